This is an optimization exercise on Yosys and OpenROAD, whose aim is small area and a short achievable clock period, not a production implementation. In this exercise RTL edits were held to simulation tests only and were not proved equivalent to the original. Runs are listed by start time; runs that overlapped did not see each other's results, and the first one shown may already differ from the original design. Some runs may be left out. An edit can pass the tests and still lose a function that they never use.

**design.v**
```verilog
module Triangle_wave (freq, clk, out, reset, stop, volume);
	input  logic        clk, reset, stop;
	input  logic [11:0] freq;
	input  logic [3:0]  volume;
	output logic [23:0] out;
	logic signed [14:0] v;
	logic               h;
	logic signed [14:0] a, am, fv, fs;
	assign fs   = {3'b000, freq};
	logic               park, turn;
	assign a    = v + fs;
	assign fv   = fs - v;
	assign park = stop & ~a[14] & ~fv[14];           
	assign turn = (a >= 15'sd12000);
	assign am   = a - 15'sd24000;
	always_ff @(posedge clk) begin
		if (reset) begin
			v <= -15'sd12000;
			h <= 1'b0;
		end else if (park) begin
			v <= '0;
			h <= 1'b0;
		end else if (turn) begin
			v <= am;
			h <= ~h;
		end else begin
			v <= a;
		end
	end
	logic signed [14:0] u;
	logic signed [21:0] q;
	logic        [31:0] s;
	assign u = h ? -v : v;
	assign q = 22'sd87 * u + 22'sd529856;
	assign s = {{8{q[21]}}, q, 2'b00};
	assign out = s >> volume;
endmodule
module synth (reset, freqs, play, clk, out, volume);
	input  logic        reset, clk;
	input  logic [5:0]  play;
	input  logic [71:0] freqs;
	input  logic [23:0] volume;
	output logic [23:0] out;
	logic [5:0][23:0] w;
	genvar n;
	generate
		for (n = 0; n < 6; n = n + 1) begin : all_notes
			Triangle_wave tr_note (.freq(freqs[12*n +: 12]), .clk(clk), .out(w[n]), .reset(reset),
				.stop(~play[n]), .volume(volume[4*n +: 4]));
		end
	endgenerate
	logic signed [26:0] S;
	assign S = (play[0] ? {{3{w[0][23]}}, w[0]} : 27'd0) + (play[1] ? {{3{w[1][23]}}, w[1]} : 27'd0)
	         + (play[2] ? {{3{w[2][23]}}, w[2]} : 27'd0) + (play[3] ? {{3{w[3][23]}}, w[3]} : 27'd0)
	         + (play[4] ? {{3{w[4][23]}}, w[4]} : 27'd0) + {{3{w[5][23]}}, w[5]};
	logic [2:0] cnt;
	assign cnt = play[0] + play[1] + play[2] + play[3] + play[4];
	logic m3, m5;
	logic [1:0] k;
	always_comb begin
		m3 = 0; m5 = 0; k = 0;
		case (cnt)
			3'd1: k = 1;
			3'd2: m3 = 1;
			3'd3: k = 2;
			3'd4: m5 = 1;
			3'd5: begin m3 = 1; k = 1; end
			default: ;
		endcase
	end
	logic [26:0] Q;
	logic [2:0]  r [27];
	logic [3:0]  t [26];
	always_comb begin
		Q[26] = S[26];
		r[26] = S[26] ? (m5 ? 3'd4 : m3 ? 3'd2 : 3'd0) : 3'd0;
		for (int i = 25; i >= 0; i--) begin
			t[i] = {r[i+1], S[i]};
			if (m5) begin
				Q[i] = t[i] >= 5;
				r[i] = Q[i] ? t[i] - 5 : t[i];
			end else if (m3) begin
				Q[i] = t[i] >= 3;
				r[i] = Q[i] ? t[i] - 3 : t[i];
			end else begin
				Q[i] = S[i];
				r[i] = 0;
			end
		end
	end
	logic [23:0] Qs;
	logic        inexact;
	always_comb begin
		case (k)
			2'd1: begin Qs = Q[24:1]; inexact = (r[0] != 0) | Q[0]; end
			2'd2: begin Qs = Q[25:2]; inexact = (r[0] != 0) | (Q[1:0] != 0); end
			default: begin Qs = Q[23:0]; inexact = (r[0] != 0); end
		endcase
	end
	assign out = Qs + (S[26] & inexact);
endmodule
```
**run.sh**
```bash
#!/bin/bash
# synth_recipe.tcl (not shown) runs the flow's synth.tcl, then flattens the netlist and writes it again
# the make line also repeats each setting of config.mk as NAME=value (left out here)
make -C /OpenROAD-flow-scripts/flow DESIGN_CONFIG=/design/flow/config.mk WORK_HOME=/design/flow/orfs CLKGATE_MAP_FILE= SYNTH_SCRIPT=/design/flow/synth_recipe.tcl finish
```
**config.mk**
```make
export PLATFORM = sky130hd
export DESIGN_NAME = synth
export DESIGN_NICKNAME = synth
export VERILOG_FILES = /design/flow/design.v
export SDC_FILE = /design/flow/constraint.sdc
export NUM_CORES = 4
export LEC_CHECK = 0
export CAP_MARGIN = 20
export CORE_MARGIN = 2
export CORE_UTILIZATION = 40
export SLEW_MARGIN = 20
```
**constraint.sdc**
```tcl
create_clock -name core_clock -period 120.0 [get_ports {clk}]
set_input_delay 24.0000 -clock core_clock [delete_from_list [all_inputs] [get_ports {clk}]]
set_output_delay 24.0000 -clock core_clock [all_outputs]
set_load 0.01 [all_outputs]
```
==> impl_metrics.json, run 1 <==
{
  "rsz0062_at_grt": "false",
  "root_buffer": "clkbuf_16",
  "synth_top_area_share_pct": 17.7,
  "timing.fmax_mhz": 11.3,
  "place_congestion": 0.922,
  "antenna_found_initial": 7,
  "grt_pass1_vias": 35400,
  "status": "complete, no violations",
  "slew_headroom_pct": 25.9,
  "synth_ff_type": "dfxtp_1",
  "hp-start": "all_notes[0].tr_note.v[13]$_SDFF_PP0_",
  "die_area_sq_um": 108000,
  "wire_per_inst_um": 15.3,
  "yosys_warnings": 4,
  "crit_required_ps": 96000,
  "timing.rr.start": "all_notes[2].tr_note.v[1]$_SDFF_PP0_",
  "period_needed_ps": 88630,
  "start_util_pct": 40.2,
  "synthTopCellsByCount": "inv_1 (963), ha_1 (573), nor2_1 (553), fa_1 (373), nand2_1 (338)",
  "drive_gt1_share_pct": 3.85,
  "synth_area_leaders": "fa_1 (18%), ha_1 (17%), inv_1 (8.6%), xnor2_1 (6.3%), mux2i_1 (6.2%)",
  "arrival_ps": 64630,
  "crit_top_cell": "ha_1",
  "nets": 6526,
  "dieWidth_um": 328,
  "cts_sinks": 96,
  "hold_buffers": 0,
  "port_buffers": 127,
  "clk_latency_ps": 410,
  "synth_cell_types": 120,
  "maxCapViolCount": 0,
  "synth-seq-cells": 96,
  "critPathLaunch": "volume[13]",
  "drv_slew": 0,
  "hold_path.class": "reg2reg",
  "final_antenna_net_count": 0,
  "syn_area_per_cell_sq_um": 7.65,
  "cpPeakStageDelay_ps": 1020,
  "syn_nets": 6552,
  "wirelength_mm": 105,
  "first_pass_iters": 6,
  "cts_tree": "built",
  "cpMaxStageDelayCell": "clkdlybuf4s50_1",
  "drc": 0,
  "setup_viol": 0,
  "vias": 36300,
  "post-synth-top-area-cell": "fa_1",
  "drt_iter0_markers": 2208,
  "start_kind": "input pin",
  "htreeDepth": 3,
  "die_h_um": 328,
  "grt_usage_pct": 19.6,
  "synth_edf_count": 0,
  "clock_path_buffers": 2,
  "multi_input_area_sq_um": 35700,
  "syn2layout_area_growth_pct": 6.67,
  "grt_start_max_net_pins": 63,
  "yosysSeqAreaShare_pct": 4.56,
  "synthCells": 5502,
  "yosysMostFrequentCell": "inv_1",
  "finClkSkew_ps": 11.8,
  "post-cts-setup-buffers": 0,
  "path_clk_slew_ps": 70,
  "r2r_cells": 27,
  "rows": 119,
  "post-route-period-util_pct": 73.9,
  "critPathKind": "in2out",
  "synthArstFlopShare_pct": 0,
  "synth_area_sq_um": 42100,
  "seq_area_sq_um": 1920,
  "dpl.hpwl_mm": 88.6,
  "numCtsBuffers": 9,
  "post_cts_resized": 0,
  "grt_pass1_wl_mm": 177,
  "core_area_sq_um": 105000,
  "end_kind": "primary output",
  "ios": 128,
  "worstMarginPinSlew_ps": 1100,
  "hold_depth": 2,
  "vias_per_cell": 5.28,
  "fin_setup_tns_ps": 0,
  "fillCellCount": 10800,
  "gr-total-overflow": 0,
  "hold_viol_final": 0,
  "critPathMaxFanout": 25
}
[cell usage in the layout, fill, tap and decap left out, drive strengths merged, types with 44 or more instances in the layout]
cell type | Yosys | layout
a211oi | 86 | 86
a21oi | 313 | 313
a31oi | 44 | 44
clkdlybuf4s50 | 0 | 126
dfxtp | 96 | 96
fa | 373 | 373
ha | 573 | 573
inv | 972 | 975
mux2i | 260 | 260
nand2 | 338 | 338
nand2b | 55 | 55
nand3 | 80 | 80
nor2 | 554 | 554
nor2b | 47 | 47
nor3 | 77 | 77
o21ai | 247 | 247
o21bai | 106 | 106
xnor2 | 305 | 305
xor2 | 76 | 76
[per-layer routing]
metal  part of all wire [%]  GRT usage, %  vias up
met5                  0.065             0        -
met4                    1.9          4.60       10
met3                    4.0          1.92       88
met2                     47          33.4      766
met1                     47          26.5    17000
li1                       -             -    18400
[cell type report]
class                           instances  area share (%)
Timing Repair Buffer                  164            3.44
Sequential cell                        96            4.28
Tap cell                             1391            3.88
Clock buffer                            9           0.501
Clock inverter                          7           0.139
Antenna cell                            3          0.0167
Multi-Input combinational cell       4222            79.5
Inverter                              983            8.22
[sequential cells by signal, summed over array words and instances (netlist names)]
name / cells
all_notes.tr_note.h: 6
all_notes.tr_note.v: 90
[metrics by stage]
stage	instance area [sq um]	setup WS, ps	hold WS (ps)	util, %	std cells
after floorplan	42100	38220	603	-	5502
after CTS	44900	32080	689	42.8	6872
after detailed placement	44600	32250	676	42.6	6856
after global routing	44900	27740	727	42.8	6873
final	44900	31370	693	42.8	6875
after global placement	44600	33410	664	42.6	6856
[path summary, 6_finish.rpt]
check | end | slack, ps
max reg2reg | all_notes[2].tr_note.v[12]$_SDFF_PP1_ | 115470
min reg2reg | all_notes[0].tr_note.v[13]$_SDFF_PP0_ | 690
max | out[20] | 31370
min | all_notes[0].tr_note.v[13]$_SDFF_PP0_ | 690
[cells by family after synthesis]
| logic type | share of synthesized area, % |
|---|---|
| muxes | 7.54 |
| AOI/OAI and AO/OA | 19.2 |
| DFF | 4.56 |
| and+or+nand+nor | 15.4 |
| buffers and inverters | 10.6 |
| adders and majority gates | 34.8 |
| xor gates and xnor gates | 7.94 |
[worst max-delay path: cells and delay by family]
family          cells  cell delay, ps
fa+ha+maj          32            8350
buf+inv            25            4380
mux                 2             580
compound gates     69           16570
xor+xnor            4             680
simple gates       52           10020
Power of run 1 is not shown: default switching activity piles up to over one toggle a cycle in this logic, so the estimate is an artifact.
==> run 2, diff against run 1 <==
==> design.v (replaced) <==
module rca #(parameter W = 8) (
	input  logic [W-1:0] a, b,
	input  logic         ci,
	output logic [W-1:0] s,
	output logic         co
);
	logic [W:0] c;
	assign c[0] = ci;
	genvar i;
	generate
		for (i = 0; i < W; i = i + 1) begin : bit_
			assign s[i]   = a[i] ^ b[i] ^ c[i];
			assign c[i+1] = (a[i] & b[i]) | (c[i] & (a[i] ^ b[i]));
		end
	endgenerate
	assign co = c[W];
endmodule
module csa #(parameter W = 8) (
	input  logic [W-1:0] a, b, c,
	output logic [W-1:0] s, y
);
	assign s = a ^ b ^ c;
	assign y = (a & b) | (c & (a ^ b));
endmodule
module Triangle_wave (freq, clk, out, reset, stop, volume);
	input  logic        clk, reset, stop;
	input  logic [11:0] freq;
	input  logic [3:0]  volume;
	output logic [23:0] out;
	logic [14:0] v;       
	logic        h;
	logic [14:0] a;
	rca #(15) add_a (.a(v), .b({3'b000, freq}), .ci(1'b0), .s(a), .co());
	logic turn;
	assign turn = ~a[14] & a[13] & (a[12] | (a[11] & a[10] & a[9] & (a[8] | (a[7] & a[6] & a[5]))));
	logic [12:0] lc;
	assign lc[0] = 1'b1;
	genvar i;
	generate
		for (i = 0; i < 12; i = i + 1) begin : le_
			assign lc[i+1] = (freq[i] & ~v[i]) | (lc[i] & (freq[i] | ~v[i]));
		end
	endgenerate
	logic park;
	assign park = stop & ~a[14] & (v[14] | (~v[13] & ~v[12] & lc[12]));
	logic [8:0] an;
	rca #(9) add_t (.a(a[14:6]), .b({1'b0, turn, 3'b000, turn, 2'b00, turn}), .ci(1'b0), .s(an), .co());
	always_ff @(posedge clk) begin
		if (reset) begin
			v <= 15'b101_0001_0010_0000;    
			h <= 1'b0;
		end else if (park) begin
			v <= '0;
			h <= 1'b0;
		end else begin
			v <= {an, a[5:0]};
			h <= h ^ turn;
		end
	end
	logic [14:0] e, ef, nf;
	assign e  = v ^ {15{h}};
	assign ef = {~e[14], e[13:0]};
	assign nf = {e[14], ~e[13:0]};
	logic [21:0] q;
	logic mq_w1, mq_w2, mq_w3, mq_w4, mq_w5, mq_w6, mq_w7, mq_w8, mq_w9, mq_w10, mq_w11, mq_w12;
	logic mq_w13, mq_w14, mq_w15, mq_w16, mq_w17, mq_w18, mq_w19, mq_w20, mq_w21, mq_w22, mq_w23, mq_w24;
	logic mq_w25, mq_w26, mq_w27, mq_w28, mq_w29, mq_w30, mq_w31, mq_w32, mq_w33, mq_w34, mq_w35, mq_w36;
	logic mq_w37, mq_w38, mq_w39, mq_w40, mq_w41, mq_w42, mq_w43, mq_w44, mq_w45, mq_w46, mq_w47, mq_w48;
	logic mq_w49, mq_w50, mq_w51, mq_w52, mq_w53, mq_w54, mq_w55, mq_w56, mq_w57, mq_w58, mq_w59, mq_w60;
	logic mq_w61, mq_w62, mq_w63, mq_w64, mq_w65, mq_w66, mq_w67, mq_w68, mq_w69, mq_w70, mq_w71, mq_w72;
	logic mq_w73, mq_w74, mq_w75, mq_w76, mq_w77, mq_w78, mq_w79, mq_w80, mq_w81, mq_w82, mq_w83, mq_w84;
	logic mq_w85, mq_w86, mq_w87, mq_w88, mq_w89, mq_w90, mq_w91, mq_w92, mq_w93, mq_w94, mq_w95, mq_w96;
	logic mq_w97, mq_w98, mq_w99, mq_w100, mq_w101, mq_w102, mq_w103, mq_w104, mq_w105, mq_w106, mq_w107, mq_w108;
	logic mq_w109, mq_w110, mq_w111, mq_w112, mq_w113, mq_w114, mq_w115, mq_w116, mq_w117, mq_w118, mq_w119;
	assign mq_w1 = 1'b1 ^ nf[0] ^ h;
	assign mq_w2 = (1'b1 & nf[0]) | (h & (1'b1 ^ nf[0]));
	assign mq_w3 = nf[1] ^ h ^ mq_w2;
	assign mq_w4 = (nf[1] & h) | (mq_w2 & (nf[1] ^ h));
	assign mq_w5 = nf[2] ^ h ^ mq_w4;
	assign mq_w6 = (nf[2] & h) | (mq_w4 & (nf[2] ^ h));
	assign mq_w7 = ef[0] ^ nf[3] ^ mq_w6;
	assign mq_w8 = (ef[0] & nf[3]) | (mq_w6 & (ef[0] ^ nf[3]));
	assign mq_w9 = ef[0] ^ ef[1] ^ nf[4];
	assign mq_w10 = (ef[0] & ef[1]) | (nf[4] & (ef[0] ^ ef[1]));
	assign mq_w11 = h ^ mq_w9 ^ mq_w8;
	assign mq_w12 = (h & mq_w9) | (mq_w8 & (h ^ mq_w9));
	assign mq_w13 = ef[1] ^ ef[2] ^ nf[5];
	assign mq_w14 = (ef[1] & ef[2]) | (nf[5] & (ef[1] ^ ef[2]));
	assign mq_w15 = mq_w10 ^ mq_w13 ^ mq_w12;
	assign mq_w16 = (mq_w10 & mq_w13) | (mq_w12 & (mq_w10 ^ mq_w13));
	assign mq_w17 = 1'b1 ^ ef[0] ^ ef[2];
	assign mq_w18 = (1'b1 & ef[0]) | (ef[2] & (1'b1 ^ ef[0]));
	assign mq_w19 = ef[3] ^ nf[6] ^ h;
	assign mq_w20 = (ef[3] & nf[6]) | (h & (ef[3] ^ nf[6]));
	assign mq_w21 = mq_w14 ^ mq_w17 ^ mq_w19;
	assign mq_w22 = (mq_w14 & mq_w17) | (mq_w19 & (mq_w14 ^ mq_w17));
	assign mq_w23 = 1'b1 ^ ef[1] ^ ef[3];
	assign mq_w24 = (1'b1 & ef[1]) | (ef[3] & (1'b1 ^ ef[1]));
	assign mq_w25 = ef[4] ^ nf[7] ^ mq_w18;
	assign mq_w26 = (ef[4] & nf[7]) | (mq_w18 & (ef[4] ^ nf[7]));
	assign mq_w27 = mq_w20 ^ mq_w23 ^ mq_w22;
	assign mq_w28 = (mq_w20 & mq_w23) | (mq_w22 & (mq_w20 ^ mq_w23));
	assign mq_w29 = 1'b1 ^ ef[2] ^ ef[4];
	assign mq_w30 = (1'b1 & ef[2]) | (ef[4] & (1'b1 ^ ef[2]));
	assign mq_w31 = ef[5] ^ nf[8] ^ mq_w24;
	assign mq_w32 = (ef[5] & nf[8]) | (mq_w24 & (ef[5] ^ nf[8]));
	assign mq_w33 = mq_w29 ^ mq_w26 ^ mq_w31;
	assign mq_w34 = (mq_w29 & mq_w26) | (mq_w31 & (mq_w29 ^ mq_w26));
	assign mq_w35 = ef[3] ^ ef[5] ^ ef[6];
	assign mq_w36 = (ef[3] & ef[5]) | (ef[6] & (ef[3] ^ ef[5]));
	assign mq_w37 = nf[9] ^ mq_w30 ^ mq_w35;
	assign mq_w38 = (nf[9] & mq_w30) | (mq_w35 & (nf[9] ^ mq_w30));
	assign mq_w39 = mq_w32 ^ mq_w37 ^ mq_w34;
	assign mq_w40 = (mq_w32 & mq_w37) | (mq_w34 & (mq_w32 ^ mq_w37));
	assign mq_w41 = 1'b1 ^ ef[4] ^ ef[6];
	assign mq_w42 = (1'b1 & ef[4]) | (ef[6] & (1'b1 ^ ef[4]));
	assign mq_w43 = ef[7] ^ nf[10] ^ mq_w36;
	assign mq_w44 = (ef[7] & nf[10]) | (mq_w36 & (ef[7] ^ nf[10]));
	assign mq_w45 = mq_w41 ^ mq_w38 ^ mq_w43;
	assign mq_w46 = (mq_w41 & mq_w38) | (mq_w43 & (mq_w41 ^ mq_w38));
	assign mq_w47 = ef[5] ^ ef[7] ^ ef[8];
	assign mq_w48 = (ef[5] & ef[7]) | (ef[8] & (ef[5] ^ ef[7]));
	assign mq_w49 = nf[11] ^ mq_w42 ^ mq_w47;
	assign mq_w50 = (nf[11] & mq_w42) | (mq_w47 & (nf[11] ^ mq_w42));
	assign mq_w51 = mq_w44 ^ mq_w49 ^ mq_w46;
	assign mq_w52 = (mq_w44 & mq_w49) | (mq_w46 & (mq_w44 ^ mq_w49));
	assign mq_w53 = 1'b1 ^ ef[6] ^ ef[8];
	assign mq_w54 = (1'b1 & ef[6]) | (ef[8] & (1'b1 ^ ef[6]));
	assign mq_w55 = ef[9] ^ nf[12] ^ mq_w48;
	assign mq_w56 = (ef[9] & nf[12]) | (mq_w48 & (ef[9] ^ nf[12]));
	assign mq_w57 = mq_w53 ^ mq_w50 ^ mq_w55;
	assign mq_w58 = (mq_w53 & mq_w50) | (mq_w55 & (mq_w53 ^ mq_w50));
	assign mq_w59 = ef[7] ^ ef[9] ^ ef[10];
	assign mq_w60 = (ef[7] & ef[9]) | (ef[10] & (ef[7] ^ ef[9]));
	assign mq_w61 = nf[13] ^ mq_w54 ^ mq_w59;
	assign mq_w62 = (nf[13] & mq_w54) | (mq_w59 & (nf[13] ^ mq_w54));
	assign mq_w63 = mq_w56 ^ mq_w61 ^ mq_w58;
	assign mq_w64 = (mq_w56 & mq_w61) | (mq_w58 & (mq_w56 ^ mq_w61));
	assign mq_w65 = 1'b1 ^ ef[8] ^ ef[10];
	assign mq_w66 = (1'b1 & ef[8]) | (ef[10] & (1'b1 ^ ef[8]));
	assign mq_w67 = ef[11] ^ nf[14] ^ mq_w60;
	assign mq_w68 = (ef[11] & nf[14]) | (mq_w60 & (ef[11] ^ nf[14]));
	assign mq_w69 = mq_w65 ^ mq_w62 ^ mq_w67;
	assign mq_w70 = (mq_w65 & mq_w62) | (mq_w67 & (mq_w65 ^ mq_w62));
	assign mq_w71 = 1'b1 ^ ef[9] ^ ef[11];
	assign mq_w72 = (1'b1 & ef[9]) | (ef[11] & (1'b1 ^ ef[9]));
	assign mq_w73 = ef[12] ^ mq_w66 ^ mq_w71;
	assign mq_w74 = (ef[12] & mq_w66) | (mq_w71 & (ef[12] ^ mq_w66));
	assign mq_w75 = mq_w68 ^ mq_w73 ^ mq_w70;
	assign mq_w76 = (mq_w68 & mq_w73) | (mq_w70 & (mq_w68 ^ mq_w73));
	assign mq_w77 = 1'b1 ^ ef[10] ^ ef[12];
	assign mq_w78 = (1'b1 & ef[10]) | (ef[12] & (1'b1 ^ ef[10]));
	assign mq_w79 = ef[13] ^ mq_w72 ^ mq_w77;
	assign mq_w80 = (ef[13] & mq_w72) | (mq_w77 & (ef[13] ^ mq_w72));
	assign mq_w81 = mq_w74 ^ mq_w79 ^ mq_w76;
	assign mq_w82 = (mq_w74 & mq_w79) | (mq_w76 & (mq_w74 ^ mq_w79));
	assign mq_w83 = ef[11] ^ ef[13] ^ ef[14];
	assign mq_w84 = (ef[11] & ef[13]) | (ef[14] & (ef[11] ^ ef[13]));
	assign mq_w85 = mq_w78 ^ mq_w83 ^ mq_w80;
	assign mq_w86 = (mq_w78 & mq_w83) | (mq_w80 & (mq_w78 ^ mq_w83));
	assign mq_w87 = ef[12] ^ ef[14] ^ mq_w84;
	assign mq_w88 = (ef[12] & ef[14]) | (mq_w84 & (ef[12] ^ ef[14]));
	assign mq_w89 = mq_w16 ^ mq_w21;
	assign mq_w90 = mq_w16 & mq_w21;
	assign mq_w91 = mq_w25 ^ mq_w27 ^ mq_w90;
	assign mq_w92 = (mq_w25 & mq_w27) | (mq_w90 & (mq_w25 ^ mq_w27));
	assign mq_w93 = mq_w28 ^ mq_w33 ^ mq_w92;
	assign mq_w94 = (mq_w28 & mq_w33) | (mq_w92 & (mq_w28 ^ mq_w33));
	assign mq_w95 = mq_w39 ^ mq_w94;
	assign mq_w96 = mq_w39 & mq_w94;
	assign mq_w97 = mq_w40 ^ mq_w45 ^ mq_w96;
	assign mq_w98 = (mq_w40 & mq_w45) | (mq_w96 & (mq_w40 ^ mq_w45));
	assign mq_w99 = mq_w51 ^ mq_w98;
	assign mq_w100 = mq_w51 & mq_w98;
	assign mq_w101 = mq_w52 ^ mq_w57 ^ mq_w100;
	assign mq_w102 = (mq_w52 & mq_w57) | (mq_w100 & (mq_w52 ^ mq_w57));
	assign mq_w103 = mq_w63 ^ mq_w102;
	assign mq_w104 = mq_w63 & mq_w102;
	assign mq_w105 = mq_w64 ^ mq_w69 ^ mq_w104;
	assign mq_w106 = (mq_w64 & mq_w69) | (mq_w104 & (mq_w64 ^ mq_w69));
	assign mq_w107 = mq_w75 ^ mq_w106;
	assign mq_w108 = mq_w75 & mq_w106;
	assign mq_w109 = mq_w81 ^ mq_w108;
	assign mq_w110 = mq_w81 & mq_w108;
	assign mq_w111 = mq_w82 ^ mq_w85 ^ mq_w110;
	assign mq_w112 = (mq_w82 & mq_w85) | (mq_w110 & (mq_w82 ^ mq_w85));
	assign mq_w113 = mq_w86 ^ mq_w87 ^ mq_w112;
	assign mq_w114 = (mq_w86 & mq_w87) | (mq_w112 & (mq_w86 ^ mq_w87));
	assign mq_w115 = ef[13] ^ mq_w88 ^ mq_w114;
	assign mq_w116 = (ef[13] & mq_w88) | (mq_w114 & (ef[13] ^ mq_w88));
	assign mq_w117 = ef[14] ^ 1'b1 ^ mq_w116;
	assign mq_w118 = (ef[14] & 1'b1) | (mq_w116 & (ef[14] ^ 1'b1));
	assign mq_w119 = 1'b1 ^ mq_w118;
	assign q = {mq_w119, mq_w117, mq_w115, mq_w113, mq_w111, mq_w109, mq_w107, mq_w105, mq_w103, mq_w101, mq_w99, mq_w97, mq_w95, mq_w93, mq_w91, mq_w89, mq_w15, mq_w11, mq_w7, mq_w5, mq_w3, mq_w1};
	logic [31:0] s;
	assign s = {{8{q[21]}}, q, 2'b00};
	assign out = s >> volume;
endmodule
module synth (reset, freqs, play, clk, out, volume);
	input  logic        reset, clk;
	input  logic [5:0]  play;
	input  logic [71:0] freqs;
	input  logic [23:0] volume;
	output logic [23:0] out;
	logic [5:0][23:0] w;
	genvar n;
	generate
		for (n = 0; n < 6; n = n + 1) begin : all_notes
			Triangle_wave tr_note (.freq(freqs[12*n +: 12]), .clk(clk), .out(w[n]), .reset(reset),
				.stop(~play[n]), .volume(volume[4*n +: 4]));
		end
	endgenerate
	logic [5:0][22:0] wm;
	logic [5:0]       wn;
	generate
		for (n = 0; n < 6; n = n + 1) begin : mask
			if (n < 5) begin : m
				assign wm[n] = w[n][22:0] & {23{play[n]}};
				assign wn[n] = ~(w[n][23] & play[n]);
			end else begin : m
				assign wm[n] = w[n][22:0];
				assign wn[n] = ~w[n][23];
			end
		end
	endgenerate
	logic [26:0] S, SA, SB;
	logic ms_w1, ms_w2, ms_w3, ms_w4, ms_w5, ms_w6, ms_w7, ms_w8, ms_w9, ms_w10, ms_w11, ms_w12;
	logic ms_w13, ms_w14, ms_w15, ms_w16, ms_w17, ms_w18, ms_w19, ms_w20, ms_w21, ms_w22, ms_w23, ms_w24;
	logic ms_w25, ms_w26, ms_w27, ms_w28, ms_w29, ms_w30, ms_w31, ms_w32, ms_w33, ms_w34, ms_w35, ms_w36;
	logic ms_w37, ms_w38, ms_w39, ms_w40, ms_w41, ms_w42, ms_w43, ms_w44, ms_w45, ms_w46, ms_w47, ms_w48;
	logic ms_w49, ms_w50, ms_w51, ms_w52, ms_w53, ms_w54, ms_w55, ms_w56, ms_w57, ms_w58, ms_w59, ms_w60;
	logic ms_w61, ms_w62, ms_w63, ms_w64, ms_w65, ms_w66, ms_w67, ms_w68, ms_w69, ms_w70, ms_w71, ms_w72;
	logic ms_w73, ms_w74, ms_w75, ms_w76, ms_w77, ms_w78, ms_w79, ms_w80, ms_w81, ms_w82, ms_w83, ms_w84;
	logic ms_w85, ms_w86, ms_w87, ms_w88, ms_w89, ms_w90, ms_w91, ms_w92, ms_w93, ms_w94, ms_w95, ms_w96;
	logic ms_w97, ms_w98, ms_w99, ms_w100, ms_w101, ms_w102, ms_w103, ms_w104, ms_w105, ms_w106, ms_w107, ms_w108;
	logic ms_w109, ms_w110, ms_w111, ms_w112, ms_w113, ms_w114, ms_w115, ms_w116, ms_w117, ms_w118, ms_w119, ms_w120;
	logic ms_w121, ms_w122, ms_w123, ms_w124, ms_w125, ms_w126, ms_w127, ms_w128, ms_w129, ms_w130, ms_w131, ms_w132;
	logic ms_w133, ms_w134, ms_w135, ms_w136, ms_w137, ms_w138, ms_w139, ms_w140, ms_w141, ms_w142, ms_w143, ms_w144;
	logic ms_w145, ms_w146, ms_w147, ms_w148, ms_w149, ms_w150, ms_w151, ms_w152, ms_w153, ms_w154, ms_w155, ms_w156;
	logic ms_w157, ms_w158, ms_w159, ms_w160, ms_w161, ms_w162, ms_w163, ms_w164, ms_w165, ms_w166, ms_w167, ms_w168;
	logic ms_w169, ms_w170, ms_w171, ms_w172, ms_w173, ms_w174, ms_w175, ms_w176, ms_w177, ms_w178, ms_w179, ms_w180;
	logic ms_w181, ms_w182, ms_w183, ms_w184, ms_w185, ms_w186, ms_w187, ms_w188, ms_w189, ms_w190;
	assign ms_w1 = wm[0][0] ^ wm[1][0] ^ wm[2][0];
	assign ms_w2 = (wm[0][0] & wm[1][0]) | (wm[2][0] & (wm[0][0] ^ wm[1][0]));
	assign ms_w3 = wm[3][0] ^ wm[4][0] ^ wm[5][0];
	assign ms_w4 = (wm[3][0] & wm[4][0]) | (wm[5][0] & (wm[3][0] ^ wm[4][0]));
	assign ms_w5 = wm[0][1] ^ wm[1][1] ^ wm[2][1];
	assign ms_w6 = (wm[0][1] & wm[1][1]) | (wm[2][1] & (wm[0][1] ^ wm[1][1]));
	assign ms_w7 = wm[3][1] ^ wm[4][1] ^ wm[5][1];
	assign ms_w8 = (wm[3][1] & wm[4][1]) | (wm[5][1] & (wm[3][1] ^ wm[4][1]));
	assign ms_w9 = ms_w2 ^ ms_w4 ^ ms_w5;
	assign ms_w10 = (ms_w2 & ms_w4) | (ms_w5 & (ms_w2 ^ ms_w4));
	assign ms_w11 = wm[0][2] ^ wm[1][2] ^ wm[2][2];
	assign ms_w12 = (wm[0][2] & wm[1][2]) | (wm[2][2] & (wm[0][2] ^ wm[1][2]));
	assign ms_w13 = wm[3][2] ^ wm[4][2] ^ wm[5][2];
	assign ms_w14 = (wm[3][2] & wm[4][2]) | (wm[5][2] & (wm[3][2] ^ wm[4][2]));
	assign ms_w15 = ms_w6 ^ ms_w8 ^ ms_w11;
	assign ms_w16 = (ms_w6 & ms_w8) | (ms_w11 & (ms_w6 ^ ms_w8));
	assign ms_w17 = ms_w13 ^ ms_w10 ^ ms_w15;
	assign ms_w18 = (ms_w13 & ms_w10) | (ms_w15 & (ms_w13 ^ ms_w10));
	assign ms_w19 = wm[0][3] ^ wm[1][3] ^ wm[2][3];
	assign ms_w20 = (wm[0][3] & wm[1][3]) | (wm[2][3] & (wm[0][3] ^ wm[1][3]));
	assign ms_w21 = wm[3][3] ^ wm[4][3] ^ wm[5][3];
	assign ms_w22 = (wm[3][3] & wm[4][3]) | (wm[5][3] & (wm[3][3] ^ wm[4][3]));
	assign ms_w23 = ms_w12 ^ ms_w14 ^ ms_w19;
	assign ms_w24 = (ms_w12 & ms_w14) | (ms_w19 & (ms_w12 ^ ms_w14));
	assign ms_w25 = ms_w21 ^ ms_w16 ^ ms_w23;
	assign ms_w26 = (ms_w21 & ms_w16) | (ms_w23 & (ms_w21 ^ ms_w16));
	assign ms_w27 = wm[0][4] ^ wm[1][4] ^ wm[2][4];
	assign ms_w28 = (wm[0][4] & wm[1][4]) | (wm[2][4] & (wm[0][4] ^ wm[1][4]));
	assign ms_w29 = wm[3][4] ^ wm[4][4] ^ wm[5][4];
	assign ms_w30 = (wm[3][4] & wm[4][4]) | (wm[5][4] & (wm[3][4] ^ wm[4][4]));
	assign ms_w31 = ms_w20 ^ ms_w22 ^ ms_w27;
	assign ms_w32 = (ms_w20 & ms_w22) | (ms_w27 & (ms_w20 ^ ms_w22));
	assign ms_w33 = ms_w29 ^ ms_w24 ^ ms_w31;
	assign ms_w34 = (ms_w29 & ms_w24) | (ms_w31 & (ms_w29 ^ ms_w24));
	assign ms_w35 = wm[0][5] ^ wm[1][5] ^ wm[2][5];
	assign ms_w36 = (wm[0][5] & wm[1][5]) | (wm[2][5] & (wm[0][5] ^ wm[1][5]));
	assign ms_w37 = wm[3][5] ^ wm[4][5] ^ wm[5][5];
	assign ms_w38 = (wm[3][5] & wm[4][5]) | (wm[5][5] & (wm[3][5] ^ wm[4][5]));
	assign ms_w39 = ms_w28 ^ ms_w30 ^ ms_w35;
	assign ms_w40 = (ms_w28 & ms_w30) | (ms_w35 & (ms_w28 ^ ms_w30));
	assign ms_w41 = ms_w37 ^ ms_w32 ^ ms_w39;
	assign ms_w42 = (ms_w37 & ms_w32) | (ms_w39 & (ms_w37 ^ ms_w32));
	assign ms_w43 = wm[0][6] ^ wm[1][6] ^ wm[2][6];
	assign ms_w44 = (wm[0][6] & wm[1][6]) | (wm[2][6] & (wm[0][6] ^ wm[1][6]));
	assign ms_w45 = wm[3][6] ^ wm[4][6] ^ wm[5][6];
	assign ms_w46 = (wm[3][6] & wm[4][6]) | (wm[5][6] & (wm[3][6] ^ wm[4][6]));
	assign ms_w47 = ms_w36 ^ ms_w38 ^ ms_w43;
	assign ms_w48 = (ms_w36 & ms_w38) | (ms_w43 & (ms_w36 ^ ms_w38));
	assign ms_w49 = ms_w45 ^ ms_w40 ^ ms_w47;
	assign ms_w50 = (ms_w45 & ms_w40) | (ms_w47 & (ms_w45 ^ ms_w40));
	assign ms_w51 = wm[0][7] ^ wm[1][7] ^ wm[2][7];
	assign ms_w52 = (wm[0][7] & wm[1][7]) | (wm[2][7] & (wm[0][7] ^ wm[1][7]));
	assign ms_w53 = wm[3][7] ^ wm[4][7] ^ wm[5][7];
	assign ms_w54 = (wm[3][7] & wm[4][7]) | (wm[5][7] & (wm[3][7] ^ wm[4][7]));
	assign ms_w55 = ms_w44 ^ ms_w46 ^ ms_w51;
	assign ms_w56 = (ms_w44 & ms_w46) | (ms_w51 & (ms_w44 ^ ms_w46));
	assign ms_w57 = ms_w53 ^ ms_w48 ^ ms_w55;
	assign ms_w58 = (ms_w53 & ms_w48) | (ms_w55 & (ms_w53 ^ ms_w48));
	assign ms_w59 = wm[0][8] ^ wm[1][8] ^ wm[2][8];
	assign ms_w60 = (wm[0][8] & wm[1][8]) | (wm[2][8] & (wm[0][8] ^ wm[1][8]));
	assign ms_w61 = wm[3][8] ^ wm[4][8] ^ wm[5][8];
	assign ms_w62 = (wm[3][8] & wm[4][8]) | (wm[5][8] & (wm[3][8] ^ wm[4][8]));
	assign ms_w63 = ms_w52 ^ ms_w54 ^ ms_w59;
	assign ms_w64 = (ms_w52 & ms_w54) | (ms_w59 & (ms_w52 ^ ms_w54));
	assign ms_w65 = ms_w61 ^ ms_w56 ^ ms_w63;
	assign ms_w66 = (ms_w61 & ms_w56) | (ms_w63 & (ms_w61 ^ ms_w56));
	assign ms_w67 = wm[0][9] ^ wm[1][9] ^ wm[2][9];
	assign ms_w68 = (wm[0][9] & wm[1][9]) | (wm[2][9] & (wm[0][9] ^ wm[1][9]));
	assign ms_w69 = wm[3][9] ^ wm[4][9] ^ wm[5][9];
	assign ms_w70 = (wm[3][9] & wm[4][9]) | (wm[5][9] & (wm[3][9] ^ wm[4][9]));
	assign ms_w71 = ms_w60 ^ ms_w62 ^ ms_w67;
	assign ms_w72 = (ms_w60 & ms_w62) | (ms_w67 & (ms_w60 ^ ms_w62));
	assign ms_w73 = ms_w69 ^ ms_w64 ^ ms_w71;
	assign ms_w74 = (ms_w69 & ms_w64) | (ms_w71 & (ms_w69 ^ ms_w64));
	assign ms_w75 = wm[0][10] ^ wm[1][10] ^ wm[2][10];
	assign ms_w76 = (wm[0][10] & wm[1][10]) | (wm[2][10] & (wm[0][10] ^ wm[1][10]));
	assign ms_w77 = wm[3][10] ^ wm[4][10] ^ wm[5][10];
	assign ms_w78 = (wm[3][10] & wm[4][10]) | (wm[5][10] & (wm[3][10] ^ wm[4][10]));
	assign ms_w79 = ms_w68 ^ ms_w70 ^ ms_w75;
	assign ms_w80 = (ms_w68 & ms_w70) | (ms_w75 & (ms_w68 ^ ms_w70));
	assign ms_w81 = ms_w77 ^ ms_w72 ^ ms_w79;
	assign ms_w82 = (ms_w77 & ms_w72) | (ms_w79 & (ms_w77 ^ ms_w72));
	assign ms_w83 = wm[0][11] ^ wm[1][11] ^ wm[2][11];
	assign ms_w84 = (wm[0][11] & wm[1][11]) | (wm[2][11] & (wm[0][11] ^ wm[1][11]));
	assign ms_w85 = wm[3][11] ^ wm[4][11] ^ wm[5][11];
	assign ms_w86 = (wm[3][11] & wm[4][11]) | (wm[5][11] & (wm[3][11] ^ wm[4][11]));
	assign ms_w87 = ms_w76 ^ ms_w78 ^ ms_w83;
	assign ms_w88 = (ms_w76 & ms_w78) | (ms_w83 & (ms_w76 ^ ms_w78));
	assign ms_w89 = ms_w85 ^ ms_w80 ^ ms_w87;
	assign ms_w90 = (ms_w85 & ms_w80) | (ms_w87 & (ms_w85 ^ ms_w80));
	assign ms_w91 = wm[0][12] ^ wm[1][12] ^ wm[2][12];
	assign ms_w92 = (wm[0][12] & wm[1][12]) | (wm[2][12] & (wm[0][12] ^ wm[1][12]));
	assign ms_w93 = wm[3][12] ^ wm[4][12] ^ wm[5][12];
	assign ms_w94 = (wm[3][12] & wm[4][12]) | (wm[5][12] & (wm[3][12] ^ wm[4][12]));
	assign ms_w95 = ms_w84 ^ ms_w86 ^ ms_w91;
	assign ms_w96 = (ms_w84 & ms_w86) | (ms_w91 & (ms_w84 ^ ms_w86));
	assign ms_w97 = ms_w93 ^ ms_w88 ^ ms_w95;
	assign ms_w98 = (ms_w93 & ms_w88) | (ms_w95 & (ms_w93 ^ ms_w88));
	assign ms_w99 = wm[0][13] ^ wm[1][13] ^ wm[2][13];
	assign ms_w100 = (wm[0][13] & wm[1][13]) | (wm[2][13] & (wm[0][13] ^ wm[1][13]));
	assign ms_w101 = wm[3][13] ^ wm[4][13] ^ wm[5][13];
	assign ms_w102 = (wm[3][13] & wm[4][13]) | (wm[5][13] & (wm[3][13] ^ wm[4][13]));
	assign ms_w103 = ms_w92 ^ ms_w94 ^ ms_w99;
	assign ms_w104 = (ms_w92 & ms_w94) | (ms_w99 & (ms_w92 ^ ms_w94));
	assign ms_w105 = ms_w101 ^ ms_w96 ^ ms_w103;
	assign ms_w106 = (ms_w101 & ms_w96) | (ms_w103 & (ms_w101 ^ ms_w96));
	assign ms_w107 = wm[0][14] ^ wm[1][14] ^ wm[2][14];
	assign ms_w108 = (wm[0][14] & wm[1][14]) | (wm[2][14] & (wm[0][14] ^ wm[1][14]));
	assign ms_w109 = wm[3][14] ^ wm[4][14] ^ wm[5][14];
	assign ms_w110 = (wm[3][14] & wm[4][14]) | (wm[5][14] & (wm[3][14] ^ wm[4][14]));
	assign ms_w111 = ms_w100 ^ ms_w102 ^ ms_w107;
	assign ms_w112 = (ms_w100 & ms_w102) | (ms_w107 & (ms_w100 ^ ms_w102));
	assign ms_w113 = ms_w109 ^ ms_w104 ^ ms_w111;
	assign ms_w114 = (ms_w109 & ms_w104) | (ms_w111 & (ms_w109 ^ ms_w104));
	assign ms_w115 = wm[0][15] ^ wm[1][15] ^ wm[2][15];
	assign ms_w116 = (wm[0][15] & wm[1][15]) | (wm[2][15] & (wm[0][15] ^ wm[1][15]));
	assign ms_w117 = wm[3][15] ^ wm[4][15] ^ wm[5][15];
	assign ms_w118 = (wm[3][15] & wm[4][15]) | (wm[5][15] & (wm[3][15] ^ wm[4][15]));
	assign ms_w119 = ms_w108 ^ ms_w110 ^ ms_w115;
	assign ms_w120 = (ms_w108 & ms_w110) | (ms_w115 & (ms_w108 ^ ms_w110));
	assign ms_w121 = ms_w117 ^ ms_w112 ^ ms_w119;
	assign ms_w122 = (ms_w117 & ms_w112) | (ms_w119 & (ms_w117 ^ ms_w112));
	assign ms_w123 = wm[0][16] ^ wm[1][16] ^ wm[2][16];
	assign ms_w124 = (wm[0][16] & wm[1][16]) | (wm[2][16] & (wm[0][16] ^ wm[1][16]));
	assign ms_w125 = wm[3][16] ^ wm[4][16] ^ wm[5][16];
	assign ms_w126 = (wm[3][16] & wm[4][16]) | (wm[5][16] & (wm[3][16] ^ wm[4][16]));
	assign ms_w127 = ms_w116 ^ ms_w118 ^ ms_w123;
	assign ms_w128 = (ms_w116 & ms_w118) | (ms_w123 & (ms_w116 ^ ms_w118));
	assign ms_w129 = ms_w125 ^ ms_w120 ^ ms_w127;
	assign ms_w130 = (ms_w125 & ms_w120) | (ms_w127 & (ms_w125 ^ ms_w120));
	assign ms_w131 = wm[0][17] ^ wm[1][17] ^ wm[2][17];
	assign ms_w132 = (wm[0][17] & wm[1][17]) | (wm[2][17] & (wm[0][17] ^ wm[1][17]));
	assign ms_w133 = wm[3][17] ^ wm[4][17] ^ wm[5][17];
	assign ms_w134 = (wm[3][17] & wm[4][17]) | (wm[5][17] & (wm[3][17] ^ wm[4][17]));
	assign ms_w135 = ms_w124 ^ ms_w126 ^ ms_w131;
	assign ms_w136 = (ms_w124 & ms_w126) | (ms_w131 & (ms_w124 ^ ms_w126));
	assign ms_w137 = ms_w133 ^ ms_w128 ^ ms_w135;
	assign ms_w138 = (ms_w133 & ms_w128) | (ms_w135 & (ms_w133 ^ ms_w128));
	assign ms_w139 = wm[0][18] ^ wm[1][18] ^ wm[2][18];
	assign ms_w140 = (wm[0][18] & wm[1][18]) | (wm[2][18] & (wm[0][18] ^ wm[1][18]));
	assign ms_w141 = wm[3][18] ^ wm[4][18] ^ wm[5][18];
	assign ms_w142 = (wm[3][18] & wm[4][18]) | (wm[5][18] & (wm[3][18] ^ wm[4][18]));
	assign ms_w143 = ms_w132 ^ ms_w134 ^ ms_w139;
	assign ms_w144 = (ms_w132 & ms_w134) | (ms_w139 & (ms_w132 ^ ms_w134));
	assign ms_w145 = ms_w141 ^ ms_w136 ^ ms_w143;
	assign ms_w146 = (ms_w141 & ms_w136) | (ms_w143 & (ms_w141 ^ ms_w136));
	assign ms_w147 = wm[0][19] ^ wm[1][19] ^ wm[2][19];
	assign ms_w148 = (wm[0][19] & wm[1][19]) | (wm[2][19] & (wm[0][19] ^ wm[1][19]));
	assign ms_w149 = wm[3][19] ^ wm[4][19] ^ wm[5][19];
	assign ms_w150 = (wm[3][19] & wm[4][19]) | (wm[5][19] & (wm[3][19] ^ wm[4][19]));
	assign ms_w151 = ms_w140 ^ ms_w142 ^ ms_w147;
	assign ms_w152 = (ms_w140 & ms_w142) | (ms_w147 & (ms_w140 ^ ms_w142));
	assign ms_w153 = ms_w149 ^ ms_w144 ^ ms_w151;
	assign ms_w154 = (ms_w149 & ms_w144) | (ms_w151 & (ms_w149 ^ ms_w144));
	assign ms_w155 = wm[0][20] ^ wm[1][20] ^ wm[2][20];
	assign ms_w156 = (wm[0][20] & wm[1][20]) | (wm[2][20] & (wm[0][20] ^ wm[1][20]));
	assign ms_w157 = wm[3][20] ^ wm[4][20] ^ wm[5][20];
	assign ms_w158 = (wm[3][20] & wm[4][20]) | (wm[5][20] & (wm[3][20] ^ wm[4][20]));
	assign ms_w159 = ms_w148 ^ ms_w150 ^ ms_w155;
	assign ms_w160 = (ms_w148 & ms_w150) | (ms_w155 & (ms_w148 ^ ms_w150));
	assign ms_w161 = ms_w157 ^ ms_w152 ^ ms_w159;
	assign ms_w162 = (ms_w157 & ms_w152) | (ms_w159 & (ms_w157 ^ ms_w152));
	assign ms_w163 = wm[0][21] ^ wm[1][21] ^ wm[2][21];
	assign ms_w164 = (wm[0][21] & wm[1][21]) | (wm[2][21] & (wm[0][21] ^ wm[1][21]));
	assign ms_w165 = wm[3][21] ^ wm[4][21] ^ wm[5][21];
	assign ms_w166 = (wm[3][21] & wm[4][21]) | (wm[5][21] & (wm[3][21] ^ wm[4][21]));
	assign ms_w167 = ms_w156 ^ ms_w158 ^ ms_w163;
	assign ms_w168 = (ms_w156 & ms_w158) | (ms_w163 & (ms_w156 ^ ms_w158));
	assign ms_w169 = ms_w165 ^ ms_w160 ^ ms_w167;
	assign ms_w170 = (ms_w165 & ms_w160) | (ms_w167 & (ms_w165 ^ ms_w160));
	assign ms_w171 = wm[0][22] ^ wm[1][22] ^ wm[2][22];
	assign ms_w172 = (wm[0][22] & wm[1][22]) | (wm[2][22] & (wm[0][22] ^ wm[1][22]));
	assign ms_w173 = wm[3][22] ^ wm[4][22] ^ wm[5][22];
	assign ms_w174 = (wm[3][22] & wm[4][22]) | (wm[5][22] & (wm[3][22] ^ wm[4][22]));
	assign ms_w175 = ms_w164 ^ ms_w166 ^ ms_w171;
	assign ms_w176 = (ms_w164 & ms_w166) | (ms_w171 & (ms_w164 ^ ms_w166));
	assign ms_w177 = ms_w173 ^ ms_w168 ^ ms_w175;
	assign ms_w178 = (ms_w173 & ms_w168) | (ms_w175 & (ms_w173 ^ ms_w168));
	assign ms_w179 = wn[0] ^ wn[1] ^ wn[2];
	assign ms_w180 = (wn[0] & wn[1]) | (wn[2] & (wn[0] ^ wn[1]));
	assign ms_w181 = wn[3] ^ wn[4] ^ wn[5];
	assign ms_w182 = (wn[3] & wn[4]) | (wn[5] & (wn[3] ^ wn[4]));
	assign ms_w183 = ms_w172 ^ ms_w174 ^ ms_w179;
	assign ms_w184 = (ms_w172 & ms_w174) | (ms_w179 & (ms_w172 ^ ms_w174));
	assign ms_w185 = ms_w181 ^ ms_w176 ^ ms_w183;
	assign ms_w186 = (ms_w181 & ms_w176) | (ms_w183 & (ms_w181 ^ ms_w176));
	assign ms_w187 = 1'b1 ^ ms_w180 ^ ms_w182;
	assign ms_w188 = (1'b1 & ms_w180) | (ms_w182 & (1'b1 ^ ms_w180));
	assign ms_w189 = ms_w184 ^ ms_w187 ^ ms_w186;
	assign ms_w190 = (ms_w184 & ms_w187) | (ms_w186 & (ms_w184 ^ ms_w187));
	assign SA = {1'b1, ms_w188, ms_w189, ms_w178, ms_w170, ms_w162, ms_w154, ms_w146, ms_w138, ms_w130, ms_w122, ms_w114, ms_w106, ms_w98, ms_w90, ms_w82, ms_w74, ms_w66, ms_w58, ms_w50, ms_w42, ms_w34, ms_w26, ms_w18, ms_w17, ms_w7, ms_w1};
	assign SB = {1'b0, ms_w190, 1'b0, ms_w185, ms_w177, ms_w169, ms_w161, ms_w153, ms_w145, ms_w137, ms_w129, ms_w121, ms_w113, ms_w105, ms_w97, ms_w89, ms_w81, ms_w73, ms_w65, ms_w57, ms_w49, ms_w41, ms_w33, ms_w25, 1'b0, ms_w9, ms_w3};
	assign S = SA + SB;
	logic [2:0] cnt;
	assign cnt = play[0] + play[1] + play[2] + play[3] + play[4];
	logic m3, m5;
	logic [1:0] k;
	always_comb begin
		m3 = 0; m5 = 0; k = 0;
		case (cnt)
			3'd1: k = 1;
			3'd2: m3 = 1;
			3'd3: k = 2;
			3'd4: m5 = 1;
			3'd5: begin m3 = 1; k = 1; end
			default: ;
		endcase
	end
	logic [25:0] Q3, Q5;
	logic [2:0]  R3 [27];
	logic [4:0]  R5 [27];
	assign R3[26] = S[26] ? 3'b100 : 3'b001;
	assign R5[26] = S[26] ? 5'b10000 : 5'b00001;
	generate
		for (n = 25; n >= 0; n = n - 1) begin : div
			logic b;
			logic [2:0] p3;
			logic [4:0] p5;
			assign b  = S[n];
			assign p3 = R3[n+1];
			assign p5 = R5[n+1];
			assign Q3[n] = p3[2] | (p3[1] & b);
			assign R3[n] = b ? {p3[2], p3[0], p3[1]} : {p3[1], p3[2], p3[0]};
			assign Q5[n] = p5[4] | p5[3] | (p5[2] & b);
			assign R5[n] = b ? {p5[4], p5[1], p5[3], p5[0], p5[2]} : {p5[2], p5[4], p5[1], p5[3], p5[0]};
		end
	endgenerate
	logic [25:0] Q;
	logic        rnz;
	assign Q   = m5 ? Q5 : m3 ? Q3 : S[25:0];
	assign rnz = m5 ? ~R5[0][0] : m3 ? ~R3[0][0] : 1'b0;
	logic [23:0] Qs;
	logic        inexact;
	always_comb begin
		case (k)
			2'd1: begin Qs = Q[24:1]; inexact = rnz | Q[0]; end
			2'd2: begin Qs = Q[25:2]; inexact = rnz | (Q[1:0] != 0); end
			default: begin Qs = Q[23:0]; inexact = rnz; end
		endcase
	end
	logic [23:0] ones;
	assign ones[0] = S[26] & inexact;
	generate
		for (n = 1; n < 24; n = n + 1) begin : inc
			assign ones[n] = ones[0] & (&Qs[n-1:0]);
		end
	endgenerate
	assign out = Qs ^ ones;
endmodule
==> impl_metrics.json, run 2 <==
{
  "yosys_warnings": 4,
  "numCtsBuffers": 9,
  "synth_edf_count": 0,
  "holdWs_ps": 571,
  "syn2layout_area_growth_pct": 7.02,
  "syn_area_per_cell_sq_um": 7.88,
  "setup_viol": 0,
  "final_antenna_net_count": 0,
  "largest-register": "all_notes.tr_note.v",
  "path_clk_slew_ps": 70,
  "r2r_setup_slack_ps": 112360,
  "timing.fmax_mhz": 15.8,
  "wirelength_mm": 99.4,
  "status": "complete, no violations",
  "rsz0062_at_grt": "false",
  "yosysMostFrequentCell": "inv_1",
  "port_buffers": 127,
  "synthTopCellsByCount": "inv_1 (674), nor2_1 (461), fa_1 (415), nand2_1 (407), ha_1 (319)",
  "post-synth-top-area-cell": "fa_1",
  "reg.largest.list": "all_notes.tr_note.v: 90 flops, all_notes.tr_note.h: 6 flops",
  "first_pass_iters": 6,
  "timing.rr.start": "all_notes[3].tr_note.v[1]$_SDFF_PP0_",
  "yosysSeqAreaShare_pct": 5.39,
  "dieWidth_um": 303,
  "post_cts_resized": 0,
  "clock_path_buffers": 2,
  "hold_buffers": 0,
  "worstMarginPinSlew_ps": 1090,
  "grt_pass1_vias": 30400,
  "post-cts-setup-buffers": 0,
  "cpPeakStageDelay_ps": 1100,
  "drive_gt1_share_pct": 6.50,
  "cts_tree": "built",
  "hold_depth": 2,
  "end_kind": "primary output",
  "nets": 5322,
  "slew_headroom_pct": 26.9,
  "cp_top_family": "compound AO/OA/AOI/OAI gates",
  "ios": 128,
  "post-route-period-util_pct": 52.7,
  "vias": 31100,
  "drc": 0,
  "final_cell_mix": "inv_1 (674), nor2_1 (459), fa_1 (415), nand2_1 (407), ha_1 (319)",
  "place_congestion": 0.974,
  "holdPathEnd": "all_notes[1].tr_note.v[0]$_SDFF_PP0_",
  "hold_path.class": "reg2reg",
  "cpMaxStageDelayCell": "clkdlybuf4s50_1",
  "arrival_ps": 39300,
  "synth_ff_type": "dfxtp_1",
  "hp-start": "all_notes[1].tr_note.v[0]$_SDFF_PP0_",
  "maxCapViolCount": 0,
  "path_buf_inv": 5,
  "drt_iter0_markers": 2324,
  "synth_top_area_share_pct": 23.3,
  "wire_per_inst_um": 17.6,
  "vias_per_cell": 5.50,
  "layout_commonest_cell": "inv_1",
  "critPathKind": "in2out",
  "grt_start_max_net_pins": 43,
  "gr-total-overflow": 0,
  "start_kind": "input pin",
  "start_util_pct": 40.3,
  "synth-seq-cells": 96,
  "syn_nets": 5362,
  "synth_area_sq_um": 35700,
  "crit_required_ps": 96000,
  "synthArstFlopShare_pct": 0,
  "critPathMaxFanout": 30,
  "reg2reg_to": "all_notes[3].tr_note.v[14]$_SDFF_PP1_",
  "dpl.hpwl_mm": 82.7,
  "drv_slew": 0,
  "period_needed_ps": 63300,
  "finClkSkew_ps": 14.1,
  "synthCells": 4524,
  "grt_usage_pct": 21.8,
  "r2r_cells": 31,
  "seq_area_sq_um": 1920,
  "root_buffer": "clkbuf_16",
  "synth_area_leaders": "fa_1 (23%), ha_1 (11%), inv_1 (7.1%), dfxtp_1 (5.4%), nor2_1 (4.9%)",
  "hold_viol_final": 0,
  "htreeDepth": 3,
  "largest_reg_flops": 90,
  "antenna_found_initial": 3,
  "crit_top_cell": "a211oi_1",
  "core_area_sq_um": 88400,
  "die_h_um": 303,
  "die_area_sq_um": 91500,
  "rows": 109,
  "grt_pass1_wl_mm": 162,
  "synth_cell_types": 121,
  "clk_latency_ps": 410,
  "cts_sinks": 96,
  "fin_setup_tns_ps": 0,
  "fillCellCount": 9059,
  "multi_input_area_sq_um": 30100
}
-- run 2: worst max-delay path by stage --
stage	start	to	slack (ps)	depth (start not counted)
2_1_floorplan	volume[9]	out[18]	60630	48
5_1_grt	volume[3]	out[22]	55440	45
3_3_place_gp	volume[2]	out[19]	57140	45
4_1_cts	volume[3]	out[22]	56930	44
6_report	volume[3]	out[19]	56700	44
3_5_place_dp	volume[3]	out[22]	56980	44
-- run 2: routing by layer --
| metal | vias to the layer above | global-route usage, % | wire (um) |
|---|---|---|---|
| met4 | 4 | 6.35 | 2940 |
| met3 | 126 | 1.91 | 4300 |
| met1 | 14900 | 29.9 | 45300 |
| met5 | - | 0 | 24 |
| met2 | 804 | 36.5 | 46800 |
| li1 | 15300 | - | - |
-- run 2: through the flow --
stage / cell area (sq um) / worst slack (ps) / cells / util, %
after CTS: 38200 / 56930 / 5654 / 43.2
final: 38200 / 56700 / 5655 / 43.2
after floorplan: 35700 / 60630 / 4524 / -
after global placement: 37800 / 57140 / 5638 / 42.8
after detailed placement: 37800 / 56980 / 5638 / 42.8
after global routing: 38200 / 55440 / 5655 / 43.2
-- run 2: layout make-up --
class | count | area share (%)
multi-input combinational | 3499 | 79.0
inverter | 685 | 6.74
sequential | 96 | 5.04
timing repair buffer | 193 | 4.62
tap | 1165 | 3.82
clock buffer | 10 | 0.626
clock inverter | 6 | 0.193
antenna | 1 | 0.00656
-- run 2: worst min-delay path: cells and delay by family, from the launching register on --
family	cells	cell delay (ps)
DFF	1	360
adders and majority gates	1	130
and+or+nand+nor	1	40
-- run 2: cells by family (layout without fill, tap and decap cells) --
| group | after synthesis | after routing | synth area share, % |
|---|---|---|---|
| flops | 96 | 96 | 5.39 |
| simple gates | 1282 | 1282 | 16.2 |
| compound gates | 1039 | 1039 | 20.2 |
| fa+ha+maj | 734 | 734 | 34.5 |
| other cells | 0 | 1 | 0 |
| buf+inv | 929 | 894 | 10.4 |
| mux | 233 | 233 | 8.11 |
| xor+xnor | 211 | 211 | 5.20 |
Power of run 2 is left out for the same reason.
==> run 3, diff against run 2 <==
--- a/config.mk
+++ b/config.mk
@@ -5,6 +5,7 @@
 export SDC_FILE = /design/flow/constraint.sdc
 export NUM_CORES = 4
 export LEC_CHECK = 0
+export ABC_AREA = 1
 export CAP_MARGIN = 20
 export CORE_MARGIN = 2
 export CORE_UTILIZATION = 40
==> impl_metrics.json, run 3 <==
{
  "antenna_found_initial": 10,
  "post-cts-setup-buffers": 0,
  "hold_viol_final": 0,
  "yosysMostFrequentCell": "nand2_1",
  "grt_usage_pct": 20.4,
  "yosysSeqAreaShare_pct": 6.15,
  "synth_area_leaders": "fa_1 (27%), ha_1 (13%), nand2_1 (12%), inv_1 (10%), nand3_1 (6.7%)",
  "port_buffers": 127,
  "vias": 27900,
  "dpl.hpwl_mm": 69.3,
  "drive_gt1_share_pct": 2.62,
  "hold_buffers": 0,
  "synth_top_area_share_pct": 26.6,
  "end_kind": "primary output",
  "drv_slew": 0,
  "drt_iter0_markers": 1979,
  "maxCapViolCount": 0,
  "slew_headroom_pct": 28.8,
  "reg.largest.list": "all_notes.tr_note.v: 90 flops, all_notes.tr_note.h: 6 flops",
  "grt_pass1_vias": 27000,
  "cpMaxStageDelayCell": "clkdlybuf4s50_1",
  "root_buffer": "clkbuf_16",
  "timing.fmax_mhz": 16.5,
  "rsz0062_at_grt": "false",
  "hold_path.class": "reg2reg",
  "clk_latency_ps": 390,
  "start_kind": "input pin",
  "setup_viol": 0,
  "synth_ff_type": "dfxtp_1",
  "synthTopCellsByCount": "nand2_1 (987), inv_1 (867), nand3_1 (419), fa_1 (415), o21ai_0 (350)",
  "final_cell_mix": "nand2_1 (987), inv_1 (867), nand3_1 (419), fa_1 (415), o21ai_0 (350)",
  "start_util_pct": 40.4,
  "path_buf_inv": 7,
  "syn_area_per_cell_sq_um": 6.89,
  "layout_commonest_cell": "nand2_1",
  "critPathKind": "in2out",
  "post-synth-top-area-cell": "fa_1",
  "yosys_warnings": 4,
  "final_antenna_net_count": 0,
  "vias_per_cell": 5.01,
  "synthArstFlopShare_pct": 0,
  "path_clk_slew_ps": 70,
  "htreeDepth": 3,
  "worstMarginPinSlew_ps": 1060,
  "nets": 5370,
  "wirelength_mm": 80.3,
  "rows": 102,
  "cts_tree": "built",
  "synthCells": 4534,
  "crit_top_cell": "nand3_1",
  "synth_cell_types": 60,
  "die_h_um": 283,
  "drc": 0,
  "synth-seq-cells": 96,
  "syn_nets": 5372,
  "first_pass_iters": 6,
  "largest-register": "all_notes.tr_note.v",
  "synth_area_sq_um": 31200,
  "critPathMaxFanout": 26,
  "numCtsBuffers": 9,
  "post_cts_resized": 0,
  "clock_path_buffers": 2,
  "largest_reg_flops": 90,
  "cpPeakStageDelay_ps": 1030,
  "ios": 128,
  "fin_setup_tns_ps": 0,
  "die_area_sq_um": 80400,
  "crit_required_ps": 96000,
  "post-route-period-util_pct": 50.6,
  "cp_top_family": "simple AND/OR/NAND/NOR gates",
  "status": "complete, no violations",
  "grt_start_max_net_pins": 45,
  "core_area_sq_um": 77300,
  "fillCellCount": 8189,
  "grt_pass1_wl_mm": 136,
  "period_needed_ps": 60700,
  "dieWidth_um": 283,
  "wire_per_inst_um": 14.4,
  "arrival_ps": 36700,
  "synth_edf_count": 0,
  "finClkSkew_ps": 12.6,
  "cts_sinks": 96,
  "gr-total-overflow": 0,
  "syn2layout_area_growth_pct": 7.62,
  "place_congestion": 0.968
}
-- run 3: cell types whose count changed after synthesis, moves of 63 or more --
| cell | change |
|---|---|
| nor2_1 | -131 |
| inv_1 | +193 |
| nand3_1 | +331 |
| a21oi_1 | -124 |
| mux2i_1 | -102 |
| nand2_1 | +580 |
| o21ai_0 | +110 |
| xor2_1 | -66 |
| nor3_1 | -68 |
| and2_1 | -63 |
-- run 3: metrics by stage --
step | hold WS (ps) | setup slack, ps | utilization [%] | cells | instance area (sq um)
finish | 573 | 59300 | 43.5 | 5579 | 33600
global route | 604 | 57950 | 43.5 | 5579 | 33600
CTS | 571 | 59390 | 43.5 | 5577 | 33600
detailed placement | 560 | 59400 | 43.1 | 5561 | 33400
global placement | 559 | 59400 | 43.1 | 5561 | 33400
floorplan | 533 | 63290 | - | 4534 | 31200
-- run 3: tightest hold or removal path, delay by kind of cell, from the launching register on --
family	cells	cell delay, ps
adders and majority gates	1	130
DFF	1	370
and+or+nand+nor	1	30
-- run 3: path summary, 6_finish.rpt --
kind,from,endpoint,slack [ps],cells past startpoint
max,volume[4],out[1],59300,59
min,all_notes[0].tr_note.v[0]$_SDFF_PP0_,all_notes[0].tr_note.v[0]$_SDFF_PP0_,570,2
max reg2reg,all_notes[2].tr_note.v[0]$_SDFF_PP0_,all_notes[2].tr_note.v[14]$_SDFF_PP1_,112610,33
min reg2reg,all_notes[0].tr_note.v[0]$_SDFF_PP0_,all_notes[0].tr_note.v[0]$_SDFF_PP0_,570,2
-- run 3: cell families (layout without fill, tap and decap cells) --
kind of cell,count (synthesis),count (layout),share of synthesized area (%)
AOI/OAI and AO/OA,607,607,11.1
and+or+nand+nor,1865,1865,25.4
muxes,44,44,1.41
DFF,96,96,6.15
adders and majority gates,734,734,39.4
other,0,2,0
buffers and inverters,1057,1060,12.8
xor gates and xnor gates,131,131,3.74
-- run 3: layout make-up --
| type | count | area, sq um | share of cell area [%] |
|---|---|---|---|
| antenna | 2 | 5.00 | 0.0149 |
| clock buffer | 11 | 243 | 0.722 |
| clock inverter | 5 | 31.3 | 0.0930 |
| inverter | 894 | 3360 | 9.98 |
| multi-input combinational | 3381 | 25300 | 75.3 |
| sequential | 96 | 1920 | 5.72 |
| tap | 1040 | 1300 | 3.87 |
| timing repair buffer | 150 | 1440 | 4.28 |
-- run 3: layer usage --
layer	global-route usage, %	wire length [um]	share of wire [%]
met5	0	99	0.12
met4	5.98	2020	2.5
met3	2.57	3520	4.4
met2	34.9	38300	48
met1	26.9	36300	45
Power of run 3 is left out for the same reason.
==> run 4, diff against run 3 <==
--- a/design.v
+++ b/design.v
@@ -34,15 +34,15 @@
 	logic turn;
 	assign turn = ~a[14] & a[13] & (a[12] | (a[11] & a[10] & a[9] & (a[8] | (a[7] & a[6] & a[5]))));
 	logic [12:0] lc;
-	assign lc[0] = 1'b1;
+	assign lc[0] = ~a[0];
 	genvar i;
 	generate
 		for (i = 0; i < 12; i = i + 1) begin : le_
-			assign lc[i+1] = (freq[i] & ~v[i]) | (lc[i] & (freq[i] | ~v[i]));
+			assign lc[i+1] = (freq[i] & ~a[i+1]) | (lc[i] & (freq[i] | ~a[i+1]));
 		end
 	endgenerate
 	logic park;
-	assign park = stop & ~a[14] & (v[14] | (~v[13] & ~v[12] & lc[12]));
+	assign park = stop & ~a[14] & ~a[13] & lc[12];
 	logic [8:0] an;
 	rca #(9) add_t (.a(a[14:6]), .b({1'b0, turn, 3'b000, turn, 2'b00, turn}), .ci(1'b0), .s(an), .co());
 	always_ff @(posedge clk) begin
==> impl_metrics.json, run 4 <==
{
  "status": "complete, no violations",
  "cpPeakStageDelay_ps": 1060,
  "die_area_sq_um": 76900,
  "yosysMostFrequentCell": "nand2_1",
  "end_kind": "primary output",
  "path_clk_slew_ps": 80,
  "synth_ff_type": "dfxtp_1",
  "post-route-period-util_pct": 50.3,
  "ios": 128,
  "die_h_um": 277,
  "critPathKind": "in2out",
  "gr-total-overflow": 0,
  "core_area_sq_um": 74200,
  "fillCellCount": 7828,
  "drt_iter0_markers": 1925,
  "rows": 100,
  "numCtsBuffers": 9,
  "layout_commonest_cell": "nand2_1",
  "syn_nets": 5062,
  "synth_top_area_share_pct": 27.8,
  "arrival_ps": 36380,
  "synthCells": 4356,
  "post_cts_resized": 0,
  "wirelength_mm": 76.3,
  "setup_viol": 0,
  "post-synth-top-area-cell": "fa_1",
  "hold_buffers": 0,
  "fin_setup_tns_ps": 0,
  "first_pass_iters": 6,
  "cts_tree": "built",
  "synth_edf_count": 0,
  "root_buffer": "clkbuf_16",
  "synth_area_leaders": "fa_1 (28%), nand2_1 (12%), inv_1 (11%), ha_1 (7.8%), o21ai_0 (7.0%)",
  "syn2layout_area_growth_pct": 7.30,
  "yosysSeqAreaShare_pct": 6.43,
  "final_antenna_net_count": 0,
  "hold_path.class": "reg2reg",
  "grt_pass1_wl_mm": 130,
  "grt_pass1_vias": 26400,
  "period_needed_ps": 60380,
  "timing.fmax_mhz": 16.6,
  "slew_headroom_pct": 30.5,
  "crit_top_cell": "nand2_1",
  "antenna_found_initial": 7,
  "htreeDepth": 3,
  "vias_per_cell": 5.08,
  "grt_start_max_net_pins": 44,
  "cpMaxStageDelayCell": "clkdlybuf4s50_1",
  "synth_cell_types": 58,
  "synthTopCellsByCount": "nand2_1 (959), inv_1 (841), o21ai_0 (416), fa_1 (415), nand3_1 (405)",
  "cts_sinks": 96,
  "post-cts-setup-buffers": 0,
  "wire_per_inst_um": 14.4,
  "drive_gt1_share_pct": 3.11,
  "clock_path_buffers": 2,
  "largest_reg_flops": 90,
  "dieWidth_um": 277,
  "final_cell_mix": "nand2_1 (959), inv_1 (841), o21ai_0 (416), fa_1 (415), nand3_1 (405)",
  "crit_required_ps": 96000,
  "vias": 27000,
  "utilization_pct": 43.2,
  "yosys_warnings": 4,
  "nets": 5046,
  "maxCapViolCount": 0,
  "synth_area_sq_um": 29900,
  "place_congestion": 0.954,
  "drv_slew": 0,
  "start_kind": "input pin",
  "reg.largest.list": "all_notes.tr_note.v: 90 flops, all_notes.tr_note.h: 6 flops",
  "rsz0062_at_grt": "false",
  "finClkSkew_ps": 10.3,
  "hold_viol_final": 0,
  "synthArstFlopShare_pct": 0,
  "critPathMaxFanout": 28,
  "dpl.hpwl_mm": 65.6,
  "largest-register": "all_notes.tr_note.v",
  "clk_latency_ps": 390,
  "grt_usage_pct": 20.4,
  "worstMarginPinSlew_ps": 1040,
  "syn_area_per_cell_sq_um": 6.86,
  "synth-seq-cells": 96,
  "drc": 0,
  "start_util_pct": 40.3,
  "port_buffers": 127
}
==> run 4: metal layers <==
metal / GRT usage, % / vias up / wire length [um]
li1: - / 13800 / -
met1: 27.4 / 12500 / 35100
met2: 34.5 / 567 / 35600
met3: 2.40 / 98 / 3470
met4: 5.87 / 12 / 2030
met5: 0 / - / 87
==> run 4: final timing paths <==
path	depth (start not counted)	slack, ps	end	startpoint
worst min register to register	3	600	all_notes[4].tr_note.h$_SDFF_PP0_	all_notes[4].tr_note.h$_SDFF_PP0_
worst max register to register	28	113010	all_notes[2].tr_note.v[13]$_SDFF_PP0_	all_notes[2].tr_note.v[0]$_SDFF_PP0_
worst min-delay path	3	600	all_notes[4].tr_note.h$_SDFF_PP0_	all_notes[4].tr_note.h$_SDFF_PP0_
worst max-delay path	75	59620	out[18]	volume[0]
==> run 4: kinds of logic (layout without fill, tap and decap cells) <==
| kind of cell | count (synthesis) | count (layout) | synth area share [%] |
|---|---|---|---|
| flip-flops | 96 | 96 | 6.43 |
| AND/OR/NAND/NOR | 1728 | 1728 | 25.1 |
| adder cells (fa/ha/maj) | 603 | 603 | 35.7 |
| XOR/XNOR | 136 | 136 | 4.16 |
| other | 0 | 1 | 0 |
| multiplexers | 51 | 51 | 1.71 |
| buffers and inverters | 1039 | 1028 | 13.5 |
| AO/OA/AOI/OAI | 703 | 703 | 13.5 |
==> run 4: critical path: cells and delay by family <==
| kind | cells | cell delay (ps) |
|---|---|---|
| AO/OA/AOI/OAI | 6 | 1530 |
| adder cells (fa/ha/maj) | 5 | 2080 |
| buffers and inverters | 8 | 2450 |
| AND/OR/NAND/NOR | 56 | 6290 |
==> run 4: cell type report <==
type	instances	area [sq um]	area share, %
repair buffers	141	1380	4.29
multi-input cells	3221	24000	74.7
well taps	969	1210	3.78
flip-flops and latches	96	1920	5.99
clock buffers	11	243	0.757
clock inverters	5	86.3	0.269
inverters	871	3270	10.2
diodes	1	2.50	0.00780
==> run 4: stage by stage <==
stage               area [sq um]  setup WS (ps)  hold slack [ps]  instances
floorplan                  29900          63300              601       4356
global placement           31700          59830              570       5298
detailed placement         31700          59720              593       5298
CTS                        32100          59710              604       5314
global route               32100          58120              650       5314
finish                     32100          59620              603       5315
Power of run 4 is left out for the same reason.
==> run 5, diff against run 4 <==
--- a/config.mk
+++ b/config.mk
@@ -8,5 +8,5 @@
 export ABC_AREA = 1
 export CAP_MARGIN = 20
 export CORE_MARGIN = 2
-export CORE_UTILIZATION = 40
+export CORE_UTILIZATION = 65
 export SLEW_MARGIN = 20
==> impl_metrics.json, run 5 <==
{
  "status": "complete, no violations",
  "cpMaxStageDelayCell": "clkdlybuf4s50_1",
  "die_h_um": 218,
  "largest_reg_flops": 90,
  "core_area_sq_um": 45400,
  "slew_headroom_pct": 29.3,
  "hold_path.class": "reg2reg",
  "grt_pass1_vias": 26400,
  "crit_top_cell": "nand3_1",
  "yosysSeqAreaShare_pct": 6.43,
  "start_util_pct": 65.8,
  "antenna_found_initial": 2,
  "place_congestion": 0.977,
  "vias": 27700,
  "cts_sinks": 96,
  "synth_mux_area_share_pct": 1.71,
  "period_needed_ps": 60310,
  "multi_input_area_sq_um": 24000,
  "root_buffer": "clkbuf_16",
  "finClkSkew_ps": 18.4,
  "timing.rr.start": "all_notes[3].tr_note.v[0]$_SDFF_PP0_",
  "final_antenna_net_count": 0,
  "critPathKind": "in2out",
  "synth_top_family_by_area": "adder cells",
  "path_clk_slew_ps": 70,
  "layout_commonest_cell": "nand2_1",
  "gr-total-overflow": 0,
  "rsz0062_at_grt": "false",
  "final_cell_mix": "nand2_1 (959), inv_1 (841), o21ai_0 (416), fa_1 (415), nand3_1 (405)",
  "yosys_warnings": 4,
  "rows": 78,
  "clk_latency_ps": 410,
  "cts_tree": "built",
  "synthArstFlopShare_pct": 0,
  "synth_compound_area_share_pct": 13.5,
  "nets": 5048,
  "synth_cell_types": 58,
  "vias_per_cell": 5.60,
  "synth_edf_count": 0,
  "crit_required_ps": 96000,
  "syn2layout_area_growth_pct": 5.64,
  "syn_nets": 5062,
  "drt_iter0_markers": 2075,
  "endpoint": "out[18]",
  "end_kind": "primary output",
  "reg2reg_to": "all_notes[3].tr_note.v[13]$_SDFF_PP0_",
  "grt_pass1_wl_mm": 127,
  "drive_gt1_share_pct": 3.15,
  "first_pass_iters": 6,
  "synth_area_leaders": "fa_1 (28%), nand2_1 (12%), inv_1 (11%), ha_1 (7.8%), o21ai_0 (7.0%)",
  "post-route-period-util_pct": 50.3,
  "maxCapViolCount": 0,
  "dieWidth_um": 218,
  "fin_setup_tns_ps": 0,
  "yosysMostFrequentCell": "nand2_1",
  "synthCells": 4356,
  "synthTopCellsByCount": "nand2_1 (959), inv_1 (841), o21ai_0 (416), fa_1 (415), nand3_1 (405)",
  "fillCellCount": 4077,
  "dpl.hpwl_mm": 64.3,
  "cpPeakStageDelay_ps": 1140,
  "setup_viol": 0,
  "synth_ff_type": "dfxtp_1",
  "wirelength_mm": 75.6,
  "ios": 128,
  "synthXorXnorAreaFrac_pct": 4.16,
  "synth_top_area_share_pct": 27.8,
  "grt_start_max_net_pins": 44,
  "critPathLaunch": "volume[4]",
  "arrival_ps": 36310,
  "post_cts_resized": 0,
  "hold_viol_final": 0,
  "yosys.area_share.simple_pct": 25.1,
  "die_area_sq_um": 47700,
  "critPathMaxFanout": 32,
  "worstMarginPinSlew_ps": 1060,
  "hold_buffers": 0,
  "synth_area_sq_um": 29900,
  "seq_area_sq_um": 1920,
  "grt_usage_pct": 32.9,
  "numCtsBuffers": 9,
  "htreeDepth": 3,
  "clock_path_buffers": 2,
  "hp-start": "all_notes[4].tr_note.h$_SDFF_PP0_",
  "synth-adder-area-share_pct": 35.7,
  "drv_slew": 0,
  "post-synth-top-area-cell": "fa_1",
  "post-cts-setup-buffers": 0,
  "hold_depth": 3,
  "largest-register": "all_notes.tr_note.v",
  "start_kind": "input pin",
  "r2r_cells": 28,
  "reg.largest.list": "all_notes.tr_note.v: 90 flops, all_notes.tr_note.h: 6 flops",
  "timing.fmax_mhz": 16.6,
  "synth-seq-cells": 96,
  "wire_per_inst_um": 15.3,
  "syn_area_per_cell_sq_um": 6.86,
  "drc": 0,
  "r2r_setup_slack_ps": 112940,
  "port_buffers": 127
}
-- run 5: cell counts after synthesis --
No cell type changed its count.
-- run 5: per-stage QoR --
step / setup WS [ps] / utilization (%) / instances / hold slack (ps) / instance area, sq um
2_1_floorplan: 63300 / - / 4356 / 601 / 29900
3_3_place_gp: 60030 / 68.9 / 4931 / 573 / 31300
3_5_place_dp: 59900 / 68.9 / 4931 / 592 / 31300
4_1_cts: 59860 / 69.6 / 4947 / 603 / 31600
5_1_grt: 58350 / 69.6 / 4947 / 639 / 31600
6_report: 59690 / 69.6 / 4948 / 610 / 31600
-- run 5: kinds of logic after synthesis --
| family | after synthesis |
|---|---|
| multiplexers | 51 |
| flip-flops | 96 |
| AO/OA/AOI/OAI | 703 |
| buffers and inverters | 1039 |
| adder cells (fa/ha/maj) | 603 |
| AND/OR/NAND/NOR | 1728 |
| XOR/XNOR | 136 |
-- run 5: final cells by class --
type | count | share of cell area, %
well taps | 600 | 2.38
diodes | 1 | 0.00793
flip-flops and latches | 96 | 6.09
multi-input cells | 3221 | 75.9
inverters | 871 | 10.4
clock inverters | 6 | 0.163
clock buffers | 10 | 0.725
repair buffers | 143 | 4.41
-- run 5: critical path: cells and delay by family --
kind / cells / cell delay (ps)
buffers and inverters: 8 / 2470
AOI/OAI and AO/OA: 7 / 1500
adders and majority gates: 5 / 2150
xor gates and xnor gates: 1 / 310
and+or+nand+nor: 40 / 5870
-- run 5: per-layer routing --
layer / track usage, % / wire [um]
met1: 44.1 / 33600
met2: 55.4 / 35800
met5: 0 / 13
met3: 4.16 / 4130
met4: 10.2 / 2120
-- run 5: worst min-delay path by stage --
stage	endpoint	slack, ps
2_1_floorplan	all_notes[0].tr_note.v[0]$_SDFF_PP0_	600
3_3_place_gp	all_notes[4].tr_note.h$_SDFF_PP0_	570
3_5_place_dp	all_notes[4].tr_note.h$_SDFF_PP0_	590
4_1_cts	all_notes[4].tr_note.h$_SDFF_PP0_	600
5_1_grt	all_notes[4].tr_note.h$_SDFF_PP0_	640
6_report	all_notes[4].tr_note.h$_SDFF_PP0_	610
Power of run 5 is left out for the same reason.
==> run 6, diff against run 5 <==
==> flow/run.sh (new file) <==
#!/bin/bash
# The standard layout, with plain buffers (buf_2) on the ports instead of the
# default delay-cell buffers; everything else is standard.sh.
set -euo pipefail
export BUFFER_PORTS_ARGS="-buffer_cell sky130_fd_sc_hd__buf_2"
bash standard.sh > standard.log 2>&1
==> standard.sh (new file) <==
#!/bin/bash
# synth_recipe.tcl (not shown) runs the flow's synth.tcl, then flattens the netlist and writes it again
# the make line also repeats each setting of config.mk as NAME=value (left out here)
make -C /OpenROAD-flow-scripts/flow DESIGN_CONFIG=/design/flow/config.mk WORK_HOME=/design/flow/orfs CLKGATE_MAP_FILE= SYNTH_SCRIPT=/design/flow/synth_recipe.tcl "${@:-finish}"
removed: run.sh
==> impl_metrics.json, run 6 <==
{
  "dpl.hpwl_mm": 63.4,
  "start_util_pct": 65.8,
  "synth_ff_type": "dfxtp_1",
  "dieWidth_um": 218,
  "synth_area_sq_um": 29900,
  "numCtsBuffers": 9,
  "largest_reg_flops": 90,
  "grt_pass1_wl_mm": 127,
  "grt_usage_pct": 32.6,
  "multi_input_area_sq_um": 24000,
  "timing.fmax_mhz": 16.9,
  "first_pass_iters": 6,
  "yosys_warnings": 4,
  "fin_setup_tns_ps": 0,
  "setup_viol": 0,
  "layout_commonest_cell": "nand2_1",
  "fillCellCount": 4266,
  "post-cts-setup-buffers": 0,
  "reg.largest.list": "all_notes.tr_note.v: 90 flops, all_notes.tr_note.h: 6 flops",
  "synthTopCellsByCount": "nand2_1 (959), inv_1 (841), o21ai_0 (416), fa_1 (415), nand3_1 (405)",
  "rsz0062_at_grt": "false",
  "crit_top_cell": "nand3_1",
  "synth_cell_types": 58,
  "period_needed_ps": 59140,
  "yosysSeqAreaShare_pct": 6.43,
  "post_cts_resized": 0,
  "arrival_ps": 35140,
  "ios": 128,
  "worstMarginPinSlew_ps": 1020,
  "critPathMaxFanout": 32,
  "port_buffers": 127,
  "nets": 5045,
  "hp-start": "all_notes[3].tr_note.v[0]$_SDFF_PP0_",
  "cts_sinks": 96,
  "hold_path.class": "reg2reg",
  "post-synth-top-area-cell": "fa_1",
  "wirelength_mm": 74.6,
  "post-route-period-util_pct": 49.3,
  "die_area_sq_um": 47700,
  "timing.rr.start": "all_notes[3].tr_note.v[0]$_SDFF_PP0_",
  "cp_top_family": "simple AND/OR/NAND/NOR gates",
  "r2r_cells": 28,
  "slew_headroom_pct": 31.7,
  "path_clk_slew_ps": 90,
  "gr-total-overflow": 0,
  "antenna_found_initial": 2,
  "hold_buffers": 0,
  "clk_latency_ps": 410,
  "end_kind": "primary output",
  "die_h_um": 218,
  "syn_area_per_cell_sq_um": 6.86,
  "synthArstFlopShare_pct": 0,
  "rows": 78,
  "grt_pass1_vias": 26200,
  "r2r_setup_slack_ps": 112930,
  "root_buffer": "clkbuf_16",
  "path_buf_inv": 7,
  "wire_per_inst_um": 15.1,
  "syn2layout_area_growth_pct": 3.51,
  "start_kind": "input pin",
  "synthCells": 4356,
  "place_congestion": 0.998,
  "drc": 0,
  "maxCapViolCount": 0,
  "synth_area_leaders": "fa_1 (28%), nand2_1 (12%), inv_1 (11%), ha_1 (7.8%), o21ai_0 (7.0%)",
  "seq_area_sq_um": 1920,
  "drv_slew": 0,
  "cpMaxStageDelayCell": "nor2_1",
  "final_antenna_net_count": 0,
  "htreeDepth": 3,
  "yosysMostFrequentCell": "nand2_1",
  "vias_per_cell": 5.56,
  "worstSetupPathDepth": 62,
  "drive_gt1_share_pct": 6.03,
  "vias": 27500,
  "cts_tree": "built",
  "core_area_sq_um": 45400,
  "critPathKind": "in2out",
  "largest-register": "all_notes.tr_note.v",
  "synth-seq-cells": 96,
  "synth_edf_count": 0,
  "cpPeakStageDelay_ps": 620,
  "grt_start_max_net_pins": 44,
  "syn_nets": 5062,
  "drt_iter0_markers": 2013,
  "reg2reg_to": "all_notes[3].tr_note.v[13]$_SDFF_PP0_",
  "crit_required_ps": 96000,
  "status": "complete, no violations",
  "endpoint": "out[19]",
  "final_cell_mix": "nand2_1 (959), inv_1 (841), o21ai_0 (416), fa_1 (415), nand3_1 (405)",
  "synth_top_area_share_pct": 27.8,
  "critPathLaunch": "volume[4]",
  "clock_path_buffers": 2,
  "hold_viol_final": 0,
  "finClkSkew_ps": 10.3
}
==> run 6: how the worst min path moves through the flow <==
stage | cells past startpoint | to | slack (ps)
6_report | 3 | all_notes[3].tr_note.v[0]$_SDFF_PP0_ | 660
2_1_floorplan | 3 | all_notes[0].tr_note.v[0]$_SDFF_PP0_ | 600
5_1_grt | 3 | all_notes[5].tr_note.v[0]$_SDFF_PP0_ | 700
3_3_place_gp | 3 | all_notes[3].tr_note.v[0]$_SDFF_PP0_ | 630
4_1_cts | 3 | all_notes[3].tr_note.v[0]$_SDFF_PP0_ | 660
3_5_place_dp | 3 | all_notes[3].tr_note.v[0]$_SDFF_PP0_ | 640
==> run 6: worst register-to-register path: cells and delay by family, from the launching register on <==
| family | cells | cell delay (ps) |
|---|---|---|
| buffers and inverters | 4 | 310 |
| AOI/OAI and AO/OA | 1 | 90 |
| DFF | 1 | 380 |
| and+or+nand+nor | 3 | 360 |
| adders and majority gates | 20 | 5820 |
==> run 6: logic make-up (layout without fill, tap and decap cells) <==
family                     after synthesis  after routing  share of synthesized area [%]
DFF                                     96             96                           6.43
xor gates and xnor gates               136            136                           4.16
muxes                                   51             51                           1.71
buffers and inverters                 1039           1027                           13.5
AOI/OAI and AO/OA                      703            703                           13.5
other                                    0              1                              0
and+or+nand+nor                       1728           1728                           25.1
adders and majority gates              603            603                           35.7
==> run 6: per-layer routing <==
metal	track usage, %	up-vias	wire length, um	part of all wire [%]
li1	-	13800	-	-
met1	44.9	12900	33700	45
met2	54.7	700	35200	47
met3	3.90	96	4030	5.4
met4	8.14	4	1660	2.2
met5	0	-	22	0.029
==> run 6: area by class of cell <==
type	instances	share of cell area, %
Antenna cell	1	0.00809
Clock buffer	10	0.773
Clock inverter	6	0.202
Inverter	871	10.6
Multi-Input combinational cell	3221	77.4
Sequential cell	96	6.21
Tap cell	600	2.43
Timing Repair Buffer	140	2.37
==> run 6: per-stage QoR <==
step	std cells	instance area, sq um	util [%]	hold WS (ps)	worst slack [ps]
2_1_floorplan	4356	29900	-	601	63300
3_3_place_gp	4928	30600	67.5	630	61240
3_5_place_dp	4928	30600	67.5	643	61150
4_1_cts	4944	30900	68.2	662	61140
5_1_grt	4944	30900	68.2	702	59740
6_report	4945	30900	68.2	659	60860
Power of run 6 is left out for the same reason.
==> run 7, diff against run 6 <==
==> flow/run.sh (replaced) <==
#!/bin/bash
# The standard layout, with plain buffers (buf_2) on the ports instead of the
# default delay-cell buffers, and timing repair aiming for 66 ns of setup slack
# (a 54 ns period) instead of 0; everything else is standard.sh.
set -euo pipefail
export BUFFER_PORTS_ARGS="-buffer_cell sky130_fd_sc_hd__buf_2"
export SETUP_SLACK_MARGIN=66
bash standard.sh > standard.log 2>&1
==> impl_metrics.json, run 7 <==
{
  "rows": 78,
  "synth-seq-cells": 96,
  "dpl_worst_slack_ps": 61550,
  "final_cell_mix": "nand2_1 (818), inv_1 (816), fa_1 (409), o21ai_0 (315), nor2_1 (201)",
  "critPathMaxFanout": 8,
  "drc": 0,
  "hold_path.class": "reg2reg",
  "r2r_setup_slack_ps": 112940,
  "period_needed_ps": 57610,
  "die_area_sq_um": 47700,
  "post-route-period-util_pct": 48.0,
  "numCtsBuffers": 9,
  "fillCellCount": 3441,
  "htreeDepth": 3,
  "start_kind": "input pin",
  "dieWidth_um": 218,
  "syn2layout_area_growth_pct": 17.5,
  "grt_start_max_net_pins": 44,
  "grt_pass1_wl_mm": 134,
  "grt_pass1_vias": 27900,
  "cpMaxStageDelayCell": "fa_2",
  "worstMarginPinSlew_ps": 1280,
  "clk_latency_ps": 390,
  "synthArstFlopShare_pct": 0,
  "largest_reg_flops": 90,
  "synthTopCellsByCount": "nand2_1 (959), inv_1 (841), o21ai_0 (416), fa_1 (415), nand3_1 (405)",
  "clock_path_buffers": 2,
  "setup_viol": 0,
  "cpPeakStageDelay_ps": 600,
  "syn_area_per_cell_sq_um": 6.86,
  "timing.fmax_mhz": 17.4,
  "gr-total-overflow": 0,
  "final_antenna_net_count": 0,
  "drv_slew": 0,
  "root_buffer": "clkbuf_16",
  "crit_required_ps": 96000,
  "place_congestion": 1.02,
  "cts_sinks": 96,
  "yosys_warnings": 4,
  "post-synth-top-area-cell": "fa_1",
  "status": "complete, no violations",
  "fin_ws_ps": 62390,
  "synth_cell_types": 58,
  "port_buffers": 127,
  "crit_top_cell": "nand2_2",
  "dpl.hpwl_mm": 64.3,
  "ios": 128,
  "synth_area_leaders": "fa_1 (28%), nand2_1 (12%), inv_1 (11%), ha_1 (7.8%), o21ai_0 (7.0%)",
  "vias_per_cell": 5.76,
  "yosysSeqAreaShare_pct": 6.43,
  "layout_commonest_cell": "nand2_1",
  "finClkSkew_ps": 8.32,
  "drt_iter0_markers": 2543,
  "reg.largest.list": "all_notes.tr_note.v: 90 flops, all_notes.tr_note.h: 6 flops",
  "syn_nets": 5062,
  "critPathKind": "in2out",
  "slew_headroom_pct": 14.4,
  "maxCapViolCount": 0,
  "yosysMostFrequentCell": "nand2_1",
  "rsz0062_at_grt": "true",
  "antenna_cells": 0,
  "synthCells": 4356,
  "wirelength_mm": 83.0,
  "vias": 29100,
  "synth_ff_type": "dfxtp_1",
  "wire_per_inst_um": 16.4,
  "cts_tree": "built",
  "core_area_sq_um": 45400,
  "path_clk_slew_ps": 80,
  "nets": 5157,
  "end_kind": "primary output",
  "arrival_ps": 33610,
  "antenna_found_initial": 2,
  "first_pass_iters": 6,
  "die_h_um": 218,
  "grt_usage_pct": 34.6,
  "synth_area_sq_um": 29900,
  "fin_setup_tns_ps": 0,
  "start_util_pct": 65.8,
  "synth_top_area_share_pct": 27.8,
  "synth_edf_count": 0,
  "hold_viol_final": 0,
  "drive_gt1_share_pct": 20.0,
  "largest-register": "all_notes.tr_note.v"
}
run 7: changes by cell type in the layout (fill, tap and decap cells not counted), sizes merged, moves of 3 or more:
| cell | previous run | this run |
|---|---|---|
| inv | 854 | 842 |
| clkinvlp | 0 | 26 |
| buf | 140 | 234 |
| bufinv | 0 | 3 |
| clkinv | 23 | 19 |
run 7: through the flow:
step                std cells  utilization [%]  instance area, sq um  hold WS, ps
floorplan                4356                -                 30800          601
global placement         4931             69.2                 31400          572
detailed placement       4931             69.2                 31400          591
CTS                      5032             74.5                 33800          604
global route             5056             77.4                 35100          644
finish                   5056             77.4                 35100          609
run 7: cell type report:
cell class                 count  area, sq um  share of cell area (%)
timing repair buffer         239         1840                    5.24
timing repair inverter        12         85.1                   0.242
clock inverter                 7          138                   0.392
inverter                     871         3390                    9.64
sequential                    96         1920                    5.47
tap                          600          751                    2.14
multi-input combinational   3222        26800                    76.2
clock buffer                   9          225                   0.641
run 7: final timing paths:
kind	to	depth (start not counted)	startpoint
worst min-delay path	all_notes[5].tr_note.h$_SDFF_PP0_	3	all_notes[5].tr_note.h$_SDFF_PP0_
worst max-delay path	out[6]	80	volume[4]
worst min register to register	all_notes[5].tr_note.h$_SDFF_PP0_	3	all_notes[5].tr_note.h$_SDFF_PP0_
worst max register to register	all_notes[1].tr_note.v[13]$_SDFF_PP0_	29	all_notes[1].tr_note.v[0]$_SDFF_PP0_
run 7: timing repair:
| item | in CTS | in global routing |
|---|---|---|
| setup buffers | 69 | 23 |
| pin swaps | 82 | 121 |
| endpoints found under the setup margin | 24 | 24 |
| gates cloned | 16 | 1 |
| resized for setup | 344 | 284 |
| hold buffers | 0 | 0 |
run 7: cell families (layout without fill, tap and decap cells):
kind of cell | Yosys count | after routing | share of synthesized area (%)
buf+inv | 1039 | 1138 | 13.5
xor+xnor | 136 | 136 | 4.16
mux | 51 | 51 | 1.71
simple gates | 1728 | 1728 | 25.1
fa+ha+maj | 603 | 603 | 35.7
compound gates | 703 | 704 | 13.5
flops | 96 | 96 | 6.43
run 7: metal layers:
metal,wire length (um),up-vias,track usage (%)
li1,-,14100,-
met3,5670,226,5.48
met4,3100,4,12.0
met2,39600,1082,58.0
met5,27,-,0
met1,34600,13800,45.4
run 7: worst max-delay path: cells and delay by family:
family          cells  cell delay (ps)
compound gates      8             1380
xor+xnor            1              210
fa+ha+maj           5             1930
buf+inv            10             1270
simple gates       56             4790
Power of run 7 is left out for the same reason.
==> run 8, diff against run 7 <==
==> design.v (replaced) <==
module fa (input logic a, b, c, output logic s, y);
	assign s = a ^ b ^ c;
	assign y = (a & b) | (a & c) | (b & c);
endmodule
module ha (input logic a, b, output logic s, y);
	assign s = a ^ b;
	assign y = a & b;
endmodule
module fa1 (input logic a, b, output logic s, y);
	assign s = ~(a ^ b);
	assign y = a | b;
endmodule
module Triangle_wave (freq, clk, out, reset, stop, volume);
	input  logic        clk, reset, stop;
	input  logic [11:0] freq;
	input  logic [3:0]  volume;
	output logic [23:0] out;
	logic [14:0] v;       
	logic        h;
	logic [14:0] a;
	logic ma_w1, ma_w2, ma_w4, ma_w5, ma_w7, ma_w8, ma_w10, ma_w11, ma_w13, ma_w14, ma_w16, ma_w17;
	logic ma_w19, ma_w20, ma_w22, ma_w23, ma_w25, ma_w26, ma_w28, ma_w29, ma_w31, ma_w32, ma_w34, ma_w35;
	logic ma_w37, ma_w38, ma_w40, ma_w41, ma_w43;
	ha ma_u3 (.a(v[0]), .b(freq[0]), .s(ma_w1), .y(ma_w2));
	fa ma_u6 (.a(v[1]), .b(freq[1]), .c(ma_w2), .s(ma_w4), .y(ma_w5));
	fa ma_u9 (.a(v[2]), .b(freq[2]), .c(ma_w5), .s(ma_w7), .y(ma_w8));
	fa ma_u12 (.a(v[3]), .b(freq[3]), .c(ma_w8), .s(ma_w10), .y(ma_w11));
	fa ma_u15 (.a(v[4]), .b(freq[4]), .c(ma_w11), .s(ma_w13), .y(ma_w14));
	fa ma_u18 (.a(v[5]), .b(freq[5]), .c(ma_w14), .s(ma_w16), .y(ma_w17));
	fa ma_u21 (.a(v[6]), .b(freq[6]), .c(ma_w17), .s(ma_w19), .y(ma_w20));
	fa ma_u24 (.a(v[7]), .b(freq[7]), .c(ma_w20), .s(ma_w22), .y(ma_w23));
	fa ma_u27 (.a(v[8]), .b(freq[8]), .c(ma_w23), .s(ma_w25), .y(ma_w26));
	fa ma_u30 (.a(v[9]), .b(freq[9]), .c(ma_w26), .s(ma_w28), .y(ma_w29));
	fa ma_u33 (.a(v[10]), .b(freq[10]), .c(ma_w29), .s(ma_w31), .y(ma_w32));
	fa ma_u36 (.a(v[11]), .b(freq[11]), .c(ma_w32), .s(ma_w34), .y(ma_w35));
	ha ma_u39 (.a(v[12]), .b(ma_w35), .s(ma_w37), .y(ma_w38));
	ha ma_u42 (.a(v[13]), .b(ma_w38), .s(ma_w40), .y(ma_w41));
	assign ma_w43 = v[14] ^ ma_w41;
	assign a = {ma_w43, ma_w40, ma_w37, ma_w34, ma_w31, ma_w28, ma_w25, ma_w22, ma_w19, ma_w16, ma_w13, ma_w10, ma_w7, ma_w4, ma_w1};
	logic turn;
	assign turn = ~a[14] & a[13] & (a[12] | (a[11] & a[10] & a[9] & (a[8] | (a[7] & a[6] & a[5]))));
	logic [12:0] lc;
	assign lc[0] = ~a[0];
	genvar i;
	generate
		for (i = 0; i < 12; i = i + 1) begin : le_
			assign lc[i+1] = (freq[i] & ~a[i+1]) | (lc[i] & (freq[i] | ~a[i+1]));
		end
	endgenerate
	logic park;
	assign park = stop & ~a[14] & ~a[13] & lc[12];
	logic [8:0] an;
	logic mt_w1, mt_w2, mt_w4, mt_w5, mt_w7, mt_w8, mt_w10, mt_w11, mt_w13, mt_w14, mt_w16, mt_w17;
	logic mt_w19, mt_w20, mt_w22, mt_w23, mt_w25;
	ha mt_u3 (.a(a[6]), .b(turn), .s(mt_w1), .y(mt_w2));
	ha mt_u6 (.a(a[7]), .b(mt_w2), .s(mt_w4), .y(mt_w5));
	ha mt_u9 (.a(a[8]), .b(mt_w5), .s(mt_w7), .y(mt_w8));
	fa mt_u12 (.a(a[9]), .b(turn), .c(mt_w8), .s(mt_w10), .y(mt_w11));
	ha mt_u15 (.a(a[10]), .b(mt_w11), .s(mt_w13), .y(mt_w14));
	ha mt_u18 (.a(a[11]), .b(mt_w14), .s(mt_w16), .y(mt_w17));
	ha mt_u21 (.a(a[12]), .b(mt_w17), .s(mt_w19), .y(mt_w20));
	fa mt_u24 (.a(a[13]), .b(turn), .c(mt_w20), .s(mt_w22), .y(mt_w23));
	assign mt_w25 = a[14] ^ mt_w23;
	assign an = {mt_w25, mt_w22, mt_w19, mt_w16, mt_w13, mt_w10, mt_w7, mt_w4, mt_w1};
	always_ff @(posedge clk) begin
		if (reset) begin
			v <= 15'b101_0001_0010_0000;    
			h <= 1'b0;
		end else if (park) begin
			v <= '0;
			h <= 1'b0;
		end else begin
			v <= {an, a[5:0]};
			h <= h ^ turn;
		end
	end
	logic [14:0] e, ef, nf;
	assign e  = v ^ {15{h}};
	assign ef = {~e[14], e[13:0]};
	assign nf = {e[14], ~e[13:0]};
	logic [21:0] q;
	logic mq_w1, mq_w2, mq_w4, mq_w5, mq_w7, mq_w8, mq_w10, mq_w11, mq_w13, mq_w14, mq_w16, mq_w17;
	logic mq_w19, mq_w20, mq_w22, mq_w23, mq_w25, mq_w26, mq_w28, mq_w29, mq_w31, mq_w32, mq_w34, mq_w35;
	logic mq_w37, mq_w38, mq_w40, mq_w41, mq_w43, mq_w44, mq_w46, mq_w47, mq_w49, mq_w50, mq_w52, mq_w53;
	logic mq_w55, mq_w56, mq_w58, mq_w59, mq_w61, mq_w62, mq_w64, mq_w65, mq_w67, mq_w68, mq_w70, mq_w71;
	logic mq_w73, mq_w74, mq_w76, mq_w77, mq_w79, mq_w80, mq_w82, mq_w83, mq_w85, mq_w86, mq_w88, mq_w89;
	logic mq_w91, mq_w92, mq_w94, mq_w95, mq_w97, mq_w98, mq_w100, mq_w101, mq_w103, mq_w104, mq_w106, mq_w107;
	logic mq_w109, mq_w110, mq_w112, mq_w113, mq_w115, mq_w116, mq_w118, mq_w119, mq_w121, mq_w122, mq_w124, mq_w125;
	logic mq_w127, mq_w128, mq_w130, mq_w131, mq_w133, mq_w134, mq_w136, mq_w137, mq_w139, mq_w140, mq_w142, mq_w143;
	logic mq_w145, mq_w146, mq_w148, mq_w149, mq_w151, mq_w152, mq_w154, mq_w155, mq_w157, mq_w158, mq_w160, mq_w161;
	logic mq_w163, mq_w164, mq_w166, mq_w167, mq_w169, mq_w170, mq_w172, mq_w173, mq_w175, mq_w176, mq_w178;
	fa1 mq_u3 (.a(nf[0]), .b(h), .s(mq_w1), .y(mq_w2));
	fa mq_u6 (.a(nf[1]), .b(h), .c(mq_w2), .s(mq_w4), .y(mq_w5));
	fa mq_u9 (.a(nf[2]), .b(h), .c(mq_w5), .s(mq_w7), .y(mq_w8));
	fa mq_u12 (.a(ef[0]), .b(nf[3]), .c(mq_w8), .s(mq_w10), .y(mq_w11));
	fa mq_u15 (.a(ef[0]), .b(ef[1]), .c(nf[4]), .s(mq_w13), .y(mq_w14));
	fa mq_u18 (.a(h), .b(mq_w13), .c(mq_w11), .s(mq_w16), .y(mq_w17));
	fa mq_u21 (.a(ef[1]), .b(ef[2]), .c(nf[5]), .s(mq_w19), .y(mq_w20));
	fa mq_u24 (.a(mq_w14), .b(mq_w19), .c(mq_w17), .s(mq_w22), .y(mq_w23));
	fa1 mq_u27 (.a(ef[0]), .b(ef[2]), .s(mq_w25), .y(mq_w26));
	fa mq_u30 (.a(ef[3]), .b(nf[6]), .c(h), .s(mq_w28), .y(mq_w29));
	fa mq_u33 (.a(mq_w20), .b(mq_w25), .c(mq_w28), .s(mq_w31), .y(mq_w32));
	fa1 mq_u36 (.a(ef[1]), .b(ef[3]), .s(mq_w34), .y(mq_w35));
	fa mq_u39 (.a(ef[4]), .b(nf[7]), .c(mq_w26), .s(mq_w37), .y(mq_w38));
	fa mq_u42 (.a(mq_w29), .b(mq_w34), .c(mq_w32), .s(mq_w40), .y(mq_w41));
	fa1 mq_u45 (.a(ef[2]), .b(ef[4]), .s(mq_w43), .y(mq_w44));
	fa mq_u48 (.a(ef[5]), .b(nf[8]), .c(mq_w35), .s(mq_w46), .y(mq_w47));
	fa mq_u51 (.a(mq_w43), .b(mq_w38), .c(mq_w46), .s(mq_w49), .y(mq_w50));
	fa mq_u54 (.a(ef[3]), .b(ef[5]), .c(ef[6]), .s(mq_w52), .y(mq_w53));
	fa mq_u57 (.a(nf[9]), .b(mq_w44), .c(mq_w52), .s(mq_w55), .y(mq_w56));
	fa mq_u60 (.a(mq_w47), .b(mq_w55), .c(mq_w50), .s(mq_w58), .y(mq_w59));
	fa1 mq_u63 (.a(ef[4]), .b(ef[6]), .s(mq_w61), .y(mq_w62));
	fa mq_u66 (.a(ef[7]), .b(nf[10]), .c(mq_w53), .s(mq_w64), .y(mq_w65));
	fa mq_u69 (.a(mq_w61), .b(mq_w56), .c(mq_w64), .s(mq_w67), .y(mq_w68));
	fa mq_u72 (.a(ef[5]), .b(ef[7]), .c(ef[8]), .s(mq_w70), .y(mq_w71));
	fa mq_u75 (.a(nf[11]), .b(mq_w62), .c(mq_w70), .s(mq_w73), .y(mq_w74));
	fa mq_u78 (.a(mq_w65), .b(mq_w73), .c(mq_w68), .s(mq_w76), .y(mq_w77));
	fa1 mq_u81 (.a(ef[6]), .b(ef[8]), .s(mq_w79), .y(mq_w80));
	fa mq_u84 (.a(ef[9]), .b(nf[12]), .c(mq_w71), .s(mq_w82), .y(mq_w83));
	fa mq_u87 (.a(mq_w79), .b(mq_w74), .c(mq_w82), .s(mq_w85), .y(mq_w86));
	fa mq_u90 (.a(ef[7]), .b(ef[9]), .c(ef[10]), .s(mq_w88), .y(mq_w89));
	fa mq_u93 (.a(nf[13]), .b(mq_w80), .c(mq_w88), .s(mq_w91), .y(mq_w92));
	fa mq_u96 (.a(mq_w83), .b(mq_w91), .c(mq_w86), .s(mq_w94), .y(mq_w95));
	fa1 mq_u99 (.a(ef[8]), .b(ef[10]), .s(mq_w97), .y(mq_w98));
	fa mq_u102 (.a(ef[11]), .b(nf[14]), .c(mq_w89), .s(mq_w100), .y(mq_w101));
	fa mq_u105 (.a(mq_w97), .b(mq_w92), .c(mq_w100), .s(mq_w103), .y(mq_w104));
	fa1 mq_u108 (.a(ef[9]), .b(ef[11]), .s(mq_w106), .y(mq_w107));
	fa mq_u111 (.a(ef[12]), .b(mq_w98), .c(mq_w106), .s(mq_w109), .y(mq_w110));
	fa mq_u114 (.a(mq_w101), .b(mq_w109), .c(mq_w104), .s(mq_w112), .y(mq_w113));
	fa1 mq_u117 (.a(ef[10]), .b(ef[12]), .s(mq_w115), .y(mq_w116));
	fa mq_u120 (.a(ef[13]), .b(mq_w107), .c(mq_w115), .s(mq_w118), .y(mq_w119));
	fa mq_u123 (.a(mq_w110), .b(mq_w118), .c(mq_w113), .s(mq_w121), .y(mq_w122));
	fa mq_u126 (.a(ef[11]), .b(ef[13]), .c(ef[14]), .s(mq_w124), .y(mq_w125));
	fa mq_u129 (.a(mq_w116), .b(mq_w124), .c(mq_w119), .s(mq_w127), .y(mq_w128));
	fa mq_u132 (.a(ef[12]), .b(ef[14]), .c(mq_w125), .s(mq_w130), .y(mq_w131));
	ha mq_u135 (.a(mq_w23), .b(mq_w31), .s(mq_w133), .y(mq_w134));
	fa mq_u138 (.a(mq_w37), .b(mq_w40), .c(mq_w134), .s(mq_w136), .y(mq_w137));
	fa mq_u141 (.a(mq_w41), .b(mq_w49), .c(mq_w137), .s(mq_w139), .y(mq_w140));
	ha mq_u144 (.a(mq_w58), .b(mq_w140), .s(mq_w142), .y(mq_w143));
	fa mq_u147 (.a(mq_w59), .b(mq_w67), .c(mq_w143), .s(mq_w145), .y(mq_w146));
	ha mq_u150 (.a(mq_w76), .b(mq_w146), .s(mq_w148), .y(mq_w149));
	fa mq_u153 (.a(mq_w77), .b(mq_w85), .c(mq_w149), .s(mq_w151), .y(mq_w152));
	ha mq_u156 (.a(mq_w94), .b(mq_w152), .s(mq_w154), .y(mq_w155));
	fa mq_u159 (.a(mq_w95), .b(mq_w103), .c(mq_w155), .s(mq_w157), .y(mq_w158));
	ha mq_u162 (.a(mq_w112), .b(mq_w158), .s(mq_w160), .y(mq_w161));
	ha mq_u165 (.a(mq_w121), .b(mq_w161), .s(mq_w163), .y(mq_w164));
	fa mq_u168 (.a(mq_w122), .b(mq_w127), .c(mq_w164), .s(mq_w166), .y(mq_w167));
	fa mq_u171 (.a(mq_w128), .b(mq_w130), .c(mq_w167), .s(mq_w169), .y(mq_w170));
	fa mq_u174 (.a(ef[13]), .b(mq_w131), .c(mq_w170), .s(mq_w172), .y(mq_w173));
	fa1 mq_u177 (.a(ef[14]), .b(mq_w173), .s(mq_w175), .y(mq_w176));
	assign mq_w178 = ~mq_w176;
	assign q = {mq_w178, mq_w175, mq_w172, mq_w169, mq_w166, mq_w163, mq_w160, mq_w157, mq_w154, mq_w151, mq_w148, mq_w145, mq_w142, mq_w139, mq_w136, mq_w133, mq_w22, mq_w16, mq_w10, mq_w7, mq_w4, mq_w1};
	logic [31:0] s;
	assign s = {{8{q[21]}}, q, 2'b00};
	assign out = s >> volume;
endmodule
module synth (reset, freqs, play, clk, out, volume);
	input  logic        reset, clk;
	input  logic [5:0]  play;
	input  logic [71:0] freqs;
	input  logic [23:0] volume;
	output logic [23:0] out;
	genvar n;
	logic [5:0][23:0] w;
	generate
		for (n = 0; n < 6; n = n + 1) begin : all_notes
			Triangle_wave tr_note (.freq(freqs[12*n +: 12]), .clk(clk), .out(w[n]), .reset(reset),
				.stop(~play[n]), .volume(volume[4*n +: 4]));
		end
	endgenerate
	logic [5:0][22:0] wm;
	logic [5:0]       wn;
	generate
		for (n = 0; n < 6; n = n + 1) begin : mask
			if (n < 5) begin : m
				assign wm[n] = w[n][22:0] & {23{play[n]}};
				assign wn[n] = ~(w[n][23] & play[n]);
			end else begin : m
				assign wm[n] = w[n][22:0];
				assign wn[n] = ~w[n][23];
			end
		end
	endgenerate
	logic [26:0] S, SA, SB;
	logic ms_w1, ms_w2, ms_w4, ms_w5, ms_w7, ms_w8, ms_w10, ms_w11, ms_w13, ms_w14, ms_w16, ms_w17;
	logic ms_w19, ms_w20, ms_w22, ms_w23, ms_w25, ms_w26, ms_w28, ms_w29, ms_w31, ms_w32, ms_w34, ms_w35;
	logic ms_w37, ms_w38, ms_w40, ms_w41, ms_w43, ms_w44, ms_w46, ms_w47, ms_w49, ms_w50, ms_w52, ms_w53;
	logic ms_w55, ms_w56, ms_w58, ms_w59, ms_w61, ms_w62, ms_w64, ms_w65, ms_w67, ms_w68, ms_w70, ms_w71;
	logic ms_w73, ms_w74, ms_w76, ms_w77, ms_w79, ms_w80, ms_w82, ms_w83, ms_w85, ms_w86, ms_w88, ms_w89;
	logic ms_w91, ms_w92, ms_w94, ms_w95, ms_w97, ms_w98, ms_w100, ms_w101, ms_w103, ms_w104, ms_w106, ms_w107;
	logic ms_w109, ms_w110, ms_w112, ms_w113, ms_w115, ms_w116, ms_w118, ms_w119, ms_w121, ms_w122, ms_w124, ms_w125;
	logic ms_w127, ms_w128, ms_w130, ms_w131, ms_w133, ms_w134, ms_w136, ms_w137, ms_w139, ms_w140, ms_w142, ms_w143;
	logic ms_w145, ms_w146, ms_w148, ms_w149, ms_w151, ms_w152, ms_w154, ms_w155, ms_w157, ms_w158, ms_w160, ms_w161;
	logic ms_w163, ms_w164, ms_w166, ms_w167, ms_w169, ms_w170, ms_w172, ms_w173, ms_w175, ms_w176, ms_w178, ms_w179;
	logic ms_w181, ms_w182, ms_w184, ms_w185, ms_w187, ms_w188, ms_w190, ms_w191, ms_w193, ms_w194, ms_w196, ms_w197;
	logic ms_w199, ms_w200, ms_w202, ms_w203, ms_w205, ms_w206, ms_w208, ms_w209, ms_w211, ms_w212, ms_w214, ms_w215;
	logic ms_w217, ms_w218, ms_w220, ms_w221, ms_w223, ms_w224, ms_w226, ms_w227, ms_w229, ms_w230, ms_w232, ms_w233;
	logic ms_w235, ms_w236, ms_w238, ms_w239, ms_w241, ms_w242, ms_w244, ms_w245, ms_w247, ms_w248, ms_w250, ms_w251;
	logic ms_w253, ms_w254, ms_w256, ms_w257, ms_w259, ms_w260, ms_w262, ms_w263, ms_w265, ms_w266, ms_w268, ms_w269;
	logic ms_w271, ms_w272, ms_w274, ms_w275, ms_w277, ms_w278, ms_w280, ms_w281, ms_w283, ms_w284;
	fa ms_u3 (.a(wm[0][0]), .b(wm[1][0]), .c(wm[2][0]), .s(ms_w1), .y(ms_w2));
	fa ms_u6 (.a(wm[3][0]), .b(wm[4][0]), .c(wm[5][0]), .s(ms_w4), .y(ms_w5));
	fa ms_u9 (.a(wm[0][1]), .b(wm[1][1]), .c(wm[2][1]), .s(ms_w7), .y(ms_w8));
	fa ms_u12 (.a(wm[3][1]), .b(wm[4][1]), .c(wm[5][1]), .s(ms_w10), .y(ms_w11));
	fa ms_u15 (.a(ms_w2), .b(ms_w5), .c(ms_w7), .s(ms_w13), .y(ms_w14));
	fa ms_u18 (.a(wm[0][2]), .b(wm[1][2]), .c(wm[2][2]), .s(ms_w16), .y(ms_w17));
	fa ms_u21 (.a(wm[3][2]), .b(wm[4][2]), .c(wm[5][2]), .s(ms_w19), .y(ms_w20));
	fa ms_u24 (.a(ms_w8), .b(ms_w11), .c(ms_w16), .s(ms_w22), .y(ms_w23));
	fa ms_u27 (.a(ms_w19), .b(ms_w14), .c(ms_w22), .s(ms_w25), .y(ms_w26));
	fa ms_u30 (.a(wm[0][3]), .b(wm[1][3]), .c(wm[2][3]), .s(ms_w28), .y(ms_w29));
	fa ms_u33 (.a(wm[3][3]), .b(wm[4][3]), .c(wm[5][3]), .s(ms_w31), .y(ms_w32));
	fa ms_u36 (.a(ms_w17), .b(ms_w20), .c(ms_w28), .s(ms_w34), .y(ms_w35));
	fa ms_u39 (.a(ms_w31), .b(ms_w23), .c(ms_w34), .s(ms_w37), .y(ms_w38));
	fa ms_u42 (.a(wm[0][4]), .b(wm[1][4]), .c(wm[2][4]), .s(ms_w40), .y(ms_w41));
	fa ms_u45 (.a(wm[3][4]), .b(wm[4][4]), .c(wm[5][4]), .s(ms_w43), .y(ms_w44));
	fa ms_u48 (.a(ms_w29), .b(ms_w32), .c(ms_w40), .s(ms_w46), .y(ms_w47));
	fa ms_u51 (.a(ms_w43), .b(ms_w35), .c(ms_w46), .s(ms_w49), .y(ms_w50));
	fa ms_u54 (.a(wm[0][5]), .b(wm[1][5]), .c(wm[2][5]), .s(ms_w52), .y(ms_w53));
	fa ms_u57 (.a(wm[3][5]), .b(wm[4][5]), .c(wm[5][5]), .s(ms_w55), .y(ms_w56));
	fa ms_u60 (.a(ms_w41), .b(ms_w44), .c(ms_w52), .s(ms_w58), .y(ms_w59));
	fa ms_u63 (.a(ms_w55), .b(ms_w47), .c(ms_w58), .s(ms_w61), .y(ms_w62));
	fa ms_u66 (.a(wm[0][6]), .b(wm[1][6]), .c(wm[2][6]), .s(ms_w64), .y(ms_w65));
	fa ms_u69 (.a(wm[3][6]), .b(wm[4][6]), .c(wm[5][6]), .s(ms_w67), .y(ms_w68));
	fa ms_u72 (.a(ms_w53), .b(ms_w56), .c(ms_w64), .s(ms_w70), .y(ms_w71));
	fa ms_u75 (.a(ms_w67), .b(ms_w59), .c(ms_w70), .s(ms_w73), .y(ms_w74));
	fa ms_u78 (.a(wm[0][7]), .b(wm[1][7]), .c(wm[2][7]), .s(ms_w76), .y(ms_w77));
	fa ms_u81 (.a(wm[3][7]), .b(wm[4][7]), .c(wm[5][7]), .s(ms_w79), .y(ms_w80));
	fa ms_u84 (.a(ms_w65), .b(ms_w68), .c(ms_w76), .s(ms_w82), .y(ms_w83));
	fa ms_u87 (.a(ms_w79), .b(ms_w71), .c(ms_w82), .s(ms_w85), .y(ms_w86));
	fa ms_u90 (.a(wm[0][8]), .b(wm[1][8]), .c(wm[2][8]), .s(ms_w88), .y(ms_w89));
	fa ms_u93 (.a(wm[3][8]), .b(wm[4][8]), .c(wm[5][8]), .s(ms_w91), .y(ms_w92));
	fa ms_u96 (.a(ms_w77), .b(ms_w80), .c(ms_w88), .s(ms_w94), .y(ms_w95));
	fa ms_u99 (.a(ms_w91), .b(ms_w83), .c(ms_w94), .s(ms_w97), .y(ms_w98));
	fa ms_u102 (.a(wm[0][9]), .b(wm[1][9]), .c(wm[2][9]), .s(ms_w100), .y(ms_w101));
	fa ms_u105 (.a(wm[3][9]), .b(wm[4][9]), .c(wm[5][9]), .s(ms_w103), .y(ms_w104));
	fa ms_u108 (.a(ms_w89), .b(ms_w92), .c(ms_w100), .s(ms_w106), .y(ms_w107));
	fa ms_u111 (.a(ms_w103), .b(ms_w95), .c(ms_w106), .s(ms_w109), .y(ms_w110));
	fa ms_u114 (.a(wm[0][10]), .b(wm[1][10]), .c(wm[2][10]), .s(ms_w112), .y(ms_w113));
	fa ms_u117 (.a(wm[3][10]), .b(wm[4][10]), .c(wm[5][10]), .s(ms_w115), .y(ms_w116));
	fa ms_u120 (.a(ms_w101), .b(ms_w104), .c(ms_w112), .s(ms_w118), .y(ms_w119));
	fa ms_u123 (.a(ms_w115), .b(ms_w107), .c(ms_w118), .s(ms_w121), .y(ms_w122));
	fa ms_u126 (.a(wm[0][11]), .b(wm[1][11]), .c(wm[2][11]), .s(ms_w124), .y(ms_w125));
	fa ms_u129 (.a(wm[3][11]), .b(wm[4][11]), .c(wm[5][11]), .s(ms_w127), .y(ms_w128));
	fa ms_u132 (.a(ms_w113), .b(ms_w116), .c(ms_w124), .s(ms_w130), .y(ms_w131));
	fa ms_u135 (.a(ms_w127), .b(ms_w119), .c(ms_w130), .s(ms_w133), .y(ms_w134));
	fa ms_u138 (.a(wm[0][12]), .b(wm[1][12]), .c(wm[2][12]), .s(ms_w136), .y(ms_w137));
	fa ms_u141 (.a(wm[3][12]), .b(wm[4][12]), .c(wm[5][12]), .s(ms_w139), .y(ms_w140));
	fa ms_u144 (.a(ms_w125), .b(ms_w128), .c(ms_w136), .s(ms_w142), .y(ms_w143));
	fa ms_u147 (.a(ms_w139), .b(ms_w131), .c(ms_w142), .s(ms_w145), .y(ms_w146));
	fa ms_u150 (.a(wm[0][13]), .b(wm[1][13]), .c(wm[2][13]), .s(ms_w148), .y(ms_w149));
	fa ms_u153 (.a(wm[3][13]), .b(wm[4][13]), .c(wm[5][13]), .s(ms_w151), .y(ms_w152));
	fa ms_u156 (.a(ms_w137), .b(ms_w140), .c(ms_w148), .s(ms_w154), .y(ms_w155));
	fa ms_u159 (.a(ms_w151), .b(ms_w143), .c(ms_w154), .s(ms_w157), .y(ms_w158));
	fa ms_u162 (.a(wm[0][14]), .b(wm[1][14]), .c(wm[2][14]), .s(ms_w160), .y(ms_w161));
	fa ms_u165 (.a(wm[3][14]), .b(wm[4][14]), .c(wm[5][14]), .s(ms_w163), .y(ms_w164));
	fa ms_u168 (.a(ms_w149), .b(ms_w152), .c(ms_w160), .s(ms_w166), .y(ms_w167));
	fa ms_u171 (.a(ms_w163), .b(ms_w155), .c(ms_w166), .s(ms_w169), .y(ms_w170));
	fa ms_u174 (.a(wm[0][15]), .b(wm[1][15]), .c(wm[2][15]), .s(ms_w172), .y(ms_w173));
	fa ms_u177 (.a(wm[3][15]), .b(wm[4][15]), .c(wm[5][15]), .s(ms_w175), .y(ms_w176));
	fa ms_u180 (.a(ms_w161), .b(ms_w164), .c(ms_w172), .s(ms_w178), .y(ms_w179));
	fa ms_u183 (.a(ms_w175), .b(ms_w167), .c(ms_w178), .s(ms_w181), .y(ms_w182));
	fa ms_u186 (.a(wm[0][16]), .b(wm[1][16]), .c(wm[2][16]), .s(ms_w184), .y(ms_w185));
	fa ms_u189 (.a(wm[3][16]), .b(wm[4][16]), .c(wm[5][16]), .s(ms_w187), .y(ms_w188));
	fa ms_u192 (.a(ms_w173), .b(ms_w176), .c(ms_w184), .s(ms_w190), .y(ms_w191));
	fa ms_u195 (.a(ms_w187), .b(ms_w179), .c(ms_w190), .s(ms_w193), .y(ms_w194));
	fa ms_u198 (.a(wm[0][17]), .b(wm[1][17]), .c(wm[2][17]), .s(ms_w196), .y(ms_w197));
	fa ms_u201 (.a(wm[3][17]), .b(wm[4][17]), .c(wm[5][17]), .s(ms_w199), .y(ms_w200));
	fa ms_u204 (.a(ms_w185), .b(ms_w188), .c(ms_w196), .s(ms_w202), .y(ms_w203));
	fa ms_u207 (.a(ms_w199), .b(ms_w191), .c(ms_w202), .s(ms_w205), .y(ms_w206));
	fa ms_u210 (.a(wm[0][18]), .b(wm[1][18]), .c(wm[2][18]), .s(ms_w208), .y(ms_w209));
	fa ms_u213 (.a(wm[3][18]), .b(wm[4][18]), .c(wm[5][18]), .s(ms_w211), .y(ms_w212));
	fa ms_u216 (.a(ms_w197), .b(ms_w200), .c(ms_w208), .s(ms_w214), .y(ms_w215));
	fa ms_u219 (.a(ms_w211), .b(ms_w203), .c(ms_w214), .s(ms_w217), .y(ms_w218));
	fa ms_u222 (.a(wm[0][19]), .b(wm[1][19]), .c(wm[2][19]), .s(ms_w220), .y(ms_w221));
	fa ms_u225 (.a(wm[3][19]), .b(wm[4][19]), .c(wm[5][19]), .s(ms_w223), .y(ms_w224));
	fa ms_u228 (.a(ms_w209), .b(ms_w212), .c(ms_w220), .s(ms_w226), .y(ms_w227));
	fa ms_u231 (.a(ms_w223), .b(ms_w215), .c(ms_w226), .s(ms_w229), .y(ms_w230));
	fa ms_u234 (.a(wm[0][20]), .b(wm[1][20]), .c(wm[2][20]), .s(ms_w232), .y(ms_w233));
	fa ms_u237 (.a(wm[3][20]), .b(wm[4][20]), .c(wm[5][20]), .s(ms_w235), .y(ms_w236));
	fa ms_u240 (.a(ms_w221), .b(ms_w224), .c(ms_w232), .s(ms_w238), .y(ms_w239));
	fa ms_u243 (.a(ms_w235), .b(ms_w227), .c(ms_w238), .s(ms_w241), .y(ms_w242));
	fa ms_u246 (.a(wm[0][21]), .b(wm[1][21]), .c(wm[2][21]), .s(ms_w244), .y(ms_w245));
	fa ms_u249 (.a(wm[3][21]), .b(wm[4][21]), .c(wm[5][21]), .s(ms_w247), .y(ms_w248));
	fa ms_u252 (.a(ms_w233), .b(ms_w236), .c(ms_w244), .s(ms_w250), .y(ms_w251));
	fa ms_u255 (.a(ms_w247), .b(ms_w239), .c(ms_w250), .s(ms_w253), .y(ms_w254));
	fa ms_u258 (.a(wm[0][22]), .b(wm[1][22]), .c(wm[2][22]), .s(ms_w256), .y(ms_w257));
	fa ms_u261 (.a(wm[3][22]), .b(wm[4][22]), .c(wm[5][22]), .s(ms_w259), .y(ms_w260));
	fa ms_u264 (.a(ms_w245), .b(ms_w248), .c(ms_w256), .s(ms_w262), .y(ms_w263));
	fa ms_u267 (.a(ms_w259), .b(ms_w251), .c(ms_w262), .s(ms_w265), .y(ms_w266));
	fa ms_u270 (.a(wn[0]), .b(wn[1]), .c(wn[2]), .s(ms_w268), .y(ms_w269));
	fa ms_u273 (.a(wn[3]), .b(wn[4]), .c(wn[5]), .s(ms_w271), .y(ms_w272));
	fa ms_u276 (.a(ms_w257), .b(ms_w260), .c(ms_w268), .s(ms_w274), .y(ms_w275));
	fa ms_u279 (.a(ms_w271), .b(ms_w263), .c(ms_w274), .s(ms_w277), .y(ms_w278));
	fa1 ms_u282 (.a(ms_w269), .b(ms_w272), .s(ms_w280), .y(ms_w281));
	fa ms_u285 (.a(ms_w275), .b(ms_w280), .c(ms_w278), .s(ms_w283), .y(ms_w284));
	assign SA = {1'b1, ms_w281, ms_w283, ms_w266, ms_w254, ms_w242, ms_w230, ms_w218, ms_w206, ms_w194, ms_w182, ms_w170, ms_w158, ms_w146, ms_w134, ms_w122, ms_w110, ms_w98, ms_w86, ms_w74, ms_w62, ms_w50, ms_w38, ms_w26, ms_w25, ms_w10, ms_w1};
	assign SB = {1'b0, ms_w284, 1'b0, ms_w277, ms_w265, ms_w253, ms_w241, ms_w229, ms_w217, ms_w205, ms_w193, ms_w181, ms_w169, ms_w157, ms_w145, ms_w133, ms_w121, ms_w109, ms_w97, ms_w85, ms_w73, ms_w61, ms_w49, ms_w37, 1'b0, ms_w13, ms_w4};
	logic [26:0] cpa_g, cpa_p;
	assign cpa_g = SA & SB;
	assign cpa_p = SA ^ SB;
	logic cpa_G1;
	assign cpa_G1 = cpa_g[1] | (cpa_p[1] & cpa_g[0]);
	logic cpa_G2, cpa_P2;
	assign cpa_G2 = cpa_g[3] | (cpa_p[3] & cpa_g[2]);
	assign cpa_P2 = cpa_p[3] & cpa_p[2];
	logic cpa_G3, cpa_P3;
	assign cpa_G3 = cpa_g[5] | (cpa_p[5] & cpa_g[4]);
	assign cpa_P3 = cpa_p[5] & cpa_p[4];
	logic cpa_G4, cpa_P4;
	assign cpa_G4 = cpa_g[7] | (cpa_p[7] & cpa_g[6]);
	assign cpa_P4 = cpa_p[7] & cpa_p[6];
	logic cpa_G5, cpa_P5;
	assign cpa_G5 = cpa_g[9] | (cpa_p[9] & cpa_g[8]);
	assign cpa_P5 = cpa_p[9] & cpa_p[8];
	logic cpa_G6, cpa_P6;
	assign cpa_G6 = cpa_g[11] | (cpa_p[11] & cpa_g[10]);
	assign cpa_P6 = cpa_p[11] & cpa_p[10];
	logic cpa_G7, cpa_P7;
	assign cpa_G7 = cpa_g[13] | (cpa_p[13] & cpa_g[12]);
	assign cpa_P7 = cpa_p[13] & cpa_p[12];
	logic cpa_G8, cpa_P8;
	assign cpa_G8 = cpa_g[15] | (cpa_p[15] & cpa_g[14]);
	assign cpa_P8 = cpa_p[15] & cpa_p[14];
	logic cpa_G9, cpa_P9;
	assign cpa_G9 = cpa_g[17] | (cpa_p[17] & cpa_g[16]);
	assign cpa_P9 = cpa_p[17] & cpa_p[16];
	logic cpa_G10, cpa_P10;
	assign cpa_G10 = cpa_g[19] | (cpa_p[19] & cpa_g[18]);
	assign cpa_P10 = cpa_p[19] & cpa_p[18];
	logic cpa_G11, cpa_P11;
	assign cpa_G11 = cpa_g[21] | (cpa_p[21] & cpa_g[20]);
	assign cpa_P11 = cpa_p[21] & cpa_p[20];
	logic cpa_G12, cpa_P12;
	assign cpa_G12 = cpa_g[23] | (cpa_p[23] & cpa_g[22]);
	assign cpa_P12 = cpa_p[23] & cpa_p[22];
	logic cpa_G13, cpa_P13;
	assign cpa_G13 = cpa_g[25] | (cpa_p[25] & cpa_g[24]);
	assign cpa_P13 = cpa_p[25] & cpa_p[24];
	logic cpa_G14;
	assign cpa_G14 = cpa_G2 | (cpa_P2 & cpa_G1);
	logic cpa_G15, cpa_P15;
	assign cpa_G15 = cpa_G4 | (cpa_P4 & cpa_G3);
	assign cpa_P15 = cpa_P4 & cpa_P3;
	logic cpa_G16, cpa_P16;
	assign cpa_G16 = cpa_G6 | (cpa_P6 & cpa_G5);
	assign cpa_P16 = cpa_P6 & cpa_P5;
	logic cpa_G17, cpa_P17;
	assign cpa_G17 = cpa_G8 | (cpa_P8 & cpa_G7);
	assign cpa_P17 = cpa_P8 & cpa_P7;
	logic cpa_G18, cpa_P18;
	assign cpa_G18 = cpa_G10 | (cpa_P10 & cpa_G9);
	assign cpa_P18 = cpa_P10 & cpa_P9;
	logic cpa_G19, cpa_P19;
	assign cpa_G19 = cpa_G12 | (cpa_P12 & cpa_G11);
	assign cpa_P19 = cpa_P12 & cpa_P11;
	logic cpa_G20;
	assign cpa_G20 = cpa_G15 | (cpa_P15 & cpa_G14);
	logic cpa_G21, cpa_P21;
	assign cpa_G21 = cpa_G17 | (cpa_P17 & cpa_G16);
	assign cpa_P21 = cpa_P17 & cpa_P16;
	logic cpa_G22, cpa_P22;
	assign cpa_G22 = cpa_G19 | (cpa_P19 & cpa_G18);
	assign cpa_P22 = cpa_P19 & cpa_P18;
	logic cpa_G23;
	assign cpa_G23 = cpa_G21 | (cpa_P21 & cpa_G20);
	logic cpa_G24;
	assign cpa_G24 = cpa_G22 | (cpa_P22 & cpa_G23);
	logic cpa_G25;
	assign cpa_G25 = cpa_G16 | (cpa_P16 & cpa_G20);
	logic cpa_G26;
	assign cpa_G26 = cpa_G18 | (cpa_P18 & cpa_G23);
	logic cpa_G27;
	assign cpa_G27 = cpa_G3 | (cpa_P3 & cpa_G14);
	logic cpa_G28;
	assign cpa_G28 = cpa_G5 | (cpa_P5 & cpa_G20);
	logic cpa_G29;
	assign cpa_G29 = cpa_G7 | (cpa_P7 & cpa_G25);
	logic cpa_G30;
	assign cpa_G30 = cpa_G9 | (cpa_P9 & cpa_G23);
	logic cpa_G31;
	assign cpa_G31 = cpa_G11 | (cpa_P11 & cpa_G26);
	logic cpa_G32;
	assign cpa_G32 = cpa_G13 | (cpa_P13 & cpa_G24);
	logic cpa_G33;
	assign cpa_G33 = cpa_g[2] | (cpa_p[2] & cpa_G1);
	logic cpa_G34;
	assign cpa_G34 = cpa_g[4] | (cpa_p[4] & cpa_G14);
	logic cpa_G35;
	assign cpa_G35 = cpa_g[6] | (cpa_p[6] & cpa_G27);
	logic cpa_G36;
	assign cpa_G36 = cpa_g[8] | (cpa_p[8] & cpa_G20);
	logic cpa_G37;
	assign cpa_G37 = cpa_g[10] | (cpa_p[10] & cpa_G28);
	logic cpa_G38;
	assign cpa_G38 = cpa_g[12] | (cpa_p[12] & cpa_G25);
	logic cpa_G39;
	assign cpa_G39 = cpa_g[14] | (cpa_p[14] & cpa_G29);
	logic cpa_G40;
	assign cpa_G40 = cpa_g[16] | (cpa_p[16] & cpa_G23);
	logic cpa_G41;
	assign cpa_G41 = cpa_g[18] | (cpa_p[18] & cpa_G30);
	logic cpa_G42;
	assign cpa_G42 = cpa_g[20] | (cpa_p[20] & cpa_G26);
	logic cpa_G43;
	assign cpa_G43 = cpa_g[22] | (cpa_p[22] & cpa_G31);
	logic cpa_G44;
	assign cpa_G44 = cpa_g[24] | (cpa_p[24] & cpa_G24);
	logic cpa_G45;
	assign cpa_G45 = cpa_g[26] | (cpa_p[26] & cpa_G32);
	assign S[0] = cpa_p[0];
	assign S[1] = cpa_p[1] ^ cpa_g[0];
	assign S[2] = cpa_p[2] ^ cpa_G1;
	assign S[3] = cpa_p[3] ^ cpa_G33;
	assign S[4] = cpa_p[4] ^ cpa_G14;
	assign S[5] = cpa_p[5] ^ cpa_G34;
	assign S[6] = cpa_p[6] ^ cpa_G27;
	assign S[7] = cpa_p[7] ^ cpa_G35;
	assign S[8] = cpa_p[8] ^ cpa_G20;
	assign S[9] = cpa_p[9] ^ cpa_G36;
	assign S[10] = cpa_p[10] ^ cpa_G28;
	assign S[11] = cpa_p[11] ^ cpa_G37;
	assign S[12] = cpa_p[12] ^ cpa_G25;
	assign S[13] = cpa_p[13] ^ cpa_G38;
	assign S[14] = cpa_p[14] ^ cpa_G29;
	assign S[15] = cpa_p[15] ^ cpa_G39;
	assign S[16] = cpa_p[16] ^ cpa_G23;
	assign S[17] = cpa_p[17] ^ cpa_G40;
	assign S[18] = cpa_p[18] ^ cpa_G30;
	assign S[19] = cpa_p[19] ^ cpa_G41;
	assign S[20] = cpa_p[20] ^ cpa_G26;
	assign S[21] = cpa_p[21] ^ cpa_G42;
	assign S[22] = cpa_p[22] ^ cpa_G31;
	assign S[23] = cpa_p[23] ^ cpa_G43;
	assign S[24] = cpa_p[24] ^ cpa_G24;
	assign S[25] = cpa_p[25] ^ cpa_G44;
	assign S[26] = cpa_p[26] ^ cpa_G32;
	logic [2:0] cnt;
	assign cnt = play[0] + play[1] + play[2] + play[3] + play[4];
	logic m3, m5;
	logic [1:0] k;
	always_comb begin
		m3 = 0; m5 = 0; k = 0;
		case (cnt)
			3'd1: k = 1;
			3'd2: m3 = 1;
			3'd3: k = 2;
			3'd4: m5 = 1;
			3'd5: begin m3 = 1; k = 1; end
			default: ;
		endcase
	end
	logic [25:0] Q3, Q5;
	logic [1:0]  r3 [27];
	logic [4:0]  R5 [27];
	assign r3[26] = {S[26], 1'b0};
	assign R5[26] = S[26] ? 5'b10000 : 5'b00001;
	generate
		for (n = 25; n >= 0; n = n - 1) begin : div
			logic b;
			logic [1:0] p3;
			logic [4:0] p5;
			assign b  = S[n];
			assign p3 = r3[n+1];
			assign p5 = R5[n+1];
			assign Q3[n] = p3[1] | (p3[0] & b);
			assign r3[n] = {b ? p3[1] : p3[0], b ? ~(p3[1] | p3[0]) : p3[1]};
			assign Q5[n] = p5[4] | p5[3] | (p5[2] & b);
			assign R5[n] = b ? {p5[4], p5[1], p5[3], p5[0], p5[2]} : {p5[2], p5[4], p5[1], p5[3], p5[0]};
		end
	endgenerate
	logic s1, s2, s4, s3, s6, s5;
	assign s1 = (cnt == 3'd0);
	assign s2 = (cnt == 3'd1);
	assign s3 = (cnt == 3'd2);
	assign s4 = (cnt == 3'd3);
	assign s5 = (cnt == 3'd4);
	assign s6 = (cnt == 3'd5);
	logic [23:0] Qs;
	assign Qs = ({24{s1}} & S[23:0]) | ({24{s2}} & S[24:1]) | ({24{s4}} & S[25:2])
	          | ({24{s3}} & Q3[23:0]) | ({24{s6}} & Q3[24:1]) | ({24{s5}} & Q5[23:0]);
	logic inexact;
	assign inexact = (s2 & S[0]) | (s4 & (S[1] | S[0])) | (s3 & r3[0] != 0) | (s6 & ((r3[0] != 0) | Q3[0]))
	               | (s5 & ~R5[0][0]);
	logic [23:0] ones;
	assign ones[0] = S[26] & inexact;
	generate
		for (n = 1; n < 24; n = n + 1) begin : inc
			assign ones[n] = ones[0] & (&Qs[n-1:0]);
		end
	endgenerate
	assign out = Qs ^ ones;
endmodule
==> flow/run.sh (replaced) <==
#!/bin/bash
# The standard layout, with plain buffers (buf_2) on the ports instead of the
# default delay-cell buffers; everything else is standard.sh.
set -euo pipefail
export BUFFER_PORTS_ARGS="-buffer_cell sky130_fd_sc_hd__buf_2"
bash standard.sh > standard.log 2>&1
==> impl_metrics.json, run 8 <==
{
  "status": "complete, no violations",
  "antenna_cells": 0,
  "synth_ff_type": "dfxtp_1",
  "root_buffer": "clkbuf_16",
  "wire_per_inst_um": 14.4,
  "vias": 25600,
  "yosys_warnings": 4,
  "hold_viol_final": 0,
  "start_kind": "input pin",
  "dpl.hpwl_mm": 58.1,
  "cpPeakStageDelay_ps": 640,
  "ios": 128,
  "grt_usage_pct": 31.1,
  "yosysMostFrequentCell": "nand2_1",
  "synthCells": 4192,
  "vias_per_cell": 5.37,
  "post-route-period-util_pct": 50.8,
  "drive_gt1_share_pct": 5.48,
  "synth_cell_types": 60,
  "slew_headroom_pct": 32.4,
  "rsz0062_at_grt": "false",
  "gr-total-overflow": 0,
  "synth_area_sq_um": 28900,
  "post_cts_resized": 0,
  "first_pass_iters": 8,
  "place_congestion": 0.974,
  "worstMarginPinSlew_ps": 1010,
  "hold_depth": 3,
  "synth_area_leaders": "fa_1 (29%), nand2_1 (13%), inv_1 (12%), ha_1 (8.9%), o21ai_0 (6.9%)",
  "cts_sinks": 96,
  "largest-register": "all_notes.tr_note.v",
  "drc": 0,
  "hold_buffers": 0,
  "arrival_ps": 36990,
  "start_util_pct": 65.6,
  "largest_reg_flops": 90,
  "path_clk_slew_ps": 70,
  "cpMaxStageDelayCell": "nor2_4",
  "hold_path.class": "reg2reg",
  "crit_top_cell": "nand2_1",
  "timing.fmax_mhz": 16.4,
  "die_area_sq_um": 46200,
  "fin_setup_tns_ps": 0,
  "grt_pass1_wl_mm": 119,
  "dpl_worst_slack_ps": 59110,
  "cts_tree": "built",
  "wirelength_mm": 68.8,
  "clock_path_buffers": 2,
  "syn2layout_area_growth_pct": 3.58,
  "critPathMaxFanout": 42,
  "synthArstFlopShare_pct": 0,
  "rows": 77,
  "syn_area_per_cell_sq_um": 6.90,
  "setup_viol": 0,
  "synth_top_area_share_pct": 29.1,
  "final_antenna_net_count": 0,
  "fin_ws_ps": 59010,
  "core_area_sq_um": 44000,
  "drt_iter0_markers": 1663,
  "nets": 4904,
  "antenna_found_initial": 6,
  "drv_slew": 0,
  "post-cts-setup-buffers": 0,
  "crit_required_ps": 96000,
  "reg.largest.list": "all_notes.tr_note.v: 90 flops, all_notes.tr_note.h: 6 flops",
  "end_kind": "primary output",
  "critPathKind": "in2out",
  "port_buffers": 127,
  "die_h_um": 215,
  "final_cell_mix": "nand2_1 (966), inv_1 (900), fa_1 (420), o21ai_0 (398), ha_1 (205)",
  "layout_commonest_cell": "nand2_1",
  "syn_nets": 4921,
  "synth-seq-cells": 96,
  "dieWidth_um": 215,
  "post-synth-top-area-cell": "fa_1",
  "finClkSkew_ps": 31.3,
  "htreeDepth": 3,
  "synth_edf_count": 0,
  "grt_pass1_vias": 24900,
  "r2r_cells": 31,
  "clk_latency_ps": 420,
  "numCtsBuffers": 9,
  "period_needed_ps": 60990,
  "synthTopCellsByCount": "nand2_1 (966), inv_1 (900), fa_1 (420), o21ai_0 (398), ha_1 (205)",
  "maxCapViolCount": 0,
  "yosysSeqAreaShare_pct": 6.65,
  "grt_start_max_net_pins": 43
}
==> run 8: through the flow <==
stage          cells  hold slack [ps]  util (%)  instance area, sq um
2_1_floorplan   4192              601         -                 28900
3_3_place_gp    4756              663      67.4                 29700
3_5_place_dp    4756              663      67.4                 29700
4_1_cts         4772              683      68.0                 29900
5_1_grt         4772              756      68.0                 29900
6_report        4772              677      68.0                 29900
==> run 8: cells by family after synthesis <==
| kind of cell | Yosys count | share of synthesized area, % |
|---|---|---|
| and+or+nand+nor | 1473 | 21.3 |
| muxes | 35 | 1.21 |
| xor gates and xnor gates | 112 | 3.42 |
| adders and majority gates | 626 | 38.0 |
| buffers and inverters | 1084 | 14.3 |
| AOI/OAI and AO/OA | 766 | 15.2 |
| DFF | 96 | 6.65 |
==> run 8: path summary, 6_finish.rpt <==
kind                                                      startpoint                               endpoint  slack [ps]
worst max-delay path                                       volume[0]                                 out[1]       59010
worst max register to register  all_notes[3].tr_note.v[0]$_SDFF_PP0_  all_notes[3].tr_note.v[14]$_SDFF_PP1_      112550
worst min register to register  all_notes[5].tr_note.v[0]$_SDFF_PP0_   all_notes[5].tr_note.v[0]$_SDFF_PP0_         680
worst min-delay path            all_notes[5].tr_note.v[0]$_SDFF_PP0_   all_notes[5].tr_note.v[0]$_SDFF_PP0_         680
==> run 8: worst max-delay path: cells and delay by family <==
kind                     cells  cell delay, ps
adder cells (fa/ha/maj)      7            2540
AND/OR/NAND/NOR             61            6390
XOR/XNOR                     1             130
AO/OA/AOI/OAI               13            2600
buffers and inverters        8            1270
==> run 8: final cells by class <==
type / instances / area [sq um]
sequential: 96 / 1920
clock buffer: 10 / 229
inverter: 924 / 3470
multi-input combinational: 3012 / 22900
clock inverter: 6 / 51.3
timing repair buffer: 132 / 673
fill: 4104 / 14100
tap: 592 / 741
==> run 8: metal layers <==
layer  global-route usage [%]  share of wire, %  up-vias  wire, um
met4                     9.65               2.7       12      1850
met2                     50.0                45      603     30600
met3                     3.64               5.2      136      3550
met5                        0              0.10        -        72
li1                         -                 -    13100         -
met1                     44.0                47    11800     32700
Power of run 8 is left out for the same reason.
==> run 9, diff against run 8 <==
==> flow/run.sh (replaced) <==
#!/bin/bash
# The standard layout (standard.sh) with three changes:
#  - synthesis keeps the fa and ha modules (one full or half adder each) whole
#    until the end, so that each maps to one adder cell, and skips the quick
#    ABC pass inside Yosys's synth (the flow's own ABC mapping still runs);
#  - plain buffers (buf_2) on the ports instead of the default delay cells.
# The final netlist is flattened by synth_recipe.tcl as usual.
set -euo pipefail
export SYNTH_KEEP_MODULES="fa ha"
export SYNTH_ARGS="-noabc"
export BUFFER_PORTS_ARGS="-buffer_cell sky130_fd_sc_hd__buf_2"
bash standard.sh > standard.log 2>&1
==> impl_metrics.json, run 9 <==
{
  "status": "complete, no violations",
  "worstMarginPinSlew_ps": 1040,
  "slew_headroom_pct": 30.5,
  "synth_ff_type": "dfxtp_1",
  "syn2layout_area_growth_pct": 3.67,
  "final_antenna_net_count": 0,
  "critPathMaxFanout": 33,
  "antenna_cells": 0,
  "synthTopCellsByCount": "nand2_1 (918), inv_1 (462), fa_1 (443), nand3_1 (313), o21ai_0 (300)",
  "dpl.hpwl_mm": 62.2,
  "rsz0062_at_grt": "false",
  "ios": 128,
  "post_cts_resized": 0,
  "root_buffer": "clkbuf_16",
  "first_pass_iters": 7,
  "hold_viol_final": 0,
  "grt_start_max_net_pins": 34,
  "gr-total-overflow": 0,
  "synth_area_leaders": "fa_1 (32%), nand2_1 (13%), ha_1 (8.4%), dfxtp_1 (7.0%), inv_1 (6.3%)",
  "drc": 0,
  "drv_slew": 0,
  "timing.fmax_mhz": 16.5,
  "syn_area_per_cell_sq_um": 7.32,
  "port_buffers": 127,
  "yosys_warnings": 4,
  "period_needed_ps": 60500,
  "arrival_ps": 36500,
  "maxCapViolCount": 0,
  "largest-register": "all_notes.tr_note.v",
  "cts_tree": "built",
  "crit_top_cell": "nand2_1",
  "fin_area_sq_um": 28400,
  "fin_setup_tns_ps": 0,
  "dieWidth_um": 209,
  "setup_viol": 0,
  "post-cts-setup-buffers": 0,
  "placed_area_sq_um": 28100,
  "vias_per_cell": 5.91,
  "core_area_sq_um": 41800,
  "start_kind": "input pin",
  "numCtsBuffers": 9,
  "htreeDepth": 3,
  "yosysSeqAreaShare_pct": 7.01,
  "synth_top_area_share_pct": 32.4,
  "critPathKind": "in2out",
  "place_congestion": 0.971,
  "syn_nets": 4474,
  "nets": 4464,
  "grt_usage_pct": 34.2,
  "die_area_sq_um": 43800,
  "cts_sinks": 96,
  "post-route-period-util_pct": 50.4,
  "path_clk_slew_ps": 80,
  "final_cell_mix": "nand2_1 (918), inv_1 (462), fa_1 (443), nand3_1 (313), o21ai_0 (300)",
  "layout_commonest_cell": "nand2_1",
  "fillCellCount": 3641,
  "yosysMostFrequentCell": "nand2_1",
  "reg.largest.list": "all_notes.tr_note.v: 90 flops, all_notes.tr_note.h: 6 flops",
  "hold_buffers": 0,
  "antenna_found_initial": 0,
  "start_util_pct": 65.6,
  "rows": 75,
  "grt_pass1_vias": 25000,
  "wirelength_mm": 72.8,
  "path_buf_inv": 6,
  "cpPeakStageDelay_ps": 670,
  "vias": 25300,
  "hold_path.class": "reg2reg",
  "synthCells": 3743,
  "largest_reg_flops": 90,
  "synth-seq-cells": 96,
  "die_h_um": 209,
  "cp_top_family": "simple AND/OR/NAND/NOR gates",
  "post-synth-top-area-cell": "fa_1",
  "synth_area_sq_um": 27400,
  "grt_pass1_wl_mm": 122,
  "clk_latency_ps": 390,
  "wire_per_inst_um": 17.0,
  "drt_iter0_markers": 2219,
  "synth_edf_count": 0,
  "end_kind": "primary output",
  "crit_required_ps": 96000,
  "finClkSkew_ps": 3.73,
  "cpMaxStageDelayCell": "a21oi_4",
  "drive_gt1_share_pct": 6.74,
  "clock_path_buffers": 2,
  "synthArstFlopShare_pct": 0,
  "synth_cell_types": 57
}
[run 9: cell count changes after synthesis, moves of 35 or more]
cell / previous run / this run
inv_1: 900 / 462
nand3_1: 184 / 313
o21ai_0: 398 / 300
xnor2_1: 89 / 0
xor2_1: 22 / 108
nand2_1: 966 / 918
nand4_1: 44 / 79
[run 9: routing by layer]
metal  routed length (um)  part of all wire [%]  global-route usage (%)  up-vias
met5                    0                     0                       0        -
met4                 2600                   3.6                    11.8        0
met3                 3830                   5.3                    4.62      158
met2                34900                    48                    57.3      880
met1                31400                    43                    45.8    12000
li1                     -                     -                       -    12200
[run 9: cells by family after synthesis]
logic type,Yosys count,synth area share [%]
compound gates,619,13.1
xor+xnor,108,3.45
fa+ha+maj,630,40.9
buf+inv,654,9.30
flops,96,7.01
mux,18,0.658
simple gates,1618,25.6
[run 9: final timing paths]
kind                            slack [ps]                            startpoint  cells after the start                               endpoint
worst min register to register         650  all_notes[4].tr_note.v[0]$_SDFF_PP0_                      3   all_notes[4].tr_note.v[0]$_SDFF_PP0_
worst max register to register      111900  all_notes[4].tr_note.v[0]$_SDFF_PP0_                     31  all_notes[4].tr_note.v[14]$_SDFF_PP1_
worst max-delay path                 59500                             volume[8]                     72                                 out[3]
worst min-delay path                   650  all_notes[4].tr_note.v[0]$_SDFF_PP0_                      3   all_notes[4].tr_note.v[0]$_SDFF_PP0_
[run 9: stage by stage]
stage / utilization, % / setup WS (ps) / hold WS (ps) / instances
floorplan: - / 62900 / 585 / 3743
global placement: 67.3 / 60350 / 619 / 4261
detailed placement: 67.3 / 59930 / 645 / 4261
CTS: 68.0 / 59930 / 664 / 4277
global route: 68.0 / 58320 / 693 / 4277
finish: 68.0 / 59500 / 654 / 4277
[run 9: worst reg2reg max path: cells and delay by family, from the launching register on]
kind                       cells  cell delay (ps)
adders and majority gates     22             6860
xor gates and xnor gates       1              170
DFF                            1              320
buffers and inverters          3              260
and+or+nand+nor                5              370
[run 9: area by class of cell]
class	count	area, sq um	share of cell area, %
Clock buffer	9	225	0.793
Clock inverter	7	71.3	0.251
Inverter	497	1870	6.57
Multi-Input combinational cell	2993	22900	80.8
Sequential cell	96	1920	6.77
Tap cell	539	674	2.37
Timing Repair Buffer	136	703	2.48
[run 9: Yosys stat by module (local to each module, per instance)]
| module | cells | flip-flops and latches | area, sq um |
|---|---|---|---|
| synth | 3223 | 96 | 17700 |
| fa | 1 | 0 | 20.0 |
| ha | 1 | 0 | 12.5 |
Power of run 9 is left out for the same reason.
==> run 10, diff against run 9 <==
--- a/design.v
+++ b/design.v
@@ -79,6 +79,8 @@
 	assign ef = {~e[14], e[13:0]};
 	assign nf = {e[14], ~e[13:0]};
 	logic [21:0] q;
+	logic        hn;
+	assign hn = ~h;
 	logic mq_w1, mq_w2, mq_w4, mq_w5, mq_w7, mq_w8, mq_w10, mq_w11, mq_w13, mq_w14, mq_w16, mq_w17;
 	logic mq_w19, mq_w20, mq_w22, mq_w23, mq_w25, mq_w26, mq_w28, mq_w29, mq_w31, mq_w32, mq_w34, mq_w35;
 	logic mq_w37, mq_w38, mq_w40, mq_w41, mq_w43, mq_w44, mq_w46, mq_w47, mq_w49, mq_w50, mq_w52, mq_w53;
@@ -295,145 +297,7 @@
 	fa ms_u285 (.a(ms_w275), .b(ms_w280), .c(ms_w278), .s(ms_w283), .y(ms_w284));
 	assign SA = {1'b1, ms_w281, ms_w283, ms_w266, ms_w254, ms_w242, ms_w230, ms_w218, ms_w206, ms_w194, ms_w182, ms_w170, ms_w158, ms_w146, ms_w134, ms_w122, ms_w110, ms_w98, ms_w86, ms_w74, ms_w62, ms_w50, ms_w38, ms_w26, ms_w25, ms_w10, ms_w1};
 	assign SB = {1'b0, ms_w284, 1'b0, ms_w277, ms_w265, ms_w253, ms_w241, ms_w229, ms_w217, ms_w205, ms_w193, ms_w181, ms_w169, ms_w157, ms_w145, ms_w133, ms_w121, ms_w109, ms_w97, ms_w85, ms_w73, ms_w61, ms_w49, ms_w37, 1'b0, ms_w13, ms_w4};
-	logic [26:0] cpa_g, cpa_p;
-	assign cpa_g = SA & SB;
-	assign cpa_p = SA ^ SB;
-	logic cpa_G1;
-	assign cpa_G1 = cpa_g[1] | (cpa_p[1] & cpa_g[0]);
-	logic cpa_G2, cpa_P2;
-	assign cpa_G2 = cpa_g[3] | (cpa_p[3] & cpa_g[2]);
-	assign cpa_P2 = cpa_p[3] & cpa_p[2];
-	logic cpa_G3, cpa_P3;
-	assign cpa_G3 = cpa_g[5] | (cpa_p[5] & cpa_g[4]);
-	assign cpa_P3 = cpa_p[5] & cpa_p[4];
-	logic cpa_G4, cpa_P4;
-	assign cpa_G4 = cpa_g[7] | (cpa_p[7] & cpa_g[6]);
-	assign cpa_P4 = cpa_p[7] & cpa_p[6];
-	logic cpa_G5, cpa_P5;
-	assign cpa_G5 = cpa_g[9] | (cpa_p[9] & cpa_g[8]);
-	assign cpa_P5 = cpa_p[9] & cpa_p[8];
-	logic cpa_G6, cpa_P6;
-	assign cpa_G6 = cpa_g[11] | (cpa_p[11] & cpa_g[10]);
-	assign cpa_P6 = cpa_p[11] & cpa_p[10];
-	logic cpa_G7, cpa_P7;
-	assign cpa_G7 = cpa_g[13] | (cpa_p[13] & cpa_g[12]);
-	assign cpa_P7 = cpa_p[13] & cpa_p[12];
-	logic cpa_G8, cpa_P8;
-	assign cpa_G8 = cpa_g[15] | (cpa_p[15] & cpa_g[14]);
-	assign cpa_P8 = cpa_p[15] & cpa_p[14];
-	logic cpa_G9, cpa_P9;
-	assign cpa_G9 = cpa_g[17] | (cpa_p[17] & cpa_g[16]);
-	assign cpa_P9 = cpa_p[17] & cpa_p[16];
-	logic cpa_G10, cpa_P10;
-	assign cpa_G10 = cpa_g[19] | (cpa_p[19] & cpa_g[18]);
-	assign cpa_P10 = cpa_p[19] & cpa_p[18];
-	logic cpa_G11, cpa_P11;
-	assign cpa_G11 = cpa_g[21] | (cpa_p[21] & cpa_g[20]);
-	assign cpa_P11 = cpa_p[21] & cpa_p[20];
-	logic cpa_G12, cpa_P12;
-	assign cpa_G12 = cpa_g[23] | (cpa_p[23] & cpa_g[22]);
-	assign cpa_P12 = cpa_p[23] & cpa_p[22];
-	logic cpa_G13, cpa_P13;
-	assign cpa_G13 = cpa_g[25] | (cpa_p[25] & cpa_g[24]);
-	assign cpa_P13 = cpa_p[25] & cpa_p[24];
-	logic cpa_G14;
-	assign cpa_G14 = cpa_G2 | (cpa_P2 & cpa_G1);
-	logic cpa_G15, cpa_P15;
-	assign cpa_G15 = cpa_G4 | (cpa_P4 & cpa_G3);
-	assign cpa_P15 = cpa_P4 & cpa_P3;
-	logic cpa_G16, cpa_P16;
-	assign cpa_G16 = cpa_G6 | (cpa_P6 & cpa_G5);
-	assign cpa_P16 = cpa_P6 & cpa_P5;
-	logic cpa_G17, cpa_P17;
-	assign cpa_G17 = cpa_G8 | (cpa_P8 & cpa_G7);
-	assign cpa_P17 = cpa_P8 & cpa_P7;
-	logic cpa_G18, cpa_P18;
-	assign cpa_G18 = cpa_G10 | (cpa_P10 & cpa_G9);
-	assign cpa_P18 = cpa_P10 & cpa_P9;
-	logic cpa_G19, cpa_P19;
-	assign cpa_G19 = cpa_G12 | (cpa_P12 & cpa_G11);
-	assign cpa_P19 = cpa_P12 & cpa_P11;
-	logic cpa_G20;
-	assign cpa_G20 = cpa_G15 | (cpa_P15 & cpa_G14);
-	logic cpa_G21, cpa_P21;
-	assign cpa_G21 = cpa_G17 | (cpa_P17 & cpa_G16);
-	assign cpa_P21 = cpa_P17 & cpa_P16;
-	logic cpa_G22, cpa_P22;
-	assign cpa_G22 = cpa_G19 | (cpa_P19 & cpa_G18);
-	assign cpa_P22 = cpa_P19 & cpa_P18;
-	logic cpa_G23;
-	assign cpa_G23 = cpa_G21 | (cpa_P21 & cpa_G20);
-	logic cpa_G24;
-	assign cpa_G24 = cpa_G22 | (cpa_P22 & cpa_G23);
-	logic cpa_G25;
-	assign cpa_G25 = cpa_G16 | (cpa_P16 & cpa_G20);
-	logic cpa_G26;
-	assign cpa_G26 = cpa_G18 | (cpa_P18 & cpa_G23);
-	logic cpa_G27;
-	assign cpa_G27 = cpa_G3 | (cpa_P3 & cpa_G14);
-	logic cpa_G28;
-	assign cpa_G28 = cpa_G5 | (cpa_P5 & cpa_G20);
-	logic cpa_G29;
-	assign cpa_G29 = cpa_G7 | (cpa_P7 & cpa_G25);
-	logic cpa_G30;
-	assign cpa_G30 = cpa_G9 | (cpa_P9 & cpa_G23);
-	logic cpa_G31;
-	assign cpa_G31 = cpa_G11 | (cpa_P11 & cpa_G26);
-	logic cpa_G32;
-	assign cpa_G32 = cpa_G13 | (cpa_P13 & cpa_G24);
-	logic cpa_G33;
-	assign cpa_G33 = cpa_g[2] | (cpa_p[2] & cpa_G1);
-	logic cpa_G34;
-	assign cpa_G34 = cpa_g[4] | (cpa_p[4] & cpa_G14);
-	logic cpa_G35;
-	assign cpa_G35 = cpa_g[6] | (cpa_p[6] & cpa_G27);
-	logic cpa_G36;
-	assign cpa_G36 = cpa_g[8] | (cpa_p[8] & cpa_G20);
-	logic cpa_G37;
-	assign cpa_G37 = cpa_g[10] | (cpa_p[10] & cpa_G28);
-	logic cpa_G38;
-	assign cpa_G38 = cpa_g[12] | (cpa_p[12] & cpa_G25);
-	logic cpa_G39;
-	assign cpa_G39 = cpa_g[14] | (cpa_p[14] & cpa_G29);
-	logic cpa_G40;
-	assign cpa_G40 = cpa_g[16] | (cpa_p[16] & cpa_G23);
-	logic cpa_G41;
-	assign cpa_G41 = cpa_g[18] | (cpa_p[18] & cpa_G30);
-	logic cpa_G42;
-	assign cpa_G42 = cpa_g[20] | (cpa_p[20] & cpa_G26);
-	logic cpa_G43;
-	assign cpa_G43 = cpa_g[22] | (cpa_p[22] & cpa_G31);
-	logic cpa_G44;
-	assign cpa_G44 = cpa_g[24] | (cpa_p[24] & cpa_G24);
-	logic cpa_G45;
-	assign cpa_G45 = cpa_g[26] | (cpa_p[26] & cpa_G32);
-	assign S[0] = cpa_p[0];
-	assign S[1] = cpa_p[1] ^ cpa_g[0];
-	assign S[2] = cpa_p[2] ^ cpa_G1;
-	assign S[3] = cpa_p[3] ^ cpa_G33;
-	assign S[4] = cpa_p[4] ^ cpa_G14;
-	assign S[5] = cpa_p[5] ^ cpa_G34;
-	assign S[6] = cpa_p[6] ^ cpa_G27;
-	assign S[7] = cpa_p[7] ^ cpa_G35;
-	assign S[8] = cpa_p[8] ^ cpa_G20;
-	assign S[9] = cpa_p[9] ^ cpa_G36;
-	assign S[10] = cpa_p[10] ^ cpa_G28;
-	assign S[11] = cpa_p[11] ^ cpa_G37;
-	assign S[12] = cpa_p[12] ^ cpa_G25;
-	assign S[13] = cpa_p[13] ^ cpa_G38;
-	assign S[14] = cpa_p[14] ^ cpa_G29;
-	assign S[15] = cpa_p[15] ^ cpa_G39;
-	assign S[16] = cpa_p[16] ^ cpa_G23;
-	assign S[17] = cpa_p[17] ^ cpa_G40;
-	assign S[18] = cpa_p[18] ^ cpa_G30;
-	assign S[19] = cpa_p[19] ^ cpa_G41;
-	assign S[20] = cpa_p[20] ^ cpa_G26;
-	assign S[21] = cpa_p[21] ^ cpa_G42;
-	assign S[22] = cpa_p[22] ^ cpa_G31;
-	assign S[23] = cpa_p[23] ^ cpa_G43;
-	assign S[24] = cpa_p[24] ^ cpa_G24;
-	assign S[25] = cpa_p[25] ^ cpa_G44;
-	assign S[26] = cpa_p[26] ^ cpa_G32;
+	assign S = SA + SB;
 	logic [2:0] cnt;
 	assign cnt = play[0] + play[1] + play[2] + play[3] + play[4];
 	logic m3, m5;
@@ -450,37 +314,37 @@
 		endcase
 	end
 	logic [25:0] Q3, Q5;
-	logic [1:0]  r3 [27];
+	logic [2:0]  R3 [27];
 	logic [4:0]  R5 [27];
-	assign r3[26] = {S[26], 1'b0};
+	assign R3[26] = S[26] ? 3'b100 : 3'b001;
 	assign R5[26] = S[26] ? 5'b10000 : 5'b00001;
 	generate
 		for (n = 25; n >= 0; n = n - 1) begin : div
 			logic b;
-			logic [1:0] p3;
+			logic [2:0] p3;
 			logic [4:0] p5;
 			assign b  = S[n];
-			assign p3 = r3[n+1];
+			assign p3 = R3[n+1];
 			assign p5 = R5[n+1];
-			assign Q3[n] = p3[1] | (p3[0] & b);
-			assign r3[n] = {b ? p3[1] : p3[0], b ? ~(p3[1] | p3[0]) : p3[1]};
+			assign Q3[n] = p3[2] | (p3[1] & b);
+			assign R3[n] = b ? {p3[2], p3[0], p3[1]} : {p3[1], p3[2], p3[0]};
 			assign Q5[n] = p5[4] | p5[3] | (p5[2] & b);
 			assign R5[n] = b ? {p5[4], p5[1], p5[3], p5[0], p5[2]} : {p5[2], p5[4], p5[1], p5[3], p5[0]};
 		end
 	endgenerate
-	logic s1, s2, s4, s3, s6, s5;
-	assign s1 = (cnt == 3'd0);
-	assign s2 = (cnt == 3'd1);
-	assign s3 = (cnt == 3'd2);
-	assign s4 = (cnt == 3'd3);
-	assign s5 = (cnt == 3'd4);
-	assign s6 = (cnt == 3'd5);
+	logic [25:0] Q;
+	logic        rnz;
+	assign Q   = m5 ? Q5 : m3 ? Q3 : S[25:0];
+	assign rnz = m5 ? ~R5[0][0] : m3 ? ~R3[0][0] : 1'b0;
 	logic [23:0] Qs;
-	assign Qs = ({24{s1}} & S[23:0]) | ({24{s2}} & S[24:1]) | ({24{s4}} & S[25:2])
-	          | ({24{s3}} & Q3[23:0]) | ({24{s6}} & Q3[24:1]) | ({24{s5}} & Q5[23:0]);
-	logic inexact;
-	assign inexact = (s2 & S[0]) | (s4 & (S[1] | S[0])) | (s3 & r3[0] != 0) | (s6 & ((r3[0] != 0) | Q3[0]))
-	               | (s5 & ~R5[0][0]);
+	logic        inexact;
+	always_comb begin
+		case (k)
+			2'd1: begin Qs = Q[24:1]; inexact = rnz | Q[0]; end
+			2'd2: begin Qs = Q[25:2]; inexact = rnz | (Q[1:0] != 0); end
+			default: begin Qs = Q[23:0]; inexact = rnz; end
+		endcase
+	end
 	logic [23:0] ones;
 	assign ones[0] = S[26] & inexact;
 	generate
==> impl_metrics.json, run 10 <==
{
  "period_needed_ps": 58460,
  "critPathMaxFanout": 29,
  "dieWidth_um": 214,
  "rows": 76,
  "worstMarginPinSlew_ps": 1160,
  "wire_per_inst_um": 15.5,
  "htreeDepth": 3,
  "largest-register": "all_notes.tr_note.v",
  "path_clk_slew_ps": 70,
  "syn_nets": 4803,
  "vias": 26700,
  "fin_setup_tns_ps": 0,
  "post-route-period-util_pct": 48.7,
  "status": "complete, no violations",
  "syn_area_per_cell_sq_um": 7.00,
  "synth_top_area_share_pct": 30.4,
  "yosysMostFrequentCell": "nand2_1",
  "drt_iter0_markers": 2225,
  "synth_area_leaders": "fa_1 (30%), nand2_1 (14%), ha_1 (8.1%), nand3_1 (7.8%), dfxtp_1 (6.7%)",
  "setup_viol": 0,
  "arrival_ps": 34460,
  "slew_headroom_pct": 22.4,
  "hold_buffers": 0,
  "wirelength_mm": 72.2,
  "antenna_found_initial": 5,
  "die_area_sq_um": 45600,
  "dpl.hpwl_mm": 61.4,
  "numCtsBuffers": 9,
  "drc": 0,
  "crit_required_ps": 96000,
  "vias_per_cell": 5.71,
  "crit_top_cell": "nand2_1",
  "layout_commonest_cell": "nand2_1",
  "end_kind": "primary output",
  "yosys_warnings": 4,
  "synth_edf_count": 0,
  "start_kind": "input pin",
  "finClkSkew_ps": 18.4,
  "synthTopCellsByCount": "nand2_1 (1089), inv_1 (495), nand3_1 (446), fa_1 (433), o21ai_0 (341)",
  "cpPeakStageDelay_ps": 700,
  "post_cts_resized": 0,
  "cts_sinks": 96,
  "syn2layout_area_growth_pct": 3.96,
  "synth_area_sq_um": 28600,
  "die_h_um": 214,
  "drive_gt1_share_pct": 6.01,
  "hold_viol_final": 0,
  "post-cts-setup-buffers": 0,
  "synthArstFlopShare_pct": 0,
  "root_buffer": "clkbuf_16",
  "cpMaxStageDelayCell": "xor2_1",
  "grt_usage_pct": 32.7,
  "place_congestion": 0.988,
  "cts_tree": "built",
  "grt_pass1_vias": 25100,
  "ios": 128,
  "final_antenna_net_count": 0,
  "grt_start_max_net_pins": 41,
  "clock_path_buffers": 2,
  "yosysSeqAreaShare_pct": 6.73,
  "core_area_sq_um": 43300,
  "nets": 4796,
  "synth_cell_types": 60,
  "gr-total-overflow": 0,
  "final_cell_mix": "nand2_1 (1089), inv_1 (495), nand3_1 (446), fa_1 (433), o21ai_0 (341)",
  "maxCapViolCount": 0,
  "synth-seq-cells": 96,
  "rsz0062_at_grt": "false",
  "drv_slew": 0,
  "start_util_pct": 66.0,
  "post-synth-top-area-cell": "fa_1",
  "port_buffers": 127,
  "critPathKind": "in2out",
  "timing.fmax_mhz": 17.1,
  "grt_pass1_wl_mm": 120,
  "synthCells": 4080,
  "hold_path.class": "reg2reg",
  "reg.largest.list": "all_notes.tr_note.v: 90 flops, all_notes.tr_note.h: 6 flops",
  "synth_ff_type": "dfxtp_1",
  "first_pass_iters": 8,
  "largest_reg_flops": 90,
  "clk_latency_ps": 400
}
-- run 10: stage by stage --
step           instance area [sq um]  worst slack [ps]  cells  hold WS [ps]  util (%)
5_1_grt                        29700             60130   4663           701      68.6
2_1_floorplan                  28600             64100   4080           585         -
3_5_place_dp                   29400             61810   4647           623      68.0
6_report                       29700             61540   4665           662      68.6
3_3_place_gp                   29400             61840   4647           617      68.0
4_1_cts                        29700             61790   4663           669      68.6
-- run 10: layout make-up --
cell class	instances	area, sq um
tap	585	732
sequential	96	1920
inverter	524	1970
antenna	2	5.00
fill	3981	13600
clock buffer	10	229
clock inverter	6	53.8
timing repair buffer	141	741
multi-input combinational	3301	24000
-- run 10: worst max-delay path: cells and delay by family --
kind            cells  cell delay [ps]
fa+ha+maj           4             1860
xor+xnor            1              700
simple gates       44             4940
compound gates      6             1630
buf+inv             5             1300
-- run 10: layer usage --
layer  GRT usage, %  part of all wire, %  up-vias
met5              0                0.053        -
li1               -                    -    13300
met2           54.3                   47      777
met4           9.82                  2.6        6
met1           45.0                   44    12500
met3           4.13                  5.7      118
-- run 10: Yosys stat by module, one instance, submodules excluded --
| module | cells | times used | flip-flops and latches | area (sq um) |
|---|---|---|---|---|
| synth | 3560 | 1 | 96 | 18800 |
| fa | 1 | 430 | 0 | 20.0 |
| ha | 1 | 90 | 0 | 12.5 |
-- run 10: cell families (layout without fill, tap and decap cells) --
family	count (synthesis)	count (layout)	synth area share, %
AOI/OAI and AO/OA	642	642	12.7
xor gates and xnor gates	116	116	3.65
adders and majority gates	623	623	38.6
buffers and inverters	683	681	9.13
DFF	96	96	6.73
muxes	12	12	0.421
other	0	2	0
and+or+nand+nor	1908	1908	28.7
-- run 10: worst paths after layout --
path	from	end	slack (ps)	depth (start not counted)
worst max register to register	all_notes[1].tr_note.v[0]$_SDFF_PP0_	all_notes[1].tr_note.v[14]$_SDFF_PP1_	111970	31
worst min-delay path	all_notes[5].tr_note.v[0]$_SDFF_PP0_	all_notes[5].tr_note.v[0]$_SDFF_PP0_	660	3
worst min register to register	all_notes[5].tr_note.v[0]$_SDFF_PP0_	all_notes[5].tr_note.v[0]$_SDFF_PP0_	660	3
worst max-delay path	volume[20]	out[12]	61540	60
Power of run 10 is left out for the same reason.
==> run 11, diff against run 10 <==
--- a/design.v
+++ b/design.v
@@ -297,7 +297,190 @@
 	fa ms_u285 (.a(ms_w275), .b(ms_w280), .c(ms_w278), .s(ms_w283), .y(ms_w284));
 	assign SA = {1'b1, ms_w281, ms_w283, ms_w266, ms_w254, ms_w242, ms_w230, ms_w218, ms_w206, ms_w194, ms_w182, ms_w170, ms_w158, ms_w146, ms_w134, ms_w122, ms_w110, ms_w98, ms_w86, ms_w74, ms_w62, ms_w50, ms_w38, ms_w26, ms_w25, ms_w10, ms_w1};
 	assign SB = {1'b0, ms_w284, 1'b0, ms_w277, ms_w265, ms_w253, ms_w241, ms_w229, ms_w217, ms_w205, ms_w193, ms_w181, ms_w169, ms_w157, ms_w145, ms_w133, ms_w121, ms_w109, ms_w97, ms_w85, ms_w73, ms_w61, ms_w49, ms_w37, 1'b0, ms_w13, ms_w4};
-	assign S = SA + SB;
+	logic [26:0] cpa_g, cpa_p;
+	assign cpa_g = SA & SB;
+	assign cpa_p = SA ^ SB;
+	logic cpa_G1;
+	assign cpa_G1 = cpa_g[1] | (cpa_p[1] & cpa_g[0]);
+	logic cpa_G2, cpa_P2;
+	assign cpa_G2 = cpa_g[3] | (cpa_p[3] & cpa_g[2]);
+	assign cpa_P2 = cpa_p[3] & cpa_p[2];
+	logic cpa_G3, cpa_P3;
+	assign cpa_G3 = cpa_g[5] | (cpa_p[5] & cpa_g[4]);
+	assign cpa_P3 = cpa_p[5] & cpa_p[4];
+	logic cpa_G4, cpa_P4;
+	assign cpa_G4 = cpa_g[7] | (cpa_p[7] & cpa_g[6]);
+	assign cpa_P4 = cpa_p[7] & cpa_p[6];
+	logic cpa_G5, cpa_P5;
+	assign cpa_G5 = cpa_g[9] | (cpa_p[9] & cpa_g[8]);
+	assign cpa_P5 = cpa_p[9] & cpa_p[8];
+	logic cpa_G6, cpa_P6;
+	assign cpa_G6 = cpa_g[11] | (cpa_p[11] & cpa_g[10]);
+	assign cpa_P6 = cpa_p[11] & cpa_p[10];
+	logic cpa_G7, cpa_P7;
+	assign cpa_G7 = cpa_g[13] | (cpa_p[13] & cpa_g[12]);
+	assign cpa_P7 = cpa_p[13] & cpa_p[12];
+	logic cpa_G8, cpa_P8;
+	assign cpa_G8 = cpa_g[15] | (cpa_p[15] & cpa_g[14]);
+	assign cpa_P8 = cpa_p[15] & cpa_p[14];
+	logic cpa_G9, cpa_P9;
+	assign cpa_G9 = cpa_g[17] | (cpa_p[17] & cpa_g[16]);
+	assign cpa_P9 = cpa_p[17] & cpa_p[16];
+	logic cpa_G10, cpa_P10;
+	assign cpa_G10 = cpa_g[19] | (cpa_p[19] & cpa_g[18]);
+	assign cpa_P10 = cpa_p[19] & cpa_p[18];
+	logic cpa_G11, cpa_P11;
+	assign cpa_G11 = cpa_g[21] | (cpa_p[21] & cpa_g[20]);
+	assign cpa_P11 = cpa_p[21] & cpa_p[20];
+	logic cpa_G12, cpa_P12;
+	assign cpa_G12 = cpa_g[23] | (cpa_p[23] & cpa_g[22]);
+	assign cpa_P12 = cpa_p[23] & cpa_p[22];
+	logic cpa_G13, cpa_P13;
+	assign cpa_G13 = cpa_g[25] | (cpa_p[25] & cpa_g[24]);
+	assign cpa_P13 = cpa_p[25] & cpa_p[24];
+	logic cpa_G14;
+	assign cpa_G14 = cpa_g[2] | (cpa_p[2] & cpa_G1);
+	logic cpa_G15;
+	assign cpa_G15 = cpa_G2 | (cpa_P2 & cpa_G1);
+	logic cpa_G16, cpa_P16;
+	assign cpa_G16 = cpa_g[6] | (cpa_p[6] & cpa_G3);
+	assign cpa_P16 = cpa_p[6] & cpa_P3;
+	logic cpa_G17, cpa_P17;
+	assign cpa_G17 = cpa_G4 | (cpa_P4 & cpa_G3);
+	assign cpa_P17 = cpa_P4 & cpa_P3;
+	logic cpa_G18, cpa_P18;
+	assign cpa_G18 = cpa_g[10] | (cpa_p[10] & cpa_G5);
+	assign cpa_P18 = cpa_p[10] & cpa_P5;
+	logic cpa_G19, cpa_P19;
+	assign cpa_G19 = cpa_G6 | (cpa_P6 & cpa_G5);
+	assign cpa_P19 = cpa_P6 & cpa_P5;
+	logic cpa_G20, cpa_P20;
+	assign cpa_G20 = cpa_g[14] | (cpa_p[14] & cpa_G7);
+	assign cpa_P20 = cpa_p[14] & cpa_P7;
+	logic cpa_G21, cpa_P21;
+	assign cpa_G21 = cpa_G8 | (cpa_P8 & cpa_G7);
+	assign cpa_P21 = cpa_P8 & cpa_P7;
+	logic cpa_G22, cpa_P22;
+	assign cpa_G22 = cpa_g[18] | (cpa_p[18] & cpa_G9);
+	assign cpa_P22 = cpa_p[18] & cpa_P9;
+	logic cpa_G23, cpa_P23;
+	assign cpa_G23 = cpa_G10 | (cpa_P10 & cpa_G9);
+	assign cpa_P23 = cpa_P10 & cpa_P9;
+	logic cpa_G24, cpa_P24;
+	assign cpa_G24 = cpa_g[22] | (cpa_p[22] & cpa_G11);
+	assign cpa_P24 = cpa_p[22] & cpa_P11;
+	logic cpa_G25, cpa_P25;
+	assign cpa_G25 = cpa_G12 | (cpa_P12 & cpa_G11);
+	assign cpa_P25 = cpa_P12 & cpa_P11;
+	logic cpa_G26, cpa_P26;
+	assign cpa_G26 = cpa_g[26] | (cpa_p[26] & cpa_G13);
+	assign cpa_P26 = cpa_p[26] & cpa_P13;
+	logic cpa_G27;
+	assign cpa_G27 = cpa_g[4] | (cpa_p[4] & cpa_G15);
+	logic cpa_G28;
+	assign cpa_G28 = cpa_G3 | (cpa_P3 & cpa_G15);
+	logic cpa_G29;
+	assign cpa_G29 = cpa_G16 | (cpa_P16 & cpa_G15);
+	logic cpa_G30;
+	assign cpa_G30 = cpa_G17 | (cpa_P17 & cpa_G15);
+	logic cpa_G31, cpa_P31;
+	assign cpa_G31 = cpa_g[12] | (cpa_p[12] & cpa_G19);
+	assign cpa_P31 = cpa_p[12] & cpa_P19;
+	logic cpa_G32, cpa_P32;
+	assign cpa_G32 = cpa_G7 | (cpa_P7 & cpa_G19);
+	assign cpa_P32 = cpa_P7 & cpa_P19;
+	logic cpa_G33, cpa_P33;
+	assign cpa_G33 = cpa_G20 | (cpa_P20 & cpa_G19);
+	assign cpa_P33 = cpa_P20 & cpa_P19;
+	logic cpa_G34, cpa_P34;
+	assign cpa_G34 = cpa_G21 | (cpa_P21 & cpa_G19);
+	assign cpa_P34 = cpa_P21 & cpa_P19;
+	logic cpa_G35, cpa_P35;
+	assign cpa_G35 = cpa_g[20] | (cpa_p[20] & cpa_G23);
+	assign cpa_P35 = cpa_p[20] & cpa_P23;
+	logic cpa_G36, cpa_P36;
+	assign cpa_G36 = cpa_G11 | (cpa_P11 & cpa_G23);
+	assign cpa_P36 = cpa_P11 & cpa_P23;
+	logic cpa_G37, cpa_P37;
+	assign cpa_G37 = cpa_G24 | (cpa_P24 & cpa_G23);
+	assign cpa_P37 = cpa_P24 & cpa_P23;
+	logic cpa_G38, cpa_P38;
+	assign cpa_G38 = cpa_G25 | (cpa_P25 & cpa_G23);
+	assign cpa_P38 = cpa_P25 & cpa_P23;
+	logic cpa_G39;
+	assign cpa_G39 = cpa_g[8] | (cpa_p[8] & cpa_G30);
+	logic cpa_G40;
+	assign cpa_G40 = cpa_G5 | (cpa_P5 & cpa_G30);
+	logic cpa_G41;
+	assign cpa_G41 = cpa_G18 | (cpa_P18 & cpa_G30);
+	logic cpa_G42;
+	assign cpa_G42 = cpa_G19 | (cpa_P19 & cpa_G30);
+	logic cpa_G43;
+	assign cpa_G43 = cpa_G31 | (cpa_P31 & cpa_G30);
+	logic cpa_G44;
+	assign cpa_G44 = cpa_G32 | (cpa_P32 & cpa_G30);
+	logic cpa_G45;
+	assign cpa_G45 = cpa_G33 | (cpa_P33 & cpa_G30);
+	logic cpa_G46;
+	assign cpa_G46 = cpa_G34 | (cpa_P34 & cpa_G30);
+	logic cpa_G47, cpa_P47;
+	assign cpa_G47 = cpa_g[24] | (cpa_p[24] & cpa_G38);
+	assign cpa_P47 = cpa_p[24] & cpa_P38;
+	logic cpa_G48, cpa_P48;
+	assign cpa_G48 = cpa_G13 | (cpa_P13 & cpa_G38);
+	assign cpa_P48 = cpa_P13 & cpa_P38;
+	logic cpa_G49, cpa_P49;
+	assign cpa_G49 = cpa_G26 | (cpa_P26 & cpa_G38);
+	assign cpa_P49 = cpa_P26 & cpa_P38;
+	logic cpa_G50;
+	assign cpa_G50 = cpa_g[16] | (cpa_p[16] & cpa_G46);
+	logic cpa_G51;
+	assign cpa_G51 = cpa_G9 | (cpa_P9 & cpa_G46);
+	logic cpa_G52;
+	assign cpa_G52 = cpa_G22 | (cpa_P22 & cpa_G46);
+	logic cpa_G53;
+	assign cpa_G53 = cpa_G23 | (cpa_P23 & cpa_G46);
+	logic cpa_G54;
+	assign cpa_G54 = cpa_G35 | (cpa_P35 & cpa_G46);
+	logic cpa_G55;
+	assign cpa_G55 = cpa_G36 | (cpa_P36 & cpa_G46);
+	logic cpa_G56;
+	assign cpa_G56 = cpa_G37 | (cpa_P37 & cpa_G46);
+	logic cpa_G57;
+	assign cpa_G57 = cpa_G38 | (cpa_P38 & cpa_G46);
+	logic cpa_G58;
+	assign cpa_G58 = cpa_G47 | (cpa_P47 & cpa_G46);
+	logic cpa_G59;
+	assign cpa_G59 = cpa_G48 | (cpa_P48 & cpa_G46);
+	logic cpa_G60;
+	assign cpa_G60 = cpa_G49 | (cpa_P49 & cpa_G46);
+	assign S[0] = cpa_p[0];
+	assign S[1] = cpa_p[1] ^ cpa_g[0];
+	assign S[2] = cpa_p[2] ^ cpa_G1;
+	assign S[3] = cpa_p[3] ^ cpa_G14;
+	assign S[4] = cpa_p[4] ^ cpa_G15;
+	assign S[5] = cpa_p[5] ^ cpa_G27;
+	assign S[6] = cpa_p[6] ^ cpa_G28;
+	assign S[7] = cpa_p[7] ^ cpa_G29;
+	assign S[8] = cpa_p[8] ^ cpa_G30;
+	assign S[9] = cpa_p[9] ^ cpa_G39;
+	assign S[10] = cpa_p[10] ^ cpa_G40;
+	assign S[11] = cpa_p[11] ^ cpa_G41;
+	assign S[12] = cpa_p[12] ^ cpa_G42;
+	assign S[13] = cpa_p[13] ^ cpa_G43;
+	assign S[14] = cpa_p[14] ^ cpa_G44;
+	assign S[15] = cpa_p[15] ^ cpa_G45;
+	assign S[16] = cpa_p[16] ^ cpa_G46;
+	assign S[17] = cpa_p[17] ^ cpa_G50;
+	assign S[18] = cpa_p[18] ^ cpa_G51;
+	assign S[19] = cpa_p[19] ^ cpa_G52;
+	assign S[20] = cpa_p[20] ^ cpa_G53;
+	assign S[21] = cpa_p[21] ^ cpa_G54;
+	assign S[22] = cpa_p[22] ^ cpa_G55;
+	assign S[23] = cpa_p[23] ^ cpa_G56;
+	assign S[24] = cpa_p[24] ^ cpa_G57;
+	assign S[25] = cpa_p[25] ^ cpa_G58;
+	assign S[26] = cpa_p[26] ^ cpa_G59;
 	logic [2:0] cnt;
 	assign cnt = play[0] + play[1] + play[2] + play[3] + play[4];
 	logic m3, m5;
@@ -314,37 +497,37 @@
 		endcase
 	end
 	logic [25:0] Q3, Q5;
-	logic [2:0]  R3 [27];
+	logic [1:0]  r3 [27];
 	logic [4:0]  R5 [27];
-	assign R3[26] = S[26] ? 3'b100 : 3'b001;
+	assign r3[26] = {S[26], 1'b0};
 	assign R5[26] = S[26] ? 5'b10000 : 5'b00001;
 	generate
 		for (n = 25; n >= 0; n = n - 1) begin : div
 			logic b;
-			logic [2:0] p3;
+			logic [1:0] p3;
 			logic [4:0] p5;
 			assign b  = S[n];
-			assign p3 = R3[n+1];
+			assign p3 = r3[n+1];
 			assign p5 = R5[n+1];
-			assign Q3[n] = p3[2] | (p3[1] & b);
-			assign R3[n] = b ? {p3[2], p3[0], p3[1]} : {p3[1], p3[2], p3[0]};
+			assign Q3[n] = p3[1] | (p3[0] & b);
+			assign r3[n] = {b ? p3[1] : p3[0], b ? ~(p3[1] | p3[0]) : p3[1]};
 			assign Q5[n] = p5[4] | p5[3] | (p5[2] & b);
 			assign R5[n] = b ? {p5[4], p5[1], p5[3], p5[0], p5[2]} : {p5[2], p5[4], p5[1], p5[3], p5[0]};
 		end
 	endgenerate
-	logic [25:0] Q;
-	logic        rnz;
-	assign Q   = m5 ? Q5 : m3 ? Q3 : S[25:0];
-	assign rnz = m5 ? ~R5[0][0] : m3 ? ~R3[0][0] : 1'b0;
+	logic s1, s2, s4, s3, s6, s5;
+	assign s1 = (cnt == 3'd0);
+	assign s2 = (cnt == 3'd1);
+	assign s3 = (cnt == 3'd2);
+	assign s4 = (cnt == 3'd3);
+	assign s5 = (cnt == 3'd4);
+	assign s6 = (cnt == 3'd5);
 	logic [23:0] Qs;
-	logic        inexact;
-	always_comb begin
-		case (k)
-			2'd1: begin Qs = Q[24:1]; inexact = rnz | Q[0]; end
-			2'd2: begin Qs = Q[25:2]; inexact = rnz | (Q[1:0] != 0); end
-			default: begin Qs = Q[23:0]; inexact = rnz; end
-		endcase
-	end
+	assign Qs = ({24{s1}} & S[23:0]) | ({24{s2}} & S[24:1]) | ({24{s4}} & S[25:2])
+	          | ({24{s3}} & Q3[23:0]) | ({24{s6}} & Q3[24:1]) | ({24{s5}} & Q5[23:0]);
+	logic inexact;
+	assign inexact = (s2 & S[0]) | (s4 & (S[1] | S[0])) | (s3 & r3[0] != 0) | (s6 & ((r3[0] != 0) | Q3[0]))
+	               | (s5 & ~R5[0][0]);
 	logic [23:0] ones;
 	assign ones[0] = S[26] & inexact;
 	generate
==> impl_metrics.json, run 11 <==
{
  "post-synth-top-area-cell": "fa_1",
  "clock_path_buffers": 2,
  "root_buffer": "clkbuf_16",
  "grt_pass1_wl_mm": 122,
  "drc": 0,
  "met3RoutedLength_mm": 3.60,
  "die_area_sq_um": 44100,
  "reg.largest.list": "all_notes.tr_note.v: 90 flops, all_notes.tr_note.h: 6 flops",
  "numCtsBuffers": 9,
  "place_congestion": 1.04,
  "grt_start_max_net_pins": 37,
  "timing.rr.start": "all_notes[4].tr_note.v[0]$_SDFF_PP0_",
  "end_kind": "primary output",
  "grt_pass1_vias": 25000,
  "hp-start": "all_notes[0].tr_note.v[0]$_SDFF_PP0_",
  "path_clk_slew_ps": 90,
  "syn_nets": 4558,
  "finClkSkew_ps": 19.9,
  "fin_setup_tns_ps": 0,
  "synthTopCellsByCount": "nand2_1 (982), inv_1 (490), fa_1 (436), o21ai_0 (313), nand3_1 (301)",
  "largest-register": "all_notes.tr_note.v",
  "start_kind": "input pin",
  "setup_viol": 0,
  "clk_latency_ps": 410,
  "worstMarginPinSlew_ps": 1020,
  "vias": 25800,
  "synth_edf_count": 0,
  "fin_ws_ps": 60830,
  "wl_met1_mm": 31.7,
  "seq_area_sq_um": 1920,
  "drive_gt1_share_pct": 6.89,
  "arrival_ps": 35170,
  "syn_area_per_cell_sq_um": 7.19,
  "hold_buffers": 0,
  "start_util_pct": 65.7,
  "rsz0062_at_grt": "false",
  "dpl_worst_slack_ps": 61040,
  "grt_usage_pct": 34.3,
  "synthArstFlopShare_pct": 0,
  "core_area_sq_um": 41900,
  "dpl.hpwl_mm": 62.5,
  "nets": 4551,
  "yosys_warnings": 4,
  "rows": 75,
  "htreeDepth": 3,
  "vias_per_cell": 5.89,
  "dpl.cell_count": 4356,
  "drt_iter0_markers": 2150,
  "first_pass_iters": 6,
  "post-route-period-util_pct": 49.3,
  "wirelength_mm": 73.6,
  "hold_path.class": "reg2reg",
  "antenna_found_initial": 1,
  "multi_input_area_sq_um": 23100,
  "yosysSeqAreaShare_pct": 6.97,
  "final_antenna_net_count": 0,
  "cpMaxStageDelayCell": "a21oi_4",
  "period_needed_ps": 59170,
  "critPathKind": "in2out",
  "slew_headroom_pct": 31.9,
  "critPathMaxFanout": 36,
  "utilization_pct": 68.4,
  "syn2layout_area_growth_pct": 4.08,
  "synthCells": 3835,
  "dr_wl_met2_mm": 35.4,
  "fillCellCount": 3537,
  "synth_area_sq_um": 27600,
  "timing.fmax_mhz": 16.9,
  "synth_area_leaders": "fa_1 (32%), nand2_1 (13%), ha_1 (8.3%), dfxtp_1 (7.0%), inv_1 (6.7%)",
  "post_cts_resized": 0,
  "top_layer": "met4",
  "drv_slew": 0,
  "crit_top_cell": "nand2_2",
  "critPathLaunch": "volume[12]",
  "largest_reg_flops": 90,
  "synth_ff_type": "dfxtp_1",
  "post-cts-setup-buffers": 0,
  "synth-seq-cells": 96,
  "port_buffers": 127,
  "gr-total-overflow": 0,
  "yosysMostFrequentCell": "nand2_1",
  "cpPeakStageDelay_ps": 700,
  "final_cell_mix": "nand2_1 (982), inv_1 (490), fa_1 (436), o21ai_0 (313), nand3_1 (301)",
  "layout_commonest_cell": "nand2_1",
  "maxCapViolCount": 0,
  "final_cell_count_no_fill": 4373,
  "cts_tree": "built",
  "dieWidth_um": 210,
  "synth_top_area_share_pct": 31.7,
  "crit_required_ps": 96000,
  "die_h_um": 210,
  "wire_per_inst_um": 16.8,
  "cts_sinks": 96,
  "synth_cell_types": 61,
  "ios": 128,
  "hold_viol_final": 0,
  "status": "complete, no violations"
}
run 11: cell count changes after synthesis, moves of 9 or more:
| cell | delta |
|---|---|
| nand2_2 | +25 |
| o21ai_0 | -28 |
| nand2_1 | -107 |
| nand3_2 | -12 |
| nand3_1 | -145 |
| a21oi_1 | -13 |
| nor2_1 | -11 |
| xnor2_1 | -9 |
| nand4_1 | +26 |
| o22ai_1 | +11 |
run 11: per-layer routing:
layer | track usage, % | up-vias
met1 | 45.5 | 12300
met3 | 3.74 | 139
met2 | 58.0 | 839
met5 | 0 | -
met4 | 13.4 | 0
li1 | - | 12400
run 11: cell type report:
class	instances	share of cell area, %
antenna	1	0.00872
clock buffer	11	0.881
sequential	96	6.70
clock inverter	5	0.375
inverter	512	6.70
tap	539	2.35
multi-input combinational	3071	80.5
timing repair buffer	138	2.50
run 11: cell families (layout without fill, tap and decap cells):
kind of cell,after synthesis,after routing,share of synthesized area [%]
mux,19,19,0.690
xor+xnor,107,107,3.40
simple gates,1707,1707,26.8
compound gates,615,615,12.7
buf+inv,668,666,9.31
other cells,0,1,0
flops,96,96,6.97
fa+ha+maj,623,623,40.1
run 11: metrics by stage:
step                area (sq um)  hold slack, ps
floorplan                  27600             592
global placement           28300             620
detailed placement         28300             626
CTS                        28700             650
global route               28700             709
finish                     28700             646
run 11: final timing paths:
| kind | end | slack, ps | cells after the start |
|---|---|---|---|
| worst min-delay path | all_notes[0].tr_note.v[0]$_SDFF_PP0_ | 650 | 3 |
| worst max-delay path | out[1] | 60830 | 72 |
| worst min register to register | all_notes[0].tr_note.v[0]$_SDFF_PP0_ | 650 | 3 |
| worst max register to register | all_notes[4].tr_note.v[14]$_SDFF_PP1_ | 111820 | 31 |
run 11: critical path, delay by kind of cell:
kind	cells	cell delay, ps
buffers and inverters	5	1270
and+or+nand+nor	57	5530
AOI/OAI and AO/OA	3	1370
xor gates and xnor gates	2	760
adders and majority gates	5	2190
run 11: modules after synthesis (local to each module, per instance):
module	cells	flops+latches	copies in the design	area, sq um
synth	3315	96	1	17800
fa	1	0	430	20.0
ha	1	0	90	12.5
Power of run 11 is left out for the same reason.
==> run 12, diff against run 11 <==
==> design.v: back to that of run 8 <==
==> flow/run.sh (replaced) <==
#!/bin/bash
# The standard layout (standard.sh) with three changes:
#  - synthesis keeps the fa and ha modules (one full or half adder each) whole
#    until the end, so that each maps to one adder cell, and skips the quick
#    ABC pass inside Yosys's synth (the flow's own ABC mapping still runs);
#  - plain buffers (buf_2) on the ports instead of the default delay cells;
#  - timing repair aims for 61 ns of setup slack (a 59 ns period), not 0.
# The final netlist is flattened by synth_recipe.tcl as usual.
set -euo pipefail
export SYNTH_KEEP_MODULES="fa ha"
export SYNTH_ARGS="-noabc"
export BUFFER_PORTS_ARGS="-buffer_cell sky130_fd_sc_hd__buf_2"
export SETUP_SLACK_MARGIN=61
bash standard.sh > standard.log 2>&1
==> impl_metrics.json, run 12 <==
{
  "status": "complete, no violations",
  "cpPeakStageDelay_ps": 510,
  "grt_usage_pct": 34.5,
  "fillCellCount": 3484,
  "die_area_sq_um": 43800,
  "critPathMaxFanout": 26,
  "vias": 25900,
  "hold_buffers": 0,
  "first_pass_iters": 13,
  "arrival_ps": 34500,
  "drt_iter0_markers": 2272,
  "start_kind": "input pin",
  "crit_top_cell": "nand4_1",
  "final_antenna_net_count": 0,
  "start_util_pct": 65.6,
  "grt_pass1_vias": 25200,
  "utilization_pct": 71.0,
  "rows": 75,
  "top_usage_layer": "met2",
  "syn_nets": 4474,
  "endpoint": "out[21]",
  "post-synth-top-area-cell": "fa_1",
  "synthTopCellsByCount": "nand2_1 (918), inv_1 (462), fa_1 (443), nand3_1 (313), o21ai_0 (300)",
  "hold_depth": 3,
  "largest_reg_flops": 90,
  "wirelength_mm": 75.5,
  "synth_ff_type": "dfxtp_1",
  "synth_cell_types": 57,
  "antenna_cells": 0,
  "synth_edf_count": 0,
  "dpl.hpwl_mm": 62.2,
  "crit_required_ps": 96000,
  "final_cell_mix": "nand2_1 (912), inv_1 (445), fa_1 (435), nand3_1 (298), o21ai_0 (228)",
  "syn2layout_area_growth_pct": 8.13,
  "syn_area_per_cell_sq_um": 7.32,
  "synthArstFlopShare_pct": 0,
  "htreeDepth": 3,
  "cts_tree": "built",
  "finClkSkew_ps": 3.32,
  "port_buffers": 127,
  "slew_headroom_pct": 27.9,
  "hold_viol_final": 0,
  "multi_input_area_sq_um": 23300,
  "core_area_sq_um": 41800,
  "grt_start_max_net_pins": 31,
  "root_buffer": "clkbuf_16",
  "r2r_setup_slack_ps": 111910,
  "antenna_found_initial": 0,
  "cpMaxStageDelayCell": "fa_2",
  "seq_area_sq_um": 1920,
  "final_cell_count_no_fill": 4351,
  "drv_slew": 0,
  "synth_top_area_share_pct": 32.4,
  "synth_area_leaders": "fa_1 (32%), nand2_1 (13%), ha_1 (8.4%), dfxtp_1 (7.0%), inv_1 (6.3%)",
  "timing.fmax_mhz": 17.1,
  "setup_viol": 0,
  "synth_area_sq_um": 27400,
  "use_met2_pct": 57.8,
  "worstMarginPinSlew_ps": 1080,
  "reg.largest.list": "all_notes.tr_note.v: 90 flops, all_notes.tr_note.h: 6 flops",
  "yosys_warnings": 4,
  "vias_per_cell": 5.96,
  "place_congestion": 0.971,
  "dieWidth_um": 209,
  "yosysSeqAreaShare_pct": 7.01,
  "fin_setup_tns_ps": 0,
  "synthCells": 3743,
  "r2r_cells": 31,
  "wire_per_inst_um": 17.4,
  "post-route-period-util_pct": 48.7,
  "yosysMostFrequentCell": "nand2_1",
  "use_met1_pct": 46.2,
  "clock_path_buffers": 2,
  "nets": 4538,
  "die_h_um": 209,
  "end_kind": "primary output",
  "gr-total-overflow": 0,
  "holdWs_ps": 655,
  "grt_pass1_wl_mm": 123,
  "grt_use_met3_pct": 4.65,
  "cts_sinks": 96,
  "reg2reg_to": "all_notes[4].tr_note.v[14]$_SDFF_PP1_",
  "layout_commonest_cell": "nand2_1",
  "largest-register": "all_notes.tr_note.v",
  "drive_gt1_share_pct": 11.4,
  "dpl.cell_count": 4261,
  "drc": 0,
  "maxCapViolCount": 0,
  "clk_latency_ps": 390,
  "period_needed_ps": 58500,
  "rsz0062_at_grt": "false",
  "path_clk_slew_ps": 80,
  "critPathKind": "in2out",
  "ios": 128,
  "timing.rr.start": "all_notes[4].tr_note.v[0]$_SDFF_PP0_",
  "hold_path.class": "reg2reg",
  "synth-seq-cells": 96,
  "critPathLaunch": "volume[8]",
  "numCtsBuffers": 9
}
-- run 12: worst min path at each step --
stage | startpoint | end
after floorplan | all_notes[5].tr_note.v[0]$_SDFF_PP0_ | all_notes[5].tr_note.v[0]$_SDFF_PP0_
after global placement | all_notes[0].tr_note.v[0]$_SDFF_PP0_ | all_notes[0].tr_note.v[0]$_SDFF_PP0_
final | all_notes[4].tr_note.v[0]$_SDFF_PP0_ | all_notes[4].tr_note.v[0]$_SDFF_PP0_
after detailed placement | all_notes[4].tr_note.v[0]$_SDFF_PP0_ | all_notes[4].tr_note.v[0]$_SDFF_PP0_
after global routing | all_notes[1].tr_note.v[0]$_SDFF_PP0_ | all_notes[1].tr_note.v[0]$_SDFF_PP0_
after CTS | all_notes[4].tr_note.v[0]$_SDFF_PP0_ | all_notes[4].tr_note.v[0]$_SDFF_PP0_
-- run 12: area by class of cell --
| cell class | instances | share of cell area, % |
|---|---|---|
| clock buffers | 9 | 0.760 |
| multi-input cells | 2994 | 78.8 |
| inverters | 497 | 6.62 |
| repair buffers | 188 | 4.31 |
| well taps | 539 | 2.28 |
| flip-flops and latches | 96 | 6.49 |
| clock inverters | 7 | 0.241 |
| repair inverters | 21 | 0.498 |
-- run 12: Yosys stat by module, one instance, submodules excluded --
module / cell area, sq um / cells
fa: 20.0 / 1
ha: 12.5 / 1
synth: 17700 / 3223
-- run 12: through the flow --
stage	setup WS, ps	instance area, sq um
floorplan	62900	27400
global placement	60350	28100
detailed placement	59930	28100
CTS	61030	28500
global route	60860	29600
finish	61500	29600
-- run 12: cells by family (layout without fill, tap and decap cells) --
logic type	count (synthesis)	in the layout	share of synthesized area, %
compound gates	619	620	13.1
fa+ha+maj	630	630	40.9
buf+inv	654	722	9.30
flops	96	96	7.01
mux	18	18	0.658
simple gates	1618	1618	25.6
xor+xnor	108	108	3.45
-- run 12: metal layers --
layer | up-vias | wire length, um
li1 | 12400 | -
met1 | 12400 | 31800
met2 | 1006 | 36500
met3 | 163 | 4670
met4 | 0 | 2590
met5 | - | 0
-- run 12: critical path, delay by kind of cell --
kind | cells | cell delay (ps)
XOR/XNOR | 1 | 240
buffers and inverters | 6 | 840
adder cells (fa/ha/maj) | 5 | 2140
AND/OR/NAND/NOR | 48 | 6260
AO/OA/AOI/OAI | 6 | 990
-- run 12: what timing repair did --
item / CTS / global route
buffers inserted: 1 / 50
pin swaps: 1 / 43
gates cloned: 6 / 17
endpoints found under the setup margin: 24 / 24
resized for setup: 20 / 231
Power of run 12 is left out for the same reason.
==> run 13, diff against run 12 <==
--- a/design.v
+++ b/design.v
@@ -10,10 +10,11 @@
 	assign s = ~(a ^ b);
 	assign y = a | b;
 endmodule
-module Triangle_wave (freq, clk, out, reset, stop, volume);
+module Triangle_wave (freq, clk, out, reset, stop, volume, en);
 	input  logic        clk, reset, stop;
 	input  logic [11:0] freq;
 	input  logic [3:0]  volume;
+	input  logic        en;       
 	output logic [23:0] out;
 	logic [14:0] v;       
 	logic        h;
@@ -79,6 +80,8 @@
 	assign ef = {~e[14], e[13:0]};
 	assign nf = {e[14], ~e[13:0]};
 	logic [21:0] q;
+	logic        hn;
+	assign hn = ~h;
 	logic mq_w1, mq_w2, mq_w4, mq_w5, mq_w7, mq_w8, mq_w10, mq_w11, mq_w13, mq_w14, mq_w16, mq_w17;
 	logic mq_w19, mq_w20, mq_w22, mq_w23, mq_w25, mq_w26, mq_w28, mq_w29, mq_w31, mq_w32, mq_w34, mq_w35;
 	logic mq_w37, mq_w38, mq_w40, mq_w41, mq_w43, mq_w44, mq_w46, mq_w47, mq_w49, mq_w50, mq_w52, mq_w53;
@@ -152,7 +155,12 @@
 	assign q = {mq_w178, mq_w175, mq_w172, mq_w169, mq_w166, mq_w163, mq_w160, mq_w157, mq_w154, mq_w151, mq_w148, mq_w145, mq_w142, mq_w139, mq_w136, mq_w133, mq_w22, mq_w16, mq_w10, mq_w7, mq_w4, mq_w1};
 	logic [31:0] s;
 	assign s = {{8{q[21]}}, q, 2'b00};
-	assign out = s >> volume;
+	logic [24:0] y;
+	assign y = 25'(s >> {volume[3:1], 1'b0});
+	logic k0, k1;
+	assign k0 = en & ~volume[0];
+	assign k1 = en & volume[0];
+	assign out = (y[23:0] & {24{k0}}) | (y[24:1] & {24{k1}});
 endmodule
 module synth (reset, freqs, play, clk, out, volume);
 	input  logic        reset, clk;
@@ -165,7 +173,7 @@
 	generate
 		for (n = 0; n < 6; n = n + 1) begin : all_notes
 			Triangle_wave tr_note (.freq(freqs[12*n +: 12]), .clk(clk), .out(w[n]), .reset(reset),
-				.stop(~play[n]), .volume(volume[4*n +: 4]));
+				.stop(~play[n]), .volume(volume[4*n +: 4]), .en(n < 5 ? play[n] : 1'b1));
 		end
 	endgenerate
 	logic [5:0][22:0] wm;
@@ -173,8 +181,8 @@
 	generate
 		for (n = 0; n < 6; n = n + 1) begin : mask
 			if (n < 5) begin : m
-				assign wm[n] = w[n][22:0] & {23{play[n]}};
-				assign wn[n] = ~(w[n][23] & play[n]);
+				assign wm[n] = w[n][22:0];
+				assign wn[n] = ~w[n][23];
 			end else begin : m
 				assign wm[n] = w[n][22:0];
 				assign wn[n] = ~w[n][23];
@@ -337,103 +345,148 @@
 	assign cpa_G13 = cpa_g[25] | (cpa_p[25] & cpa_g[24]);
 	assign cpa_P13 = cpa_p[25] & cpa_p[24];
 	logic cpa_G14;
-	assign cpa_G14 = cpa_G2 | (cpa_P2 & cpa_G1);
-	logic cpa_G15, cpa_P15;
-	assign cpa_G15 = cpa_G4 | (cpa_P4 & cpa_G3);
-	assign cpa_P15 = cpa_P4 & cpa_P3;
+	assign cpa_G14 = cpa_g[2] | (cpa_p[2] & cpa_G1);
+	logic cpa_G15;
+	assign cpa_G15 = cpa_G2 | (cpa_P2 & cpa_G1);
 	logic cpa_G16, cpa_P16;
-	assign cpa_G16 = cpa_G6 | (cpa_P6 & cpa_G5);
-	assign cpa_P16 = cpa_P6 & cpa_P5;
+	assign cpa_G16 = cpa_g[6] | (cpa_p[6] & cpa_G3);
+	assign cpa_P16 = cpa_p[6] & cpa_P3;
 	logic cpa_G17, cpa_P17;
-	assign cpa_G17 = cpa_G8 | (cpa_P8 & cpa_G7);
-	assign cpa_P17 = cpa_P8 & cpa_P7;
+	assign cpa_G17 = cpa_G4 | (cpa_P4 & cpa_G3);
+	assign cpa_P17 = cpa_P4 & cpa_P3;
 	logic cpa_G18, cpa_P18;
-	assign cpa_G18 = cpa_G10 | (cpa_P10 & cpa_G9);
-	assign cpa_P18 = cpa_P10 & cpa_P9;
+	assign cpa_G18 = cpa_g[10] | (cpa_p[10] & cpa_G5);
+	assign cpa_P18 = cpa_p[10] & cpa_P5;
 	logic cpa_G19, cpa_P19;
-	assign cpa_G19 = cpa_G12 | (cpa_P12 & cpa_G11);
-	assign cpa_P19 = cpa_P12 & cpa_P11;
-	logic cpa_G20;
-	assign cpa_G20 = cpa_G15 | (cpa_P15 & cpa_G14);
+	assign cpa_G19 = cpa_G6 | (cpa_P6 & cpa_G5);
+	assign cpa_P19 = cpa_P6 & cpa_P5;
+	logic cpa_G20, cpa_P20;
+	assign cpa_G20 = cpa_g[14] | (cpa_p[14] & cpa_G7);
+	assign cpa_P20 = cpa_p[14] & cpa_P7;
 	logic cpa_G21, cpa_P21;
-	assign cpa_G21 = cpa_G17 | (cpa_P17 & cpa_G16);
-	assign cpa_P21 = cpa_P17 & cpa_P16;
+	assign cpa_G21 = cpa_G8 | (cpa_P8 & cpa_G7);
+	assign cpa_P21 = cpa_P8 & cpa_P7;
 	logic cpa_G22, cpa_P22;
-	assign cpa_G22 = cpa_G19 | (cpa_P19 & cpa_G18);
-	assign cpa_P22 = cpa_P19 & cpa_P18;
-	logic cpa_G23;
-	assign cpa_G23 = cpa_G21 | (cpa_P21 & cpa_G20);
-	logic cpa_G24;
-	assign cpa_G24 = cpa_G22 | (cpa_P22 & cpa_G23);
-	logic cpa_G25;
-	assign cpa_G25 = cpa_G16 | (cpa_P16 & cpa_G20);
-	logic cpa_G26;
-	assign cpa_G26 = cpa_G18 | (cpa_P18 & cpa_G23);
+	assign cpa_G22 = cpa_g[18] | (cpa_p[18] & cpa_G9);
+	assign cpa_P22 = cpa_p[18] & cpa_P9;
+	logic cpa_G23, cpa_P23;
+	assign cpa_G23 = cpa_G10 | (cpa_P10 & cpa_G9);
+	assign cpa_P23 = cpa_P10 & cpa_P9;
+	logic cpa_G24, cpa_P24;
+	assign cpa_G24 = cpa_g[22] | (cpa_p[22] & cpa_G11);
+	assign cpa_P24 = cpa_p[22] & cpa_P11;
+	logic cpa_G25, cpa_P25;
+	assign cpa_G25 = cpa_G12 | (cpa_P12 & cpa_G11);
+	assign cpa_P25 = cpa_P12 & cpa_P11;
+	logic cpa_G26, cpa_P26;
+	assign cpa_G26 = cpa_g[26] | (cpa_p[26] & cpa_G13);
+	assign cpa_P26 = cpa_p[26] & cpa_P13;
 	logic cpa_G27;
-	assign cpa_G27 = cpa_G3 | (cpa_P3 & cpa_G14);
+	assign cpa_G27 = cpa_g[4] | (cpa_p[4] & cpa_G15);
 	logic cpa_G28;
-	assign cpa_G28 = cpa_G5 | (cpa_P5 & cpa_G20);
+	assign cpa_G28 = cpa_G3 | (cpa_P3 & cpa_G15);
 	logic cpa_G29;
-	assign cpa_G29 = cpa_G7 | (cpa_P7 & cpa_G25);
+	assign cpa_G29 = cpa_G16 | (cpa_P16 & cpa_G15);
 	logic cpa_G30;
-	assign cpa_G30 = cpa_G9 | (cpa_P9 & cpa_G23);
-	logic cpa_G31;
-	assign cpa_G31 = cpa_G11 | (cpa_P11 & cpa_G26);
-	logic cpa_G32;
-	assign cpa_G32 = cpa_G13 | (cpa_P13 & cpa_G24);
-	logic cpa_G33;
-	assign cpa_G33 = cpa_g[2] | (cpa_p[2] & cpa_G1);
-	logic cpa_G34;
-	assign cpa_G34 = cpa_g[4] | (cpa_p[4] & cpa_G14);
-	logic cpa_G35;
-	assign cpa_G35 = cpa_g[6] | (cpa_p[6] & cpa_G27);
-	logic cpa_G36;
-	assign cpa_G36 = cpa_g[8] | (cpa_p[8] & cpa_G20);
-	logic cpa_G37;
-	assign cpa_G37 = cpa_g[10] | (cpa_p[10] & cpa_G28);
-	logic cpa_G38;
-	assign cpa_G38 = cpa_g[12] | (cpa_p[12] & cpa_G25);
+	assign cpa_G30 = cpa_G17 | (cpa_P17 & cpa_G15);
+	logic cpa_G31, cpa_P31;
+	assign cpa_G31 = cpa_g[12] | (cpa_p[12] & cpa_G19);
+	assign cpa_P31 = cpa_p[12] & cpa_P19;
+	logic cpa_G32, cpa_P32;
+	assign cpa_G32 = cpa_G7 | (cpa_P7 & cpa_G19);
+	assign cpa_P32 = cpa_P7 & cpa_P19;
+	logic cpa_G33, cpa_P33;
+	assign cpa_G33 = cpa_G20 | (cpa_P20 & cpa_G19);
+	assign cpa_P33 = cpa_P20 & cpa_P19;
+	logic cpa_G34, cpa_P34;
+	assign cpa_G34 = cpa_G21 | (cpa_P21 & cpa_G19);
+	assign cpa_P34 = cpa_P21 & cpa_P19;
+	logic cpa_G35, cpa_P35;
+	assign cpa_G35 = cpa_g[20] | (cpa_p[20] & cpa_G23);
+	assign cpa_P35 = cpa_p[20] & cpa_P23;
+	logic cpa_G36, cpa_P36;
+	assign cpa_G36 = cpa_G11 | (cpa_P11 & cpa_G23);
+	assign cpa_P36 = cpa_P11 & cpa_P23;
+	logic cpa_G37, cpa_P37;
+	assign cpa_G37 = cpa_G24 | (cpa_P24 & cpa_G23);
+	assign cpa_P37 = cpa_P24 & cpa_P23;
+	logic cpa_G38, cpa_P38;
+	assign cpa_G38 = cpa_G25 | (cpa_P25 & cpa_G23);
+	assign cpa_P38 = cpa_P25 & cpa_P23;
 	logic cpa_G39;
-	assign cpa_G39 = cpa_g[14] | (cpa_p[14] & cpa_G29);
+	assign cpa_G39 = cpa_g[8] | (cpa_p[8] & cpa_G30);
 	logic cpa_G40;
-	assign cpa_G40 = cpa_g[16] | (cpa_p[16] & cpa_G23);
+	assign cpa_G40 = cpa_G5 | (cpa_P5 & cpa_G30);
 	logic cpa_G41;
-	assign cpa_G41 = cpa_g[18] | (cpa_p[18] & cpa_G30);
+	assign cpa_G41 = cpa_G18 | (cpa_P18 & cpa_G30);
 	logic cpa_G42;
-	assign cpa_G42 = cpa_g[20] | (cpa_p[20] & cpa_G26);
+	assign cpa_G42 = cpa_G19 | (cpa_P19 & cpa_G30);
 	logic cpa_G43;
-	assign cpa_G43 = cpa_g[22] | (cpa_p[22] & cpa_G31);
+	assign cpa_G43 = cpa_G31 | (cpa_P31 & cpa_G30);
 	logic cpa_G44;
-	assign cpa_G44 = cpa_g[24] | (cpa_p[24] & cpa_G24);
+	assign cpa_G44 = cpa_G32 | (cpa_P32 & cpa_G30);
 	logic cpa_G45;
-	assign cpa_G45 = cpa_g[26] | (cpa_p[26] & cpa_G32);
+	assign cpa_G45 = cpa_G33 | (cpa_P33 & cpa_G30);
+	logic cpa_G46;
+	assign cpa_G46 = cpa_G34 | (cpa_P34 & cpa_G30);
+	logic cpa_G47, cpa_P47;
+	assign cpa_G47 = cpa_g[24] | (cpa_p[24] & cpa_G38);
+	assign cpa_P47 = cpa_p[24] & cpa_P38;
+	logic cpa_G48, cpa_P48;
+	assign cpa_G48 = cpa_G13 | (cpa_P13 & cpa_G38);
+	assign cpa_P48 = cpa_P13 & cpa_P38;
+	logic cpa_G49, cpa_P49;
+	assign cpa_G49 = cpa_G26 | (cpa_P26 & cpa_G38);
+	assign cpa_P49 = cpa_P26 & cpa_P38;
+	logic cpa_G50;
+	assign cpa_G50 = cpa_g[16] | (cpa_p[16] & cpa_G46);
+	logic cpa_G51;
+	assign cpa_G51 = cpa_G9 | (cpa_P9 & cpa_G46);
+	logic cpa_G52;
+	assign cpa_G52 = cpa_G22 | (cpa_P22 & cpa_G46);
+	logic cpa_G53;
+	assign cpa_G53 = cpa_G23 | (cpa_P23 & cpa_G46);
+	logic cpa_G54;
+	assign cpa_G54 = cpa_G35 | (cpa_P35 & cpa_G46);
+	logic cpa_G55;
+	assign cpa_G55 = cpa_G36 | (cpa_P36 & cpa_G46);
+	logic cpa_G56;
+	assign cpa_G56 = cpa_G37 | (cpa_P37 & cpa_G46);
+	logic cpa_G57;
+	assign cpa_G57 = cpa_G38 | (cpa_P38 & cpa_G46);
+	logic cpa_G58;
+	assign cpa_G58 = cpa_G47 | (cpa_P47 & cpa_G46);
+	logic cpa_G59;
+	assign cpa_G59 = cpa_G48 | (cpa_P48 & cpa_G46);
+	logic cpa_G60;
+	assign cpa_G60 = cpa_G49 | (cpa_P49 & cpa_G46);
 	assign S[0] = cpa_p[0];
 	assign S[1] = cpa_p[1] ^ cpa_g[0];
 	assign S[2] = cpa_p[2] ^ cpa_G1;
-	assign S[3] = cpa_p[3] ^ cpa_G33;
-	assign S[4] = cpa_p[4] ^ cpa_G14;
-	assign S[5] = cpa_p[5] ^ cpa_G34;
-	assign S[6] = cpa_p[6] ^ cpa_G27;
-	assign S[7] = cpa_p[7] ^ cpa_G35;
-	assign S[8] = cpa_p[8] ^ cpa_G20;
-	assign S[9] = cpa_p[9] ^ cpa_G36;
-	assign S[10] = cpa_p[10] ^ cpa_G28;
-	assign S[11] = cpa_p[11] ^ cpa_G37;
-	assign S[12] = cpa_p[12] ^ cpa_G25;
-	assign S[13] = cpa_p[13] ^ cpa_G38;
-	assign S[14] = cpa_p[14] ^ cpa_G29;
-	assign S[15] = cpa_p[15] ^ cpa_G39;
-	assign S[16] = cpa_p[16] ^ cpa_G23;
-	assign S[17] = cpa_p[17] ^ cpa_G40;
-	assign S[18] = cpa_p[18] ^ cpa_G30;
-	assign S[19] = cpa_p[19] ^ cpa_G41;
-	assign S[20] = cpa_p[20] ^ cpa_G26;
-	assign S[21] = cpa_p[21] ^ cpa_G42;
-	assign S[22] = cpa_p[22] ^ cpa_G31;
-	assign S[23] = cpa_p[23] ^ cpa_G43;
-	assign S[24] = cpa_p[24] ^ cpa_G24;
-	assign S[25] = cpa_p[25] ^ cpa_G44;
-	assign S[26] = cpa_p[26] ^ cpa_G32;
+	assign S[3] = cpa_p[3] ^ cpa_G14;
+	assign S[4] = cpa_p[4] ^ cpa_G15;
+	assign S[5] = cpa_p[5] ^ cpa_G27;
+	assign S[6] = cpa_p[6] ^ cpa_G28;
+	assign S[7] = cpa_p[7] ^ cpa_G29;
+	assign S[8] = cpa_p[8] ^ cpa_G30;
+	assign S[9] = cpa_p[9] ^ cpa_G39;
+	assign S[10] = cpa_p[10] ^ cpa_G40;
+	assign S[11] = cpa_p[11] ^ cpa_G41;
+	assign S[12] = cpa_p[12] ^ cpa_G42;
+	assign S[13] = cpa_p[13] ^ cpa_G43;
+	assign S[14] = cpa_p[14] ^ cpa_G44;
+	assign S[15] = cpa_p[15] ^ cpa_G45;
+	assign S[16] = cpa_p[16] ^ cpa_G46;
+	assign S[17] = cpa_p[17] ^ cpa_G50;
+	assign S[18] = cpa_p[18] ^ cpa_G51;
+	assign S[19] = cpa_p[19] ^ cpa_G52;
+	assign S[20] = cpa_p[20] ^ cpa_G53;
+	assign S[21] = cpa_p[21] ^ cpa_G54;
+	assign S[22] = cpa_p[22] ^ cpa_G55;
+	assign S[23] = cpa_p[23] ^ cpa_G56;
+	assign S[24] = cpa_p[24] ^ cpa_G57;
+	assign S[25] = cpa_p[25] ^ cpa_G58;
+	assign S[26] = cpa_p[26] ^ cpa_G59;
 	logic [2:0] cnt;
 	assign cnt = play[0] + play[1] + play[2] + play[3] + play[4];
 	logic m3, m5;
==> flow/run.sh (replaced) <==
#!/bin/bash
# The standard layout (standard.sh) with three changes:
#  - synthesis keeps the fa and ha modules (one full or half adder each) whole
#    until the end, so that each maps to one adder cell, and skips the quick
#    ABC pass inside Yosys's synth (the flow's own ABC mapping still runs);
#  - plain buffers (buf_2) on the ports instead of the default delay cells.
# The final netlist is flattened by synth_recipe.tcl as usual.
set -euo pipefail
export SYNTH_KEEP_MODULES="fa ha"
export SYNTH_ARGS="-noabc"
export BUFFER_PORTS_ARGS="-buffer_cell sky130_fd_sc_hd__buf_2"
bash standard.sh > standard.log 2>&1
==> impl_metrics.json, run 13 <==
{
  "status": "complete, no violations",
  "synth_area_sq_um": 26900,
  "yosysSeqAreaShare_pct": 7.13,
  "synth_ff_type": "dfxtp_1",
  "drv_slew": 0,
  "critPathLaunch": "volume[1]",
  "synthArstFlopShare_pct": 0,
  "yosys_warnings": 4,
  "synthTopCellsByCount": "nand2_1 (893), inv_1 (504), fa_1 (436), o21ai_0 (309), nand3_1 (270)",
  "r2r_setup_slack_ps": 111800,
  "path_clk_slew_ps": 70,
  "rows": 74,
  "dieWidth_um": 208,
  "synth_mux_area_share_pct": 1.49,
  "clock_path_buffers": 2,
  "arrival_ps": 34610,
  "die_h_um": 208,
  "timing.rr.start": "all_notes[1].tr_note.v[0]$_SDFF_PP0_",
  "synthXorXnorAreaFrac_pct": 3.61,
  "post-cts-setup-buffers": 0,
  "vias_per_cell": 5.91,
  "setup_viol": 0,
  "numCtsBuffers": 9,
  "reg2reg_to": "all_notes[1].tr_note.v[14]$_SDFF_PP1_",
  "drc": 0,
  "hold_viol_final": 0,
  "synthCells": 3620,
  "grt_usage_pct": 34.0,
  "yosysMostFrequentCell": "nand2_1",
  "worstMarginPinSlew_ps": 1070,
  "rsz0062_at_grt": "false",
  "place_congestion": 1.01,
  "post-synth-top-area-cell": "fa_1",
  "synth_top_family_by_area": "adder cells",
  "timing.fmax_mhz": 17.1,
  "layout_commonest_cell": "nand2_1",
  "cp_top_family": "simple AND/OR/NAND/NOR gates",
  "antenna_found_initial": 5,
  "slew_headroom_pct": 28.7,
  "synth_area_leaders": "fa_1 (32%), nand2_1 (12%), ha_1 (8.5%), dfxtp_1 (7.1%), inv_1 (7.0%)",
  "post_cts_resized": 0,
  "critPathMaxFanout": 36,
  "hold_depth": 3,
  "crit_required_ps": 96000,
  "hold_buffers": 0,
  "cpPeakStageDelay_ps": 620,
  "syn2layout_area_growth_pct": 4.34,
  "syn_area_per_cell_sq_um": 7.44,
  "synth_top_area_share_pct": 32.4,
  "wirelength_mm": 71.5,
  "grt_pass1_wl_mm": 120,
  "cts_sinks": 96,
  "hold_path.class": "reg2reg",
  "grt_start_max_net_pins": 37,
  "gr-total-overflow": 0,
  "path_buf_inv": 5,
  "maxCapViolCount": 0,
  "yosys.area_share.simple_pct": 23.8,
  "worstSetupPathDepth": 73,
  "drive_gt1_share_pct": 6.97,
  "synth-adder-area-share_pct": 41.0,
  "post-route-period-util_pct": 48.8,
  "final_cell_mix": "nand2_1 (893), inv_1 (504), fa_1 (436), o21ai_0 (309), nand3_1 (270)",
  "synth-seq-cells": 96,
  "fin_setup_tns_ps": 0,
  "synth_edf_count": 0,
  "core_area_sq_um": 40800,
  "htreeDepth": 3,
  "period_needed_ps": 58610,
  "synth_cell_types": 58,
  "grt_pass1_vias": 24800,
  "crit_top_cell": "nand2_2",
  "placed_area_sq_um": 27800,
  "fin_area_sq_um": 28100,
  "cpMaxStageDelayCell": "fa_1",
  "largest_reg_flops": 90,
  "endpoint": "out[3]",
  "end_kind": "primary output",
  "start_kind": "input pin",
  "nets": 4363,
  "vias": 24700,
  "dpl.hpwl_mm": 61.6,
  "r2r_cells": 31,
  "start_util_pct": 66.0,
  "ios": 128,
  "first_pass_iters": 6,
  "finClkSkew_ps": 12.4,
  "syn_nets": 4343,
  "clk_latency_ps": 400,
  "wire_per_inst_um": 17.1,
  "synth_compound_area_share_pct": 13.6,
  "port_buffers": 127,
  "critPathKind": "in2out",
  "cts_tree": "built",
  "final_antenna_net_count": 0,
  "reg.largest.list": "all_notes.tr_note.v: 90 flops, all_notes.tr_note.h: 6 flops",
  "drt_iter0_markers": 2023,
  "die_area_sq_um": 43100,
  "root_buffer": "clkbuf_16",
  "largest-register": "all_notes.tr_note.v"
}
[run 13: changes by cell type after synthesis, sizes merged, moves of 31 or more]
cell | before | now
a21oi | 125 | 76
a31oi | 44 | 13
inv | 472 | 512
nand3 | 317 | 275
nor2 | 208 | 121
o22ai | 30 | 91
[run 13: kinds of logic (layout without fill, tap and decap cells)]
family | Yosys count | count (layout)
multiplexers | 40 | 40
other | 0 | 2
XOR/XNOR | 108 | 108
flip-flops | 96 | 96
AO/OA/AOI/OAI | 620 | 620
AND/OR/NAND/NOR | 1467 | 1467
adder cells (fa/ha/maj) | 621 | 621
buffers and inverters | 668 | 692
[run 13: tightest hold or removal path: cells and delay by family, from the launching register on]
kind	cells	cell delay (ps)
adder cells (fa/ha/maj)	1	130
buffers and inverters	1	50
flip-flops	1	340
AND/OR/NAND/NOR	1	90
[run 13: per-layer routing]
| layer | track usage, % | up-vias | wire length (um) |
|---|---|---|---|
| met5 | 0 | - | 28 |
| met4 | 12.4 | 4 | 2410 |
| met3 | 4.66 | 159 | 4200 |
| met2 | 57.9 | 873 | 34800 |
| met1 | 44.4 | 11700 | 30100 |
| li1 | - | 11900 | - |
[run 13: per-module statistics from Yosys (local to each module, per instance)]
module	times used	flip-flops and latches	cells	area (sq um)
ha	90	0	1	12.5
fa	430	0	1	20.0
synth	1	96	3100	17200
[run 13: worst min path at each step]
stage,from,to,slack (ps)
after floorplan,all_notes[0].tr_note.v[0]$_SDFF_PP0_,all_notes[0].tr_note.v[0]$_SDFF_PP0_,590
after global placement,all_notes[1].tr_note.v[0]$_SDFF_PP0_,all_notes[1].tr_note.v[0]$_SDFF_PP0_,620
after detailed placement,all_notes[4].tr_note.v[0]$_SDFF_PP0_,all_notes[4].tr_note.v[0]$_SDFF_PP0_,630
after CTS,all_notes[4].tr_note.v[0]$_SDFF_PP0_,all_notes[4].tr_note.v[0]$_SDFF_PP0_,650
after global routing,all_notes[4].tr_note.v[0]$_SDFF_PP0_,all_notes[4].tr_note.v[0]$_SDFF_PP0_,700
final,all_notes[4].tr_note.v[0]$_SDFF_PP0_,all_notes[4].tr_note.v[0]$_SDFF_PP0_,650
[run 13: final cells by class]
type	instances	area [sq um]
multi-input cells	2856	22500
fillers	3445	12700
inverters	538	2020
flip-flops and latches	96	1920
repair buffers	139	726
well taps	532	666
clock buffers	9	225
clock inverters	6	68.8
diodes	2	5.00
[run 13: through the flow]
stage / worst slack (ps) / cells / util [%] / hold slack [ps]
floorplan: 63420 / 3620 / - / 592
global placement: 61960 / 4161 / 68.1 / 616
detailed placement: 61560 / 4161 / 68.1 / 631
CTS: 61550 / 4176 / 68.8 / 649
global route: 60170 / 4178 / 68.9 / 698
finish: 61390 / 4178 / 68.9 / 645
Power of run 13 is left out for the same reason.
==> run 14, diff against run 13 <==
--- a/design.v
+++ b/design.v
@@ -80,8 +80,6 @@
 	assign ef = {~e[14], e[13:0]};
 	assign nf = {e[14], ~e[13:0]};
 	logic [21:0] q;
-	logic        hn;
-	assign hn = ~h;
 	logic mq_w1, mq_w2, mq_w4, mq_w5, mq_w7, mq_w8, mq_w10, mq_w11, mq_w13, mq_w14, mq_w16, mq_w17;
 	logic mq_w19, mq_w20, mq_w22, mq_w23, mq_w25, mq_w26, mq_w28, mq_w29, mq_w31, mq_w32, mq_w34, mq_w35;
 	logic mq_w37, mq_w38, mq_w40, mq_w41, mq_w43, mq_w44, mq_w46, mq_w47, mq_w49, mq_w50, mq_w52, mq_w53;
@@ -180,13 +178,8 @@
 	logic [5:0]       wn;
 	generate
 		for (n = 0; n < 6; n = n + 1) begin : mask
-			if (n < 5) begin : m
-				assign wm[n] = w[n][22:0];
-				assign wn[n] = ~w[n][23];
-			end else begin : m
-				assign wm[n] = w[n][22:0];
-				assign wn[n] = ~w[n][23];
-			end
+			assign wm[n] = w[n][22:0];
+			assign wn[n] = ~w[n][23];
 		end
 	endgenerate
 	logic [26:0] S, SA, SB;
@@ -489,19 +482,6 @@
 	assign S[26] = cpa_p[26] ^ cpa_G59;
 	logic [2:0] cnt;
 	assign cnt = play[0] + play[1] + play[2] + play[3] + play[4];
-	logic m3, m5;
-	logic [1:0] k;
-	always_comb begin
-		m3 = 0; m5 = 0; k = 0;
-		case (cnt)
-			3'd1: k = 1;
-			3'd2: m3 = 1;
-			3'd3: k = 2;
-			3'd4: m5 = 1;
-			3'd5: begin m3 = 1; k = 1; end
-			default: ;
-		endcase
-	end
 	logic [25:0] Q3, Q5;
 	logic [1:0]  r3 [27];
 	logic [4:0]  R5 [27];
@@ -532,7 +512,7 @@
 	assign Qs = ({24{s1}} & S[23:0]) | ({24{s2}} & S[24:1]) | ({24{s4}} & S[25:2])
 	          | ({24{s3}} & Q3[23:0]) | ({24{s6}} & Q3[24:1]) | ({24{s5}} & Q5[23:0]);
 	logic inexact;
-	assign inexact = (s2 & S[0]) | (s4 & (S[1] | S[0])) | (s3 & r3[0] != 0) | (s6 & ((r3[0] != 0) | Q3[0]))
+	assign inexact = (s2 & S[0]) | (s4 & (S[1] | S[0])) | (s3 & (r3[0] != 0)) | (s6 & ((r3[0] != 0) | Q3[0]))
 	               | (s5 & ~R5[0][0]);
 	logic [23:0] ones;
 	assign ones[0] = S[26] & inexact;
==> flow/run.sh (replaced) <==
#!/bin/bash
# The standard layout (standard.sh), with two changes:
#  - synthesis keeps the fa and ha modules (one full or half adder each) whole
#    until the end, so that each maps to one adder cell, and skips the quick
#    ABC pass inside Yosys's synth (the flow's own ABC mapping still runs);
#  - plain buffers (buf_2) on the ports instead of the default delay cells.
# synth_recipe.tcl still flattens the final netlist, so the registers and their
# names are those of the standard synthesis.
set -euo pipefail
export SYNTH_KEEP_MODULES="fa ha"
export SYNTH_ARGS="-noabc"
export BUFFER_PORTS_ARGS="-buffer_cell sky130_fd_sc_hd__buf_2"
bash standard.sh > standard.log 2>&1
==> impl_metrics.json, run 14 <==
{
  "status": "complete, no violations",
  "dpl.hpwl_mm": 61.3,
  "ios": 128,
  "fin_setup_tns_ps": 0,
  "core_area_sq_um": 40800,
  "nets": 4365,
  "rsz0062_at_grt": "false",
  "clock_path_buffers": 2,
  "grt_start_max_net_pins": 40,
  "antenna_found_initial": 4,
  "slew_headroom_pct": 22.6,
  "placed_area_sq_um": 27800,
  "reg.largest.list": "all_notes.tr_note.v: 90 flops, all_notes.tr_note.h: 6 flops",
  "grt_pass1_wl_mm": 119,
  "port_buffers": 127,
  "wirelength_mm": 71.4,
  "first_pass_iters": 8,
  "reg2reg_to": "all_notes[1].tr_note.v[14]$_SDFF_PP1_",
  "post_cts_resized": 0,
  "yosysMostFrequentCell": "nand2_1",
  "layout_commonest_cell": "nand2_1",
  "vias_per_cell": 5.87,
  "r2r_cells": 31,
  "grt_usage_pct": 33.8,
  "synthCells": 3626,
  "dieWidth_um": 208,
  "critPathKind": "in2out",
  "final_cell_count_no_fill": 4181,
  "drive_gt1_share_pct": 6.88,
  "cts_sinks": 96,
  "largest_reg_flops": 90,
  "timing.rr.start": "all_notes[1].tr_note.v[0]$_SDFF_PP0_",
  "fin_area_sq_um": 28100,
  "synth_area_leaders": "fa_1 (32%), nand2_1 (12%), ha_1 (8.5%), dfxtp_1 (7.1%), inv_1 (7.0%)",
  "die_area_sq_um": 43100,
  "root_buffer": "clkbuf_16",
  "start_util_pct": 66.0,
  "finClkSkew_ps": 19.0,
  "synthArstFlopShare_pct": 0,
  "final_antenna_net_count": 0,
  "cpMaxStageDelayCell": "nor2_4",
  "numCtsBuffers": 9,
  "rows": 74,
  "drc": 0,
  "hold_buffers": 0,
  "maxCapViolCount": 0,
  "die_h_um": 208,
  "drt_iter0_markers": 1898,
  "wire_per_inst_um": 17.1,
  "use_met1_pct": 44.7,
  "worstSetupPathDepth": 70,
  "cp_top_family": "simple AND/OR/NAND/NOR gates",
  "hold_path.class": "reg2reg",
  "grt_use_met3_pct": 3.95,
  "htreeDepth": 3,
  "arrival_ps": 34750,
  "setup_viol": 0,
  "clk_latency_ps": 400,
  "cts_tree": "built",
  "worstMarginPinSlew_ps": 1150,
  "endpoint": "out[1]",
  "period_needed_ps": 58750,
  "use_met2_pct": 57.7,
  "path_clk_slew_ps": 80,
  "place_congestion": 0.995,
  "yosys_warnings": 4,
  "end_kind": "primary output",
  "hold_viol_final": 0,
  "fillCellCount": 3409,
  "largest-register": "all_notes.tr_note.v",
  "syn_nets": 4349,
  "cpPeakStageDelay_ps": 630,
  "synth_top_area_share_pct": 32.4,
  "timing.fmax_mhz": 17.0,
  "vias": 24500,
  "synth_ff_type": "dfxtp_1",
  "r2r_setup_slack_ps": 111810,
  "syn_area_per_cell_sq_um": 7.43,
  "start_kind": "input pin",
  "crit_top_cell": "nand2_2",
  "gr-total-overflow": 0,
  "syn2layout_area_growth_pct": 4.45,
  "final_cell_mix": "nand2_1 (887), inv_1 (504), fa_1 (436), o21ai_0 (317), nand3_1 (271)",
  "post-synth-top-area-cell": "fa_1",
  "crit_required_ps": 96000,
  "post-cts-setup-buffers": 0,
  "dpl.cell_count": 4163,
  "drv_slew": 0,
  "synth_cell_types": 55,
  "synth_area_sq_um": 26900,
  "grt_pass1_vias": 24300,
  "post-route-period-util_pct": 49.0,
  "critPathLaunch": "volume[18]",
  "path_buf_inv": 6,
  "yosysSeqAreaShare_pct": 7.13,
  "critPathMaxFanout": 39,
  "synthTopCellsByCount": "nand2_1 (887), inv_1 (504), fa_1 (436), o21ai_0 (317), nand3_1 (271)",
  "synth_edf_count": 0,
  "top_usage_layer": "met2",
  "synth-seq-cells": 96
}
[run 14: per-stage QoR]
step	hold WS (ps)	util [%]	setup slack, ps
CTS	665	68.9	61460
global route	691	68.9	60080
global placement	623	68.1	61890
detailed placement	632	68.1	61450
floorplan	585	-	63360
finish	662	68.9	61250
[run 14: logic make-up (layout without fill, tap and decap cells)]
logic type | after synthesis | after routing | synth area share (%)
AO/OA/AOI/OAI | 621 | 621 | 13.4
buffers and inverters | 672 | 692 | 9.54
XOR/XNOR | 108 | 108 | 3.57
adder cells (fa/ha/maj) | 625 | 625 | 41.1
other | 0 | 3 | 0
flip-flops | 96 | 96 | 7.13
multiplexers | 40 | 40 | 1.49
AND/OR/NAND/NOR | 1464 | 1464 | 23.7
[run 14: how the worst min path moves through the flow]
stage | startpoint | to | slack (ps) | cells past startpoint
3_3_place_gp | all_notes[0].tr_note.v[0]$_SDFF_PP0_ | all_notes[0].tr_note.v[0]$_SDFF_PP0_ | 620 | 3
6_report | all_notes[0].tr_note.v[0]$_SDFF_PP0_ | all_notes[0].tr_note.v[0]$_SDFF_PP0_ | 660 | 3
4_1_cts | all_notes[3].tr_note.v[0]$_SDFF_PP0_ | all_notes[3].tr_note.v[0]$_SDFF_PP0_ | 670 | 3
3_5_place_dp | all_notes[1].tr_note.v[0]$_SDFF_PP0_ | all_notes[1].tr_note.v[0]$_SDFF_PP0_ | 630 | 3
2_1_floorplan | all_notes[4].tr_note.v[0]$_SDFF_PP0_ | all_notes[4].tr_note.v[0]$_SDFF_PP0_ | 590 | 3
5_1_grt | all_notes[0].tr_note.v[0]$_SDFF_PP0_ | all_notes[0].tr_note.v[0]$_SDFF_PP0_ | 690 | 3
[run 14: routing by layer]
layer  share of wire [%]  up-vias
li1                    -    11900
met1                  42    11700
met2                  49      791
met3                 5.1      136
met4                 3.2        2
met5               0.018        -
[run 14: area by class of cell]
cell class | count | area (sq um) | area share (%)
Clock inverter | 6 | 115 | 0.409
Antenna cell | 3 | 7.51 | 0.0267
Inverter | 540 | 2030 | 7.21
Clock buffer | 9 | 225 | 0.800
Multi-Input combinational cell | 2858 | 22500 | 79.8
Timing Repair Buffer | 137 | 711 | 2.53
Tap cell | 532 | 666 | 2.37
Sequential cell | 96 | 1920 | 6.83
[run 14: modules after synthesis (local to each module, per instance)]
module	cell area, sq um	cells
fa	20.0	1
ha	12.5	1
synth	17200	3106
[run 14: worst min-delay path: stages, from the launching register on]
cell and delay [ps]:
dfxtp_1 350, ha_1 140, inv_1 50, nor2_1 90
Power of run 14 is left out for the same reason.

[port drivers added, routing unchanged]
How much do the figures lean on ideal ports? The routed layouts below were timed once more, with nothing changed but the port constraints.
Step 1: set_driving_cell puts a clkbuf_16 on clk and a buf_2 on each other input, an assumption about the parent block.
Step 2 adds t to the input delays and takes it off the output delays; t is the mean of the earliest and latest rising clock arrival at the registers after step 1. Input paths then give back, and output paths get back, about the clock's delay inside the block.
a / b / c = ideal ports / drivers / drivers and shift; a / b = the first two.
run	t (ns)	setup WS [ns]	worst setup path at the end	latest minus earliest clock arrival (ns)	worst slew at a driven data input, ns
run 1	0.452	31.371 / 31.277 / 31.277	input to output	0.012 / 0.012	0.17
run 2	0.450	56.704 / 56.591 / 56.591	input to output	0.016 / 0.017	0.11
run 3	0.450	59.298 / 59.237 / 59.237	input to output	0.014 / 0.014	0.09
run 4	0.446	59.623 / 59.576 / 59.576	input to output	0.011 / 0.012	0.12
run 5	0.458	59.695 / 59.660 / 59.660	input to output	0.019 / 0.019	0.09
run 6	0.457	60.864 / 60.827 / 60.827	input to output	0.019 / 0.019	0.08
run 7	0.449	62.390 / 62.198 / 62.198	input to output	0.012 / 0.011	0.19
run 8	0.461	59.012 / 58.989 / 58.989	input to output	0.031 / 0.031	0.07
run 9	0.453	59.501 / 59.481 / 59.481	input to output	0.010 / 0.010	0.05
run 10	0.450	61.540 / 61.509 / 61.509	input to output	0.020 / 0.020	0.07
run 11	0.462	60.825 / 60.803 / 60.803	input to output	0.020 / 0.020	0.08
run 12	0.455	61.502 / 61.467 / 61.467	input to output	0.008 / 0.008	0.07
run 13	0.450	61.389 / 61.348 / 61.348	input to output	0.012 / 0.012	0.07
run 14	0.455	61.247 / 61.208 / 61.208	input to output	0.019 / 0.019	0.07
After both steps every run listed still meets setup and hold. The setup slack of run 7, which loses most, moves by -0.192 ns with the drivers and by -0.192 ns with both steps.
